Background: an optimization exercise with open tools, aiming at small area. Do not read the settings as production practice.
Where RTL was checked, it was by simulation tests only, not by an equivalence proof against the original.
The runs stand in the order in which they began. Some may have run side by side, so a run need not build on the results above it, and the first need not be the original design.
Not every run is shown, and edits may drop behaviour that the tests do not exercise.
For runs 1 and 3, only the layout was checked, not whether the RTL still works.
The clock cells of runs 10 to 13 come from the design's own scripts or RTL, not from TritonCTS.
No driver is modelled on the clock port, so clock power and skew are understated where the tree is cut down; a real chip needs a root buffer or a tree.
Power and IR drop assume default switching activity.

$ cat design/flow/config.mk
export PLATFORM = sky130hd
export DESIGN_NAME = Pong
export DESIGN_NICKNAME = Pong
export VERILOG_FILES = /design/flow/design.v
export SDC_FILE = /design/flow/constraint.sdc
export NUM_CORES = 4
export LEC_CHECK = 0
export CAP_MARGIN = 20
export CORE_MARGIN = 2
export CORE_UTILIZATION = 40
export SLEW_MARGIN = 20
$ cat design/flow/constraint.sdc
create_clock -name core_clock -period 10.0 [get_ports {clk_in}]
set_input_delay 2.0000 -clock core_clock [delete_from_list [all_inputs] [get_ports {clk_in}]]
set_output_delay 2.0000 -clock core_clock [all_outputs]
set_load 0.01 [all_outputs]
$ cat design/flow/design.v
localparam X_GMV_LEFT1 = 0;
localparam X_GMV_LEFT2 = 320;
localparam X_GMV_RIGHT1 = 320;
localparam X_GMV_RIGHT2 = 640;
localparam Y_GMV_TOP = 0;
localparam Y_GMV_BOT = 480;
localparam Y_FLOOR = 475;
localparam Y_CEIL = 5;
localparam X_LWALL = 5;
localparam X_RWALL = 635;
localparam BALL_H = 10;
localparam BALL_W = 10;
localparam PAD_H = 100;
localparam ALT_PAD_H = 150;
localparam ALT2_PAD_H = 60;
localparam PAD_W = 12;
localparam Y_BALL_VEL = 2;
localparam X_BALL_VEL = 2;
localparam ALT_X_BALL_VEL = 3;
localparam Y_PAD_VEL = 2;
localparam ALT_Y_PAD_VEL = 4;
localparam X_PAD_VEL = 2;
localparam X_BALL_DEF = 315;
localparam Y_BALL_DEF = 235;
localparam X_PADA_DEF = 20;
localparam X_PADB_DEF = 610;
localparam Y_PAD_DEF = 200;
localparam BALL_DIR_DEF = 1;
localparam DEF_SCR = 0;
localparam LEFT = 0;
localparam UP = 0;
localparam DOWN = 1;
localparam RIGHT = 1;
localparam NORMAL = 0;
localparam LONG_PAD = 1;
localparam QUICK_PAD = 2;
localparam QUICK_BALL = 3;
localparam SMALL_PAD = 4;
localparam INVERTED_PAD = 5;
localparam FLICK_PAD = 6;
localparam POWER_UP_H = 17;
localparam POWER_UP_W = 17;
localparam PADBUZZ = 3;
localparam WALLBUZZ = 6;
localparam POWER_OFF_COUNT = 260;
localparam POWER_SPAWN_COUNT = 400;
localparam LEFT_START = 10'd50;
localparam RIGHT_START = 10'd590;
localparam TOP = 10'd20;
localparam BOT = 10'd25;
localparam W = 10'd5;
localparam SPACE = 10'd5;
`timescale 1ns / 1ps
module VGAController(
	input clk,
	input sys_rst_n,
	input altcolor,
	input altcolor2,
	input pixval,
	output reg hsync,
	output reg vsync,
	output reg [9:0] xpix,
	output reg [9:0] ypix,
	output reg [2:0] rgb,
	input altcolor3
);
wire ypix_enable;
always@(posedge clk) begin
	if (~sys_rst_n)
		ypix <= 10'd0;
	else if (ypix_enable) begin
		if(ypix < 524)			 
			ypix <= ypix + 1;
		else ypix <= 0;			 
	end
end
assign ypix_enable = (xpix == 799);
always@(posedge clk) begin
	if (~sys_rst_n)
		xpix <= 10'd0;
	else if(xpix < 799)				  
		xpix <= xpix + 1;
	else 
		xpix <= 0;				 
end
always @(posedge clk) begin
	if (~sys_rst_n)
		hsync <= 1'b1;
	else if(xpix >= 0 && xpix < 640)
		hsync <= 1;
	else 
		if (xpix >= 640 && xpix < 656)
			hsync <= 1;
		else 
			if (xpix >= 656 && xpix < 752)
				hsync <= 0;
			else 
				if (xpix < 800)
					hsync <= 1;
end
always @(posedge clk) begin
	if (~sys_rst_n)
		vsync <= 1'b1;
	else if(ypix <  480)
		vsync <= 1;
	else 
		if (ypix >= 480 && ypix < 490)
			vsync <= 1;
		else 
			if (ypix >= 490 && ypix < 492)
				vsync <= 0;
			else 
				if (ypix < 525)
					vsync <= 1;
end
always @(posedge clk) begin
	if (~sys_rst_n)
		rgb <= 3'd0;
	else if(xpix < 640  && ypix < 480) begin
		rgb[2] <= altcolor3? (0):(altcolor?  0 : pixval);	 
		rgb[1] <= altcolor3? (1):(pixval? ( altcolor2? 1 : 0 ) : 1);			 
		rgb[0] <= altcolor3? (0):(pixval? 0 : 1);
	end
	else
		rgb <= 3'd0;  
end
endmodule
module CounterModule #(parameter PLAYER = 0)(
	input [2:0] score,
	input [9:0] xpix,
	input [9:0] ypix, 
	output pixval,
	output altcolor
);
 localparam LEFT_START = 10'd50;
localparam RIGHT_START = 10'd590;
localparam TOP = 10'd20;
localparam BOT = 10'd25;
localparam W = 10'd5;
localparam SPACE = 10'd5;
wire l_0, l_1, l_2, l_3, l_4, l_5, l_6;
wire r_0, r_1, r_2, r_3, r_4, r_5, r_6;
assign altcolor = pixval;
assign l_0 = ((xpix >= LEFT_START) && (xpix < LEFT_START + W) && (ypix > TOP) && (ypix <= BOT))? 1 : 0;
assign l_1 = ((xpix >= LEFT_START + (W+SPACE)) && (xpix < LEFT_START + (W+SPACE) + W) && (ypix > TOP) && (ypix <= BOT))? 1 : 0;
assign l_2 = ((xpix >= LEFT_START + 2*(W+SPACE)) && (xpix < LEFT_START + 2*(W+SPACE) + W) && (ypix > TOP) && (ypix <= BOT))? 1 : 0;
assign l_3 = ((xpix >= LEFT_START + 3*(W+SPACE)) && (xpix < LEFT_START + 3*(W+SPACE) + W) && (ypix > TOP) && (ypix <= BOT))? 1 : 0;
assign l_4 = ((xpix >= LEFT_START + 4*(W+SPACE)) && (xpix < LEFT_START + 4*(W+SPACE) + W) && (ypix > TOP) && (ypix <= BOT))? 1 : 0;
assign l_5 = ((xpix >= LEFT_START + 5*(W+SPACE)) && (xpix < LEFT_START + 5*(W+SPACE) + W) && (ypix > TOP) && (ypix <= BOT))? 1 : 0;
assign l_6 = ((xpix >= LEFT_START + 6*(W+SPACE)) && (xpix < LEFT_START + 6*(W+SPACE) + W) && (ypix > TOP) && (ypix <= BOT))? 1 : 0;
assign r_0 = ((xpix < RIGHT_START && xpix >= RIGHT_START - W) && (ypix > TOP) && (ypix <=BOT))? 1: 0;
assign r_1 = ((xpix < RIGHT_START - (W + SPACE) && xpix >= RIGHT_START - (W + SPACE) - W) && (ypix > TOP) && (ypix <=BOT))? 1: 0;
assign r_2 = ((xpix < RIGHT_START - 2*(W + SPACE) && xpix >= RIGHT_START - 2*(W + SPACE) - W) && (ypix > TOP) && (ypix <=BOT))? 1: 0;
assign r_3 = ((xpix < RIGHT_START - 3*(W + SPACE) && xpix >= RIGHT_START - 3*(W + SPACE) - W) && (ypix > TOP) && (ypix <=BOT))? 1: 0;
assign r_4 = ((xpix < RIGHT_START - 4*(W + SPACE) && xpix >= RIGHT_START - 4*(W + SPACE) - W) && (ypix > TOP) && (ypix <=BOT))? 1: 0;
assign r_5 = ((xpix < RIGHT_START - 5*(W + SPACE) && xpix >= RIGHT_START - 5*(W + SPACE) - W) && (ypix > TOP) && (ypix <=BOT))? 1: 0;
assign r_6 = ((xpix < RIGHT_START - 6*(W + SPACE) && xpix >= RIGHT_START - 6*(W + SPACE) - W) && (ypix > TOP) && (ypix <=BOT))? 1: 0;
assign pixval = (PLAYER == 0)? (
					score == 0? (l_0 || l_1 || l_2 || l_3 || l_4 || l_5 || l_6) : (
					score == 1? (l_0 || l_1 || l_2 || l_3 || l_4 || l_5) : (
					score == 2? (l_0 || l_1 || l_2 || l_3 || l_4) : (
					score == 3? (l_0 || l_1 || l_2 || l_3) : (
					score == 4? (l_0 || l_1 || l_2) : (
					score == 5? (l_0 || l_1) : (
					score == 6? (l_0) : (
					0
					)
					)
					)
					)
					)
					)
					)
					)
				: (
					score == 0? (r_0 || r_1 || r_2 || r_3 || r_4 || r_5 || r_6) : (
					score == 1? (r_0 || r_1 || r_2 || r_3 || r_4 || r_5) : (
					score == 2? (r_0 || r_1 || r_2 || r_3 || r_4) : (
					score == 3? (r_0 || r_1 || r_2 || r_3) : (
					score == 4? (r_0 || r_1 || r_2) : (
					score == 5? (r_0 || r_1) : (
					score == 6? (r_0) : (
					0
					)
					)
					)
					)
					)
					)
					)
				);
endmodule
module DisplayController (
	input gmv_flash,
	input rst_n,
	input [9:0] x_ball,
	input [9:0] y_ball,
	input [9:0] x_padA,
	input [9:0] x_padB,
	input [9:0] y_padA,
	input [9:0] y_padB,
	input [2:0] scrA,
	input [2:0] scrB,
	input lossA,
	input lossB,
	input [9:0] xpix,
	input [9:0] ypix,
	input [7:0] padA_h,
	input [7:0] padB_h,
	output pixval,
	output altcol,
	output altcol2,
	input power_en,
	input [9:0] power_pos_x,
	input [8:0] power_pos_y,
	input powerA,
	input powerB,
	input affectedA,
	input affectedB,
	output altcol3,
	input affectpowerup,
	input flickpadA,
	input flickpadB,
	input flick
);
 localparam X_GMV_LEFT1 = 0;
localparam X_GMV_LEFT2 = 320;
localparam X_GMV_RIGHT1 = 320;
localparam X_GMV_RIGHT2 = 640;
localparam Y_GMV_TOP = 0;
localparam Y_GMV_BOT = 480;
localparam Y_FLOOR = 475;
localparam Y_CEIL = 5;
localparam X_LWALL = 5;
localparam X_RWALL = 635;
localparam BALL_H = 10;
localparam BALL_W = 10;
localparam PAD_H = 100;
localparam ALT_PAD_H = 150;
localparam ALT2_PAD_H = 60;
localparam PAD_W = 12;
localparam Y_BALL_VEL = 2;
localparam X_BALL_VEL = 2;
localparam ALT_X_BALL_VEL = 3;
localparam Y_PAD_VEL = 2;
localparam ALT_Y_PAD_VEL = 4;
localparam X_PAD_VEL = 2;
localparam X_BALL_DEF = 315;
localparam Y_BALL_DEF = 235;
localparam X_PADA_DEF = 20;
localparam X_PADB_DEF = 610;
localparam Y_PAD_DEF = 200;
localparam BALL_DIR_DEF = 1;
localparam DEF_SCR = 0;
localparam LEFT = 0;
localparam UP = 0;
localparam DOWN = 1;
localparam RIGHT = 1;
localparam NORMAL = 0;
localparam LONG_PAD = 1;
localparam QUICK_PAD = 2;
localparam QUICK_BALL = 3;
localparam SMALL_PAD = 4;
localparam INVERTED_PAD = 5;
localparam FLICK_PAD = 6;
localparam POWER_UP_H = 17;
localparam POWER_UP_W = 17;
localparam PADBUZZ = 3;
localparam WALLBUZZ = 6;
localparam POWER_OFF_COUNT = 260;
localparam POWER_SPAWN_COUNT = 400;
wire altcolA;
wire altcolB;
wire altcolC;
assign p_ball = (xpix >= x_ball) && (xpix < x_ball+BALL_W) && (ypix >= y_ball) && (ypix < y_ball+BALL_H);
assign p_padA = (((xpix > x_padA) && (xpix < x_padA+PAD_W) && (ypix > y_padA + 3) && (ypix < y_padA+padA_h - 3)) ||
((xpix> x_padA + 2) && (xpix < x_padA + PAD_W - 2) && (ypix>y_padA) && (ypix <= y_padA + 3)) ||
((xpix> x_padA + 2) && (xpix < x_padA + PAD_W - 2) && (ypix>=y_padA+padA_h - 3) && (ypix < y_padA + padA_h)));
assign p_padB = (((xpix > x_padB) && (xpix < x_padB+PAD_W) && (ypix > y_padB + 3) && (ypix < y_padB+padB_h - 3)) ||
((xpix> x_padB + 2) && (xpix < x_padB + PAD_W - 2) && (ypix>y_padB) && (ypix <= y_padB + 3)) ||
((xpix> x_padB + 2) && (xpix < x_padB + PAD_W - 2) && (ypix>=y_padB+padB_h - 3) && (ypix < y_padB + padB_h)));
wire left;
wire right;
assign left = ((xpix>=X_GMV_LEFT1) && (xpix < X_GMV_LEFT2) && (ypix >= Y_GMV_TOP) && (ypix < Y_GMV_BOT))? ( gmv_flash? (xpix[4]^ypix[4]) : (0) ) : (0);
assign right = ((xpix>=X_GMV_RIGHT1) && (xpix < X_GMV_RIGHT2) && (ypix >= Y_GMV_TOP) && (ypix < Y_GMV_BOT)? ( gmv_flash? (xpix[4]^ypix[4]) : (0) ) : (0));
assign p_gameover = (~rst_n)? (lossA? (left) : (lossB? (right) : (0))) : (0);
assign p_ball_s1 = (xpix == x_ball-10'd1) && (ypix >= y_ball+10'd1) && (ypix < y_ball+BALL_H+10'd1);
assign p_ball_s2 = (xpix >= x_ball-10'd1) && (xpix < x_ball+BALL_W-10'd1) && (ypix == y_ball+BALL_H);
assign p_padA_s = ((xpix == x_padA) && (ypix > y_padA + 10'd3) && (ypix < y_padA+padA_h - 10'd3)) 
					|| ((xpix == x_padA+10'd1||xpix==x_padA+10'd2) && ((ypix == y_padA+padA_h-10'd3) || (ypix == y_padA+padA_h-10'd2) || (ypix == y_padA+padA_h-10'd1)))					
					|| ((ypix == y_padA+padA_h) && (xpix> x_padA + 2) && (xpix < x_padA + PAD_W - 2));
assign p_padB_s = ((xpix == x_padB) && (ypix > y_padB + 10'd3) && (ypix < y_padB+padB_h - 10'd3)) 
					|| ((xpix == x_padB+10'd1||xpix==x_padB+10'd2) && ((ypix == y_padB+padB_h-10'd3) || (ypix == y_padB+padB_h-10'd2) || (ypix == y_padB+padB_h-10'd1))) 
					|| ((ypix == y_padB+padB_h) && (xpix> x_padB + 2) && (xpix < x_padB + PAD_W - 2));
CounterModule scrA_mod (.score(scrA),
						.xpix(xpix),
						.ypix(ypix),
						.pixval(p_scrA),
						.altcolor(altcolA)
					   );
defparam scrA_mod.PLAYER = 0;
CounterModule scrB_mod (.score(scrB),
					    .xpix(xpix),
					    .ypix(ypix),
					    .pixval(p_scrB),
					    .altcolor(altcolB)
					   );
defparam scrB_mod.PLAYER = 1;
assign p_powerup = (power_en && gmv_flash)? ((xpix >= power_pos_x) && (xpix < power_pos_x+POWER_UP_W) && (ypix >= power_pos_y) && (ypix < power_pos_y+POWER_UP_H)) : (0);
assign pixval = (p_ball||(flickpadA? (p_padA && flick) : (p_padA))||(flickpadB? (p_padB && flick) : p_padB)||p_gameover||p_scrA||p_scrB||
				 p_ball_s1||p_ball_s2||(flickpadA?(p_padA_s && flick):(p_padA_s))||(flickpadB?(p_padB_s && flick):(p_padB_s))||p_powerup
				);
assign altcol = ((altcolA||altcolB||p_gameover||
				 p_ball_s1||p_ball_s2||p_padA_s||p_padB_s) &&
				 ~(p_ball||p_padA||p_padB)
				);
assign altcol2 = (p_powerup && ~affectpowerup) || (powerA && p_padA) || (powerB && p_padB);
assign altcol3 = (p_padA && affectedA) || (p_padB && affectedB) || (p_powerup && affectpowerup);
endmodule
module CollisionController(
		input clk,
		input sys_rst_n,
		input game_en,
		input rst_n,
		input A_up,
		input A_down,
		input B_up,
		input B_down,
		input gmv,
		output reg [9:0] y_padA,
		output reg [9:0] x_padA,
		output reg [9:0] y_padB,
		output reg [9:0] x_padB,
		output reg [9:0] x_ball,
		output reg [9:0] y_ball,
		output reg [2:0] scrA,
		output reg [2:0] scrB,
		output reg wall_col,
		output reg pad_col,
		output lossA,
		output lossB,
		output reg [2:0] Astatus,
		output reg [2:0] Bstatus,
		output reg [7:0] padA_h,
		output reg [7:0] padB_h,
		input [8:0] rand_pos,
		input [1:0] rand_type,
		output reg power_en,
		output powerA,
		output powerB,
		output reg [8:0] power_pos_y,
		output reg [9:0] power_pos_x,
		output affectedA,
		output affectedB,
		output affectpowerup,
		output flickpadA,
		output flickpadB
);
reg x_ball_dir;	
reg y_ball_dir;
reg [2:0] x_l_ball_vel;
reg [2:0] x_r_ball_vel;
reg [2:0] y_padA_vel;
reg [2:0] y_padB_vel;
reg [14:0] powercount;
reg [11:0] poweroffcount;
reg power_spawn;
reg [2:0] power_type;
reg power_dir;
reg [4:0] buzzcount;
 localparam X_GMV_LEFT1 = 0;
localparam X_GMV_LEFT2 = 320;
localparam X_GMV_RIGHT1 = 320;
localparam X_GMV_RIGHT2 = 640;
localparam Y_GMV_TOP = 0;
localparam Y_GMV_BOT = 480;
localparam Y_FLOOR = 475;
localparam Y_CEIL = 5;
localparam X_LWALL = 5;
localparam X_RWALL = 635;
localparam BALL_H = 10;
localparam BALL_W = 10;
localparam PAD_H = 100;
localparam ALT_PAD_H = 150;
localparam ALT2_PAD_H = 60;
localparam PAD_W = 12;
localparam Y_BALL_VEL = 2;
localparam X_BALL_VEL = 2;
localparam ALT_X_BALL_VEL = 3;
localparam Y_PAD_VEL = 2;
localparam ALT_Y_PAD_VEL = 4;
localparam X_PAD_VEL = 2;
localparam X_BALL_DEF = 315;
localparam Y_BALL_DEF = 235;
localparam X_PADA_DEF = 20;
localparam X_PADB_DEF = 610;
localparam Y_PAD_DEF = 200;
localparam BALL_DIR_DEF = 1;
localparam DEF_SCR = 0;
localparam LEFT = 0;
localparam UP = 0;
localparam DOWN = 1;
localparam RIGHT = 1;
localparam NORMAL = 0;
localparam LONG_PAD = 1;
localparam QUICK_PAD = 2;
localparam QUICK_BALL = 3;
localparam SMALL_PAD = 4;
localparam INVERTED_PAD = 5;
localparam FLICK_PAD = 6;
localparam POWER_UP_H = 17;
localparam POWER_UP_W = 17;
localparam PADBUZZ = 3;
localparam WALLBUZZ = 6;
localparam POWER_OFF_COUNT = 260;
localparam POWER_SPAWN_COUNT = 400;
assign lossA = (scrA == 7 ?  1 : 0);
assign lossB = (scrB == 7 ?  1 : 0);
assign powerA = ~(Astatus == NORMAL);
assign powerB = ~(Bstatus == NORMAL);
assign affectedA = (Astatus == INVERTED_PAD || Astatus == SMALL_PAD || Astatus == QUICK_PAD);
assign affectedB = (Bstatus == INVERTED_PAD || Bstatus == SMALL_PAD || Bstatus == QUICK_PAD);
assign affectpowerup = (power_en && ((power_type == INVERTED_PAD) || (power_type == SMALL_PAD || power_type == QUICK_PAD || power_type == FLICK_PAD)));
assign flickpadA = (Astatus == FLICK_PAD);
assign flickpadB = (Bstatus == FLICK_PAD);
always @(posedge clk) begin
	if (~sys_rst_n) begin
		y_ball <= Y_BALL_DEF;
		x_ball <= X_BALL_DEF;
		x_ball_dir <= BALL_DIR_DEF;
		y_ball_dir <= BALL_DIR_DEF;
		x_l_ball_vel <= X_BALL_VEL;
		x_r_ball_vel <= Y_BALL_VEL;
		y_padA <= Y_PAD_DEF;
		x_padA <= X_PADA_DEF;
		y_padB <= Y_PAD_DEF;
		x_padB <= X_PADB_DEF;
		y_padA_vel <= Y_PAD_VEL;
		y_padB_vel <= Y_PAD_VEL;
		padA_h <= PAD_H;
		padB_h <= PAD_H;
		Astatus <= NORMAL;
		Bstatus <= NORMAL;
		power_type <= 3'd1;
		powercount <= 15'd0;
		poweroffcount <= 12'd0;
		power_spawn <= 1'b0;
		power_en <= 1'b0;
		power_pos_x <= 10'd320;
		power_pos_y <= 9'd0;
		power_dir <= 1'b0;
		buzzcount <= 5'd0;
		scrA <= 3'd0;
		scrB <= 3'd0;
		wall_col <= 1'b0;
		pad_col <= 1'b0;
	end
	else if(game_en) begin
		if(~rst_n) begin
			y_ball <= Y_BALL_DEF;
			x_ball <= X_BALL_DEF;
			x_ball_dir <= BALL_DIR_DEF;
			y_ball_dir <= BALL_DIR_DEF;
			x_l_ball_vel <= X_BALL_VEL;
			x_r_ball_vel <= Y_BALL_VEL;
			y_padA <= Y_PAD_DEF;
			x_padA <= X_PADA_DEF;
			y_padB <= Y_PAD_DEF;
			x_padB <= X_PADB_DEF;
			y_padA_vel <= Y_PAD_VEL;
			y_padB_vel <= Y_PAD_VEL;
			padA_h <= PAD_H;
			padB_h <= PAD_H;
			Astatus <= NORMAL;
			Bstatus <= NORMAL;
			power_type <= 2'd1;
			powercount <= 15'd0;
			poweroffcount <= 12'd0;
			power_spawn <= 1'b0;
			power_en <= 1'b0;
			power_pos_x <= 10'd320;
			if(gmv) begin
				scrA <= DEF_SCR;
				scrB <= DEF_SCR;
				wall_col <= 1'b0;
				pad_col <= 1'b0;
			end
		end
		else begin
			if(pad_col || wall_col) begin
				buzzcount <= buzzcount + 5'd1;
			end
			if(pad_col && buzzcount >= PADBUZZ) begin
				buzzcount <= 5'd0;
				pad_col <= 1'b0;
			end
			if(wall_col && buzzcount >= WALLBUZZ) begin
				buzzcount <= 5'd0;
				wall_col <= 1'b0;
			end
			if(x_ball_dir == LEFT) begin
				if ((x_ball < x_padA + PAD_W) && (x_ball > x_padA) && (y_ball>y_padA) && 
					((y_ball + BALL_H) < (y_padA + padA_h))) begin
					x_ball_dir <= 1'b1;
					pad_col <= 1'b1;
					buzzcount <= 5'd0;
				end
			end
			else begin
				if((x_ball > x_padB) && (x_ball < x_padB+PAD_W) && ((y_ball>y_padB ) && 
				   ((y_ball + BALL_H) < (y_padB + padB_h) ))) begin
					x_ball_dir <= 1'b0;
					pad_col <= 1'b1;
					buzzcount <= 5'd0;
				end	
			end
			if (x_ball_dir == LEFT) begin
				if((x_ball < X_LWALL)) begin
					x_ball <= X_BALL_DEF;
					y_ball <= Y_BALL_DEF;
					wall_col <= 1'b1;
					buzzcount <= 5'd0;
					scrA <= scrA + 4'b0001;
				end
				else
					x_ball <= (x_ball - x_l_ball_vel);
			end		
			else begin
				if(((x_ball + BALL_W) > X_RWALL)) begin
					x_ball <= X_BALL_DEF;
					y_ball <= Y_BALL_DEF;
					wall_col <= 1'b1;
					buzzcount <= 5'd0;
					scrB <= scrB + 4'b0001;
				end
				else
					x_ball <= (x_ball + x_r_ball_vel);
			end
			if(y_ball_dir == UP) begin
				if ((y_ball < Y_CEIL))
					y_ball_dir <= DOWN;
				else
					y_ball <= y_ball - Y_BALL_VEL;
			end
			else begin
				if (((y_ball+ BALL_H)) > Y_FLOOR)
					y_ball_dir <= UP;
				else
					y_ball <= y_ball + Y_BALL_VEL;
			end
			if(Astatus != NORMAL) begin
				if(poweroffcount < POWER_OFF_COUNT) begin
					poweroffcount <= poweroffcount + 12'd1;
				end
				else begin
					poweroffcount <= 12'd0;
					Astatus <= NORMAL;
				end
			end
			if(A_up) begin										 
				if(Astatus == INVERTED_PAD) begin
					if (y_padA + padA_h < Y_FLOOR)
						y_padA <= y_padA + y_padA_vel;
				end
				else begin
					if (y_padA > Y_CEIL)
						y_padA <= y_padA - y_padA_vel;	
				end
			end
			else if(A_down) begin									 
				if(Astatus == INVERTED_PAD) begin
					if (y_padA > Y_CEIL)
						y_padA <= y_padA - y_padA_vel;
				end
				else begin
					if (y_padA + padA_h < Y_FLOOR)
						y_padA <= y_padA + y_padA_vel;
				end
			end
			if(Astatus == LONG_PAD) begin
				padA_h = ALT_PAD_H;
			end
			else if(Astatus == QUICK_PAD) begin
				y_padA_vel = ALT_Y_PAD_VEL;
			end
			else if(Astatus == QUICK_BALL) begin
				x_r_ball_vel = ALT_X_BALL_VEL;
			end
			else if(Astatus == SMALL_PAD) begin
				padA_h = ALT2_PAD_H;
			end
			else if (Astatus == NORMAL) begin
				padA_h = PAD_H;
				y_padA_vel = Y_PAD_VEL;
				x_r_ball_vel = X_BALL_VEL;
			end
			if(Bstatus != NORMAL) begin
				if(poweroffcount < POWER_OFF_COUNT) begin
					poweroffcount <= poweroffcount + 12'd1;
				end
				else begin
					poweroffcount <= 12'd0;
					Bstatus <= NORMAL;
				end
			end
			if(B_up) begin										 
				if(Bstatus == INVERTED_PAD) begin
					if (y_padB + padB_h < Y_FLOOR)
						y_padB <= y_padB + y_padB_vel;
				end
				else begin
					if (y_padB > Y_CEIL)
						y_padB <= y_padB - y_padB_vel;	
				end
			end
			else if(B_down) begin									 
				if(Bstatus == INVERTED_PAD) begin
					if (y_padB > Y_CEIL)
						y_padB <= y_padB - y_padB_vel;
				end
				else begin
					if (y_padB + padB_h < Y_FLOOR)
						y_padB <= y_padB + y_padB_vel;
				end
			end
			if(Bstatus == LONG_PAD) begin
				padB_h = ALT_PAD_H;
			end
			else if(Bstatus == QUICK_PAD) begin
				y_padB_vel = ALT_Y_PAD_VEL;
			end
			else if(Bstatus == QUICK_BALL) begin
				x_l_ball_vel = ALT_X_BALL_VEL;
			end
			else if(Bstatus == SMALL_PAD) begin
				padB_h = ALT2_PAD_H;
			end
			else if (Bstatus == NORMAL) begin
				padB_h = PAD_H;
				y_padB_vel = Y_PAD_VEL;
				x_l_ball_vel = X_BALL_VEL;
			end
			if(powercount < POWER_SPAWN_COUNT) begin
				powercount <= powercount + 15'd1;
				power_spawn <= 1'b0;
			end
			else if (powercount >= POWER_SPAWN_COUNT) begin
				powercount <= 15'd0;
				power_spawn <= 1'b1;
				power_pos_x <= 320;
			end
			if(power_spawn) begin
				power_spawn <= 1'b0;
				power_en <= 1'b1;
				if(power_type == 6) begin
					power_type <= 2'd1;
				end
				else begin
					power_type <= power_type + 2'd1;
				end
				power_dir <= power_dir + 1'b1;
			end
			if(power_en) begin
				if ((power_pos_x < X_LWALL) || (power_pos_x + POWER_UP_W > X_RWALL) || (power_pos_y + POWER_UP_H > Y_FLOOR) ||					
					(power_pos_y < Y_CEIL)) begin
					power_en <= 1'b0;
					poweroffcount <= 12'd0;
					power_pos_x <= 320;
					power_pos_y <= 240;
				end
				else if ((power_pos_x < x_padA + PAD_W) && (power_pos_x > x_padA) && (power_pos_y>y_padA) && 
					((power_pos_y + POWER_UP_H) < (y_padA + padA_h))) begin
					if(power_type == INVERTED_PAD || power_type == SMALL_PAD || power_type == QUICK_PAD || power_type == FLICK_PAD)
						Bstatus <= power_type;
					else
						Astatus <= power_type;
					power_en <= 1'b0;
					power_pos_x <= 320;
					power_pos_y <= 240;
					poweroffcount <= 12'd0;
				end
				else if((power_pos_x + POWER_UP_W> x_padB) && (power_pos_x < x_padB+PAD_W) && ((power_pos_y>y_padB ) && 
				   ((power_pos_y + POWER_UP_H) < (y_padB + padB_h) ))) begin
					if(power_type == INVERTED_PAD || power_type == SMALL_PAD || power_type == QUICK_PAD || power_type == FLICK_PAD)
						Astatus <= power_type;
					else
						Bstatus <= power_type;
					power_en <= 1'b0;
					power_pos_x <= 320;
					power_pos_y <= 240;
					poweroffcount <= 12'd0;
				end
				else begin
					if(power_dir)
						power_pos_x <= power_pos_x + 1;
					else
						power_pos_x <= power_pos_x - 1;
				end
			end
		end
	end
end
endmodule
module EnableGenerator (
input clk,
input sys_rst_n,
input pause_pulse,
output reg game_en,
output reg gmv_flash,
output pad_buzz_en,
output wall_buzz_en,
output reg flick
);
reg pause;
reg pause_en;
localparam CLOCK_MODULO_DIV = 300;  
localparam DIVGMV = 8500;
localparam DIVFLICK = 17000;
reg [8:0] counter;
reg [13:0] countergmv;
reg [14:0] counterflick;
assign pad_buzz_en = counter[7];
assign wall_buzz_en = counter[4];
always@(posedge clk) begin
	if (~sys_rst_n) begin
		game_en <= 1'b0;
		pause <= 1'b0;
		pause_en <= 1'b0;
		counter <= 9'd0;
		countergmv <= 14'd0;
		counterflick <= 15'd0;
		gmv_flash <= 1'b0;
		flick <= 1'b0;
	end
	else begin
	game_en <= 1'b0;
	if(pause_en) begin
		if(~pause_pulse) begin
			pause <= ~pause;
			pause_en <= 1'b0;
		end
	end
	if(pause_pulse)
		pause_en <= 1'b1;
	if(~pause) begin
		if(counter < CLOCK_MODULO_DIV) begin 
			counter <= counter + 1'b1;
		end
		else begin
			counter <= 0;
			game_en <= 1'b1;
		end
		if(countergmv < DIVGMV) begin
			countergmv <= countergmv + 1'b1;
		end
		else begin
			countergmv <= 1'b0;
			gmv_flash <= ~gmv_flash;
		end
		if(counterflick < DIVFLICK) begin
			counterflick <= counterflick + 1'b1;
		end
		else begin
			counterflick <= 1'b0;
			flick <= ~flick;
		end
	end
	end
end
endmodule
module rst_gen(
   output rst_n,
   output gmv,
   input lock,
   input lossA,
   input lossB,
   input clk,
   input sys_rst_n
   );
localparam N=16;
reg [N-1:0] rst_cnt;
always @(posedge clk) begin
	if (~sys_rst_n)
		rst_cnt <= {N{1'b0}};
	else begin
	if (rst_cnt < {N{1'b1}}) begin
		if (lock)
			rst_cnt <= rst_cnt + 1'd1;
	end
	if((lossA||lossB) && rst_n)
		rst_cnt <= {N{1'b0}};
	end
end
assign gmv = (rst_cnt > {1'b0,{(N-1){1'b1}}});
assign rst_n = (rst_cnt == {N{1'b1}});
endmodule
module BuzzerModule(
input clk,
input buzzer_wall_col,
input buzzer_paddle_col,
input paddle_frequency,
input wall_frequency,
output buzzer
);
assign buzzer = buzzer_wall_col? (wall_frequency) : (buzzer_paddle_col? (paddle_frequency) : (1));
endmodule
`timescale 1ns / 100ps
module Pong (
   output j01,
   output j02,
   output j03,
   output j04,
   output j05,
   output j06,
	input j13,
	input j14,
	input j15,
	input j16,
	input j17,
	input j18,
	input clk_in,
	input rst_n
);
wire lock, clk, game_rst_n, hsync, vsync, pixval, altcol, altcol2, lossA, lossB, game_en, pad_buzz_en, wall_buzz_en, wall_col, pad_col;
wire A_up, A_down, B_up, B_down, gmv, gmv_flash, power_en, powerA, powerB, affectedA, affectedB, altcol3, affectpowerup, flickpadA, flickpadB;
wire pause_pulse, reset_n, total_reset, buzz_out, flick;
wire [2:0] rgb, scrA, scrB;
wire [9:0] xpix, ypix, x_padA, y_padA, x_padB, y_padB, x_ball, y_ball, power_pos_x;
wire [2:0] Astatus, Bstatus;
wire [1:0] rand_type;
wire [7:0] padA_h, padB_h;
wire [8:0] power_pos_y, rand_pos;
wire [2:0] powerup_type;
assign j01 = hsync;
assign j02 = rgb[2];
assign j03 = rgb[1];
assign j04 = rgb[0];
assign j05 = vsync;
assign j06 = buzz_out;
assign pause_pulse = ~j13;
assign A_up = ~j14;
assign A_down = ~j15;
assign B_up = ~j16;
assign B_down = ~j17;
assign reset_n = j18;
assign total_reset = reset_n && game_rst_n;
assign clk = clk_in;
assign lock = 1'b1;
assign rand_pos = 9'd0;
assign rand_type = 2'd0;
rst_gen rst_gen_inst(.clk(clk), 
					.sys_rst_n(rst_n),
					.rst_n(game_rst_n),
					.lock(lock),
					.lossA(lossA),
					.lossB(lossB),
					.gmv(gmv)
					);
VGAController vga_ctrl (.clk(clk),
						.sys_rst_n(rst_n),
						.altcolor(altcol),
						.altcolor2(altcol2),
						.altcolor3(altcol3),
						.pixval(pixval),
						.hsync(hsync),
						.vsync(vsync),
						.xpix(xpix),
						.ypix(ypix),
						.rgb(rgb)
						);
DisplayController  disp_ctrl(.gmv_flash(gmv_flash),
							 .rst_n(game_rst_n),
							 .x_ball(x_ball),
							 .y_ball(y_ball),
							 .x_padA(x_padA),
							 .x_padB(x_padB),
							 .y_padA(y_padA),
							 .y_padB(y_padB),
							 .scrA(scrA),
							 .scrB(scrB),
							 .lossA(lossA),
							 .lossB(lossB),
							 .xpix(xpix),
							 .ypix(ypix),
							 .pixval(pixval),
							 .altcol(altcol),
							 .altcol2(altcol2),
							 .padA_h(padA_h),
							 .padB_h(padB_h),
							 .power_en(power_en),
							 .power_pos_x(power_pos_x),
							 .power_pos_y(power_pos_y),
							 .powerA(powerA),
							 .powerB(powerB),
							 .affectedA(affectedA),
							 .affectedB(affectedB),
							 .altcol3(altcol3),
							 .affectpowerup(affectpowerup),
							 .flickpadA(flickpadA),
							 .flickpadB(flickpadB),
							 .flick(flick)
);
EnableGenerator enable_gen(.clk(clk),
						   .sys_rst_n(rst_n),
						   .pause_pulse(pause_pulse),
						   .game_en(game_en),
						   .gmv_flash(gmv_flash),
						   .pad_buzz_en(pad_buzz_en),
						   .wall_buzz_en(wall_buzz_en),
						   .flick(flick)
						  );
CollisionController col_ctrl(.clk(clk),
							 .sys_rst_n(rst_n),
							 .game_en(game_en),
							 .rst_n(total_reset),
							 .gmv(gmv),
							 .A_up(A_up),
							 .A_down(A_down),
							 .B_up(B_up),
							 .B_down(B_down),
							 .y_padA(y_padA),
							 .x_padA(x_padA),
							 .y_padB(y_padB),
							 .x_padB(x_padB),
							 .x_ball(x_ball),
							 .y_ball(y_ball),
							 .scrA(scrA),
							 .scrB(scrB),
							 .wall_col(wall_col),
							 .pad_col(pad_col),
							 .lossA(lossA),
							 .lossB(lossB),
							 .Astatus(Astatus),
							 .Bstatus(Bstatus),
							 .padA_h(padA_h),
							 .padB_h(padB_h),
							 .rand_pos(rand_pos),
							 .rand_type(rand_type),
							 .power_en(power_en),
							 .power_pos_x(power_pos_x),
							 .power_pos_y(power_pos_y),
							 .powerA(powerA),
							 .powerB(powerB),
							 .affectedA(affectedA),
							 .affectedB(affectedB),
							 .affectpowerup(affectpowerup),
							 .flickpadA(flickpadA),
							 .flickpadB(flickpadB)
							);
BuzzerModule buzzer_crtl(.clk(clk),
						 .buzzer_wall_col(wall_col),
						 .buzzer_paddle_col(pad_col),
						 .paddle_frequency(pad_buzz_en),
						 .wall_frequency(wall_buzz_en),
						 .buzzer(buzz_out)
						);
endmodule
$ cat design/flow/run.sh
#!/bin/bash
# synth_recipe.tcl (not shown) runs the flow's synth.tcl, then flattens the netlist and writes it again
# the make line also repeats each setting of config.mk as NAME=value (left out here)
make -C /OpenROAD-flow-scripts/flow DESIGN_CONFIG=/design/flow/config.mk WORK_HOME=/design/flow/orfs CLKGATE_MAP_FILE= SYNTH_SCRIPT=/design/flow/synth_recipe.tcl finish
==> metrics.md, run 1 <==
| Metric | Value |
|---|---|
| Synth top area cells | `dfxtp_1 (19%), ha_1 (18%), xnor2_1 (5.8%)` |
| Vias per std cell | `6.05` |
| Layout Skew | `roughly 0.021 ns` |
| Top FF cell, synth | `dfxtp_1` |
| Critical path cell sequence | `ha_1 -> o21a_1 -> a21oi_1 -> xor2_1 -> ha_1 -> a21o_1 -> a21oi_1 -> nor2b_1 -> a2111oi_0 -> o211ai_1 -> o31ai_1 -> nand4_1 -> nand3b_1 -> nand2_1 -> and3_1` |
| Resized cells post-CTS | `0` |
| Largest net degree at the start of global routing | `65` |
| Final ANT Viol Nets | `0` |
| Final non-filler cell total | `approximately 3700` |
| Total of max-cap violations | `0` |
| Pwr dens | `80.2 nW/µm²` |
| Vias | `between 20000 and 25000` |
| Chip Height | `between 200 and 250 µm` |
| N_diodes | `0` |
| Clock Path Buffers | `3` |
| Slew headroom | `slightly below 30%` |
| Post-DP HPWL | `~56 mm` |
| Buffers on Ports | `13` |
| Synthesized instance count | `a little under 3000` |
| Crit Path Class | `flip-flop to flip-flop` |
| Reg clk slew, reported paths | `0.07 ns` |
| Clock Latency Late Sink | `0.57 ns` |
| Share of the synthesized area in the top cell type | `between 10% and 20%` |
| DRT iter0 DRCs | `around 1900` |
| Placed insts | `3608` |
| Slowest cell on crit path | `o31ai_1` |
| Row count | `86` |
| HP Class | `flip-flop to flip-flop` |
| Critical path depth | `15` |
| Avg Cell Area, Syn | `7.61 µm²` |
| GRT Resource Usage Total | `approximately 26%` |
| I/O Pins | `14` |
| Clock sinks | `around 210` |
| Number of global-route vias before repair | `slightly above 20000` |
| Synth Cell Area | `between 20000 and 25000 µm²` |
| Critical Path AT | `~6 ns` |
| Placer congestion estimate | `approximately 0.94` |
| Per-cell routed wire length | `a little over 20 µm` |
| Register area share after synthesis | `18.7%` |
| Initial Utilization | `approximately 40%` |
| Met2 GRT Util | `about 40%` |
| WP buf/inv | `0` |
| Hold Startpoint | `col_ctrl.poweroffcount[9]` |
| Crit path launch type | `flip-flop` |
| RSZ-0062 raised after global routing | `no` |
| Distinct cell type count after synthesis | `96` |
| WHS Path Cells | `2` |
| Post-synth EDFFs | `0` |
| Most frequent cell after synthesis | `ha_1` |
| CTS buffer count | `26` |
| Worst slew pin tran | `~1.1 ns` |
| Final Hold Viols | `0` |
| H-tree depth | `1` |
| CP endpoint kind | `flip-flop` |
| Root Buffer | `clkbuf_16` |
| Initial antenna violation count | `0` |
| Layout area overhead | `7.73%` |
| Full die area | `a little under 60000 µm²` |
| Chip width | `approximately 240 µm` |
| GRT busiest layer | `met2` |
| Ratio of cells with drive above 1 in the final layout | `under 10%` |
| TritonRoute pass-1 iters | `5` |
| Setup bufs post-CTS | `0` |
| R2r worst-path depth | `15` |
| Crit-path max FO | `15` |
| Period utilization | `55.2%` |
| Max incr delay on CP | `about 0.85 ns` |
| FF-to-FF setup slack | `between 4 and 5 ns` |
| Fmax | `between 0.15 and 0.2 GHz` |
| Grt ovf | `0` |
| First-pass GRT wire length | `between 100 and 150 mm` |
| Hold endpoint | `col_ctrl.poweroffcount[9]` |
| Most frequent cells after synthesis | `ha_1 (327), nor2_1 (310), nand2_1 (237), dfxtp_1 (209), a21oi_1 (177)` |
| Number of hold buffers added after cts | `0` |
| P_leak | `~9.8 nW` |
| Status | `complete, no violations` |
| Met1 usage | `around a third` |
| CTS tree | `built` |
| Final nets | `around 3200` |
| Routed WL | `74.9 mm` |
| Min Tclk post-route | `about 5.5 ns` |
| Max Slew Vio Count | `0` |
| Core outline area | `around 55000 µm²` |
| Reg-to-reg critical path startpoint | `col_ctrl.y_padB[3]` |
| Synth area leader | `dfxtp_1` |
| Setup Viol. Count Final | `0` |
| RR Endpoint | `col_ctrl.buzzcount[4]` |
| CP top delay family | `compound AO/OA/AOI/OAI gates` |
| CP required | `between 10 and 15 ns` |
| Setup tns final | `0 ns` |
| Ys async rst share | `0%` |
| Maximum VDD drop | `120 µV` |
| Yosys reg bits | `around 210` |
| GR Layer Usage met3 | `roughly 3.4%` |
| DRC | `0` |
| Ys Warns | `15` |
## layout by cell type, fill, tap and decap left out, types with 10 or more instances in the layout
master / synthesis / layout
or2_2: 17 / 17
nand2_1: 237 / 237
ha_1: 327 / 327
o21ai_0: 139 / 139
inv_1: 136 / 135
a31oi_1: 34 / 34
o21a_1: 27 / 27
o211ai_1: 30 / 30
nand2b_1: 48 / 48
or4_1: 16 / 16
o21ai_1: 14 / 13
a21boi_0: 12 / 12
nand4_1: 77 / 77
nand3_1: 127 / 127
nor3b_1: 16 / 16
nor4_1: 33 / 31
and2_1: 27 / 27
nor2b_1: 31 / 31
dfxtp_1: 209 / 208
o31ai_1: 21 / 21
a21oi_1: 177 / 177
and3_1: 29 / 29
mux2i_1: 13 / 13
xnor2_1: 147 / 147
nor3_1: 85 / 85
clkdlybuf4s50_1: 0 / 12
a21o_1: 46 / 46
or3_1: 30 / 30
o22ai_1: 28 / 28
a211o_1: 15 / 15
a2111oi_0: 17 / 16
a211oi_1: 39 / 39
o21bai_1: 10 / 10
buf_4: 0 / 34
nor2_1: 310 / 310
xor2_1: 76 / 76
clkbuf_16: 0 / 27
## worst max-delay path by stage
| stage | startpoint | endpoint | slack (ns) |
|---|---|---|---|
| 6_report | col_ctrl.y_padB[3] | col_ctrl.buzzcount[4] | 4.48 |
| 5_1_grt | col_ctrl.y_padB[2] | vga_ctrl.rgb[1] | 4.02 |
| 4_1_cts | col_ctrl.y_padB[2] | col_ctrl.buzzcount[4] | 4.59 |
| 3_5_place_dp | col_ctrl.y_padA[3] | vga_ctrl.rgb[0] | 4.61 |
| 3_3_place_gp | col_ctrl.y_padB[3] | col_ctrl.buzzcount[3] | 4.81 |
| 2_1_floorplan | col_ctrl.y_padA[2] | vga_ctrl.rgb[0] | 5.52 |
## per-stage QoR
stage	setup slack [ns]	hold slack [ns]	util, %	total power, mW	cell area [µm²]
global route	4.02	0.479	43.6	2.00	24100
floorplan	5.52	0.426	-	0.923	22400
CTS	4.59	0.455	43.6	1.96	24100
detailed placement	4.61	0.441	42.0	0.955	23200
finish	4.48	0.456	43.6	1.93	24100
global placement	4.81	0.440	42.0	0.952	23200
## state kept, by name, summed over array words and instances (netlist names), 10 cells and up
signal / flops
col_ctrl.power_pos_x: 10
col_ctrl.powercount: 15
vga_ctrl.ypix: 10
col_ctrl.y_ball: 10
col_ctrl.x_ball: 10
vga_ctrl.xpix: 10
enable_gen.countergmv: 14
rst_gen_inst.rst_cnt: 16
enable_gen.counterflick: 15
col_ctrl.poweroffcount: 12
## worst min-delay path: cells and delay by family (launching register included)
family,cells,cell delay (ns)
AND/OR/NAND/NOR,1,0.06
flip-flops,1,0.32
AO/OA/AOI/OAI,1,0.03
## report_power, final
part	switching, mW	internal, mW
Combinational	0.0545	0.0288
Clock	0.401	0.595
Sequential	0.0115	0.842
Total	0.467	1.47
## layer usage
metal	up-vias	part of all wire (%)
li1	10652	-
met1	10578	44
met2	715	43
met3	173	6.6
met4	0	5.4
met5	-	0
## logic make-up after synthesis
family                     Yosys count  synth area share (%)
and+or+nand+nor                   1141                  25.5
AOI/OAI and AO/OA                  735                  21.9
adders and majority gates          337                  19.1
buffers and inverters              270                  4.67
xor gates and xnor gates           230                  9.42
DFF                                209                  18.7
muxes                               15                 0.683
other                                1                0.0168
## area by class of cell
| type | instances | area (µm²) |
|---|---|---|
| Fill cell | 5593 | 31100 |
| Multi-Input combinational cell | 2460 | 17200 |
| Sequential cell | 209 | 4190 |
| Tap cell | 748 | 936 |
| Clock buffer | 38 | 787 |
| Inverter | 144 | 541 |
| Timing Repair Buffer | 47 | 380 |
| Clock inverter | 9 | 105 |
==> run 2: changes to the inputs <==
==> design/flow/design.v (replaced) <==
module Pong (
   output j01,
   output j02,
   output j03,
   output j04,
   output j05,
   output j06,
   input j13,
   input j14,
   input j15,
   input j16,
   input j17,
   input j18,
   input clk_in,
   input rst_n
);
wire clk = clk_in;
wire A_up = ~j14;
wire A_down = ~j15;
wire B_up = ~j16;
wire B_down = ~j17;
reg [9:0] xpix, ypix;
reg [2:0] rgb;
always @(posedge clk) begin
	if (~rst_n) begin
		xpix <= 10'd0;
		ypix <= 10'd0;
	end else begin
		xpix <= (xpix == 10'd799) ? 10'd0 : xpix + 10'd1;
		if (xpix == 10'd799)
			ypix <= (ypix == 10'd524) ? 10'd0 : ypix + 10'd1;
	end
end
wire x0 = (xpix == 10'd0);
assign j01 = ~((xpix > 10'd656) && (xpix < 10'd753));
assign j05 = ~(x0 ? (ypix == 10'd491 || ypix == 10'd492) : (ypix == 10'd490 || ypix == 10'd491));
assign j02 = rgb[2];
assign j03 = rgb[1];
assign j04 = rgb[0];
reg game_en, pause, pause_en, gmv_flash, flick;
reg [8:0] counter;
reg [13:0] countergmv;
reg [14:0] counterflick;
always @(posedge clk) begin
	if (~rst_n) begin
		game_en <= 1'b0;
		pause <= 1'b0;
		pause_en <= 1'b0;
		counter <= 9'd0;
		countergmv <= 14'd0;
		counterflick <= 15'd0;
		gmv_flash <= 1'b0;
		flick <= 1'b0;
	end else begin
		game_en <= ~pause && (counter == 9'd300);
		if (pause_en && j13) begin
			pause <= ~pause;
			pause_en <= 1'b0;
		end
		if (~j13)
			pause_en <= 1'b1;
		if (~pause) begin
			counter <= (counter == 9'd300) ? 9'd0 : counter + 9'd1;
			if (countergmv == 14'd8500) begin
				countergmv <= 14'd0;
				gmv_flash <= ~gmv_flash;
			end else
				countergmv <= countergmv + 14'd1;
			if (counterflick == 15'd17000) begin
				counterflick <= 15'd0;
				flick <= ~flick;
			end else
				counterflick <= counterflick + 15'd1;
		end
	end
end
reg [15:0] rst_cnt;
wire game_rst_n = &rst_cnt;
wire gmv = rst_cnt[15];
reg [2:0] scrA, scrB;
wire lossA = &scrA;
wire lossB = &scrB;
always @(posedge clk) begin
	if (~rst_n)
		rst_cnt <= 16'd0;
	else if (game_rst_n) begin
		if (lossA || lossB)
			rst_cnt <= 16'd0;
	end else
		rst_cnt <= rst_cnt + 16'd1;
end
wire total_reset = j18 && game_rst_n;
reg [9:0] x_ball;
reg [7:0] yk;           
reg x_dir, y_dir;
reg xl_fast, xr_fast;   
reg [7:0] ma, mb;       
reg va_fast, vb_fast;   
reg [1:0] ha, hb;       
reg [2:0] Astatus, Bstatus;
reg [2:0] power_type;
reg [8:0] powercount;
reg [8:0] poweroffcount;
reg power_spawn, power_en, power_dir;
reg [9:0] power_pos_x;
reg py240;              
reg [2:0] buzzcount;
reg wall_col, pad_col;
wire [1:0] ha_n = (Astatus == 3'd1) ? 2'd1 : (Astatus == 3'd4) ? 2'd2 : (Astatus == 3'd0) ? 2'd0 : ha;
wire [1:0] hb_n = (Bstatus == 3'd1) ? 2'd1 : (Bstatus == 3'd4) ? 2'd2 : (Bstatus == 3'd0) ? 2'd0 : hb;
wire [7:0] ea = yk - ma;
wire [7:0] eb = yk - mb;
function ball_hit(input [7:0] e, input [1:0] h);
	ball_hit = (h == 2'd1) ? (e <= 8'd69) : (h == 2'd2) ? (e <= 8'd24) : (e <= 8'd44);
endfunction
function can_down(input [7:0] m, input [1:0] h);
	can_down = (h == 2'd1) ? (m <= 8'd162) : (h == 2'd2) ? (m <= 8'd207) : (m <= 8'd187);
endfunction
function catch_y(input [7:0] m, input [1:0] h);
	catch_y = (m < 8'd120) && ((h == 2'd1) ? (m >= 8'd54) : (h == 2'd2) ? (m >= 8'd99) : (m >= 8'd79));
endfunction
wire hitA = ~x_dir && (x_ball > 10'd20) && (x_ball < 10'd32) && ball_hit(ea, ha);
wire hitB = x_dir && (x_ball > 10'd610) && (x_ball < 10'd622) && ball_hit(eb, hb);
wire wallA = ~x_dir && (x_ball < 10'd5);
wire wallB = x_dir && (x_ball > 10'd625);
wire upA = A_up ? (Astatus != 3'd5) : A_down ? (Astatus == 3'd5) : 1'b0;
wire dnA = A_up ? (Astatus == 3'd5) : A_down ? (Astatus != 3'd5) : 1'b0;
wire upB = B_up ? (Bstatus != 3'd5) : B_down ? (Bstatus == 3'd5) : 1'b0;
wire dnB = B_up ? (Bstatus == 3'd5) : B_down ? (Bstatus != 3'd5) : 1'b0;
wire oob = ~py240 || (power_pos_x < 10'd5) || (power_pos_x > 10'd618);
wire catchA = (power_pos_x > 10'd20) && (power_pos_x < 10'd32) && catch_y(ma, ha_n);
wire catchB = (power_pos_x > 10'd593) && (power_pos_x < 10'd622) && catch_y(mb, hb_n);
wire bad_type = (power_type == 3'd2) || (power_type == 3'd4) || (power_type == 3'd5) || (power_type == 3'd6);
wire poc_done = (poweroffcount == 9'd260);
always @(posedge clk) begin
	if (~rst_n) begin
		yk <= 8'd117;
		x_ball <= 10'd315;
		x_dir <= 1'b1;
		y_dir <= 1'b1;
		xl_fast <= 1'b0;
		xr_fast <= 1'b0;
		ma <= 8'd100;
		mb <= 8'd100;
		va_fast <= 1'b0;
		vb_fast <= 1'b0;
		ha <= 2'd0;
		hb <= 2'd0;
		Astatus <= 3'd0;
		Bstatus <= 3'd0;
		power_type <= 3'd1;
		powercount <= 9'd0;
		poweroffcount <= 9'd0;
		power_spawn <= 1'b0;
		power_en <= 1'b0;
		power_pos_x <= 10'd320;
		py240 <= 1'b0;
		power_dir <= 1'b0;
		buzzcount <= 3'd0;
		scrA <= 3'd0;
		scrB <= 3'd0;
		wall_col <= 1'b0;
		pad_col <= 1'b0;
	end else if (game_en) begin
		if (~total_reset) begin
			yk <= 8'd117;
			x_ball <= 10'd315;
			x_dir <= 1'b1;
			y_dir <= 1'b1;
			xl_fast <= 1'b0;
			xr_fast <= 1'b0;
			ma <= 8'd100;
			mb <= 8'd100;
			va_fast <= 1'b0;
			vb_fast <= 1'b0;
			ha <= 2'd0;
			hb <= 2'd0;
			Astatus <= 3'd0;
			Bstatus <= 3'd0;
			power_type <= 3'd1;
			powercount <= 9'd0;
			poweroffcount <= 9'd0;
			power_spawn <= 1'b0;
			power_en <= 1'b0;
			power_pos_x <= 10'd320;
			if (gmv) begin
				scrA <= 3'd0;
				scrB <= 3'd0;
				wall_col <= 1'b0;
				pad_col <= 1'b0;
			end
		end else begin
			if (pad_col || wall_col)
				buzzcount <= buzzcount + 3'd1;
			if (pad_col && buzzcount >= 3'd3) begin
				buzzcount <= 3'd0;
				pad_col <= 1'b0;
			end
			if (wall_col && buzzcount >= 3'd6) begin
				buzzcount <= 3'd0;
				wall_col <= 1'b0;
			end
			if (hitA || hitB) begin
				x_dir <= ~x_dir;
				pad_col <= 1'b1;
				buzzcount <= 3'd0;
			end
			if (wallA || wallB) begin
				x_ball <= 10'd315;
				yk <= 8'd117;
				wall_col <= 1'b1;
				buzzcount <= 3'd0;
				if (wallA) scrA <= scrA + 3'd1;
				else scrB <= scrB + 3'd1;
			end else if (x_dir)
				x_ball <= x_ball + (xr_fast ? 10'd3 : 10'd2);
			else
				x_ball <= x_ball - (xl_fast ? 10'd3 : 10'd2);
			if (~y_dir) begin
				if (yk <= 8'd1) y_dir <= 1'b1;
				else yk <= yk - 8'd1;
			end else begin
				if (yk >= 8'd233) y_dir <= 1'b0;
				else yk <= yk + 8'd1;
			end
			if ((Astatus != 3'd0) || (Bstatus != 3'd0))
				poweroffcount <= poc_done ? 9'd0 : poweroffcount + 9'd1;
			if (poc_done && Astatus != 3'd0) Astatus <= 3'd0;
			if (poc_done && Bstatus != 3'd0) Bstatus <= 3'd0;
			if (upA && ma >= 8'd3)
				ma <= ma - (va_fast ? 8'd2 : 8'd1);
			else if (dnA && can_down(ma, ha))
				ma <= ma + (va_fast ? 8'd2 : 8'd1);
			ha <= ha_n;
			if (Astatus == 3'd2) va_fast <= 1'b1;
			else if (Astatus == 3'd0) va_fast <= 1'b0;
			if (Astatus == 3'd3) xr_fast <= 1'b1;
			else if (Astatus == 3'd0) xr_fast <= 1'b0;
			if (upB && mb >= 8'd3)
				mb <= mb - (vb_fast ? 8'd2 : 8'd1);
			else if (dnB && can_down(mb, hb))
				mb <= mb + (vb_fast ? 8'd2 : 8'd1);
			hb <= hb_n;
			if (Bstatus == 3'd2) vb_fast <= 1'b1;
			else if (Bstatus == 3'd0) vb_fast <= 1'b0;
			if (Bstatus == 3'd3) xl_fast <= 1'b1;
			else if (Bstatus == 3'd0) xl_fast <= 1'b0;
			if (powercount == 9'd400) begin
				powercount <= 9'd0;
				power_spawn <= 1'b1;
				power_pos_x <= 10'd320;
			end else begin
				powercount <= powercount + 9'd1;
				power_spawn <= 1'b0;
			end
			if (power_spawn) begin
				power_en <= 1'b1;
				power_type <= (power_type == 3'd6) ? 3'd1 : power_type + 3'd1;
				power_dir <= ~power_dir;
			end
			if (power_en) begin
				if (oob || catchA || catchB) begin
					power_en <= 1'b0;
					poweroffcount <= 9'd0;
					power_pos_x <= 10'd320;
					py240 <= 1'b1;
					if (~oob) begin
						if (catchA ^ bad_type)
							Astatus <= power_type;
						else
							Bstatus <= power_type;
					end
				end else if (power_dir)
					power_pos_x <= power_pos_x + 10'd1;
				else
					power_pos_x <= power_pos_x - 10'd1;
			end
		end
	end
end
wire [9:0] dxb = xpix - x_ball;
wire [9:0] dyb = ypix - {1'b0, yk, 1'b1};
wire [9:0] eyA = ypix - {1'b0, ma, 1'b0};
wire [9:0] eyB = ypix - {1'b0, mb, 1'b0};
wire [9:0] dxp = xpix - power_pos_x;
wire bx_in = dxb < 10'd10;
wire by_in = dyb < 10'd10;
wire p_ball = bx_in && by_in;
wire dxm1 = (dxb == 10'h3ff);
wire p_ball_s1 = dxm1 && (dyb >= 10'd1) && (dyb <= 10'd10);
wire p_ball_s2 = (dxm1 || dxb < 10'd9) && (dyb == 10'd10);
function [3:0] pad_bands(input [9:0] e, input [1:0] h);
	reg [9:0] hv;
	begin
		hv = (h == 2'd1) ? 10'd150 : (h == 2'd2) ? 10'd60 : 10'd100;
		pad_bands[0] = (e >= 10'd4) && (e <= hv - 10'd4);                
		pad_bands[1] = (e >= 10'd1 && e <= 10'd3);                         
		pad_bands[2] = (e >= hv - 10'd3) && (e < hv);                      
		pad_bands[3] = (e == hv);                                          
	end
endfunction
wire [3:0] bA = pad_bands(eyA, ha);
wire [3:0] bB = pad_bands(eyB, hb);
wire xA_full = (xpix > 10'd20) && (xpix < 10'd32);
wire xA_nar = (xpix > 10'd22) && (xpix < 10'd30);
wire xB_full = (xpix > 10'd610) && (xpix < 10'd622);
wire xB_nar = (xpix > 10'd612) && (xpix < 10'd620);
wire p_padA = (xA_full && bA[0]) || (xA_nar && (bA[1] || bA[2]));
wire p_padB = (xB_full && bB[0]) || (xB_nar && (bB[1] || bB[2]));
wire p_padA_s = ((xpix == 10'd20) && bA[0]) || ((xpix == 10'd21 || xpix == 10'd22) && bA[2]) || (bA[3] && xA_nar);
wire p_padB_s = ((xpix == 10'd610) && bB[0]) || ((xpix == 10'd611 || xpix == 10'd612) && bB[2]) || (bB[3] && xB_nar);
wire flickpadA = (Astatus == 3'd6);
wire flickpadB = (Bstatus == 3'd6);
wire powerA = (Astatus != 3'd0);
wire powerB = (Bstatus != 3'd0);
wire affectedA = (Astatus == 3'd5) || (Astatus == 3'd4) || (Astatus == 3'd2);
wire affectedB = (Bstatus == 3'd5) || (Bstatus == 3'd4) || (Bstatus == 3'd2);
wire affectpowerup = power_en && bad_type;
wire chk = gmv_flash && (xpix[4] ^ ypix[4]);
wire p_gameover = ~game_rst_n && (lossA ? (chk && xpix < 10'd320) : lossB ? (chk && xpix >= 10'd320 && xpix < 10'd640) : 1'b0);
wire y_scr = (ypix > 10'd20) && (ypix <= 10'd25);
function bars_l(input [9:0] x, input [2:0] s);
	integer i;
	begin
		bars_l = 1'b0;
		for (i = 0; i < 7; i = i + 1)
			if (i < 7 - s && x >= 50 + 10*i && x < 55 + 10*i) bars_l = 1'b1;
	end
endfunction
function bars_r(input [9:0] x, input [2:0] s);
	integer i;
	begin
		bars_r = 1'b0;
		for (i = 0; i < 7; i = i + 1)
			if (i < 7 - s && x >= 585 - 10*i && x < 590 - 10*i) bars_r = 1'b1;
	end
endfunction
wire p_scrA = y_scr && bars_l(xpix, scrA);
wire p_scrB = y_scr && bars_r(xpix, scrB);
wire p_powerup = power_en && gmv_flash && (dxp < 10'd17) && (py240 ? (ypix >= 10'd240 && ypix < 10'd257) : (ypix < 10'd17));
wire pixval = p_ball || (p_padA && (~flickpadA || flick)) || (p_padB && (~flickpadB || flick)) || p_gameover ||
              p_scrA || p_scrB || p_ball_s1 || p_ball_s2 || (p_padA_s && (~flickpadA || flick)) ||
              (p_padB_s && (~flickpadB || flick)) || p_powerup;
wire altcol = (p_scrA || p_scrB || p_gameover || p_ball_s1 || p_ball_s2 || p_padA_s || p_padB_s) &&
              ~(p_ball || p_padA || p_padB);
wire altcol2 = (p_powerup && ~affectpowerup) || (powerA && p_padA) || (powerB && p_padB);
wire altcol3 = (p_padA && affectedA) || (p_padB && affectedB) || (p_powerup && affectpowerup);
always @(posedge clk) begin
	if (~rst_n)
		rgb <= 3'd0;
	else if (xpix < 10'd640 && ypix < 10'd480) begin
		rgb[2] <= ~altcol3 && ~altcol && pixval;
		rgb[1] <= altcol3 || ~pixval || altcol2;
		rgb[0] <= ~altcol3 && ~pixval;
	end else
		rgb <= 3'd0;
end
assign j06 = wall_col ? counter[4] : (pad_col ? counter[7] : 1'b1);
endmodule
==> run 2 against run 1 <==
  * Sequential power shrank 15%
  * Sequential share of layout area grew 5.1 points
  * Via count shrank 36%
  * Highest routed layer is now met5
==> metrics.md, run 2 <==
| Metric | Value |
|---|---|
| Initial Utilization | `40.4% (-0.082 points)` |
| Share of the synthesized area in the top cell type | `24.2% (+5.5 points)` |
| P_leak | `6.27 nW (-36%)` |
| Cell Int Power | `1.09 mW (-26%)` |
| Largest registers | `rst_cnt (16), counterflick (15), countergmv (14)` |
| Most frequent cells after synthesis | `nor2_1 (213), dfxtp_1 (178), nand2_1 (163), a21oi_1 (143), ha_1 (140)` |
| Top reg by flops | `rst_cnt` |
| Vias per std cell | `5.90 (-2.5%)` |
| RSZ-0062 raised after global routing | `no` |
| Layout area overhead | `7.77% (about the same)` |
| DR WL met3 | `2.44 mm (-51%)` |
| TritonRoute pass-1 iters | `6 (+1)` |
| Clock Path Buffers | `2 (-1)` |
| Core outline area | `36400 µm² (-34%)` |
| HP Class | `flip-flop to flip-flop` |
| Reg clk slew, reported paths | `0.07 ns (about the same)` |
| Compound-Gate Fraction of Synth Area | `23.8% (+1.9 points)` |
| Min Tclk post-route | `4.91 ns (-0.610 ns)` |
| CTS buffer count | `17 (-35%)` |
| Synth area leader | `dfxtp_1` |
| Final ANT Viol Nets | `0 (unchanged)` |
| Clock sinks | `178 (-15%)` |
| Final nets | `2081 (-36%)` |
| Synthesized instance count | `1935 (-34%)` |
| Buffers on Ports | `13 (unchanged)` |
| Most frequent cell after synthesis | `nor2_1` |
| Simple-gate share of the synthesized area | `25.7% (+0.16 points)` |
| Sequential power share | `49.0% (+4.8 points)` |
| Final Hold Viols | `0 (unchanged)` |
| Full die area | `38400 µm² (-34%)` |
| Pwr dens | `93.4 nW/µm² (+16%)` |
| Switching Fraction | `26.8% (+2.6 points)` |
| Critical Path AT | `2.91 ns (-3.05 ns)` |
| I/O Pins | `14 (unchanged)` |
| Yosys reg bits | `178 (-15%)` |
| Commonest non-fill, non-tap cell in the layout | `nor2_1` |
| Resized cells post-CTS | `0 (unchanged)` |
| Fmax | `0.204 GHz (+12%)` |
| Status | `complete, no violations` |
| Chip Height | `196 µm (-19%)` |
| DRT iter0 DRCs | `1085 (-43%)` |
| Critical path cell sequence | `nor4_1 -> nand3_1 -> nor3_1 -> a21oi_1 -> o22ai_1 -> nand2_1 -> clkdlybuf4s50_1` |
| Largest net degree at the start of global routing | `71 (+9.2%)` |
| Crit Path Class | `flip-flop to output port` |
| Setup bufs post-CTS | `0 (unchanged)` |
| Post-DP HPWL | `31.2 mm (-44%)` |
| Grt ovf | `0 (unchanged)` |
| Register area share after synthesis | `24.2% (+5.5 points)` |
| H-tree depth | `4 (+3)` |
| Avg Cell Area, Syn | `7.61 µm² (about the same)` |
| Max incr delay on CP | `0.80 ns (-0.05 ns)` |
| Distinct cell type count after synthesis | `88 (-8.3%)` |
| Length of routed met2 wiring | `19.0 mm (-42%)` |
| Routed WL | `42.6 mm (-43%)` |
| Initial antenna violation count | `1 (+1)` |
| CTS tree | `built` |
| Combinational share of power | `5.6% (+1.3 points)` |
| Register area | `3560 µm² (-15%)` |
| Synth top area cells | `dfxtp_1 (24%), ha_1 (12%), nor2_1 (5.4%)` |
| Fin area | `15900 µm² (-34%)` |
| GRT Resource Usage Total | `22.1% (-3.4 points)` |
| FF-to-FF setup slack | `5.39 ns (+0.91 ns)` |
| Row count | `70 (-19%)` |
| Top FF cell, synth | `dfxtp_1` |
| Clock network power share | `45.4% (-6.1 points)` |
| Ys async rst share | `0% (unchanged)` |
| Slew headroom | `29.3% (-0.035 points)` |
| Vias | `14174 (-36%)` |
| Slowest cell on crit path | `nor4_1` |
| Root Buffer | `clkbuf_16` |
| Number of global-route vias before repair | `13064 (-37%)` |
| Clock Latency Late Sink | `0.46 ns (-0.11 ns)` |
| Maximum VDD drop | `108 µV (-9.9%)` |
| Ratio of cells with drive above 1 in the final layout | `4.34% (-0.096 points)` |
| Most frequent cells in the layout | `nor2_1 (213), dfxtp_1 (178), nand2_1 (163)` |
| CP endpoint kind | `output port` |
| Number of hold buffers added after cts | `0 (unchanged)` |
| Worst slew pin tran | `1.06 ns (+0.00419 ns)` |
| Setup Viol. Count Final | `0 (unchanged)` |
| Chip width | `196 µm (-19%)` |
| Adder-Cell Fraction of Synth Area | `13.4% (-5.7 points)` |
| Crit path launch type | `flip-flop` |
| Highest metal used | `met5` |
| Ys Warns | `1 (-14)` |
| Fill count | `3683 (-34%)` |
| Multiplexer share of the synthesized area | `1.11% (+0.43 points)` |
| Net Sw Power | `0.396 mW (-15%)` |
| DRC | `0 (unchanged)` |
| Setup tns final | `0 ns (unchanged)` |
| Max Slew Vio Count | `0 (unchanged)` |
| First-pass GRT wire length | `68.3 mm (-41%)` |
| Crit-path max FO | `18 (+3)` |
| Placer congestion estimate | `0.881 (-6.1%)` |
| Area occupied by multi-input gates | `10400 µm² (-39%)` |
| Synth Cell Area | `14700 µm² (-34%)` |
| Period utilization | `49.1% (-6.1 points)` |
| Layout Skew | `0.0241 ns (+0.00296 ns)` |
| Placed Area | `15300 µm² (-34%)` |
| Post-synth EDFFs | `0 (unchanged)` |
| CP required | `8.00 ns (-2.45 ns)` |
| Largest register FFs | `16 (unchanged)` |
| Largest family of logic cells by synthesized area | `simple AND/OR/NAND/NOR gates` |
| Total of max-cap violations | `0 (unchanged)` |
| Wl on met1 | `19.8 mm (-41%)` |
| N_diodes | `0 (unchanged)` |
| Per-cell routed wire length | `17.7 µm (-13%)` |
| Synth Area in XOR/XNOR | `6.54% (-2.9 points)` |
run 2: cell count changes in the layout (fill, tap and decap cells not counted), moves of 34 or more:
cell / previous run / this run
nand3_1: 127 / 84
o21ai_0: 139 / 87
ha_1: 327 / 140
xnor2_1: 147 / 58
nor3_1: 85 / 45
a21oi_1: 177 / 143
nand2_1: 237 / 163
nor2_1: 310 / 213
nand4_1: 77 / 26
run 2: worst paths after layout:
path                                    to  cells past startpoint        from
worst max-delay path                   j05                      7     xpix[4]
worst min register to register  rst_cnt[8]                      1  rst_cnt[8]
worst min-delay path            rst_cnt[8]                      1  rst_cnt[8]
worst max register to register      rgb[2]                     18     ypix[1]
run 2: cell type report:
class                   count  share of cell area (%)
clock inverters            14                   0.851
repair buffers             26                    1.40
flip-flops and latches    178                    22.5
inverters                 143                    3.38
well taps                 468                    3.69
multi-input cells        1556                    65.5
clock buffers              18                    2.77
run 2: per-layer routing:
layer	track usage (%)	up-vias
li1	-	7011
met1	29.8	6680
met2	35.4	403
met3	3.59	78
met4	9.03	2
met5	0	-
run 2: worst max-delay path, delay by kind of cell (launching register included):
family	cells	cell delay [ns]
simple gates	4	1.19
flops	1	0.57
compound gates	2	0.20
buf+inv	1	0.49
run 2: power by group through the flow:
stage / Combinational [mW] / Sequential, mW / Clock, mW
6_report: 0.0828 / 0.726 / 0.673
3_3_place_gp: 0.0810 / 0.742 / 0
3_5_place_dp: 0.0827 / 0.743 / 0
2_1_floorplan: 0.0620 / 0.739 / 0
5_1_grt: 0.0936 / 0.728 / 0.717
4_1_cts: 0.0832 / 0.726 / 0.694
run 2: cells by family (layout without fill, tap and decap cells):
family | count (synthesis) | count (layout)
simple gates | 756 | 756
xor+xnor | 110 | 110
flops | 178 | 178
buf+inv | 201 | 201
mux | 16 | 16
fa+ha+maj | 151 | 151
compound gates | 523 | 523
run 2: metrics by stage:
| stage | hold slack (ns) | worst slack, ns | util (%) | instances | power (mW) |
|---|---|---|---|---|---|
| after CTS | 0.472 | 5.10 | 43.6 | 2403 | 1.50 |
| after detailed placement | 0.460 | 4.83 | 42.0 | 2371 | 0.825 |
| after global placement | 0.452 | 4.90 | 42.0 | 2371 | 0.823 |
| final | 0.470 | 5.09 | 43.6 | 2403 | 1.48 |
| after floorplan | 0.431 | 5.60 | - | 1935 | 0.801 |
| after global routing | 0.491 | 4.95 | 43.6 | 2403 | 1.54 |
==> run 3: changes to the inputs <==
==> design/flow/design.v (replaced) <==
module Pong (
   output j01,
   output j02,
   output j03,
   output j04,
   output j05,
   output j06,
   input j13,
   input j14,
   input j15,
   input j16,
   input j17,
   input j18,
   input clk_in,
   input rst_n
);
wire clk = clk_in;
wire A_up = ~j14;
wire A_down = ~j15;
wire B_up = ~j16;
wire B_down = ~j17;
function lt(input [9:0] a, input [9:0] b);    
	integer i;
	reg c;
	begin
		c = 1'b0;
		for (i = 0; i < 10; i = i + 1)
			c = (~a[i] & b[i]) | (~(a[i] ^ b[i]) & c);
		lt = c;
	end
endfunction
function [9:0] add(input [9:0] a, input [9:0] b, input ci);
	integer i;
	reg c;
	begin
		c = ci;
		for (i = 0; i < 10; i = i + 1) begin
			add[i] = a[i] ^ b[i] ^ c;
			c = (a[i] & b[i]) | (a[i] & c) | (b[i] & c);
		end
	end
endfunction
function [9:0] sub(input [9:0] a, input [9:0] b);
	sub = add(a, ~b, 1'b1);
endfunction
function [9:0] inc(input [9:0] a, input ci);
	integer i;
	reg c;
	begin
		c = ci;
		for (i = 0; i < 10; i = i + 1) begin
			inc[i] = a[i] ^ c;
			c = a[i] & c;
		end
	end
endfunction
reg [9:0] xpix, ypix;
reg [2:0] rgb;
wire x_end = (xpix == 10'd799);
always @(posedge clk) begin
	if (~rst_n) begin
		xpix <= 10'd0;
		ypix <= 10'd0;
	end else begin
		xpix <= x_end ? 10'd0 : inc(xpix, 1'b1);
		if (x_end)
			ypix <= (ypix == 10'd524) ? 10'd0 : inc(ypix, 1'b1);
	end
end
wire x0 = (xpix == 10'd0);
assign j01 = ~(lt(10'd656, xpix) && lt(xpix, 10'd753));
assign j05 = ~(x0 ? (ypix == 10'd491 || ypix == 10'd492) : (ypix == 10'd490 || ypix == 10'd491));
assign j02 = rgb[2];
assign j03 = rgb[1];
assign j04 = rgb[0];
reg game_en, pause, pause_en, gmv_flash, flick;
reg [8:0] counter;
reg [13:0] countergmv;
reg [14:0] counterflick;
wire cnt_end = (counter == 9'd300);
wire gmv_end = (countergmv == 14'd8500);
wire flick_end = (counterflick == 15'd17000);
wire [9:0] counter_inc = inc({1'b0, counter}, 1'b1);
always @(posedge clk) begin
	if (~rst_n) begin
		game_en <= 1'b0;
		pause <= 1'b0;
		pause_en <= 1'b0;
		counter <= 9'd0;
		countergmv <= 14'd0;
		counterflick <= 15'd0;
		gmv_flash <= 1'b0;
		flick <= 1'b0;
	end else begin
		game_en <= ~pause && cnt_end;
		if (pause_en && j13) begin
			pause <= ~pause;
			pause_en <= 1'b0;
		end
		if (~j13)
			pause_en <= 1'b1;
		if (~pause) begin
			counter <= cnt_end ? 9'd0 : counter_inc[8:0];
			countergmv <= gmv_end ? 14'd0 : countergmv + 14'd1;
			counterflick <= flick_end ? 15'd0 : counterflick + 15'd1;
			if (gmv_end) gmv_flash <= ~gmv_flash;
			if (flick_end) flick <= ~flick;
		end
	end
end
reg [15:0] rst_cnt;
wire game_rst_n = &rst_cnt;
wire gmv = rst_cnt[15];
reg [2:0] scrA, scrB;
wire lossA = &scrA;
wire lossB = &scrB;
always @(posedge clk) begin
	if (~rst_n || (game_rst_n && (lossA || lossB)))
		rst_cnt <= 16'd0;
	else if (~game_rst_n)
		rst_cnt <= rst_cnt + 16'd1;
end
wire total_reset = j18 && game_rst_n;
reg [9:0] x_ball;
reg [7:0] yk;           
reg x_dir, y_dir;
reg xl_fast, xr_fast;   
reg [7:0] ma, mb;       
reg va_fast, vb_fast;   
reg [1:0] ha, hb;       
reg [2:0] Astatus, Bstatus;
reg [2:0] power_type;
reg [8:0] powercount;
reg [8:0] poweroffcount;
reg power_spawn, power_en, power_dir;
reg [9:0] power_pos_x;
reg py240;              
reg [2:0] buzzcount;
reg wall_col, pad_col;
wire [1:0] ha_n = (Astatus == 3'd1) ? 2'd1 : (Astatus == 3'd4) ? 2'd2 : (Astatus == 3'd0) ? 2'd0 : ha;
wire [1:0] hb_n = (Bstatus == 3'd1) ? 2'd1 : (Bstatus == 3'd4) ? 2'd2 : (Bstatus == 3'd0) ? 2'd0 : hb;
wire [9:0] ea = sub({2'b0, yk}, {2'b0, ma});
wire [9:0] eb = sub({2'b0, yk}, {2'b0, mb});
function ball_hit(input [9:0] e, input [1:0] h);
	ball_hit = ~e[8] && ((h == 2'd1) ? lt(e, 10'd70) : (h == 2'd2) ? lt(e, 10'd25) : lt(e, 10'd45));
endfunction
function can_down(input [7:0] m, input [1:0] h);
	can_down = (h == 2'd1) ? lt(m, 10'd163) : (h == 2'd2) ? lt(m, 10'd208) : lt(m, 10'd188);
endfunction
function catch_y(input [7:0] m, input [1:0] h);
	catch_y = lt(m, 10'd120) && ~((h == 2'd1) ? lt(m, 10'd54) : (h == 2'd2) ? lt(m, 10'd99) : lt(m, 10'd79));
endfunction
wire hitA = ~x_dir && lt(10'd20, x_ball) && lt(x_ball, 10'd32) && ball_hit(ea, ha);
wire hitB = x_dir && lt(10'd610, x_ball) && lt(x_ball, 10'd622) && ball_hit(eb, hb);
wire wallA = ~x_dir && lt(x_ball, 10'd5);
wire wallB = x_dir && lt(10'd625, x_ball);
wire upA = A_up ? (Astatus != 3'd5) : A_down ? (Astatus == 3'd5) : 1'b0;
wire dnA = A_up ? (Astatus == 3'd5) : A_down ? (Astatus != 3'd5) : 1'b0;
wire upB = B_up ? (Bstatus != 3'd5) : B_down ? (Bstatus == 3'd5) : 1'b0;
wire dnB = B_up ? (Bstatus == 3'd5) : B_down ? (Bstatus != 3'd5) : 1'b0;
wire oob = ~py240 || lt(power_pos_x, 10'd5) || lt(10'd618, power_pos_x);
wire catchA = lt(10'd20, power_pos_x) && lt(power_pos_x, 10'd32) && catch_y(ma, ha_n);
wire catchB = lt(10'd593, power_pos_x) && lt(power_pos_x, 10'd622) && catch_y(mb, hb_n);
wire bad_type = (power_type == 3'd2) || (power_type == 3'd4) || (power_type == 3'd5) || (power_type == 3'd6);
wire poc_done = (poweroffcount == 9'd260);
wire clr = ~rst_n || (game_en && ~total_reset);
wire tick = game_en && total_reset;
wire pad_end = pad_col && (buzzcount >= 3'd3);
wire wall_end = wall_col && (buzzcount >= 3'd6);
wire hit = hitA || hitB;
wire wall = wallA || wallB;
always @(posedge clk) begin
	if (~rst_n || (game_en && ~total_reset && gmv)) begin
		scrA <= 3'd0;
		scrB <= 3'd0;
		wall_col <= 1'b0;
		pad_col <= 1'b0;
	end else if (tick) begin
		pad_col <= hit || (pad_col && ~pad_end);
		wall_col <= wall || (wall_col && ~wall_end);
		if (wallA) scrA <= scrA + 3'd1;
		if (wallB) scrB <= scrB + 3'd1;
	end
end
wire p_gone = power_en && (oob || catchA || catchB);
always @(posedge clk) begin
	if (~rst_n) begin
		buzzcount <= 3'd0;
		py240 <= 1'b0;
		power_dir <= 1'b0;
	end else if (tick) begin
		if (pad_end || wall_end || hit || wall)
			buzzcount <= 3'd0;
		else if (pad_col || wall_col)
			buzzcount <= buzzcount + 3'd1;
		if (p_gone)
			py240 <= 1'b1;
		if (power_spawn)
			power_dir <= ~power_dir;
	end
end
wire bounce = y_dir ? ~lt({2'b0, yk}, 10'd233) : ~|yk[7:1];
wire x_load = clr || (tick && wall);
wire [9:0] x_step = ~tick ? 10'd0 :
                    x_dir ? {8'd1, xr_fast} :
                    (xl_fast ? 10'h3fd : 10'h3fe);
wire [9:0] x_sum = add(x_ball, x_step, 1'b0);
wire y_load = clr || (tick && wall && bounce);
wire [9:0] y_sum = add({2'b0, yk}, {{9{~y_dir}}, 1'b1}, 1'b0);
wire movA_up = tick && upA && ~lt({2'b0, ma}, 10'd3);
wire movA_dn = tick && ~movA_up && dnA && can_down(ma, ha);
wire movB_up = tick && upB && ~lt({2'b0, mb}, 10'd3);
wire movB_dn = tick && ~movB_up && dnB && can_down(mb, hb);
wire [9:0] ma_sum = add({2'b0, ma}, {{8{movA_up}}, movA_up | (movA_dn & va_fast), (movA_up | movA_dn) & ~va_fast}, 1'b0);
wire [9:0] mb_sum = add({2'b0, mb}, {{8{movB_up}}, movB_up | (movB_dn & vb_fast), (movB_up | movB_dn) & ~vb_fast}, 1'b0);
wire pc_end = (powercount == 9'd400);
wire px_load = clr || (tick && (power_en ? (oob || catchA || catchB) : pc_end));
wire px_move = tick && power_en;
wire [9:0] px_sum = add(power_pos_x, {{9{px_move & ~power_dir}}, px_move}, 1'b0);
wire [9:0] pc_sum = inc({1'b0, powercount}, tick);
wire status_on = (Astatus != 3'd0) || (Bstatus != 3'd0);
wire poc_clr = clr || (tick && (p_gone || (status_on && poc_done)));
wire [9:0] poc_sum = inc({1'b0, poweroffcount}, tick && status_on);
always @(posedge clk) begin
	x_ball <= x_load ? 10'd315 : x_sum;
	if (y_load) yk <= 8'd117;
	else if (tick && ~bounce) yk <= y_sum[7:0];
	ma <= clr ? 8'd100 : ma_sum[7:0];
	mb <= clr ? 8'd100 : mb_sum[7:0];
	power_pos_x <= px_load ? 10'd320 : px_sum;
	powercount <= (clr || (tick && pc_end)) ? 9'd0 : pc_sum[8:0];
	poweroffcount <= poc_clr ? 9'd0 : poc_sum[8:0];
end
always @(posedge clk) begin
	if (clr) begin
		x_dir <= 1'b1;
		y_dir <= 1'b1;
		xl_fast <= 1'b0;
		xr_fast <= 1'b0;
		va_fast <= 1'b0;
		vb_fast <= 1'b0;
		ha <= 2'd0;
		hb <= 2'd0;
		Astatus <= 3'd0;
		Bstatus <= 3'd0;
		power_type <= 3'd1;
		power_spawn <= 1'b0;
		power_en <= 1'b0;
	end else if (game_en) begin
		if (hit)
			x_dir <= ~x_dir;
		if (bounce)
			y_dir <= ~y_dir;
		if (poc_done) begin
			Astatus <= 3'd0;
			Bstatus <= 3'd0;
		end
		ha <= ha_n;
		if (Astatus == 3'd2) va_fast <= 1'b1;
		else if (Astatus == 3'd0) va_fast <= 1'b0;
		if (Astatus == 3'd3) xr_fast <= 1'b1;
		else if (Astatus == 3'd0) xr_fast <= 1'b0;
		hb <= hb_n;
		if (Bstatus == 3'd2) vb_fast <= 1'b1;
		else if (Bstatus == 3'd0) vb_fast <= 1'b0;
		if (Bstatus == 3'd3) xl_fast <= 1'b1;
		else if (Bstatus == 3'd0) xl_fast <= 1'b0;
		power_spawn <= pc_end;
		if (power_spawn) begin
			power_en <= 1'b1;
			power_type <= (power_type == 3'd6) ? 3'd1 : power_type + 3'd1;
		end
		if (p_gone) begin
			power_en <= 1'b0;
			if (~oob) begin
				if (catchA ^ bad_type)
					Astatus <= power_type;
				else
					Bstatus <= power_type;
			end
		end
	end
end
wire [9:0] dxb = sub(xpix, x_ball);
wire [9:0] dyb = sub(ypix, {1'b0, yk, 1'b1});
wire [9:0] eyA = {sub({1'b0, ypix[9:1]}, {2'b0, ma}), ypix[0]};
wire [9:0] eyB = {sub({1'b0, ypix[9:1]}, {2'b0, mb}), ypix[0]};
wire [9:0] dxp = sub(xpix, power_pos_x);
wire bx_in = lt(dxb, 10'd10);
wire by_in = lt(dyb, 10'd10);
wire p_ball = bx_in && by_in;
wire dxm1 = &dxb;
wire dy10 = (dyb == 10'd10);
wire p_ball_s1 = dxm1 && (by_in || dy10) && (dyb != 10'd0);
wire p_ball_s2 = (dxm1 || lt(dxb, 10'd9)) && dy10;
function [3:0] pad_bands(input [9:0] e, input [1:0] h);
	reg ge4, le_h4, lt_h, eq_h;
	begin
		ge4 = |e[9:2];
		le_h4 = (h == 2'd1) ? lt(e, 10'd147) : (h == 2'd2) ? lt(e, 10'd57) : lt(e, 10'd97);
		lt_h = (h == 2'd1) ? lt(e, 10'd150) : (h == 2'd2) ? lt(e, 10'd60) : lt(e, 10'd100);
		eq_h = (h == 2'd1) ? (e == 10'd150) : (h == 2'd2) ? (e == 10'd60) : (e == 10'd100);
		pad_bands[0] = ge4 && le_h4;
		pad_bands[1] = ~ge4 && (|e[1:0]);
		pad_bands[2] = ~le_h4 && lt_h;
		pad_bands[3] = eq_h;
	end
endfunction
wire [3:0] bA = pad_bands(eyA, ha);
wire [3:0] bB = pad_bands(eyB, hb);
wire xA_full = lt(10'd20, xpix) && lt(xpix, 10'd32);
wire xA_nar = lt(10'd22, xpix) && lt(xpix, 10'd30);
wire xB_full = lt(10'd610, xpix) && lt(xpix, 10'd622);
wire xB_nar = lt(10'd612, xpix) && lt(xpix, 10'd620);
wire p_padA = (xA_full && bA[0]) || (xA_nar && (bA[1] || bA[2]));
wire p_padB = (xB_full && bB[0]) || (xB_nar && (bB[1] || bB[2]));
wire p_padA_s = ((xpix == 10'd20) && bA[0]) || ((xpix == 10'd21 || xpix == 10'd22) && bA[2]) || (bA[3] && xA_nar);
wire p_padB_s = ((xpix == 10'd610) && bB[0]) || ((xpix == 10'd611 || xpix == 10'd612) && bB[2]) || (bB[3] && xB_nar);
wire flickpadA = (Astatus == 3'd6);
wire flickpadB = (Bstatus == 3'd6);
wire powerA = (Astatus != 3'd0);
wire powerB = (Bstatus != 3'd0);
wire affectedA = (Astatus == 3'd5) || (Astatus == 3'd4) || (Astatus == 3'd2);
wire affectedB = (Bstatus == 3'd5) || (Bstatus == 3'd4) || (Bstatus == 3'd2);
wire affectpowerup = power_en && bad_type;
wire chk = gmv_flash && (xpix[4] ^ ypix[4]);
wire x_left = lt(xpix, 10'd320);
wire p_gameover = ~game_rst_n && chk && (lossA ? x_left : (lossB && ~x_left));
wire y_scr = lt(10'd20, ypix) && lt(ypix, 10'd26);
function bars_l(input [9:0] x, input [2:0] s);
	integer i;
	begin
		bars_l = 1'b0;
		for (i = 0; i < 7; i = i + 1)
			if (lt({7'b0, s}, 7 - i) && ~lt(x, 50 + 10*i) && lt(x, 55 + 10*i)) bars_l = 1'b1;
	end
endfunction
function bars_r(input [9:0] x, input [2:0] s);
	integer i;
	begin
		bars_r = 1'b0;
		for (i = 0; i < 7; i = i + 1)
			if (lt({7'b0, s}, 7 - i) && ~lt(x, 585 - 10*i) && lt(x, 590 - 10*i)) bars_r = 1'b1;
	end
endfunction
wire p_scrA = y_scr && bars_l(xpix, scrA);
wire p_scrB = y_scr && bars_r(xpix, scrB);
wire p_powerup = power_en && gmv_flash && lt(dxp, 10'd17) &&
                 (py240 ? (~lt(ypix, 10'd240) && lt(ypix, 10'd257)) : lt(ypix, 10'd17));
wire pixval = p_ball || (p_padA && (~flickpadA || flick)) || (p_padB && (~flickpadB || flick)) || p_gameover ||
              p_scrA || p_scrB || p_ball_s1 || p_ball_s2 || (p_padA_s && (~flickpadA || flick)) ||
              (p_padB_s && (~flickpadB || flick)) || p_powerup;
wire altcol = (p_scrA || p_scrB || p_gameover || p_ball_s1 || p_ball_s2 || p_padA_s || p_padB_s) &&
              ~(p_ball || p_padA || p_padB);
wire altcol2 = (p_powerup && ~affectpowerup) || (powerA && p_padA) || (powerB && p_padB);
wire altcol3 = (p_padA && affectedA) || (p_padB && affectedB) || (p_powerup && affectpowerup);
wire visible = lt(xpix, 10'd640) && lt(ypix, 10'd480);
always @(posedge clk) begin
	if (~rst_n || ~visible)
		rgb <= 3'd0;
	else begin
		rgb[2] <= ~altcol3 && ~altcol && pixval;
		rgb[1] <= altcol3 || ~pixval || altcol2;
		rgb[0] <= ~altcol3 && ~pixval;
	end
end
assign j06 = wall_col ? counter[4] : (pad_col ? counter[7] : 1'b1);
endmodule
--- a/design/flow/config.mk
+++ b/design/flow/config.mk
@@ -7,5 +7,5 @@
 export LEC_CHECK = 0
 export CAP_MARGIN = 20
 export CORE_MARGIN = 2
-export CORE_UTILIZATION = 40
+export CORE_UTILIZATION = 60
 export SLEW_MARGIN = 20
==> run 3 against run 2 <==
  * Routed wire length fell by 30%
  * Synthesized cell count fell by 29%
  * Utilization increased by 22 points
  * Register-to-register slack got worse by 1.3 ns
  * Maximum frequency is 29% lower
  * Clock skew is 0.0044 ns lower
  * Hold slack improved by 0.0068 ns
  * Flip-flop and latch count did not move
  * Sequential share of layout area increased by 4.4 points
  * Final cell count decreased by 31%
  * Critical endpoint is now power_pos_x[9]
==> metrics.md, run 3 <==
| Metric | Value |
|---|---|
| Vias | `9896 (-30%)` |
| Pwr dens | `111 nW/µm² (+19%)` |
| Post-DP HPWL | `22.9 mm (-27%)` |
| Crit Path Class | `primary input to flip-flop` |
| Critical Path AT | `7.30 ns (+4.39 ns)` |
| Clock Path Buffers | `2 (unchanged)` |
| R2r worst-path depth | `19 (+1)` |
| TritonRoute pass-1 iters | `5 (-1)` |
| Reg clk slew, reported paths | `0.08 ns (about the same)` |
| Max incr delay on CP | `0.50 ns (-0.30 ns)` |
| Slowest cell on crit path | `clkdlybuf4s50_1` |
| Routed WL | `29.9 mm (-30%)` |
| Critical path cell sequence | `clkdlybuf4s50_1 -> inv_1 -> or4_1 -> inv_6 -> and2_2 -> and2b_1 -> inv_1 -> fa_1 -> inv_1 -> fa_1 -> fa_1 -> fa_1 -> fa_1 -> fa_1 -> fa_1 -> fa_1 -> xnor2_1 -> xnor2_1 -> and3_1` |
| Final Hold Viols | `0 (unchanged)` |
| Share of the synthesized area in the top cell type | `28.8% (+4.6 points)` |
| Fill count | `1700 (-54%)` |
| Worst slew pin tran | `0.952 ns (-0.105 ns)` |
| I/O Pins | `14 (unchanged)` |
| Layout area overhead | `7.31%` |
| Setup tns final | `0 ns (unchanged)` |
| Status | `complete, no violations` |
| Most frequent cells after synthesis | `dfxtp_1 (178), nor2_1 (134), inv_1 (105), nand2_1 (100), fa_1 (86)` |
| Met2 GRT Util | `45.2% (+9.8 points)` |
| Initial Utilization | `61.2% (+21 points)` |
| Chip width | `148 µm (-25%)` |
| Top FF cell, synth | `dfxtp_1` |
| CP required | `10.34 ns (+2.34 ns)` |
| Root Buffer | `clkbuf_16` |
| Fmax | `0.144 GHz (-29%)` |
| Most frequent cells in the layout | `dfxtp_1 (178), nor2_1 (134), inv_1 (105)` |
| Buffers on Ports | `13 (unchanged)` |
| GRT busiest layer | `met2` |
| Commonest non-fill, non-tap cell in the layout | `dfxtp_1` |
| Ratio of cells with drive above 1 in the final layout | `5.65% (+1.3 points)` |
| DRT iter0 DRCs | `546 (-50%)` |
| Per-cell routed wire length | `18.1 µm (+2.3%)` |
| Core outline area | `20200 µm² (-44%)` |
| Crit path launch type | `primary input` |
| Full die area | `21800 µm² (-43%)` |
| Setup bufs post-CTS | `0 (unchanged)` |
| Layout Skew | `0.0197 ns (-0.00443 ns)` |
| Ys Warns | `1 (unchanged)` |
| Synth Cell Area | `12400 µm² (-16%)` |
| GRT Resource Usage Total | `28.6% (+6.4 points)` |
| Total power | `1.47 mW (-0.57%)` |
| Period utilization | `69.6% (+21 points)` |
| Crit-path most repeated cell | `fa_1` |
| Vias per std cell | `5.99 (+1.6%)` |
| Largest net degree at the start of global routing | `29 (-59%)` |
| CTS buffer count | `17 (unchanged)` |
| Total of max-cap violations | `0 (unchanged)` |
| P_leak | `5.57 nW (-11%)` |
| CP endpoint kind | `flip-flop` |
| WHS Path Cells | `2 (+1)` |
| CTS tree | `built` |
| Max Slew Vio Count | `0 (unchanged)` |
| DRC | `0 (unchanged)` |
| Row count | `52 (-26%)` |
| HP Class | `flip-flop to flip-flop` |
| Yosys reg bits | `178 (unchanged)` |
| Placer congestion estimate | `0.936 (+6.3%)` |
| Synth area leader | `dfxtp_1` |
| Register area share after synthesis | `28.8% (+4.6 points)` |
| Grt ovf | `0 (unchanged)` |
| Slew headroom | `36.3% (+7.0 points)` |
| RSZ-0062 raised after global routing | `no` |
| Number of global-route vias before repair | `9542 (-27%)` |
| Avg Cell Area, Syn | `9.01 µm² (+18%)` |
| Ys async rst share | `0% (unchanged)` |
| Min Tclk post-route | `6.96 ns (+2.05 ns)` |
| Distinct cell type count after synthesis | `93 (+5.7%)` |
| First-pass GRT wire length | `49.3 mm (-28%)` |
| Synth top area cells | `dfxtp_1 (29%), fa_1 (14%), ha_1 (8.5%)` |
| Synthesized instance count | `1374 (-29%)` |
| Initial antenna violation count | `0 (-1)` |
| Met1 usage | `39.7% (+10 points)` |
| Post-synth EDFFs | `0 (unchanged)` |
| Chip Height | `148 µm (-25%)` |
| GR Layer Usage met3 | `4.10% (+0.51 points)` |
| Resized cells post-CTS | `0 (unchanged)` |
| Area occupied by multi-input gates | `8190 µm² (-21%)` |
| N_diodes | `0 (unchanged)` |
| Number of hold buffers added after cts | `0 (unchanged)` |
| Most frequent cell after synthesis | `dfxtp_1` |
| Largest registers | `rst_cnt (16), counterflick (15), countergmv (14)` |
| Largest register FFs | `16 (unchanged)` |
| Clock sinks | `178 (unchanged)` |
| Setup Viol. Count Final | `0 (unchanged)` |
| Clock Latency Late Sink | `0.44 ns (-0.02 ns)` |
| Final nets | `1546 (-26%)` |
| Final ANT Viol Nets | `0 (unchanged)` |
| Register area | `3560 µm² (unchanged)` |
| Crit-path max FO | `9 (-9)` |
| Top reg by flops | `rst_cnt` |
| H-tree depth | `4 (unchanged)` |
| Maximum VDD drop | `104 µV (-3.8%)` |
-- run 3: cell count changes in the layout (fill, tap and decap cells not counted), sizes merged, moves of 56 or more --
cell and delta:
ha -56, nand2 -63, o21ai -56, fa +75, nor2 -79, a21oi -88
-- run 3: final timing paths --
kind | startpoint | endpoint | slack (ns)
setup / recovery | j18 | power_pos_x[9] | 3.04
hold / removal | power_spawn | power_spawn | 0.48
setup reg to reg | xpix[0] | rgb[2] | 4.11
hold reg to reg | power_spawn | power_spawn | 0.48
-- run 3: cell families (layout without fill, tap and decap cells) --
logic type	Yosys count	count (layout)	synth area share (%)
and+or+nand+nor	555	555	24.4
AOI/OAI and AO/OA	226	226	12.5
DFF	178	178	28.8
adders and majority gates	170	170	22.4
buffers and inverters	152	159	5.06
xor gates and xnor gates	71	71	5.03
muxes	22	22	1.81
-- run 3: report_power, final --
group / internal, mW / leakage (nW) / total, mW / switching (mW)
Clock: 0.340 / 0.284 / 0.685 / 0.345
Sequential: 0.716 / 1.44 / 0.725 / 0.00909
Combinational: 0.0239 / 3.84 / 0.0631 / 0.0392
Total: 1.08 / 5.57 / 1.47 / 0.394
-- run 3: layout make-up --
class / count / share of cell area (%)
Clock inverter: 15 / 1.34
Sequential cell: 178 / 26.8
Timing Repair Buffer: 20 / 1.38
Clock buffer: 17 / 3.20
Multi-Input combinational cell: 1044 / 61.6
Tap cell: 270 / 2.54
Inverter: 107 / 3.06
-- run 3: stage by stage --
| stage | setup slack [ns] | hold WS (ns) | area (µm²) | util, % | instances |
|---|---|---|---|---|---|
| CTS | 3.07 | 0.478 | 13300 | 65.6 | 1651 |
| global route | 2.82 | 0.498 | 13300 | 65.6 | 1651 |
| global placement | 2.70 | 0.448 | 12700 | 62.6 | 1619 |
| floorplan | 3.59 | 0.440 | 12400 | - | 1374 |
| finish | 3.04 | 0.477 | 13300 | 65.6 | 1651 |
| detailed placement | 2.60 | 0.455 | 12700 | 62.6 | 1619 |
-- run 3: per-layer routing --
metal,up-vias,routed length (µm)
met3,53,1450
li1,4828,-
met1,4740,13800
met5,-,0
met2,275,13800
met4,0,895
-- run 3: worst max-delay path: cells and delay by family --
family / cells / cell delay [ns]
adders and majority gates: 8 / 2.91
and+or+nand+nor: 4 / 1.19
buffers and inverters: 5 / 0.94
xor gates and xnor gates: 2 / 0.27
==> run 4: changes to the inputs <==
--- a/design/flow/design.v
+++ b/design/flow/design.v
@@ -73,17 +73,16 @@
 assign j02 = rgb[2];
 assign j03 = rgb[1];
 assign j04 = rgb[0];
-reg game_en, pause, pause_en, gmv_flash, flick;
+reg pause, pause_en, gmv_flash, flick;
 reg [8:0] counter;
 reg [13:0] countergmv;
 reg [14:0] counterflick;
-wire cnt_end = (counter == 9'd300);
-wire gmv_end = (countergmv == 14'd8500);
-wire flick_end = (counterflick == 15'd17000);
-wire [9:0] counter_inc = inc({1'b0, counter}, 1'b1);
+wire game_en = &{counter[8], counter[5], counter[3], counter[2], counter[0]};
+wire gmv_end = &{countergmv[13], countergmv[8], countergmv[5], countergmv[4], countergmv[2]};
+wire flick_end = &{counterflick[14], counterflick[9], counterflick[6], counterflick[5], counterflick[3]};
+wire [9:0] counter_inc = inc({1'b0, counter}, ~pause);
 always @(posedge clk) begin
 	if (~rst_n) begin
-		game_en <= 1'b0;
 		pause <= 1'b0;
 		pause_en <= 1'b0;
 		counter <= 9'd0;
@@ -92,7 +91,7 @@
 		gmv_flash <= 1'b0;
 		flick <= 1'b0;
 	end else begin
-		game_en <= ~pause && cnt_end;
+		counter <= game_en ? {8'd0, ~pause} : counter_inc[8:0];
 		if (pause_en && j13) begin
 			pause <= ~pause;
 			pause_en <= 1'b0;
@@ -100,7 +99,6 @@
 		if (~j13)
 			pause_en <= 1'b1;
 		if (~pause) begin
-			counter <= cnt_end ? 9'd0 : counter_inc[8:0];
 			countergmv <= gmv_end ? 14'd0 : countergmv + 14'd1;
 			counterflick <= flick_end ? 15'd0 : counterflick + 15'd1;
 			if (gmv_end) gmv_flash <= ~gmv_flash;
@@ -132,7 +130,7 @@
 reg [2:0] power_type;
 reg [8:0] powercount;
 reg [8:0] poweroffcount;
-reg power_spawn, power_en, power_dir;
+reg power_en, power_dir;
 reg [9:0] power_pos_x;
 reg py240;              
 reg [2:0] buzzcount;
@@ -162,7 +160,7 @@
 wire catchA = lt(10'd20, power_pos_x) && lt(power_pos_x, 10'd32) && catch_y(ma, ha_n);
 wire catchB = lt(10'd593, power_pos_x) && lt(power_pos_x, 10'd622) && catch_y(mb, hb_n);
 wire bad_type = (power_type == 3'd2) || (power_type == 3'd4) || (power_type == 3'd5) || (power_type == 3'd6);
-wire poc_done = (poweroffcount == 9'd260);
+wire poc_done = poweroffcount[8] & poweroffcount[2];
 wire clr = ~rst_n || (game_en && ~total_reset);
 wire tick = game_en && total_reset;
 wire pad_end = pad_col && (buzzcount >= 3'd3);
@@ -213,7 +211,8 @@
 wire movB_dn = tick && ~movB_up && dnB && can_down(mb, hb);
 wire [9:0] ma_sum = add({2'b0, ma}, {{8{movA_up}}, movA_up | (movA_dn & va_fast), (movA_up | movA_dn) & ~va_fast}, 1'b0);
 wire [9:0] mb_sum = add({2'b0, mb}, {{8{movB_up}}, movB_up | (movB_dn & vb_fast), (movB_up | movB_dn) & ~vb_fast}, 1'b0);
-wire pc_end = (powercount == 9'd400);
+wire pc_end = &{powercount[8], powercount[7], powercount[4]} & ~powercount[0];
+wire power_spawn = &{powercount[8], powercount[7], powercount[4], powercount[0]};
 wire px_load = clr || (tick && (power_en ? (oob || catchA || catchB) : pc_end));
 wire px_move = tick && power_en;
 wire [9:0] px_sum = add(power_pos_x, {{9{px_move & ~power_dir}}, px_move}, 1'b0);
@@ -228,7 +227,7 @@
 	ma <= clr ? 8'd100 : ma_sum[7:0];
 	mb <= clr ? 8'd100 : mb_sum[7:0];
 	power_pos_x <= px_load ? 10'd320 : px_sum;
-	powercount <= (clr || (tick && pc_end)) ? 9'd0 : pc_sum[8:0];
+	powercount <= clr ? 9'd0 : (tick && power_spawn) ? 9'd1 : pc_sum[8:0];
 	poweroffcount <= poc_clr ? 9'd0 : poc_sum[8:0];
 end
 always @(posedge clk) begin
@@ -244,7 +243,6 @@
 		Astatus <= 3'd0;
 		Bstatus <= 3'd0;
 		power_type <= 3'd1;
-		power_spawn <= 1'b0;
 		power_en <= 1'b0;
 	end else if (game_en) begin
 		if (hit)
@@ -265,7 +263,6 @@
 		else if (Bstatus == 3'd0) vb_fast <= 1'b0;
 		if (Bstatus == 3'd3) xl_fast <= 1'b1;
 		else if (Bstatus == 3'd0) xl_fast <= 1'b0;
-		power_spawn <= pc_end;
 		if (power_spawn) begin
 			power_en <= 1'b1;
 			power_type <= (power_type == 3'd6) ? 3'd1 : power_type + 3'd1;
--- a/design/flow/config.mk
+++ b/design/flow/config.mk
@@ -7,5 +7,6 @@
 export LEC_CHECK = 0
 export CAP_MARGIN = 20
 export CORE_MARGIN = 2
-export CORE_UTILIZATION = 60
+export CORE_UTILIZATION = 70
+export CTS_BUF_LIST = sky130_fd_sc_hd__clkbuf_8
 export SLEW_MARGIN = 20
==> run 4 against run 3 <==
  * Flip-flop and latch count fell by 2
  * Maximum frequency rose by 3.3%
  * Clock power fell by 26%
  * Critical path depth did not move
  * Sequential power fell by 1%
  * Worst setup slack improved by 0.22 ns
  * Sequential share of layout area rose by 1.4 points
  * Synthesized cell count fell by 6.3%
  * Clock skew fell by 0.00052 ns
  * Clock-buffer cell count rose by 1
  * Die area fell by 18%
  * Register-to-register slack got worse by 0.10 ns
  * Highest routed layer unchanged
==> metrics.md, run 4 <==
| Metric | Value |
|---|---|
| DRT iter0 DRCs | `918 (+68%)` |
| Routed WL | `27.8 mm (-7.3%)` |
| CTS tree | `built` |
| Initial antenna violation count | `0 (unchanged)` |
| RSZ-0062 raised after global routing | `no` |
| Ratio of cells with drive above 1 in the final layout | `5.06% (-0.59 points)` |
| Total of max-cap violations | `0 (unchanged)` |
| DRC | `0 (unchanged)` |
| Synth Cell Area | `11700 µm² (-5.2%)` |
| Commonest non-fill, non-tap cell in the layout | `dfxtp_1` |
| Chip Height | `133 µm (-9.6%)` |
| Top FF cell, synth | `dfxtp_1` |
| Pwr dens | `102 nW/µm² (-7.6%)` |
| Buffers on Ports | `13 (unchanged)` |
| Synthesized instance count | `1287 (-6.3%)` |
| Register area share after synthesis | `30.0% (+1.2 points)` |
| Core outline area | `16500 µm² (-19%)` |
| Clock sinks | `176 (-1.1%)` |
| CP required | `10.41 ns (+0.07 ns)` |
| Crit path from | `j18` |
| Number of hold buffers added after cts | `0 (unchanged)` |
| P_leak | `5.21 nW (-6.3%)` |
| Crit Path Class | `primary input to flip-flop` |
| Share of the synthesized area in the top cell type | `30.0% (+1.2 points)` |
| WHS Path Cells | `2 (unchanged)` |
| Most frequent cell after synthesis | `dfxtp_1` |
| Avg Cell Area, Syn | `9.11 µm² (+1.2%)` |
| Root Buffer | `clkbuf_8` |
| Critical Path AT | `7.15 ns (-0.15 ns)` |
| Chip width | `133 µm (-9.6%)` |
| N_diodes | `0 (unchanged)` |
| Clock Path Buffers | `2 (unchanged)` |
| GRT Resource Usage Total | `32.4% (+3.8 points)` |
| First-pass GRT wire length | `45.6 mm (-7.6%)` |
| Status | `complete, no violations` |
| Top reg by flops | `rst_cnt` |
| Final nets | `1467 (-5.1%)` |
| Crit-path max FO | `12 (+3)` |
| Largest net degree at the start of global routing | `37 (+28%)` |
| Max Slew Vio Count | `0 (unchanged)` |
| Most frequent cells after synthesis | `dfxtp_1 (176), nor2_1 (108), inv_1 (98), nand2_1 (92), fa_1 (86)` |
| Vias per std cell | `6.24 (+4.1%)` |
| Per-cell routed wire length | `18.2 µm (+0.41%)` |
| I/O Pins | `14 (unchanged)` |
| Total power | `1.28 mW (-13%)` |
| Crit path launch type | `primary input` |
| Met1 usage | `43.0% (+3.3 points)` |
| Resized cells post-CTS | `0 (unchanged)` |
| Grt ovf | `0 (unchanged)` |
| Layout area overhead | `6.30%` |
| CP endpoint kind | `flip-flop` |
| Min Tclk post-route | `6.73 ns (-0.224 ns)` |
| Clock Latency Late Sink | `0.49 ns (+0.05 ns)` |
| Setup tns final | `0 ns (unchanged)` |
| Synth top area cells | `dfxtp_1 (30%), fa_1 (15%), ha_1 (8.7%)` |
| R2r worst-path depth | `21 (+2)` |
| Placer congestion estimate | `0.937 (+0.11%)` |
| Initial Utilization | `71.2% (+10 points)` |
| Ys async rst share | `0% (unchanged)` |
| Ys Warns | `1 (unchanged)` |
| Reg clk slew, reported paths | `0.11 ns (+0.03 ns)` |
| Synth area leader | `dfxtp_1` |
| GRT busiest layer | `met2` |
| Fmax | `0.148 GHz (+3.3%)` |
| CTS buffer count | `17 (unchanged)` |
| Setup bufs post-CTS | `0 (unchanged)` |
| Post-DP HPWL | `20.9 mm (-8.9%)` |
| Met2 GRT Util | `52.7% (+7.5 points)` |
| Post-synth EDFFs | `0 (unchanged)` |
| HP Class | `flip-flop to flip-flop` |
| FF-to-FF setup slack | `4.01 ns (-0.10 ns)` |
| Largest registers | `rst_cnt (16), counterflick (15), countergmv (14)` |
| Worst slew pin tran | `0.982 ns (+0.0302 ns)` |
| Maximum VDD drop | `112 µV (+7.6%)` |
| Final Hold Viols | `0 (unchanged)` |
| Crit path to | `power_pos_x[9]` |
| RR Endpoint | `power_pos_x[9]` |
| Reg-to-reg critical path startpoint | `rst_cnt[0]` |
| Vias | `9513 (-3.9%)` |
| H-tree depth | `4 (unchanged)` |
| Row count | `47 (-9.6%)` |
| TritonRoute pass-1 iters | `5 (unchanged)` |
| Most frequent cells in the layout | `dfxtp_1 (176), nor2_1 (108), inv_1 (98)` |
| Full die area | `17800 µm² (-18%)` |
| Slew headroom | `34.3% (-2.0 points)` |
| Largest register FFs | `16 (unchanged)` |
| Layout Skew | `0.0191 ns (-0.000522 ns)` |
| Final ANT Viol Nets | `0 (unchanged)` |
| Yosys reg bits | `176 (-1.1%)` |
| Distinct cell type count after synthesis | `79 (-15%)` |
| Period utilization | `67.3% (-2.2 points)` |
| Number of global-route vias before repair | `9148 (-4.1%)` |
| Setup Viol. Count Final | `0 (unchanged)` |
| GR Layer Usage met3 | `6.77% (+2.7 points)` |
[run 4: per-layer routing]
layer	share of wire [%]	wire length (µm)	up-vias
met5	0	0	-
met4	3.0	839	0
met3	7.3	2020	68
met2	47	13000	356
met1	43	11900	4578
li1	-	-	4511
[run 4: power by group]
group	leakage (nW)	total, mW	internal (mW)	switching, mW
clock network	0.203	0.505	0.197	0.308
registers	1.42	0.717	0.708	0.00914
logic	3.59	0.0556	0.0218	0.0338
total	5.21	1.28	0.927	0.351
[run 4: critical path, stage by stage]
cell and delay [ns]:
clkdlybuf4s50_1 0.44, nand3_1 0.09, buf_4 0.24, inv_1 0.33
nand2_1 0.26, nor2_1 0.25, inv_1 0.15, fa_1 0.17
inv_1 0.05, fa_1 0.37, fa_1 0.39, fa_1 0.39
fa_1 0.39, fa_1 0.39, fa_1 0.39, fa_1 0.39
xor2_1 0.17, xnor2_1 0.13, nor3_1 0.15
[run 4: how the worst min path moves through the flow]
| stage | startpoint | endpoint | slack [ns] |
|---|---|---|---|
| after floorplan | counterflick[14] | counterflick[14] | 0.44 |
| after global placement | counterflick[14] | counterflick[14] | 0.45 |
| after detailed placement | counterflick[14] | counterflick[14] | 0.46 |
| after CTS | counterflick[14] | counterflick[14] | 0.49 |
| after global routing | countergmv[13] | countergmv[13] | 0.52 |
| final | counterflick[14] | counterflick[14] | 0.50 |
[run 4: logic make-up (layout without fill, tap and decap cells)]
group                      count (synthesis)  in the layout  share of synthesized area (%)
muxes                                     14             14                           1.22
DFF                                      176            176                           30.0
and+or+nand+nor                          522            522                           23.8
AOI/OAI and AO/OA                        208            208                           12.3
xor gates and xnor gates                  65             65                           4.85
buffers and inverters                    134            151                           4.36
adders and majority gates                168            168                           23.4
[run 4: final cells by class]
cell class,instances,area (µm²)
Clock buffer,18,248
Tap cell,220,275
Clock inverter,14,166
Inverter,99,372
Fill cell,1231,4000
Sequential cell,176,3520
Multi-Input combinational cell,977,7700
Timing Repair Buffer,20,183
[run 4: per-stage QoR]
step / instance area, µm² / util (%) / setup slack [ns] / hold WS (ns) / instances
6_report: 12500 / 75.7 / 3.27 / 0.495 / 1524
3_5_place_dp: 12100 / 73.2 / 2.79 / 0.463 / 1492
5_1_grt: 12500 / 75.7 / 3.03 / 0.520 / 1524
4_1_cts: 12500 / 75.7 / 3.31 / 0.490 / 1524
3_3_place_gp: 12100 / 73.2 / 2.84 / 0.454 / 1492
2_1_floorplan: 11700 / - / 4.06 / 0.437 / 1287
==> run 5: changes to the inputs <==
==> design/flow/flow/run.sh (new file) <==
#!/bin/bash
# Own layout flow: the standard synthesis, then the logic between the
# registers is re-mapped with a stronger ABC script (the registers, their
# names and cell types are kept), then the standard layout from the
# floorplan on. Each tool writes its output to a log file of its own.
set -euo pipefail
WORK=$(pwd)
FLOWDIR=$WORK/flow
R=$WORK/orfs/results/${FLOW_PLATFORM}/Pong/base
LIB=$FLOW_HOME/platforms/${FLOW_PLATFORM}/lib/sky130_fd_sc_hd__tt_025C_1v80.lib

# 1. standard synthesis
bash standard.sh synth > $WORK/log_1_synth.txt 2>&1
cp $R/1_2_yosys.v $WORK/1_2_yosys_standard.v

# 2. re-map the combinational logic
python3 $FLOWDIR/genlogic.py $LIB $WORK/cells_logic.v > $WORK/log_2_genlogic.txt 2>&1
DONT_USE=$(grep -o 'cell *( *"\?sky130_fd_sc_hd__\(lpflow\|probe\)[a-z0-9_]*' $LIB | sed 's/.*(\s*"\?//' | sed 's/^/-dont_use /' | tr '\n' ' ')
cat > $WORK/reabc.ys <<EOT
read_liberty -lib $LIB
read_verilog $WORK/cells_logic.v
read_verilog $WORK/1_2_yosys_standard.v
hierarchy -top $FLOW_TOP
rename -hide w:_* c:_*
flatten
techmap
opt -fast
stat
abc -liberty $LIB $DONT_USE -script $FLOWDIR/area.abc
read_liberty -lib -overwrite $LIB
opt_clean -purge
splitnets
opt_clean -purge
hilomap -singleton -hicell sky130_fd_sc_hd__conb_1 HI -locell sky130_fd_sc_hd__conb_1 LO
insbuf -buf sky130_fd_sc_hd__buf_4 A X
check -assert -mapped
stat -liberty $LIB
write_verilog -noattr -noexpr -nohex -nodec $R/1_2_yosys.v
EOT
yosys -s $WORK/reabc.ys > $WORK/log_2_reabc.txt 2>&1

# 3. standard layout from the synthesized netlist on
CTS_ARGS="${CTS_ARGS_OVERRIDE:--sink_clustering_enable -repair_clock_nets -dont_use_dummy_load -buf_list sky130_fd_sc_hd__clkbuf_8}" bash standard.sh finish > $WORK/log_3_layout.txt 2>&1
==> design/flow/flow/area.abc (new file) <==
strash
&get -n
&deepsyn -T 60 -S 1
&dch -f
&nf -R 1000
&put
==> design/flow/flow/genlogic.py (new file) <==
# Writes Verilog models of the combinational cells of a liberty file (their
# 'function' attributes), so that yosys can re-map the logic between registers.
import re, sys
lib = open(sys.argv[1]).read()
out = []
def block(text, start):
    depth = 1
    i = start
    while depth:
        c = text[i]
        if c == '{':
            depth += 1
        elif c == '}':
            depth -= 1
        i += 1
    return text[start:i]
def conv(f):
    f = f.replace('!', '~')
    f = re.sub(r"(\w+)\s*'", r'~\1', f)
    f = f.replace('+', '|').replace('*', '&')
    f = re.sub(r'(\w|\))\s+(?=[\w(~])', r'\1 & ', f)
    return f
for m in re.finditer(r'\n\s*cell\s*\(\s*"?(\w+)"?\s*\)\s*\{', lib):
    name = m.group(1)
    body = block(lib, m.end())
    if re.search(r'\bff\s*\(|\blatch\s*\(|statetable', body):
        continue
    pins = []
    for pm in re.finditer(r'\bpin\s*\(\s*"?(\w+)"?\s*\)\s*\{', body):
        pb = block(body, pm.end())
        d = re.search(r'direction\s*:\s*"?(\w+)"?', pb)
        f = re.search(r'function\s*:\s*"([^"]*)"', pb)
        pins.append((pm.group(1), d.group(1) if d else None, f.group(1) if f else None))
    outs = [p for p in pins if p[1] == 'output']
    ins = [p for p in pins if p[1] == 'input']
    if not outs or any(f is None for _, _, f in outs):
        continue
    s = 'module %s(%s);\n' % (name, ', '.join([p[0] for p in ins] + [p[0] for p in outs]))
    for p in ins:
        s += '  input %s;\n' % p[0]
    for p in outs:
        s += '  output %s;\n  assign %s = %s;\n' % (p[0], p[0], conv(p[2]))
    out.append(s + 'endmodule\n')
open(sys.argv[2], 'w').write('\n'.join(out))
==> design/flow/standard.sh (new file) <==
#!/bin/bash
# synth_recipe.tcl (not shown) runs the flow's synth.tcl, then flattens the netlist and writes it again
# the make line also repeats each setting of config.mk as NAME=value (left out here)
make -C /OpenROAD-flow-scripts/flow DESIGN_CONFIG=/design/flow/config.mk WORK_HOME=/design/flow/orfs CLKGATE_MAP_FILE= SYNTH_SCRIPT=/design/flow/synth_recipe.tcl "${@:-finish}"
--- a/design/flow/config.mk
+++ b/design/flow/config.mk
@@ -8,5 +8,4 @@
 export CAP_MARGIN = 20
 export CORE_MARGIN = 2
 export CORE_UTILIZATION = 70
-export CTS_BUF_LIST = sky130_fd_sc_hd__clkbuf_8
 export SLEW_MARGIN = 20
removed: design/flow/run.sh
==> run 5 against run 4 <==
  * First-iteration DRC count grew 22%
  * Maximum frequency rose by 40%
  * Routed wire length shrank 0.40%
  * Critical path type is now flip-flop to output port
  * Combinational power grew 17%
  * Register-to-register slack improved by 1.6 ns
  * Clock skew grew 0.0053 ns
  * Die area down 13%
  * Hold slack worse by 0.039 ns
==> metrics.md, run 5 <==
| Metric | Value |
|---|---|
| Resized cells post-CTS | `0 (unchanged)` |
| Largest registers | `rst_cnt (16), counterflick (15), countergmv (14)` |
| Period utilization | `48.0% (-19 points)` |
| H-tree depth | `4 (unchanged)` |
| Fmax | `0.208 GHz (+40%)` |
| Ratio of cells with drive above 1 in the final layout | `1.56% (-3.5 points)` |
| GRT Resource Usage Total | `35.4% (+3.0 points)` |
| Max Slew Vio Count | `0 (unchanged)` |
| Final non-filler cell total | `1594 (+4.6%)` |
| I/O Pins | `14 (unchanged)` |
| Most frequent cells in the layout | `nor2_1 (179), dfxtp_1 (176), a21oi_1 (159)` |
| Clock Latency Late Sink | `0.47 ns (-0.02 ns)` |
| CTS tree | `built` |
| Chip width | `125 µm (-6.6%)` |
| Vias | `10352 (+8.8%)` |
| Final ANT Viol Nets | `0 (unchanged)` |
| Final nets | `1420 (-3.2%)` |
| Fin area | `10800 µm² (-13%)` |
| Synthesized instance count | `1375 (+6.8%)` |
| Number of hold buffers added after cts | `0 (unchanged)` |
| Placer congestion estimate | `1.00 (+6.8%)` |
| Row count | `44 (-6.4%)` |
| RSZ-0062 raised after global routing | `no` |
| Clock sinks | `176 (unchanged)` |
| Min Tclk post-route | `4.80 ns (-1.94 ns)` |
| Grt ovf | `0 (unchanged)` |
| Core outline area | `14400 µm² (-13%)` |
| Post-DP HPWL | `20.3 mm (-2.8%)` |
| Layout area overhead | `6.20% (about the same)` |
| P_leak | `3.80 nW (-27%)` |
| Setup Viol. Count Final | `0 (unchanged)` |
| Root Buffer | `clkbuf_8` |
| Largest net degree at the start of global routing | `30 (-19%)` |
| First-pass GRT wire length | `45.3 mm (-0.57%)` |
| Slew headroom | `37.4% (+3.1 points)` |
| Chip Height | `125 µm (-6.6%)` |
| Crit-path max FO | `14 (+2)` |
| Layout Skew | `0.0244 ns (+0.00528 ns)` |
| Placed insts | `1577 (+5.7%)` |
| Total of max-cap violations | `0 (unchanged)` |
| Top reg by flops | `rst_cnt` |
| Final Hold Viols | `0 (unchanged)` |
| Initial Utilization | `70.9% (-0.30 points)` |
| Crit Path Class | `flip-flop to output port` |
| Clock Path Buffers | `2 (unchanged)` |
| Placed Area | `10600 µm² (-12%)` |
| Avg Cell Area, Syn | `7.41 µm² (-19%)` |
| CP endpoint kind | `output port` |
| DRT iter0 DRCs | `1124 (+22%)` |
| Setup bufs post-CTS | `0 (unchanged)` |
| Worst slew pin tran | `0.929 ns (-0.0529 ns)` |
| Number of global-route vias before repair | `9401 (+2.8%)` |
| HP Class | `flip-flop to flip-flop` |
| Maximum VDD drop | `137 µV (+23%)` |
| TritonRoute pass-1 iters | `8 (+3)` |
| Full die area | `15500 µm² (-13%)` |
| Routed WL | `27.6 mm (-0.40%)` |
| Synth Cell Area | `10200 µm² (-13%)` |
| CTS buffer count | `17 (unchanged)` |
| Pwr dens | `108 nW/µm² (+5.1%)` |
| Per-cell routed wire length | `17.3 µm (-4.8%)` |
| CP required | `8.00 ns (-2.41 ns)` |
| Largest register FFs | `16 (unchanged)` |
| N_diodes | `0 (unchanged)` |
| DRC | `0 (unchanged)` |
| Critical Path AT | `2.80 ns (-4.35 ns)` |
| Setup tns final | `0 ns (unchanged)` |
| Crit path launch type | `flip-flop` |
| Initial antenna violation count | `0 (unchanged)` |
| Reg clk slew, reported paths | `0.09 ns (-0.02 ns)` |
| Status | `complete, no violations` |
| Vias per std cell | `6.49 (+4.0%)` |
| Commonest non-fill, non-tap cell in the layout | `nor2_1` |
| Ys Warns | `1 (unchanged)` |
| Buffers on Ports | `13 (unchanged)` |
## run 5: cell type report
class                   instances  area, µm²
multi-input cells            1162       6530
fillers                      1153       3540
flip-flops and latches        176       3520
clock buffers                  17        234
well taps                     184        230
repair buffers                 18        168
inverters                      37        139
## run 5: critical path, cell delays in order (launching register included)
cell and delay, ns:
dfxtp_1 0.47, or2_0 0.43, nor2_1 0.22, nand2_1 0.16, nor4_1 0.32, nand2_1 0.09, nand3_1 0.10, clkdlybuf4s50_1 0.55
## run 5: path summary, 6_finish.rpt
| kind | start | end | slack (ns) | depth (start not counted) |
|---|---|---|---|---|
| worst min register to register | powercount[2] | powercount[2] | 0.46 | 1 |
| worst max-delay path | xpix[1] | j05 | 5.20 | 7 |
| worst max register to register | ypix[2] | rgb[1] | 5.62 | 20 |
| worst min-delay path | powercount[2] | powercount[2] | 0.46 | 1 |
## run 5: metrics by stage
step | utilization (%) | worst slack [ns] | total power, mW | hold slack (ns)
after floorplan | - | 5.97 | 0.779 | 0.422
after global placement | 73.7 | 5.28 | 0.800 | 0.435
after detailed placement | 73.7 | 5.17 | 0.802 | 0.439
after CTS | 75.3 | 5.25 | 1.17 | 0.457
after global routing | 75.3 | 5.04 | 1.20 | 0.471
final | 75.3 | 5.20 | 1.17 | 0.456
## run 5: metal layers
layer	share of wire, %	wire [µm]	global-route usage, %	vias up
met3	8.7	2400	7.30	89
met5	0	0	0	-
li1	-	-	-	5053
met4	3.5	971	14.2	0
met2	45	12600	58.2	512
met1	42	11700	45.8	4698
## run 5: power by group
group,total (mW),internal (mW),switching (mW),leakage [nW]
combinational,0.0648,0.0245,0.0404,2.26
sequential,0.723,0.711,0.0124,1.42
clock,0.378,0.150,0.228,0.122
total,1.17,0.886,0.280,3.80
==> run 6: changes to the inputs <==
--- a/design/flow/design.v
+++ b/design/flow/design.v
@@ -137,8 +137,7 @@
 reg wall_col, pad_col;
 wire [1:0] ha_n = (Astatus == 3'd1) ? 2'd1 : (Astatus == 3'd4) ? 2'd2 : (Astatus == 3'd0) ? 2'd0 : ha;
 wire [1:0] hb_n = (Bstatus == 3'd1) ? 2'd1 : (Bstatus == 3'd4) ? 2'd2 : (Bstatus == 3'd0) ? 2'd0 : hb;
-wire [9:0] ea = sub({2'b0, yk}, {2'b0, ma});
-wire [9:0] eb = sub({2'b0, yk}, {2'b0, mb});
+wire [9:0] e_hit = sub({2'b0, yk}, {2'b0, x_dir ? mb : ma});
 function ball_hit(input [9:0] e, input [1:0] h);
 	ball_hit = ~e[8] && ((h == 2'd1) ? lt(e, 10'd70) : (h == 2'd2) ? lt(e, 10'd25) : lt(e, 10'd45));
 endfunction
@@ -148,8 +147,9 @@
 function catch_y(input [7:0] m, input [1:0] h);
 	catch_y = lt(m, 10'd120) && ~((h == 2'd1) ? lt(m, 10'd54) : (h == 2'd2) ? lt(m, 10'd99) : lt(m, 10'd79));
 endfunction
-wire hitA = ~x_dir && lt(10'd20, x_ball) && lt(x_ball, 10'd32) && ball_hit(ea, ha);
-wire hitB = x_dir && lt(10'd610, x_ball) && lt(x_ball, 10'd622) && ball_hit(eb, hb);
+wire hit_y = ball_hit(e_hit, x_dir ? hb : ha);
+wire hitA = ~x_dir && lt(10'd20, x_ball) && lt(x_ball, 10'd32) && hit_y;
+wire hitB = x_dir && lt(10'd610, x_ball) && lt(x_ball, 10'd622) && hit_y;
 wire wallA = ~x_dir && lt(x_ball, 10'd5);
 wire wallB = x_dir && lt(10'd625, x_ball);
 wire upA = A_up ? (Astatus != 3'd5) : A_down ? (Astatus == 3'd5) : 1'b0;
@@ -280,8 +280,8 @@
 end
 wire [9:0] dxb = sub(xpix, x_ball);
 wire [9:0] dyb = sub(ypix, {1'b0, yk, 1'b1});
-wire [9:0] eyA = {sub({1'b0, ypix[9:1]}, {2'b0, ma}), ypix[0]};
-wire [9:0] eyB = {sub({1'b0, ypix[9:1]}, {2'b0, mb}), ypix[0]};
+wire pad_sel = xpix[9];
+wire [9:0] eyP = {sub({1'b0, ypix[9:1]}, {2'b0, pad_sel ? mb : ma}), ypix[0]};
 wire [9:0] dxp = sub(xpix, power_pos_x);
 wire bx_in = lt(dxb, 10'd10);
 wire by_in = lt(dyb, 10'd10);
@@ -303,22 +303,18 @@
 		pad_bands[3] = eq_h;
 	end
 endfunction
-wire [3:0] bA = pad_bands(eyA, ha);
-wire [3:0] bB = pad_bands(eyB, hb);
-wire xA_full = lt(10'd20, xpix) && lt(xpix, 10'd32);
-wire xA_nar = lt(10'd22, xpix) && lt(xpix, 10'd30);
-wire xB_full = lt(10'd610, xpix) && lt(xpix, 10'd622);
-wire xB_nar = lt(10'd612, xpix) && lt(xpix, 10'd620);
-wire p_padA = (xA_full && bA[0]) || (xA_nar && (bA[1] || bA[2]));
-wire p_padB = (xB_full && bB[0]) || (xB_nar && (bB[1] || bB[2]));
-wire p_padA_s = ((xpix == 10'd20) && bA[0]) || ((xpix == 10'd21 || xpix == 10'd22) && bA[2]) || (bA[3] && xA_nar);
-wire p_padB_s = ((xpix == 10'd610) && bB[0]) || ((xpix == 10'd611 || xpix == 10'd612) && bB[2]) || (bB[3] && xB_nar);
-wire flickpadA = (Astatus == 3'd6);
-wire flickpadB = (Bstatus == 3'd6);
-wire powerA = (Astatus != 3'd0);
-wire powerB = (Bstatus != 3'd0);
-wire affectedA = (Astatus == 3'd5) || (Astatus == 3'd4) || (Astatus == 3'd2);
-wire affectedB = (Bstatus == 3'd5) || (Bstatus == 3'd4) || (Bstatus == 3'd2);
+wire [3:0] bA = pad_bands(eyP, pad_sel ? hb : ha);
+wire [3:0] bB = bA;
+wire x_full = (lt(10'd20, xpix) && lt(xpix, 10'd32)) || (lt(10'd610, xpix) && lt(xpix, 10'd622));
+wire x_nar = (lt(10'd22, xpix) && lt(xpix, 10'd30)) || (lt(10'd612, xpix) && lt(xpix, 10'd620));
+wire x_edge = (xpix == 10'd20) || (xpix == 10'd610);
+wire x_edge2 = (xpix == 10'd21) || (xpix == 10'd22) || (xpix == 10'd611) || (xpix == 10'd612);
+wire p_pad = (x_full && bA[0]) || (x_nar && (bA[1] || bA[2]));
+wire p_pad_s = (x_edge && bA[0]) || (x_edge2 && bA[2]) || (bA[3] && x_nar);
+wire [2:0] pstat = pad_sel ? Bstatus : Astatus;
+wire flickpad = (pstat == 3'd6);
+wire powerpad = (pstat != 3'd0);
+wire affectedpad = (pstat == 3'd5) || (pstat == 3'd4) || (pstat == 3'd2);
 wire affectpowerup = power_en && bad_type;
 wire chk = gmv_flash && (xpix[4] ^ ypix[4]);
 wire x_left = lt(xpix, 10'd320);
@@ -340,17 +336,15 @@
 			if (lt({7'b0, s}, 7 - i) && ~lt(x, 585 - 10*i) && lt(x, 590 - 10*i)) bars_r = 1'b1;
 	end
 endfunction
-wire p_scrA = y_scr && bars_l(xpix, scrA);
-wire p_scrB = y_scr && bars_r(xpix, scrB);
+wire p_scr = y_scr && (xpix[9] ? bars_r(xpix, scrB) : bars_l(xpix, scrA));
 wire p_powerup = power_en && gmv_flash && lt(dxp, 10'd17) &&
                  (py240 ? (~lt(ypix, 10'd240) && lt(ypix, 10'd257)) : lt(ypix, 10'd17));
-wire pixval = p_ball || (p_padA && (~flickpadA || flick)) || (p_padB && (~flickpadB || flick)) || p_gameover ||
-              p_scrA || p_scrB || p_ball_s1 || p_ball_s2 || (p_padA_s && (~flickpadA || flick)) ||
-              (p_padB_s && (~flickpadB || flick)) || p_powerup;
-wire altcol = (p_scrA || p_scrB || p_gameover || p_ball_s1 || p_ball_s2 || p_padA_s || p_padB_s) &&
-              ~(p_ball || p_padA || p_padB);
-wire altcol2 = (p_powerup && ~affectpowerup) || (powerA && p_padA) || (powerB && p_padB);
-wire altcol3 = (p_padA && affectedA) || (p_padB && affectedB) || (p_powerup && affectpowerup);
+wire pad_on = ~flickpad || flick;
+wire pixval = p_ball || (p_pad && pad_on) || p_gameover || p_scr || p_ball_s1 || p_ball_s2 ||
+              (p_pad_s && pad_on) || p_powerup;
+wire altcol = (p_scr || p_gameover || p_ball_s1 || p_ball_s2 || p_pad_s) && ~(p_ball || p_pad);
+wire altcol2 = (p_powerup && ~affectpowerup) || (powerpad && p_pad);
+wire altcol3 = (p_pad && affectedpad) || (p_powerup && affectpowerup);
 wire visible = lt(xpix, 10'd640) && lt(ypix, 10'd480);
 always @(posedge clk) begin
 	if (~rst_n || ~visible)
--- a/design/flow/flow/run.sh
+++ b/design/flow/flow/run.sh
@@ -8,6 +8,8 @@
 FLOWDIR=$WORK/flow
 R=$WORK/orfs/results/${FLOW_PLATFORM}/Pong/base
 LIB=$FLOW_HOME/platforms/${FLOW_PLATFORM}/lib/sky130_fd_sc_hd__tt_025C_1v80.lib
+# layout options (clock tree and port buffers)
+source $FLOWDIR/opts.sh
 
 # 1. standard synthesis
 bash standard.sh synth > $WORK/log_1_synth.txt 2>&1
@@ -40,4 +42,4 @@
 yosys -s $WORK/reabc.ys > $WORK/log_2_reabc.txt 2>&1
 
 # 3. standard layout from the synthesized netlist on
-CTS_ARGS="${CTS_ARGS_OVERRIDE:--sink_clustering_enable -repair_clock_nets -dont_use_dummy_load -buf_list sky130_fd_sc_hd__clkbuf_8}" bash standard.sh finish > $WORK/log_3_layout.txt 2>&1
+CTS_ARGS="$OPT_CTS_ARGS" BUFFER_PORTS_ARGS="$OPT_BUFFER_PORTS_ARGS" bash standard.sh finish > $WORK/log_3_layout.txt 2>&1
==> design/flow/flow/opts.sh (new file) <==
OPT_CTS_ARGS="-sink_clustering_enable -repair_clock_nets -dont_use_dummy_load -buf_list sky130_fd_sc_hd__clkbuf_8 -sink_clustering_size 30 -sink_clustering_max_diameter 80"
OPT_BUFFER_PORTS_ARGS="-buffer_cell sky130_fd_sc_hd__buf_1"
==> run 6 against run 5 <==
  * Still clean
  * Synthesized cell count decreased by 7.3%
  * Clock-buffer cell count unchanged
  * Maximum frequency decreased by 3.7%
  * Die area decreased by 4.1%
  * Final area decreased by 4.6%
  * Flip-flop and latch count unchanged
  * Worst setup slack got worse by 0.18 ns
  * Area after synthesis decreased by 4.2%
  * Via count decreased by 7.5%
  * Clock skew increased by 0.0082 ns
  * Clock power decreased by 2%
  * Global-route usage decreased by 1.1 points
  * Critical endpoint is now rgb[1]
==> metrics.md, run 6 <==
| Metric | Value |
|---|---|
| Placed Area | `10100 µm² (-4.7%)` |
| Min Tclk post-route | `4.98 ns (+0.183 ns)` |
| Commonest non-fill, non-tap cell in the layout | `dfxtp_1` |
| Crit Path Class | `flip-flop to flip-flop` |
| Chip Height | `122 µm (-2.1%)` |
| HP Class | `flip-flop to flip-flop` |
| Fill count | `1111 (-3.6%)` |
| RR Endpoint | `rgb[1]` |
| CTS buffer count | `17 (unchanged)` |
| Layout area overhead | `5.82%` |
| Period utilization | `49.8% (+1.8 points)` |
| Area occupied by multi-input gates | `6130 µm² (-6.2%)` |
| Final nets | `1322 (-6.9%)` |
| Final Hold Viols | `0 (unchanged)` |
| Grt ovf | `0 (unchanged)` |
| Avg Cell Area, Syn | `7.66 µm² (+3.4%)` |
| Crit-path max FO | `28 (+14)` |
| Resized cells post-CTS | `0 (unchanged)` |
| Number of global-route vias before repair | `8498 (-9.6%)` |
| CTS tree | `built` |
| Clock sinks | `176 (unchanged)` |
| Hold endpoint | `counterflick[13]` |
| Placer congestion estimate | `0.948 (-5.3%)` |
| Crit path launch type | `flip-flop` |
| RSZ-0062 raised after global routing | `no` |
| Critical Path AT | `5.33 ns (+2.53 ns)` |
| Hold Startpoint | `counterflick[13]` |
| Final ANT Viol Nets | `0 (unchanged)` |
| Most frequent cells in the layout | `dfxtp_1 (176), nor2_1 (162), a21oi_1 (126)` |
| Critical path cell sequence | `buf_4 -> mux2i_1 -> xnor2_1 -> o32a_1 -> maj3_1 -> maj3_1 -> maj3_1 -> maj3_1 -> xnor2_1 -> a21oi_1 -> o22a_1 -> nor3_1 -> o21bai_1 -> a32oi_1 -> a31o_1 -> o2111a_1 -> o21a_1` |
| Slowest cell on crit path | `maj3_1` |
| Ratio of cells with drive above 1 in the final layout | `1.91% (+0.35 points)` |
| Post-DP HPWL | `18.2 mm (-10%)` |
| Setup bufs post-CTS | `0 (unchanged)` |
| Core outline area | `13800 µm² (-4.1%)` |
| Vias per std cell | `6.42 (-1.2%)` |
| WHS Path Cells | `1 (unchanged)` |
| First-pass GRT wire length | `40.7 mm (-10%)` |
| Clock Latency Late Sink | `0.47 ns (about the same)` |
| Top reg by flops | `rst_cnt` |
| Placed insts | `1475 (-6.5%)` |
| Maximum VDD drop | `182 µV (+33%)` |
| Per-cell routed wire length | `16.8 µm (-3.3%)` |
| Clock Path Buffers | `2 (unchanged)` |
| Reg-to-reg critical path startpoint | `xpix[9]` |
| Fin worst setup slack | `5.02 ns (-0.183 ns)` |
| Initial Utilization | `70.9% (about the same)` |
| Reg clk slew, reported paths | `0.07 ns (-0.02 ns)` |
| R2r worst-path depth | `17 (-15%)` |
| Pwr dens | `111 nW/µm² (+2.9%)` |
| Row count | `43 (-2.3%)` |
| Chip width | `122 µm (-2.1%)` |
| Largest net degree at the start of global routing | `33 (+10%)` |
| Full die area | `14900 µm² (-4.1%)` |
| Worst slew pin tran | `0.946 ns (+0.0172 ns)` |
| Final non-filler cell total | `1492 (-6.4%)` |
| N_diodes | `0 (unchanged)` |
| Routed WL | `25.0 mm (-9.5%)` |
| Synth Cell Area | `9760 µm² (-4.2%)` |
| Max incr delay on CP | `0.41 ns (-0.14 ns)` |
| Total of max-cap violations | `0 (unchanged)` |
| GRT Resource Usage Total | `34.3% (-1.1 points)` |
| Largest register FFs | `16 (unchanged)` |
| Initial antenna violation count | `0 (unchanged)` |
| Vias | `9575 (-7.5%)` |
| Largest registers | `rst_cnt (16), counterflick (15), countergmv (14)` |
| Slew headroom | `36.3% (-1.2 points)` |
| Buffers on Ports | `13 (unchanged)` |
| Ys Warns | `1 (unchanged)` |
| Dpl ws | `5.13 ns (-0.0444 ns)` |
| H-tree depth | `4 (unchanged)` |
| Post-Route Utilization | `75.0% (-0.34 points)` |
| CP required | `10.35 ns (+2.35 ns)` |
| TritonRoute pass-1 iters | `6 (-2)` |
| Setup Viol. Count Final | `0 (unchanged)` |
| DRT iter0 DRCs | `941 (-16%)` |
| Status | `complete, no violations` |
| Number of hold buffers added after cts | `0 (unchanged)` |
| Fmax | `0.201 GHz (-3.7%)` |
| Max Slew Vio Count | `0 (unchanged)` |
| Root Buffer | `clkbuf_8` |
| Fin area | `10300 µm² (-4.6%)` |
| Crit-path most repeated cell | `maj3_1` |
| I/O Pins | `14 (unchanged)` |
| Register area | `3520 µm² (unchanged)` |
| P_leak | `3.63 nW (-4.5%)` |
| FF-to-FF setup slack | `5.02 ns (-0.60 ns)` |
| Layout Skew | `0.0326 ns (+0.00817 ns)` |
| CP endpoint kind | `flip-flop` |
| DRC | `0 (unchanged)` |
| Synthesized instance count | `1274 (-7.3%)` |
| Setup tns final | `0 ns (unchanged)` |
[run 6: critical path, delay by kind of cell (launching register included)]
kind	cells	cell delay, ns
flops	1	0.31
compound gates	8	1.58
xor+xnor	2	0.47
simple gates	1	0.25
fa+ha+maj	4	1.62
mux	1	0.32
buf+inv	1	0.31
[run 6: report_power, final]
group | switching (mW) | internal [mW] | leakage, nW
clock | 0.221 | 0.150 | 0.122
combinational | 0.0353 | 0.0180 | 2.09
sequential | 0.00986 | 0.711 | 1.42
[run 6: layer usage]
metal	share of wire, %	GRT usage (%)	vias to the layer above
met5	0	0	-
met4	3.0	12.6	0
met3	7.1	5.85	77
met2	44	54.3	375
met1	45	47.2	4397
li1	-	-	4726
[run 6: worst max-delay path by stage]
stage,from,end,slack [ns],depth (start not counted)
after floorplan,xpix[9],rgb[1],5.10,16
after global placement,xpix[9],rgb[1],5.23,17
after detailed placement,xpix[9],rgb[1],5.13,17
after CTS,xpix[9],rgb[1],5.08,17
after global routing,xpix[9],rgb[2],4.75,17
final,xpix[9],rgb[1],5.02,17
[run 6: area by class of cell]
class	instances	area share, %
clock buffer	17	2.27
inverter	30	1.09
multi-input combinational	1068	59.3
sequential	176	34.1
tap	180	2.18
timing repair buffer	21	1.05
[run 6: per-stage QoR]
step	total power [mW]	hold slack, ns
final	1.14	0.457
after global routing	1.18	0.488
after CTS	1.15	0.456
after detailed placement	0.789	0.443
after global placement	0.787	0.440
after floorplan	0.770	0.422
==> run 7: changes to the inputs <==
==> design/flow/flow/opts.sh (replaced) <==
OPT_CTS_ARGS="-sink_clustering_enable -repair_clock_nets -dont_use_dummy_load -buf_list sky130_fd_sc_hd__clkbuf_16 -sink_clustering_size 50 -sink_clustering_max_diameter 120"
OPT_BUFFER_PORTS_ARGS="-buffer_cell sky130_fd_sc_hd__buf_1"
==> run 7 against run 6 <==
  * Clock skew down 0.0099 ns
  * Sequential share of layout area fell by 0.62 points
  * First-iteration DRC count increased by 11%
  * Final cell count unchanged
  * Final area is 1.9% higher
  * Utilization grew 1.4 points
  * Routed wire length grew 0.64%
  * Worst setup slack got worse by 0.0048 ns
  * Global-route usage increased by 0.21 points
  * Critical path type unchanged
  * Critical endpoint is now rgb[2]
  * Largest power group unchanged
==> metrics.md, run 7 <==
| Metric | Value |
|---|---|
| Resized cells post-CTS | `0 (unchanged)` |
| Largest net degree at the start of global routing | `33 (unchanged)` |
| Crit-path most repeated cell | `maj3_1` |
| Layout Skew | `0.0226 ns (-0.00993 ns)` |
| Clock Path Buffers | `2 (unchanged)` |
| I/O Pins | `14 (unchanged)` |
| Crit-path max FO | `28 (unchanged)` |
| CTS buffer count | `17 (unchanged)` |
| Maximum VDD drop | `134 µV (-26%)` |
| Placer congestion estimate | `0.948 (unchanged)` |
| Largest register FFs | `16 (unchanged)` |
| Top reg by flops | `rst_cnt` |
| HP Class | `flip-flop to flip-flop` |
| Clock sinks | `176 (unchanged)` |
| Most frequent cells in the layout | `dfxtp_1 (176), nor2_1 (162), a21oi_1 (126)` |
| Commonest non-fill, non-tap cell in the layout | `dfxtp_1` |
| CTS tree | `built` |
| CP top delay family | `adder cells` |
| Initial antenna violation count | `0 (unchanged)` |
| P_leak | `3.72 nW (+2.4%)` |
| Pwr dens | `124 nW/µm² (+12%)` |
| Critical path cell sequence | `buf_4 -> mux2i_1 -> xnor2_1 -> o32a_1 -> maj3_1 -> maj3_1 -> maj3_1 -> maj3_1 -> xnor2_1 -> a21oi_1 -> o22a_1 -> nor3_1 -> o21bai_1 -> a32oi_1 -> a31o_1 -> o2111a_1 -> nor3_1` |
| DRC | `0 (unchanged)` |
| Ys Warns | `1 (unchanged)` |
| Row count | `43 (unchanged)` |
| Final Hold Viols | `0 (unchanged)` |
| Status | `complete, no violations` |
| Number of global-route vias before repair | `8633 (+1.6%)` |
| Core outline area | `13800 µm² (unchanged)` |
| Avg Cell Area, Syn | `7.66 µm² (unchanged)` |
| Max Slew Vio Count | `0 (unchanged)` |
| Number of hold buffers added after cts | `0 (unchanged)` |
| First-pass GRT wire length | `41.1 mm (+1.1%)` |
| Post-DP HPWL | `18.2 mm (unchanged)` |
| Synthesized instance count | `1274 (unchanged)` |
| Setup tns final | `0 ns (unchanged)` |
| Max incr delay on CP | `0.41 ns (about the same)` |
| Final non-filler cell total | `1492 (unchanged)` |
| Setup Viol. Count Final | `0 (unchanged)` |
| Crit path launch type | `flip-flop` |
| Vias | `9616 (+0.43%)` |
| Synth Cell Area | `9760 µm² (unchanged)` |
| Total power | `1.31 mW (+14%)` |
| Dpl ws | `5.13 ns (unchanged)` |
| Critical Path AT | `5.32 ns (about the same)` |
| Clock Latency Late Sink | `0.43 ns (-0.04 ns)` |
| Initial Utilization | `70.9% (unchanged)` |
| CP required | `10.33 ns (-0.02 ns)` |
| Root Buffer | `clkbuf_16` |
| Setup bufs post-CTS | `0 (unchanged)` |
| Placed insts | `1475 (unchanged)` |
| Full die area | `14900 µm² (unchanged)` |
| Crit Path Class | `flip-flop to flip-flop` |
| Per-cell routed wire length | `16.9 µm (+0.64%)` |
| Period utilization | `49.9% (about the same)` |
| GRT Resource Usage Total | `34.5% (+0.21 points)` |
| H-tree depth | `4 (unchanged)` |
| Largest registers | `rst_cnt (16), counterflick (15), countergmv (14)` |
| CP endpoint kind | `flip-flop` |
| Area occupied by multi-input gates | `6130 µm² (unchanged)` |
| Buffers on Ports | `13 (unchanged)` |
| Total of max-cap violations | `0 (unchanged)` |
| Final ANT Viol Nets | `0 (unchanged)` |
| TritonRoute pass-1 iters | `6 (unchanged)` |
| Slew headroom | `30.9% (-5.3 points)` |
| Final nets | `1322 (unchanged)` |
| Grt ovf | `0 (unchanged)` |
| Min Tclk post-route | `4.99 ns (+0.00482 ns)` |
| Ratio of cells with drive above 1 in the final layout | `1.91% (unchanged)` |
| Fin worst setup slack | `5.01 ns (-0.00482 ns)` |
| Chip width | `122 µm (unchanged)` |
| DRT iter0 DRCs | `1045 (+11%)` |
| Layout area overhead | `7.78%` |
| Fmax | `0.201 GHz (about the same)` |
| Routed WL | `25.2 mm (+0.64%)` |
| WP buf/inv | `1 (unchanged)` |
| Reg clk slew, reported paths | `0.07 ns (about the same)` |
| Vias per std cell | `6.45 (+0.43%)` |
| Worst slew pin tran | `1.02 ns (+0.0789 ns)` |
| Fill count | `1066 (-4.1%)` |
| Chip Height | `122 µm (unchanged)` |
| Register area | `3520 µm² (unchanged)` |
| RSZ-0062 raised after global routing | `no` |
| N_diodes | `0 (unchanged)` |
| Slowest cell on crit path | `maj3_1` |
run 7: report_power, final:
group	total, mW	internal (mW)	leakage [nW]	switching (mW)
registers	0.722	0.712	1.42	0.0102
logic	0.0537	0.0180	2.09	0.0357
clock network	0.533	0.295	0.209	0.238
run 7: path summary, 6_finish.rpt:
| kind | from | end | slack (ns) | cells past startpoint |
|---|---|---|---|---|
| max | xpix[9] | rgb[2] | 5.01 | 17 |
| min | poweroffcount[7] | poweroffcount[7] | 0.45 | 1 |
| max reg2reg | xpix[9] | rgb[2] | 5.01 | 17 |
| min reg2reg | poweroffcount[7] | poweroffcount[7] | 0.45 | 1 |
run 7: layout make-up:
class,count,share of cell area [%]
Multi-Input combinational cell,1068,58.2
Sequential cell,176,33.5
Clock buffer,17,4.04
Tap cell,180,2.14
Inverter,30,1.07
Timing Repair Buffer,21,1.03
run 7: per-layer routing:
metal / GRT usage, % / vias up / wire length, µm
met4: 12.6 / 0 / 775
met1: 47.2 / 4418 / 11300
met2: 55.1 / 402 / 11200
met5: 0 / - / 0
li1: - / 4728 / -
met3: 5.76 / 68 / 1920
run 7: worst register-to-register path: stages, from the launching register on:
cell      delay, ns
dfxtp_1        0.30
buf_4          0.31
mux2i_1        0.33
xnor2_1        0.16
o32a_1         0.36
maj3_1         0.41
maj3_1         0.41
maj3_1         0.40
maj3_1         0.40
xnor2_1        0.31
a21oi_1        0.07
o22a_1         0.24
nor3_1         0.25
o21bai_1       0.14
a32oi_1        0.10
a31o_1         0.22
o2111a_1       0.27
nor3_1         0.21
run 7: metrics by stage:
stage	area (µm²)	hold slack, ns	utilization, %
floorplan	9760	0.422	-
global placement	10100	0.440	73.3
detailed placement	10100	0.443	73.3
CTS	10500	0.454	76.4
global route	10500	0.483	76.4
finish	10500	0.455	76.4
==> run 8: changes to the inputs <==
--- a/design/flow/flow/run.sh
+++ b/design/flow/flow/run.sh
@@ -15,10 +15,13 @@
 bash standard.sh synth > $WORK/log_1_synth.txt 2>&1
 cp $R/1_2_yosys.v $WORK/1_2_yosys_standard.v
 
-# 2. re-map the combinational logic
+# 2. re-map the combinational logic (a few seeds of ABC's deepsyn, the
+#    smallest result is kept)
 python3 $FLOWDIR/genlogic.py $LIB $WORK/cells_logic.v > $WORK/log_2_genlogic.txt 2>&1
 DONT_USE=$(grep -o 'cell *( *"\?sky130_fd_sc_hd__\(lpflow\|probe\)[a-z0-9_]*' $LIB | sed 's/.*(\s*"\?//' | sed 's/^/-dont_use /' | tr '\n' ' ')
-cat > $WORK/reabc.ys <<EOT
+for S in 1 2 3; do
+  sed "s/@SEED@/$S/" $FLOWDIR/area.abc > $WORK/area_$S.abc
+  cat > $WORK/reabc_$S.ys <<EOT
 read_liberty -lib $LIB
 read_verilog $WORK/cells_logic.v
 read_verilog $WORK/1_2_yosys_standard.v
@@ -27,8 +30,7 @@
 flatten
 techmap
 opt -fast
-stat
-abc -liberty $LIB $DONT_USE -script $FLOWDIR/area.abc
+abc -liberty $LIB $DONT_USE -script $WORK/area_$S.abc
 read_liberty -lib -overwrite $LIB
 opt_clean -purge
 splitnets
@@ -36,10 +38,19 @@
 hilomap -singleton -hicell sky130_fd_sc_hd__conb_1 HI -locell sky130_fd_sc_hd__conb_1 LO
 insbuf -buf sky130_fd_sc_hd__buf_4 A X
 check -assert -mapped
-stat -liberty $LIB
-write_verilog -noattr -noexpr -nohex -nodec $R/1_2_yosys.v
+tee -o $WORK/area_$S.txt stat -liberty $LIB
+write_verilog -noattr -noexpr -nohex -nodec $WORK/reabc_$S.v
 EOT
-yosys -s $WORK/reabc.ys > $WORK/log_2_reabc.txt 2>&1
+  yosys -s $WORK/reabc_$S.ys > $WORK/log_2_reabc_$S.txt 2>&1 &
+done
+wait
+BEST=$(for S in 1 2 3; do
+  if [[ -s $WORK/area_$S.txt && -s $WORK/reabc_$S.v ]]; then
+    echo "$(grep 'Chip area' $WORK/area_$S.txt | awk '{print $NF}') $S"
+  fi
+done | sort -g | head -1 | awk '{print $2}')
+echo "kept seed $BEST" > $WORK/log_2_choice.txt
+cp $WORK/reabc_$BEST.v $R/1_2_yosys.v
 
 # 3. standard layout from the synthesized netlist on
 CTS_ARGS="$OPT_CTS_ARGS" BUFFER_PORTS_ARGS="$OPT_BUFFER_PORTS_ARGS" bash standard.sh finish > $WORK/log_3_layout.txt 2>&1
==> design/flow/flow/area.abc (replaced) <==
strash
&get -n
&deepsyn -T 60 -S @SEED@
&put
dch -f
amap -m
topo
==> design/flow/flow/opts.sh (replaced) <==
OPT_CTS_ARGS="-sink_clustering_enable -repair_clock_nets -dont_use_dummy_load -buf_list sky130_fd_sc_hd__clkbuf_8"
OPT_BUFFER_PORTS_ARGS="-buffer_cell sky130_fd_sc_hd__buf_1"
==> run 8 against run 7 <==
  * Area after synthesis fell by 1.4%
  * Non-clock buffer count fell by 4
  * Synthesized cell count rose by 9.5%
  * Sequential power fell by 1%
  * First-iteration DRC count rose by 35%
  * Clock skew rose by 0.0084 ns
  * Worst setup slack got worse by 0.25 ns
  * Flip-flop and latch count did not move
  * Routed wire length rose by 5.2%
  * Hold slack improved by 0.0096 ns
  * Die area fell by 1.4%
  * Largest power group unchanged
==> metrics.md, run 8 <==
| Metric | Value |
|---|---|
| Slowest cell on crit path | `dfxtp_1` |
| First-pass GRT wire length | `43.2 mm (+5.1%)` |
| Setup Viol. Count Final | `0 (unchanged)` |
| GR Layer Usage met3 | `9.07% (+3.3 points)` |
| Final nets | `1439 (+8.9%)` |
| Setup tns final | `0 ns (unchanged)` |
| CTS tree | `built` |
| Final ANT Viol Nets | `0 (unchanged)` |
| Worst slew pin tran | `0.785 ns (-0.240 ns)` |
| Final Hold Viols | `0 (unchanged)` |
| Status | `complete, no violations` |
| Crit-path max FO | `21 (-25%)` |
| Setup bufs post-CTS | `0 (unchanged)` |
| RSZ-0062 raised after global routing | `no` |
| Max incr delay on CP | `0.79 ns (+0.38 ns)` |
| Met1 usage | `48.1% (+0.97 points)` |
| Initial Utilization | `72.1% (+1.2 points)` |
| GRT Resource Usage Total | `36.6% (+2.1 points)` |
| Crit path from | `xpix[9]` |
| RR Endpoint | `rgb[2]` |
| Top reg by flops | `rst_cnt` |
| Full die area | `14700 µm² (-1.4%)` |
| Clock Path Buffers | `2 (unchanged)` |
| Chip Height | `121 µm (-0.70%)` |
| Per-cell routed wire length | `16.5 µm (-2.2%)` |
| Ratio of cells with drive above 1 in the final layout | `1.47% (-0.44 points)` |
| Largest net degree at the start of global routing | `22 (-33%)` |
| P_leak | `3.29 nW (-11%)` |
| Placer congestion estimate | `1.04 (+9.8%)` |
| Avg Cell Area, Syn | `6.90 µm² (-10%)` |
| Fmax | `0.191 GHz (-4.7%)` |
| Critical Path AT | `5.54 ns (+0.22 ns)` |
| Synth Cell Area | `9620 µm² (-1.4%)` |
| CTS buffer count | `17 (unchanged)` |
| WP buf/inv | `2 (+1)` |
| Met2 GRT Util | `57.4% (+2.3 points)` |
| Root Buffer | `clkbuf_8` |
| Critical path depth | `21 (+4)` |
| I/O Pins | `14 (unchanged)` |
| Crit-path most repeated cell | `nand2_1` |
| Most frequent cells in the layout | `nor2_1 (328), dfxtp_1 (176), clkinv_1 (176)` |
| Clock sinks | `176 (unchanged)` |
| Initial antenna violation count | `0 (unchanged)` |
| Slew headroom | `47.7% (+17 points)` |
| Resized cells post-CTS | `0 (unchanged)` |
| Commonest non-fill, non-tap cell in the layout | `nor2_1` |
| Buffers on Ports | `13 (unchanged)` |
| Maximum VDD drop | `124 µV (-7.8%)` |
| Ys Warns | `1 (unchanged)` |
| Post-DP HPWL | `20.1 mm (+11%)` |
| Number of hold buffers added after cts | `0 (unchanged)` |
| Vias per std cell | `6.48 (+0.47%)` |
| Layout area overhead | `5.54%` |
| Max Slew Vio Count | `0 (unchanged)` |
| Layout Skew | `0.0310 ns (+0.00838 ns)` |
| Largest registers | `rst_cnt (16), counterflick (15), countergmv (14)` |
| CP required | `10.31 ns (-0.02 ns)` |
| Vias | `10393 (+8.1%)` |
| Grt ovf | `0 (unchanged)` |
| Total of max-cap violations | `0 (unchanged)` |
| Post-Route Utilization | `76.1% (-0.32 points)` |
| Reg clk slew, reported paths | `0.09 ns (+0.02 ns)` |
| Number of global-route vias before repair | `9277 (+7.5%)` |
| Crit path launch type | `flip-flop` |
| Chip width | `121 µm (-0.70%)` |
| Row count | `42 (-2.3%)` |
| Largest register FFs | `16 (unchanged)` |
| HP Class | `flip-flop to flip-flop` |
| DRT iter0 DRCs | `1408 (+35%)` |
| FF-to-FF setup slack | `4.77 ns (-0.25 ns)` |
| DRC | `0 (unchanged)` |
| Synthesized instance count | `1395 (+9.5%)` |
| Placed Area | `9920 µm² (-1.7%)` |
| Min Hold Slack | `0.465 ns (+0.00959 ns)` |
| Crit Path Class | `flip-flop to flip-flop` |
| Clock Latency Late Sink | `0.47 ns (+0.04 ns)` |
| Crit path to | `rgb[2]` |
| Core outline area | `13300 µm² (-3.1%)` |
| Critical path cell sequence | `clkinv_1 -> o22ai_1 -> nand2_1 -> a21oi_1 -> nand2_1 -> o21ai_0 -> nand2_1 -> o21a_1 -> a21oi_1 -> nand2_1 -> o21ai_0 -> o21ai_0 -> nor3_1 -> clkinv_1 -> o41ai_1 -> nor2_1 -> a211oi_1 -> nor2_1 -> o32a_1 -> nor4_1 -> a2111oi_0` |
| Fin area | `10200 µm² (-3.5%)` |
| CP top delay family | `compound AO/OA/AOI/OAI gates` |
| Routed WL | `26.5 mm (+5.2%)` |
| Period utilization | `52.3% (+2.5 points)` |
| N_diodes | `0 (unchanged)` |
| R2r worst-path depth | `21 (+4)` |
| H-tree depth | `4 (unchanged)` |
| CP endpoint kind | `flip-flop` |
| Reg-to-reg critical path startpoint | `xpix[9]` |
| Min Tclk post-route | `5.23 ns (+0.246 ns)` |
| TritonRoute pass-1 iters | `8 (+2)` |
| Pwr dens | `112 nW/µm² (-9.8%)` |
| GRT busiest layer | `met2` |
[run 8: changes by cell type in the layout (fill, tap and decap cells not counted), sizes merged, moves of 15 or more]
cell,delta
and2,-15
o22ai,+53
xor2,-32
mux2i,-18
nand2b,-22
nor2,+166
nand2,-22
a211oi,+34
xnor2,-62
a21oi,-61
o221ai,+20
nor3,+19
o21ai,-19
clkinv,+146
[run 8: cell type report]
cell class / count / area, µm²
well taps: 176 / 220
inverters: 176 / 661
flip-flops and latches: 176 / 3520
clock buffers: 17 / 234
repair buffers: 17 / 78.8
multi-input cells: 1043 / 5440
fillers: 1030 / 3190
[run 8: through the flow]
step / power (mW) / std cells / setup WS [ns]
finish: 1.14 / 1605 / 4.77
global route: 1.17 / 1605 / 4.10
CTS: 1.14 / 1605 / 4.90
detailed placement: 0.781 / 1588 / 4.92
global placement: 0.779 / 1588 / 5.10
floorplan: 0.764 / 1395 / 5.78
[run 8: how the worst min path moves through the flow]
stage / start / end / slack, ns / depth (start not counted)
after floorplan: buzzcount[0] / buzzcount[0] / 0.43 / 2
after global placement: pause_en / pause / 0.45 / 2
final: pause_en / pause / 0.46 / 1
after CTS: pause_en / pause / 0.46 / 1
after global routing: pause_en / pause / 0.48 / 1
after detailed placement: pause_en / pause / 0.45 / 1
[run 8: power breakdown]
| part | internal (mW) | leakage, nW | switching [mW] |
|---|---|---|---|
| combinational | 0.0154 | 1.75 | 0.0360 |
| sequential | 0.708 | 1.42 | 0.00635 |
| clock | 0.150 | 0.122 | 0.223 |
[run 8: worst register-to-register path: cells and delay by family (launching register included)]
family / cells / cell delay (ns)
simple gates: 8 / 1.18
buf+inv: 2 / 0.85
compound gates: 11 / 2.27
flops: 1 / 0.79
[run 8: metal layers]
metal	share of wire, %	vias to the layer above	wire length [µm]
li1	-	5093	-
met1	41	4596	11000
met2	43	582	11500
met3	11	122	2950
met4	4.1	0	1090
met5	0	-	0
==> run 9: changes to the inputs <==
--- a/design/flow/design.v
+++ b/design/flow/design.v
@@ -107,16 +107,22 @@
 	end
 end
 reg [15:0] rst_cnt;
-wire game_rst_n = &rst_cnt;
-wire gmv = rst_cnt[15];
+reg gmv_half;
+wire game_rst_n = ~|rst_cnt;
+wire gmv = gmv_half;
 reg [2:0] scrA, scrB;
 wire lossA = &scrA;
 wire lossB = &scrB;
+wire rst_fb = rst_cnt[15] ^ rst_cnt[14] ^ rst_cnt[12] ^ rst_cnt[3] ^ (rst_cnt[15] & ~|rst_cnt[14:0]);
 always @(posedge clk) begin
-	if (~rst_n || (game_rst_n && (lossA || lossB)))
-		rst_cnt <= 16'd0;
-	else if (~game_rst_n)
-		rst_cnt <= rst_cnt + 16'd1;
+	if (~rst_n || (game_rst_n && (lossA || lossB))) begin
+		rst_cnt <= 16'd1;
+		gmv_half <= 1'b0;
+	end else begin
+		rst_cnt <= {rst_cnt[14:0], rst_fb};
+		if (rst_cnt == 16'h7f99)
+			gmv_half <= 1'b1;
+	end
 end
 wire total_reset = j18 && game_rst_n;
 reg [9:0] x_ball;
==> run 9 against run 8 <==
  * Worst setup slack better by 0.31 ns
  * Critical endpoint is now yk[7]
  * Synthesized cell count is 2.2% lower
  * Critical path depth fell by 8
  * Combinational power fell by 3%
  * Routed wire length increased by 0.55%
  * Clock power about the same
  * Via count down 2.1%
  * Area after synthesis shrank 1.6%
  * Clock skew rose by 0.0035 ns
  * Still clean on timing, DRC and antenna
  * Hold slack worse by 0.019 ns
  * Sequential share of layout area increased by 0.72 points
==> metrics.md, run 9 <==
| Metric | Value |
|---|---|
| Status | `complete, no violations` |
| Vias per std cell | `6.46 (-0.27%)` |
| Number of global-route vias before repair | `9222 (-0.59%)` |
| Final nets | `1409 (-2.1%)` |
| Period utilization | `49.2% (-3.1 points)` |
| DRT iter0 DRCs | `1092 (-22%)` |
| Row count | `42 (unchanged)` |
| Hold Startpoint | `rst_cnt[7]` |
| Initial antenna violation count | `0 (unchanged)` |
| Slew headroom | `39.4% (-8.3 points)` |
| TritonRoute pass-1 iters | `8 (unchanged)` |
| Area occupied by multi-input gates | `5270 µm² (-3.1%)` |
| Crit Path Class | `primary input to flip-flop` |
| Pwr dens | `114 nW/µm² (+1.8%)` |
| H-tree depth | `4 (unchanged)` |
| Maximum VDD drop | `175 µV (+42%)` |
| Initial Utilization | `71.5% (-0.62 points)` |
| Setup Viol. Count Final | `0 (unchanged)` |
| Full die area | `14500 µm² (-1.6%)` |
| Commonest non-fill, non-tap cell in the layout | `nor2_1` |
| Clock Path Buffers | `2 (unchanged)` |
| Synthesized instance count | `1364 (-2.2%)` |
| Worst slew pin tran | `0.906 ns (+0.121 ns)` |
| Top reg by flops | `rst_cnt` |
| Grt ovf | `0 (unchanged)` |
| RSZ-0062 raised after global routing | `no` |
| Crit path launch type | `primary input` |
| Min Hold Slack | `0.446 ns (-0.0185 ns)` |
| P_leak | `3.36 nW (+2.1%)` |
| Clock sinks | `177 (+0.57%)` |
| Vias | `10171 (-2.1%)` |
| Ratio of cells with drive above 1 in the final layout | `1.57% (+0.10 points)` |
| R2r worst-path depth | `24 (+14%)` |
| CTS tree | `built` |
| Routed WL | `26.6 mm (+0.55%)` |
| N_diodes | `0 (unchanged)` |
| HP Class | `flip-flop to flip-flop` |
| Reg-to-reg critical path startpoint | `xpix[9]` |
| Avg Cell Area, Syn | `6.94 µm² (+0.60%)` |
| Crit-path max FO | `14 (-33%)` |
| Min Tclk post-route | `4.92 ns (-0.313 ns)` |
| Per-cell routed wire length | `16.9 µm (+2.5%)` |
| Setup bufs post-CTS | `0 (unchanged)` |
| Core outline area | `13200 µm² (-0.79%)` |
| Final Hold Viols | `0 (unchanged)` |
| Critical Path AT | `5.32 ns (-0.22 ns)` |
| CP required | `10.40 ns (+0.09 ns)` |
| Layout area overhead | `5.71%` |
| Register area | `3540 µm² (+0.57%)` |
| I/O Pins | `14 (unchanged)` |
| Placer congestion estimate | `0.969 (-6.9%)` |
| Final ANT Viol Nets | `0 (unchanged)` |
| Most frequent cells in the layout | `nor2_1 (314), dfxtp_1 (177), clkinv_1 (173)` |
| Reg clk slew, reported paths | `0.10 ns (about the same)` |
| DRC | `0 (unchanged)` |
| Fmax | `0.203 GHz (+6.4%)` |
| Resized cells post-CTS | `0 (unchanged)` |
| Layout Skew | `0.0346 ns (+0.00354 ns)` |
| Chip width | `120 µm (-0.79%)` |
| Buffers on Ports | `13 (unchanged)` |
| WHS Path Cells | `2 (+1)` |
| Number of hold buffers added after cts | `0 (unchanged)` |
| Largest register FFs | `16 (unchanged)` |
| Ys Warns | `1 (unchanged)` |
| Hold endpoint | `rst_cnt[8]` |
| CTS buffer count | `17 (unchanged)` |
| First-pass GRT wire length | `43.8 mm (+1.5%)` |
| GRT Resource Usage Total | `37.4% (+0.81 points)` |
| Total of max-cap violations | `0 (unchanged)` |
| Largest net degree at the start of global routing | `40 (+82%)` |
| FF-to-FF setup slack | `5.09 ns (+0.32 ns)` |
| Post-DP HPWL | `19.9 mm (-0.88%)` |
| RR Endpoint | `rgb[2]` |
| Root Buffer | `clkbuf_8` |
| Synth Cell Area | `9460 µm² (-1.6%)` |
| CP endpoint kind | `flip-flop` |
| Max Slew Vio Count | `0 (unchanged)` |
| Chip Height | `120 µm (-0.79%)` |
| Fill count | `1154 (+12%)` |
| Setup tns final | `0 ns (unchanged)` |
| Largest registers | `rst_cnt (16), counterflick (15), countergmv (14)` |
| Clock Latency Late Sink | `0.48 ns (about the same)` |
run 9: how the worst max path moves through the flow:
stage | from | endpoint | cells after the start
final | rst_n | yk[7] | 13
after detailed placement | rst_n | yk[7] | 13
after CTS | xpix[9] | rgb[2] | 24
after global placement | rst_n | yk[7] | 13
after global routing | xpix[9] | rgb[2] | 24
after floorplan | rst_n | yk[7] | 11
run 9: final cells by class:
cell class              count  area share (%)
well taps                 176            2.20
repair buffers             18           0.863
multi-input cells        1014            52.7
clock buffers              17            2.34
inverters                 173            6.49
flip-flops and latches    177            35.4
run 9: per-layer routing:
metal  GRT usage (%)  vias to the layer above  wire length (µm)
met5               0                        -                 0
li1                -                     4950                 -
met4            16.4                        0              1140
met2            59.7                      484             11800
met3            7.69                      107              2390
met1            49.2                     4630             11300
run 9: per-stage QoR:
stage | instances | instance area (µm²) | setup slack (ns) | total power [mW] | util, %
3_5_place_dp | 1558 | 9770 | 4.71 | 0.782 | 73.8
2_1_floorplan | 1364 | 9460 | 5.33 | 0.766 | -
3_3_place_gp | 1558 | 9770 | 4.89 | 0.781 | 73.8
6_report | 1575 | 10000 | 5.08 | 1.14 | 75.5
5_1_grt | 1575 | 10000 | 4.53 | 1.18 | 75.5
4_1_cts | 1575 | 10000 | 5.17 | 1.14 | 75.5
run 9: report_power, final:
part	switching, mW	internal [mW]	leakage [nW]
sequential	0.00657	0.711	1.43
clock	0.225	0.150	0.122
combinational	0.0351	0.0146	1.81
total	0.267	0.876	3.36
run 9: worst max-delay path, cell delays in order:
cell and delay [ns]:
buf_1 0.39, clkinv_1 0.18, nor2_1 0.52, nor2_1 0.38, buf_4 0.30, nor2_1 0.33, clkinv_1 0.27, o21ai_0 0.24
clkinv_1 0.22, a21oi_1 0.14, o21ai_0 0.12, clkinv_1 0.07, a32o_1 0.14
==> run 10: changes to the inputs <==
--- a/design/flow/flow/run.sh
+++ b/design/flow/flow/run.sh
@@ -15,11 +15,11 @@
 bash standard.sh synth > $WORK/log_1_synth.txt 2>&1
 cp $R/1_2_yosys.v $WORK/1_2_yosys_standard.v
 
-# 2. re-map the combinational logic (a few seeds of ABC's deepsyn, the
+# 2. re-map the combinational logic (four seeds of ABC's deepsyn, the
 #    smallest result is kept)
 python3 $FLOWDIR/genlogic.py $LIB $WORK/cells_logic.v > $WORK/log_2_genlogic.txt 2>&1
 DONT_USE=$(grep -o 'cell *( *"\?sky130_fd_sc_hd__\(lpflow\|probe\)[a-z0-9_]*' $LIB | sed 's/.*(\s*"\?//' | sed 's/^/-dont_use /' | tr '\n' ' ')
-for S in 1 2 3; do
+for S in 1 2 3 4; do
   sed "s/@SEED@/$S/" $FLOWDIR/area.abc > $WORK/area_$S.abc
   cat > $WORK/reabc_$S.ys <<EOT
 read_liberty -lib $LIB
@@ -44,7 +44,7 @@
   yosys -s $WORK/reabc_$S.ys > $WORK/log_2_reabc_$S.txt 2>&1 &
 done
 wait
-BEST=$(for S in 1 2 3; do
+BEST=$(for S in 1 2 3 4; do
   if [[ -s $WORK/area_$S.txt && -s $WORK/reabc_$S.v ]]; then
     echo "$(grep 'Chip area' $WORK/area_$S.txt | awk '{print $NF}') $S"
   fi
@@ -53,4 +53,6 @@
 cp $WORK/reabc_$BEST.v $R/1_2_yosys.v
 
 # 3. standard layout from the synthesized netlist on
-CTS_ARGS="$OPT_CTS_ARGS" BUFFER_PORTS_ARGS="$OPT_BUFFER_PORTS_ARGS" bash standard.sh finish > $WORK/log_3_layout.txt 2>&1
+#    (after clock_tree_synthesis, flow/clock_tree.tcl replaces its tree with a
+#    two-level one of fewer buffers)
+POST_CTS_TCL=$FLOWDIR/clock_tree.tcl CTS_ARGS="$OPT_CTS_ARGS" BUFFER_PORTS_ARGS="$OPT_BUFFER_PORTS_ARGS" bash standard.sh finish > $WORK/log_3_layout.txt 2>&1
==> design/flow/flow/clock_tree.tcl (new file) <==
# Replaces the clock tree that clock_tree_synthesis built with a two-level
# tree: one root buffer driving K leaf buffers, each placed at the centre of a
# cluster of at most ceil(n/K)+1 flip-flops. Used as ORFS's POST_CTS_TCL hook.
proc remove_clock_tree {} {
  set block [ord::get_db_block]
  set clknet [$block findNet clk_in]
  set bufs {}
  foreach inst [$block getInsts] {
    set m [[$inst getMaster] getName]
    if {[string match "sky130_fd_sc_hd__clkbuf_*" $m]} {
      set a [$inst findITerm A]
      set an [$a getNet]
      if {$an != "NULL" && [$an getSigType] == "CLOCK"} { lappend bufs $inst }
    }
  }
  foreach inst [$block getInsts] {
    set it [$inst findITerm CLK]
    if {$it != "NULL" && [$it getNet] != "NULL"} {
      set net [$it getNet]
      if {[$net getName] != "clk_in"} { $it disconnect; $it connect $clknet }
    }
  }
  set nets {}
  foreach b $bufs {
    set xn [[$b findITerm X] getNet]
    if {$xn != "NULL"} { lappend nets $xn }
    odb::dbInst_destroy $b
  }
  foreach n [lsort -unique $nets] {
    if {[llength [$n getITerms]] == 0 && [llength [$n getBTerms]] == 0} { odb::dbNet_destroy $n }
  }
  puts "removed [llength $bufs] clock buffers"
}
# manual two-level clock tree: K leaf clkbuf cells at the centroids of K
# clusters of flip-flops, driven by one root buffer at the clock port side.
proc build_clock_tree {K leafcell rootcell} {
  set db [ord::get_db]
  set block [ord::get_db_block]
  set clknet [$block findNet clk_in]
  set flops {}
  foreach it [$clknet getITerms] {
    lappend flops [$it getInst]
  }
  set n [llength $flops]
  # coordinates
  set xs {}; set ys {}
  foreach f $flops {
    set b [$f getBBox]
    lappend xs [expr {([$b xMin] + [$b xMax]) / 2.0}]
    lappend ys [expr {([$b yMin] + [$b yMax]) / 2.0}]
  }
  # k-means, initial centers spread by sorting on x then y
  set idx [lsort -integer -indices [lmap x $xs {expr {int($x)}}]]
  set cx {}; set cy {}
  for {set k 0} {$k < $K} {incr k} {
    set i [lindex $idx [expr {int(($k + 0.5) * $n / $K)}]]
    lappend cx [lindex $xs $i]; lappend cy [lindex $ys $i]
  }
  set assign [lrepeat $n 0]
  for {set iter 0} {$iter < 20} {incr iter} {
    # balanced assignment: closest (flop, center) pairs first, at most cap per center
    set cap [expr {($n + $K - 1) / $K + 1}]
    set pairs {}
    for {set i 0} {$i < $n} {incr i} {
      for {set k 0} {$k < $K} {incr k} {
        lappend pairs [list [expr {abs([lindex $xs $i] - [lindex $cx $k]) + abs([lindex $ys $i] - [lindex $cy $k])}] $i $k]
      }
    }
    set pairs [lsort -real -index 0 $pairs]
    set cnt [lrepeat $K 0]
    set done [lrepeat $n 0]
    foreach p $pairs {
      lassign $p d i k
      if {[lindex $done $i] || [lindex $cnt $k] >= $cap} continue
      lset assign $i $k; lset done $i 1; lset cnt $k [expr {[lindex $cnt $k] + 1}]
    }
    for {set k 0} {$k < $K} {incr k} {
      set sx 0; set sy 0; set c 0
      for {set i 0} {$i < $n} {incr i} {
        if {[lindex $assign $i] == $k} {set sx [expr {$sx + [lindex $xs $i]}]; set sy [expr {$sy + [lindex $ys $i]}]; incr c}
      }
      if {$c > 0} {lset cx $k [expr {$sx / $c}]; lset cy $k [expr {$sy / $c}]}
    }
  }
  set lm [$db findMaster $leafcell]
  set rm [$db findMaster $rootcell]
  # root buffer at the centroid of the leaf buffers
  set root [odb::dbInst_create $block $rm "clkroot"]
  set rootnet [odb::dbNet_create $block "clknet_root"]
  $rootnet setSigType CLOCK
  set rx 0; set ry 0
  foreach x $cx y $cy {set rx [expr {$rx + $x}]; set ry [expr {$ry + $y}]}
  $root setLocation [expr {int($rx / $K)}] [expr {int($ry / $K)}]
  $root setPlacementStatus PLACED
  for {set k 0} {$k < $K} {incr k} {
    set leaf [odb::dbInst_create $block $lm "clkleaf_$k"]
    set net [odb::dbNet_create $block "clknet_leaf_$k"]
    $net setSigType CLOCK
    $leaf setLocation [expr {int([lindex $cx $k])}] [expr {int([lindex $cy $k])}]
    $leaf setPlacementStatus PLACED
    [$leaf findITerm A] connect $rootnet
    [$leaf findITerm X] connect $net
    for {set i 0} {$i < $n} {incr i} {
      if {[lindex $assign $i] == $k} {
        set it [[lindex $flops $i] findITerm CLK]
        $it disconnect
        $it connect $net
      }
    }
  }
  [$root findITerm A] connect $clknet
  [$root findITerm X] connect $rootnet
  # report cluster sizes
  set sizes {}
  for {set k 0} {$k < $K} {incr k} {lappend sizes [llength [lsearch -all $assign $k]]}
  puts "CLUSTERS $sizes"
}

remove_clock_tree
build_clock_tree 12 sky130_fd_sc_hd__clkbuf_8 sky130_fd_sc_hd__clkbuf_8
detailed_placement
check_placement -verbose
estimate_parasitics -placement
==> run 10 against run 9 <==
  * Still clean on timing, DRC and antenna
  * First-iteration DRC count up 38%
  * Hold slack worse by 0.013 ns
  * Via count up 0.32%
  * Area after synthesis up 0.57%
  * Critical endpoint is now rgb[2]
==> metrics.md, run 10 <==
| Metric | Value |
|---|---|
| Layout Skew | `0.0132 ns (-0.0214 ns)` |
| Largest register FFs | `16 (unchanged)` |
| P_leak | `3.34 nW (-0.71%)` |
| HP Class | `flip-flop to flip-flop` |
| WP buf/inv | `2 (-4)` |
| Crit path launch type | `flip-flop` |
| Crit-path max FO | `23 (+9)` |
| CP top delay family | `compound AO/OA/AOI/OAI gates` |
| Routed WL | `26.1 mm (-2.1%)` |
| Number of global-route vias before repair | `9061 (-1.7%)` |
| First-pass GRT wire length | `43.2 mm (-1.4%)` |
| Fin area | `10000 µm² (about the same)` |
| Placed Area | `9820 µm² (+0.47%)` |
| Vias | `10204 (+0.32%)` |
| Row count | `42 (unchanged)` |
| Chip Height | `121 µm (+0.27%)` |
| Pwr dens | `111 nW/µm² (-3.0%)` |
| RSZ-0062 raised after global routing | `no` |
| Total power | `1.11 mW (-3.1%)` |
| Buffers on Ports | `13 (unchanged)` |
| Full die area | `14500 µm² (+0.55%)` |
| GRT Resource Usage Total | `36.0% (-1.4 points)` |
| Placer congestion estimate | `1.07 (+11%)` |
| Initial Utilization | `71.9% (+0.41 points)` |
| Critical Path AT | `5.81 ns (+0.49 ns)` |
| Max Slew Vio Count | `0 (unchanged)` |
| Fin worst setup slack | `4.61 ns (-0.476 ns)` |
| Final ANT Viol Nets | `0 (unchanged)` |
| CP required | `10.42 ns (+0.02 ns)` |
| I/O Pins | `14 (unchanged)` |
| Final non-filler cell total | `1579 (+0.25%)` |
| Placed insts | `1566 (+0.51%)` |
| Core outline area | `13200 µm² (unchanged)` |
| Largest net degree at the start of global routing | `37 (-7.5%)` |
| Top reg by flops | `rst_cnt` |
| Post-DP HPWL | `19.7 mm (-1.4%)` |
| Final nets | `1413 (+0.28%)` |
| Layout area overhead | `5.04%` |
| Per-cell routed wire length | `16.5 µm (-2.4%)` |
| Worst slew pin tran | `0.901 ns (-0.00448 ns)` |
| Clock sinks | `177 (unchanged)` |
| Clock Latency Late Sink | `0.46 ns (-0.02 ns)` |
| Largest registers | `rst_cnt (16), counterflick (15), countergmv (14)` |
| Most frequent cells in the layout | `nor2_1 (322), clkinv_1 (194), dfxtp_1 (177)` |
| GRT busiest layer | `met2` |
| Vias per std cell | `6.46 (about the same)` |
| Synth Cell Area | `9520 µm² (+0.57%)` |
| Crit Path Class | `flip-flop to flip-flop` |
| Fmax | `0.185 GHz (-8.8%)` |
| N_diodes | `0 (unchanged)` |
| Slowest cell on crit path | `dfxtp_1` |
| Maximum VDD drop | `118 µV (-33%)` |
| Chip width | `121 µm (+0.27%)` |
| DRT iter0 DRCs | `1511 (+38%)` |
| DRC | `0 (unchanged)` |
| Avg Cell Area, Syn | `6.93 µm² (about the same)` |
| Ratio of cells with drive above 1 in the final layout | `1.21% (-0.36 points)` |
| Commonest non-fill, non-tap cell in the layout | `nor2_1` |
| Period utilization | `53.9% (+4.8 points)` |
| GR Layer Usage met3 | `5.71% (-2.0 points)` |
| TritonRoute pass-1 iters | `6 (-2)` |
| Setup Viol. Count Final | `0 (unchanged)` |
| Dpl ws | `4.81 ns (+0.105 ns)` |
| Final Hold Viols | `0 (unchanged)` |
| Min Tclk post-route | `5.39 ns (+0.476 ns)` |
| Fill count | `1063 (-7.9%)` |
| Ys Warns | `1 (unchanged)` |
| Synthesized instance count | `1373 (+0.66%)` |
| Setup tns final | `0 ns (unchanged)` |
| Grt ovf | `0 (unchanged)` |
| Status | `complete, no violations` |
| Met2 GRT Util | `56.7% (-3.0 points)` |
| Reg clk slew, reported paths | `0.10 ns (about the same)` |
| CP endpoint kind | `flip-flop` |
| Met1 usage | `50.1% (+0.89 points)` |
| Initial antenna violation count | `0 (unchanged)` |
| Total of max-cap violations | `0 (unchanged)` |
| Slew headroom | `39.8% (+0.37 points)` |
| Max incr delay on CP | `0.86 ns (+0.34 ns)` |
[run 10: per-stage QoR]
step	util [%]	hold WS, ns
5_1_grt	75.5	0.455
2_1_floorplan	-	0.397
3_3_place_gp	74.1	0.401
6_report	75.5	0.433
3_5_place_dp	74.1	0.417
[run 10: path summary, 6_finish.rpt]
kind / from / end / slack (ns) / cells past startpoint
worst min register to register: rst_cnt[5] / rst_cnt[6] / 0.43 / 2
worst max-delay path: xpix[9] / rgb[2] / 4.61 / 27
worst min-delay path: rst_cnt[5] / rst_cnt[6] / 0.43 / 2
worst max register to register: xpix[9] / rgb[2] / 4.61 / 27
[run 10: routing by layer]
layer	up-vias	routed length, µm
met5	-	0
met4	0	906
met3	72	2650
met2	555	11200
met1	4612	11300
li1	4965	-
[run 10: power by group]
part	total, mW	internal, mW	leakage [nW]	switching [mW]
logic	0.0556	0.0157	1.81	0.0399
registers	0.717	0.711	1.43	0.00630
clock network	0.335	0.116	0.0935	0.218
total	1.11	0.843	3.34	0.265
[run 10: cell type report]
| cell class | count | area, µm² | area share, % |
|---|---|---|---|
| multi-input combinational | 1002 | 5250 | 52.5 |
| sequential | 177 | 3540 | 35.4 |
| inverter | 194 | 728 | 7.29 |
| tap | 176 | 220 | 2.20 |
| buffer | 13 | 179 | 1.79 |
| timing repair buffer | 17 | 78.8 | 0.789 |
[run 10: tightest hold or removal path, cell delays in order, from the launching register on]
cell and delay [ns]:
dfxtp_1 0.31, clkinv_1 0.05, nor2_1 0.04
==> run 11: changes to the inputs <==
--- a/design/flow/design.v
+++ b/design/flow/design.v
@@ -134,6 +134,8 @@
 reg [1:0] ha, hb;       
 reg [2:0] Astatus, Bstatus;
 reg [2:0] power_type;
+localparam [2:0] S_N = 3'b010, T1 = 3'b000, T2 = 3'b001, T3 = 3'b011,
+                 T4 = 3'b111, T5 = 3'b110, T6 = 3'b100;
 reg [8:0] powercount;
 reg [8:0] poweroffcount;
 reg power_en, power_dir;
@@ -141,8 +143,8 @@
 reg py240;              
 reg [2:0] buzzcount;
 reg wall_col, pad_col;
-wire [1:0] ha_n = (Astatus == 3'd1) ? 2'd1 : (Astatus == 3'd4) ? 2'd2 : (Astatus == 3'd0) ? 2'd0 : ha;
-wire [1:0] hb_n = (Bstatus == 3'd1) ? 2'd1 : (Bstatus == 3'd4) ? 2'd2 : (Bstatus == 3'd0) ? 2'd0 : hb;
+wire [1:0] ha_n = (Astatus == T1) ? 2'd1 : (Astatus == T4) ? 2'd2 : (Astatus == S_N) ? 2'd0 : ha;
+wire [1:0] hb_n = (Bstatus == T1) ? 2'd1 : (Bstatus == T4) ? 2'd2 : (Bstatus == S_N) ? 2'd0 : hb;
 wire [9:0] e_hit = sub({2'b0, yk}, {2'b0, x_dir ? mb : ma});
 function ball_hit(input [9:0] e, input [1:0] h);
 	ball_hit = ~e[8] && ((h == 2'd1) ? lt(e, 10'd70) : (h == 2'd2) ? lt(e, 10'd25) : lt(e, 10'd45));
@@ -158,14 +160,14 @@
 wire hitB = x_dir && lt(10'd610, x_ball) && lt(x_ball, 10'd622) && hit_y;
 wire wallA = ~x_dir && lt(x_ball, 10'd5);
 wire wallB = x_dir && lt(10'd625, x_ball);
-wire upA = A_up ? (Astatus != 3'd5) : A_down ? (Astatus == 3'd5) : 1'b0;
-wire dnA = A_up ? (Astatus == 3'd5) : A_down ? (Astatus != 3'd5) : 1'b0;
-wire upB = B_up ? (Bstatus != 3'd5) : B_down ? (Bstatus == 3'd5) : 1'b0;
-wire dnB = B_up ? (Bstatus == 3'd5) : B_down ? (Bstatus != 3'd5) : 1'b0;
+wire upA = A_up ? (Astatus != T5) : A_down ? (Astatus == T5) : 1'b0;
+wire dnA = A_up ? (Astatus == T5) : A_down ? (Astatus != T5) : 1'b0;
+wire upB = B_up ? (Bstatus != T5) : B_down ? (Bstatus == T5) : 1'b0;
+wire dnB = B_up ? (Bstatus == T5) : B_down ? (Bstatus != T5) : 1'b0;
 wire oob = ~py240 || lt(power_pos_x, 10'd5) || lt(10'd618, power_pos_x);
 wire catchA = lt(10'd20, power_pos_x) && lt(power_pos_x, 10'd32) && catch_y(ma, ha_n);
 wire catchB = lt(10'd593, power_pos_x) && lt(power_pos_x, 10'd622) && catch_y(mb, hb_n);
-wire bad_type = (power_type == 3'd2) || (power_type == 3'd4) || (power_type == 3'd5) || (power_type == 3'd6);
+wire bad_type = ~(~power_type[2] && (power_type[1] == power_type[0]));
 wire poc_done = poweroffcount[8] & poweroffcount[2];
 wire clr = ~rst_n || (game_en && ~total_reset);
 wire tick = game_en && total_reset;
@@ -223,7 +225,7 @@
 wire px_move = tick && power_en;
 wire [9:0] px_sum = add(power_pos_x, {{9{px_move & ~power_dir}}, px_move}, 1'b0);
 wire [9:0] pc_sum = inc({1'b0, powercount}, tick);
-wire status_on = (Astatus != 3'd0) || (Bstatus != 3'd0);
+wire status_on = (Astatus != S_N) || (Bstatus != S_N);
 wire poc_clr = clr || (tick && (p_gone || (status_on && poc_done)));
 wire [9:0] poc_sum = inc({1'b0, poweroffcount}, tick && status_on);
 always @(posedge clk) begin
@@ -246,9 +248,9 @@
 		vb_fast <= 1'b0;
 		ha <= 2'd0;
 		hb <= 2'd0;
-		Astatus <= 3'd0;
-		Bstatus <= 3'd0;
-		power_type <= 3'd1;
+		Astatus <= S_N;
+		Bstatus <= S_N;
+		power_type <= T1;
 		power_en <= 1'b0;
 	end else if (game_en) begin
 		if (hit)
@@ -256,22 +258,22 @@
 		if (bounce)
 			y_dir <= ~y_dir;
 		if (poc_done) begin
-			Astatus <= 3'd0;
-			Bstatus <= 3'd0;
+			Astatus <= S_N;
+			Bstatus <= S_N;
 		end
 		ha <= ha_n;
-		if (Astatus == 3'd2) va_fast <= 1'b1;
-		else if (Astatus == 3'd0) va_fast <= 1'b0;
-		if (Astatus == 3'd3) xr_fast <= 1'b1;
-		else if (Astatus == 3'd0) xr_fast <= 1'b0;
+		if (Astatus == T2) va_fast <= 1'b1;
+		else if (Astatus == S_N) va_fast <= 1'b0;
+		if (Astatus == T3) xr_fast <= 1'b1;
+		else if (Astatus == S_N) xr_fast <= 1'b0;
 		hb <= hb_n;
-		if (Bstatus == 3'd2) vb_fast <= 1'b1;
-		else if (Bstatus == 3'd0) vb_fast <= 1'b0;
-		if (Bstatus == 3'd3) xl_fast <= 1'b1;
-		else if (Bstatus == 3'd0) xl_fast <= 1'b0;
+		if (Bstatus == T2) vb_fast <= 1'b1;
+		else if (Bstatus == S_N) vb_fast <= 1'b0;
+		if (Bstatus == T3) xl_fast <= 1'b1;
+		else if (Bstatus == S_N) xl_fast <= 1'b0;
 		if (power_spawn) begin
 			power_en <= 1'b1;
-			power_type <= (power_type == 3'd6) ? 3'd1 : power_type + 3'd1;
+			power_type <= {power_type[1:0], ~power_type[2]};
 		end
 		if (p_gone) begin
 			power_en <= 1'b0;
@@ -318,9 +320,9 @@
 wire p_pad = (x_full && bA[0]) || (x_nar && (bA[1] || bA[2]));
 wire p_pad_s = (x_edge && bA[0]) || (x_edge2 && bA[2]) || (bA[3] && x_nar);
 wire [2:0] pstat = pad_sel ? Bstatus : Astatus;
-wire flickpad = (pstat == 3'd6);
-wire powerpad = (pstat != 3'd0);
-wire affectedpad = (pstat == 3'd5) || (pstat == 3'd4) || (pstat == 3'd2);
+wire flickpad = (pstat == T6);
+wire powerpad = (pstat != S_N);
+wire affectedpad = (pstat == T5) || (pstat == T4) || (pstat == T2);
 wire affectpowerup = power_en && bad_type;
 wire chk = gmv_flash && (xpix[4] ^ ypix[4]);
 wire x_left = lt(xpix, 10'd320);
==> design/flow/flow/run.sh (replaced) <==
#!/bin/bash
# Own layout flow: the standard synthesis, then the logic between the
# registers is re-mapped with a stronger ABC script (the registers, their
# names and cell types are kept), then the standard layout from the
# floorplan on. Each tool writes its output to a log file of its own.
set -euo pipefail
WORK=$(pwd)
FLOWDIR=$WORK/flow
R=$WORK/orfs/results/${FLOW_PLATFORM}/Pong/base
LIB=$FLOW_HOME/platforms/${FLOW_PLATFORM}/lib/sky130_fd_sc_hd__tt_025C_1v80.lib
# layout options (clock tree and port buffers)
source $FLOWDIR/opts.sh

# 1. standard synthesis
bash standard.sh synth > $WORK/log_1_synth.txt 2>&1
cp $R/1_2_yosys.v $WORK/1_2_yosys_standard.v

# 2. re-map the combinational logic: two rounds of four seeds of ABC's
#    deepsyn, the second round starting from the smallest result of the first
python3 $FLOWDIR/genlogic.py $LIB $WORK/cells_logic.v > $WORK/log_2_genlogic.txt 2>&1
DONT_USE=$(grep -o 'cell *( *"\?sky130_fd_sc_hd__\(lpflow\|probe\)[a-z0-9_]*' $LIB | sed 's/.*(\s*"\?//' | sed 's/^/-dont_use /' | tr '\n' ' ')
remap() {  # remap ROUND INPUT: writes reabc_ROUND_SEED.v and .area
  local RD=$1 IN=$2 S
  for S in 1 2 3 4; do
    sed "s/@SEED@/$((RD * 10 + S))/" $FLOWDIR/area.abc > $WORK/reabc_${RD}_$S.abc
    cat > $WORK/reabc_${RD}_$S.ys <<EOT
read_liberty -lib $LIB
read_verilog $WORK/cells_logic.v
read_verilog $IN
hierarchy -top $FLOW_TOP
rename -hide w:_* c:_*
flatten
techmap
opt -fast
abc -liberty $LIB $DONT_USE -script $WORK/reabc_${RD}_$S.abc
read_liberty -lib -overwrite $LIB
opt_clean -purge
splitnets
opt_clean -purge
hilomap -singleton -hicell sky130_fd_sc_hd__conb_1 HI -locell sky130_fd_sc_hd__conb_1 LO
insbuf -buf sky130_fd_sc_hd__buf_4 A X
check -assert -mapped
tee -o $WORK/reabc_${RD}_$S.area stat -liberty $LIB
write_verilog -noattr -noexpr -nohex -nodec $WORK/reabc_${RD}_$S.v
EOT
    yosys -s $WORK/reabc_${RD}_$S.ys > $WORK/log_2_reabc_${RD}_$S.txt 2>&1 &
  done
  wait
}
best() {  # the netlist with the smallest area among reabc_*.v
  local F
  for F in $WORK/reabc_*_*.v; do
    if [[ -s $F && -s ${F%.v}.area ]]; then
      echo "$(grep 'Chip area' ${F%.v}.area | awk '{print $NF}') $F"
    fi
  done | sort -g | head -1 | awk '{print $2}'
}
remap 1 $WORK/1_2_yosys_standard.v
B1=$(best)
remap 2 $B1
BEST=$(best)
echo "round 1: $B1; kept: $BEST" > $WORK/log_2_choice.txt
cp $BEST $R/1_2_yosys.v

# 3. standard layout from the synthesized netlist on
#    (after clock_tree_synthesis, flow/clock_tree.tcl replaces its tree with a
#    two-level one of fewer buffers)
POST_CTS_TCL=$FLOWDIR/clock_tree.tcl CTS_ARGS="$OPT_CTS_ARGS" BUFFER_PORTS_ARGS="$OPT_BUFFER_PORTS_ARGS" bash standard.sh finish > $WORK/log_3_layout.txt 2>&1
==> run 11 against run 10 <==
  * Still clean on timing, DRC and antenna
  * Utilization shrank 0.60 points
  * Sequential power hardly changed
  * Hold slack got worse by 0.012 ns
  * Sequential share of layout area increased by 0.43 points
  * Area after synthesis fell by 1.4%
  * Flip-flop and latch count unchanged
  * Routed wire length up 0.46%
  * Clock skew is 0.0081 ns higher
  * First-iteration DRC count down 25%
  * Total power down 0.11%
  * Critical path type unchanged
  * Largest cell class unchanged
  * Largest power group unchanged
  * Highest routed layer unchanged
==> metrics.md, run 11 <==
| Metric | Value |
|---|---|
| Placer congestion estimate | `1.01 (-5.7%)` |
| Final nets | `1394 (-1.3%)` |
| Fill count | `1033 (-2.8%)` |
| Initial antenna violation count | `0 (unchanged)` |
| Max incr delay on CP | `0.57 ns (-0.29 ns)` |
| Fmax | `0.207 GHz (+12%)` |
| Crit-path max FO | `22 (-4.3%)` |
| Grt ovf | `0 (unchanged)` |
| Full die area | `14400 µm² (-1.3%)` |
| Ys Warns | `1 (unchanged)` |
| Chip width | `120 µm (-0.66%)` |
| Post-Route Utilization | `74.9% (-0.60 points)` |
| Buffers on Ports | `13 (unchanged)` |
| Commonest non-fill, non-tap cell in the layout | `nor2_1` |
| DR WL met3 | `2.29 mm (-14%)` |
| RSZ-0062 raised after global routing | `no` |
| Synthesized instance count | `1352 (-1.5%)` |
| Final non-filler cell total | `1560 (-1.2%)` |
| Crit path launch type | `flip-flop` |
| Initial Utilization | `71.2% (-0.70 points)` |
| Vias per std cell | `6.43 (-0.48%)` |
| Slew headroom | `18.2% (-22 points)` |
| Crit Path Class | `flip-flop to flip-flop` |
| TritonRoute pass-1 iters | `6 (unchanged)` |
| Ratio of cells with drive above 1 in the final layout | `1.37% (+0.16 points)` |
| Core outline area | `13200 µm² (-0.40%)` |
| Slowest cell on crit path | `clkinv_1` |
| Row count | `42 (unchanged)` |
| N_diodes | `0 (unchanged)` |
| Wl on met1 | `10.9 mm (-3.5%)` |
| Pwr dens | `112 nW/µm² (+1.1%)` |
| Per-cell routed wire length | `16.8 µm (+1.7%)` |
| Chip Height | `120 µm (-0.66%)` |
| Length of routed met2 wiring | `12.1 mm (+7.5%)` |
| Placed insts | `1547 (-1.2%)` |
| Final ANT Viol Nets | `0 (unchanged)` |
| Setup Viol. Count Final | `0 (unchanged)` |
| Post-DP HPWL | `19.7 mm (+0.10%)` |
| DRC | `0 (unchanged)` |
| Net Sw Power | `0.264 mW (-0.19%)` |
| Layout Skew | `0.0212 ns (+0.00808 ns)` |
| Highest metal used | `met4` |
| Largest net degree at the start of global routing | `31 (-16%)` |
| Final Hold Viols | `0 (unchanged)` |
| Status | `complete, no violations` |
| Period utilization | `48.4% (-5.6 points)` |
| WP buf/inv | `3 (+1)` |
| Setup tns final | `0 ns (unchanged)` |
| Clock sinks | `177 (unchanged)` |
| First-pass GRT wire length | `43.1 mm (-0.25%)` |
| CP endpoint kind | `flip-flop` |
| Placed Area | `9700 µm² (-1.2%)` |
| GRT Resource Usage Total | `36.4% (+0.41 points)` |
| Min Tclk post-route | `4.84 ns (-0.557 ns)` |
| CP required | `10.42 ns (about the same)` |
| Clock Latency Late Sink | `0.47 ns (about the same)` |
| DRT iter0 DRCs | `1127 (-25%)` |
| Vias | `10033 (-1.7%)` |
| Maximum VDD drop | `155 µV (+32%)` |
| Fin area | `9880 µm² (-1.2%)` |
| P_leak | `3.22 nW (-3.5%)` |
| CP top delay family | `compound AO/OA/AOI/OAI gates` |
| Cell Int Power | `0.842 mW (about the same)` |
| Most frequent cells in the layout | `nor2_1 (304), dfxtp_1 (177), clkinv_1 (173)` |
| I/O Pins | `14 (unchanged)` |
| HP Class | `flip-flop to flip-flop` |
| Routed WL | `26.2 mm (+0.46%)` |
| Layout area overhead | `5.23%` |
| Top reg by flops | `rst_cnt` |
| Total of max-cap violations | `0 (unchanged)` |
| Largest register FFs | `16 (unchanged)` |
| Worst slew pin tran | `1.20 ns (+0.295 ns)` |
| Combinational share of power | `4.7% (-0.3 points)` |
| Largest registers | `rst_cnt (16), counterflick (15), countergmv (14)` |
| Critical Path AT | `5.26 ns (-0.55 ns)` |
| Switching Fraction | `23.9% (about the same)` |
| Synth Cell Area | `9390 µm² (-1.4%)` |
| Number of global-route vias before repair | `9188 (+1.4%)` |
| Min Hold Slack | `0.421 ns (-0.0121 ns)` |
| Avg Cell Area, Syn | `6.94 µm² (+0.16%)` |
| Clock network power share | `30.4% (+0.2 points)` |
| Sequential power share | `64.9% (about the same)` |
| Reg clk slew, reported paths | `0.11 ns (about the same)` |
| Max Slew Vio Count | `0 (unchanged)` |
run 11: cell types whose count changed in the layout (fill, tap and decap cells not counted), moves of 4 or more:
cell / change
clkinv_1: -21
nor2_1: -18
a21oi_1: +14
nand2_1: +8
nor3_1: -7
o221ai_1: -7
a31oi_1: +6
a211oi_1: -5
o21ai_0: +5
o22ai_1: +5
a22oi_1: +4
run 11: worst paths after layout:
| check | startpoint | endpoint | slack (ns) | cells past startpoint |
|---|---|---|---|---|
| worst max-delay path | xpix[9] | rgb[2] | 5.16 | 29 |
| worst max register to register | xpix[9] | rgb[2] | 5.16 | 29 |
| worst min-delay path | rst_cnt[5] | rst_cnt[6] | 0.42 | 2 |
| worst min register to register | rst_cnt[5] | rst_cnt[6] | 0.42 | 2 |
run 11: layout make-up:
class / instances / area, µm² / share of cell area (%)
Buffer: 13 / 179 / 1.81
Inverter: 173 / 649 / 6.57
Multi-Input combinational cell: 1002 / 5190 / 52.6
Sequential cell: 177 / 3540 / 35.9
Tap cell: 176 / 220 / 2.23
Timing Repair Buffer: 19 / 91.3 / 0.925
run 11: per-layer routing:
layer  track usage [%]  vias to the layer above
met4              14.3                        0
met2              58.9                      478
met1              49.0                     4549
li1                  -                     4918
met3              5.66                       88
met5                 0                        -
run 11: power by group through the flow:
stage	clock network, mW	registers (mW)	logic, mW
detailed placement	0	0.734	0.0502
global route	0.357	0.719	0.0574
global placement	0	0.733	0.0494
finish	0.337	0.718	0.0518
floorplan	0	0.732	0.0342
run 11: worst reg2reg max path, delay by kind of cell, from the launching register on:
| kind | cells | cell delay (ns) |
|---|---|---|
| buf+inv | 3 | 0.78 |
| compound gates | 18 | 2.96 |
| flops | 1 | 0.35 |
| simple gates | 8 | 0.70 |
run 11: stage by stage:
stage	setup slack, ns	power (mW)
global route	4.45	1.13
finish	5.16	1.11
detailed placement	4.80	0.784
floorplan	5.53	0.766
global placement	5.00	0.783
==> run 12: changes to the inputs <==
--- a/design/flow/flow/run.sh
+++ b/design/flow/flow/run.sh
@@ -15,8 +15,8 @@
 bash standard.sh synth > $WORK/log_1_synth.txt 2>&1
 cp $R/1_2_yosys.v $WORK/1_2_yosys_standard.v
 
-# 2. re-map the combinational logic: two rounds of four seeds of ABC's
-#    deepsyn, the second round starting from the smallest result of the first
+# 2. re-map the combinational logic: three rounds of four seeds of ABC's
+#    deepsyn, each round starting from the smallest result so far
 python3 $FLOWDIR/genlogic.py $LIB $WORK/cells_logic.v > $WORK/log_2_genlogic.txt 2>&1
 DONT_USE=$(grep -o 'cell *( *"\?sky130_fd_sc_hd__\(lpflow\|probe\)[a-z0-9_]*' $LIB | sed 's/.*(\s*"\?//' | sed 's/^/-dont_use /' | tr '\n' ' ')
 remap() {  # remap ROUND INPUT: writes reabc_ROUND_SEED.v and .area
@@ -58,8 +58,10 @@
 remap 1 $WORK/1_2_yosys_standard.v
 B1=$(best)
 remap 2 $B1
+B2=$(best)
+remap 3 $B2
 BEST=$(best)
-echo "round 1: $B1; kept: $BEST" > $WORK/log_2_choice.txt
+echo "round 1: $B1; round 2: $B2; kept: $BEST" > $WORK/log_2_choice.txt
 cp $BEST $R/1_2_yosys.v
 
 # 3. standard layout from the synthesized netlist on
--- a/design/flow/config.mk
+++ b/design/flow/config.mk
@@ -7,5 +7,6 @@
 export LEC_CHECK = 0
 export CAP_MARGIN = 20
 export CORE_MARGIN = 2
-export CORE_UTILIZATION = 70
+export CORE_UTILIZATION = 80
+export GPL_TIMING_DRIVEN = 0
 export SLEW_MARGIN = 20
==> run 12 against run 11 <==
  * Largest cell class unchanged
  * First-iteration DRC count up 43%
  * Area after synthesis unchanged
  * Register-to-register slack worse by 1.3 ns
  * Maximum frequency down 21%
  * Critical path type unchanged
==> metrics.md, run 12 <==
| Metric | Value |
|---|---|
| Highest metal used | `met4` |
| Layout area overhead | `4.52%` |
| Grt ovf | `0 (unchanged)` |
| N_diodes | `0 (unchanged)` |
| Routed WL | `27.0 mm (+3.2%)` |
| Top reg by flops | `rst_cnt` |
| Register area | `3540 µm² (unchanged)` |
| Worst slew pin tran | `1.10 ns (-0.0976 ns)` |
| Synth Cell Area | `9390 µm² (unchanged)` |
| DRC | `0 (unchanged)` |
| Layout Skew | `0.0222 ns (+0.000991 ns)` |
| Fill count | `707 (-32%)` |
| TritonRoute pass-1 iters | `6 (unchanged)` |
| Post-DP HPWL | `19.2 mm (-2.6%)` |
| Wl on met1 | `10.1 mm (-6.8%)` |
| Initial antenna violation count | `0 (unchanged)` |
| Per-cell routed wire length | `17.8 µm (+5.8%)` |
| DR WL met3 | `3.42 mm (+50%)` |
| Maximum VDD drop | `142 µV (-8.7%)` |
| Crit-path max FO | `22 (unchanged)` |
| Placer congestion estimate | `1.04 (+2.7%)` |
| Setup tns final | `0 ns (unchanged)` |
| Ratio of cells with drive above 1 in the final layout | `1.09% (-0.29 points)` |
| First-pass GRT wire length | `44.6 mm (+3.6%)` |
| Chip Height | `112 µm (-6.2%)` |
| Largest net degree at the start of global routing | `31 (unchanged)` |
| Full die area | `12600 µm² (-12%)` |
| Commonest non-fill, non-tap cell in the layout | `nor2_1` |
| Number of global-route vias before repair | `9720 (+5.8%)` |
| GRT Resource Usage Total | `42.2% (+5.8 points)` |
| Ys Warns | `1 (unchanged)` |
| Most frequent cells in the layout | `nor2_1 (303), dfxtp_1 (177), clkinv_1 (173)` |
| Fmax | `0.163 GHz (-21%)` |
| Max incr delay on CP | `0.91 ns (+0.34 ns)` |
| CP endpoint kind | `flip-flop` |
| Vias | `10485 (+4.5%)` |
| Avg Cell Area, Syn | `6.94 µm² (unchanged)` |
| CP required | `10.39 ns (-0.03 ns)` |
| Fin worst setup slack | `3.87 ns (-1.29 ns)` |
| Final Hold Viols | `0 (unchanged)` |
| Setup Viol. Count Final | `0 (unchanged)` |
| Status | `complete, no violations` |
| Critical Path AT | `6.52 ns (+1.26 ns)` |
| Buffers on Ports | `13 (unchanged)` |
| Initial Utilization | `82.2% (+11 points)` |
| Total of max-cap violations | `0 (unchanged)` |
| Length of routed met2 wiring | `12.2 mm (+1.0%)` |
| RSZ-0062 raised after global routing | `no` |
| I/O Pins | `14 (unchanged)` |
| Dpl ws | `3.96 ns (-0.841 ns)` |
| Max Slew Vio Count | `0 (unchanged)` |
| Area occupied by multi-input gates | `5200 µm² (about the same)` |
| Vias per std cell | `6.89 (+7.1%)` |
| HP Class | `flip-flop to flip-flop` |
| Crit Path Class | `flip-flop to flip-flop` |
| Slew headroom | `26.0% (+7.8 points)` |
| Period utilization | `61.3% (+13 points)` |
| Pwr dens | `113 nW/µm² (+0.99%)` |
| Synthesized instance count | `1352 (unchanged)` |
| Largest registers | `rst_cnt (16), counterflick (15), countergmv (14)` |
| Min Tclk post-route | `6.13 ns (+1.29 ns)` |
| Core outline area | `11400 µm² (-13%)` |
| Largest register FFs | `16 (unchanged)` |
| Row count | `39 (-7.1%)` |
| P_leak | `3.20 nW (-0.68%)` |
| DRT iter0 DRCs | `1615 (+43%)` |
| Crit path launch type | `flip-flop` |
| Clock sinks | `177 (unchanged)` |
| Final ANT Viol Nets | `0 (unchanged)` |
| Clock Latency Late Sink | `0.47 ns (about the same)` |
| Final nets | `1389 (-0.36%)` |
| Chip width | `112 µm (-6.2%)` |
| Slowest cell on crit path | `dfxtp_1` |
| Reg clk slew, reported paths | `0.10 ns (about the same)` |
==> run 12: changes by cell type in the layout (fill, tap and decap cells not counted) <==
cell	change
buf_4	-5
buf_2	-1
buf_8	+1
nor2_2	+1
nor2_1	-1
==> run 12: cell type report <==
cell class | count | area share, %
buffer | 13 | 1.82
inverter | 173 | 6.62
tap | 143 | 1.82
multi-input combinational | 1002 | 53.0
timing repair buffer | 14 | 0.650
sequential | 177 | 36.1
==> run 12: worst paths after layout <==
kind / startpoint / to / slack [ns] / cells past startpoint
max: xpix[9] / rgb[2] / 3.87 / 29
max reg2reg: xpix[9] / rgb[2] / 3.87 / 29
min: rst_cnt[0] / rst_cnt[1] / 0.44 / 2
min reg2reg: rst_cnt[0] / rst_cnt[1] / 0.44 / 2
==> run 12: stage by stage <==
step / cell area (µm²) / utilization [%] / hold slack (ns) / power, mW / cells
floorplan: 9390 / - / 0.397 / 0.766 / 1352
global placement: 9610 / 84.2 / 0.400 / 0.781 / 1508
detailed placement: 9630 / 84.4 / 0.416 / 0.783 / 1509
global route: 9810 / 85.9 / 0.455 / 1.13 / 1522
finish: 9810 / 85.9 / 0.440 / 1.11 / 1522
==> run 12: routing by layer <==
layer | global-route usage, % | vias up
met5 | 0 | -
met4 | 19.3 | 0
met3 | 8.42 | 167
met2 | 70.8 | 782
met1 | 52.7 | 4631
li1 | - | 4905
==> run 12: where the power goes <==
part | total, mW | switching (mW) | internal [mW]
Sequential | 0.717 | 0.00565 | 0.711
Clock | 0.340 | 0.224 | 0.116
Combinational | 0.0525 | 0.0381 | 0.0144
Total | 1.11 | 0.268 | 0.842
==> run 12: critical path, delay by kind of cell (launching register included) <==
kind / cells / cell delay [ns]
flops: 1 / 0.91
compound gates: 18 / 3.31
buf+inv: 3 / 1.10
simple gates: 8 / 0.72
==> run 13: changes to the inputs <==
--- a/design/flow/flow/run.sh
+++ b/design/flow/flow/run.sh
@@ -15,8 +15,8 @@
 bash standard.sh synth > $WORK/log_1_synth.txt 2>&1
 cp $R/1_2_yosys.v $WORK/1_2_yosys_standard.v
 
-# 2. re-map the combinational logic: three rounds of four seeds of ABC's
-#    deepsyn, each round starting from the smallest result so far
+# 2. re-map the combinational logic with ABC's deepsyn: four seeds from the
+#    standard netlist, then twice eight seeds from the smallest result so far
 python3 $FLOWDIR/genlogic.py $LIB $WORK/cells_logic.v > $WORK/log_2_genlogic.txt 2>&1
 DONT_USE=$(grep -o 'cell *( *"\?sky130_fd_sc_hd__\(lpflow\|probe\)[a-z0-9_]*' $LIB | sed 's/.*(\s*"\?//' | sed 's/^/-dont_use /' | tr '\n' ' ')
 remap() {  # remap ROUND INPUT: writes reabc_ROUND_SEED.v and .area
@@ -58,10 +58,12 @@
 remap 1 $WORK/1_2_yosys_standard.v
 B1=$(best)
 remap 2 $B1
+remap 3 $B1
 B2=$(best)
-remap 3 $B2
+remap 4 $B2
+remap 5 $B2
 BEST=$(best)
-echo "round 1: $B1; round 2: $B2; kept: $BEST" > $WORK/log_2_choice.txt
+echo "rounds 1: $B1; 2-3: $B2; kept: $BEST" > $WORK/log_2_choice.txt
 cp $BEST $R/1_2_yosys.v
 
 # 3. standard layout from the synthesized netlist on
==> run 13 against run 12 <==
  * Highest routed layer unchanged
  * Clock skew fell by 0.0010 ns
  * Critical endpoint unchanged
  * Largest power group unchanged
  * Total power fell by 0.51%
  * Routed wire length fell by 2.4%
  * Still clean
==> metrics.md, run 13 <==
| Metric | Value |
|---|---|
| Synth Cell Area | `9370 µm² (-0.23%)` |
| Cell Int Power | `0.844 mW (+0.20%)` |
| Net Sw Power | `0.260 mW (-2.8%)` |
| Layout area overhead | `4.65%` |
| HP Class | `flip-flop to flip-flop` |
| Row count | `39 (unchanged)` |
| P_leak | `3.27 nW (+2.2%)` |
| Fin worst setup slack | `3.59 ns (-0.281 ns)` |
| Commonest non-fill, non-tap cell in the layout | `nor2_1` |
| Final nets | `1393 (+0.29%)` |
| Initial Utilization | `82.0% (-0.19 points)` |
| Status | `complete, no violations` |
| GRT Resource Usage Total | `41.7% (-0.53 points)` |
| Period utilization | `64.1% (+2.8 points)` |
| Crit path from | `xpix[9]` |
| Final Hold Viols | `0 (unchanged)` |
| First-pass GRT wire length | `44.1 mm (-1.1%)` |
| Synthesized instance count | `1355 (+0.22%)` |
| Ratio of cells with drive above 1 in the final layout | `1.16% (+0.069 points)` |
| Crit-path max FO | `22 (unchanged)` |
| DRT iter0 DRCs | `1393 (-14%)` |
| Setup Viol. Count Final | `0 (unchanged)` |
| Largest register FFs | `16 (unchanged)` |
| Vias per std cell | `6.72 (-2.4%)` |
| Core outline area | `11400 µm² (unchanged)` |
| Largest registers | `rst_cnt (16), counterflick (15), countergmv (14)` |
| Chip Height | `112 µm (-0.11%)` |
| Combinational share of power | `5.0% (+0.3 points)` |
| Dpl ws | `3.92 ns (-0.0443 ns)` |
| RSZ-0062 raised after global routing | `no` |
| Crit path launch type | `flip-flop` |
| Layout Skew | `0.0212 ns (-0.00100 ns)` |
| Number of global-route vias before repair | `9461 (-2.7%)` |
| Clock network power share | `29.9% (-0.8 points)` |
| Maximum VDD drop | `181 µV (+28%)` |
| Post-DP HPWL | `19.2 mm (+0.22%)` |
| Hold Startpoint | `rst_cnt[1]` |
| Worst slew pin tran | `0.804 ns (-0.295 ns)` |
| Slew headroom | `46.4% (+20 points)` |
| Min Tclk post-route | `6.41 ns (+0.281 ns)` |
| Crit Path Class | `flip-flop to flip-flop` |
| CP endpoint kind | `flip-flop` |
| N_diodes | `0 (unchanged)` |
| TritonRoute pass-1 iters | `6 (unchanged)` |
| Placer congestion estimate | `1.22 (+17%)` |
| Ys Warns | `1 (unchanged)` |
| Clock Latency Late Sink | `0.45 ns (-0.02 ns)` |
| DRC | `0 (unchanged)` |
| Reg clk slew, reported paths | `0.10 ns (about the same)` |
| Most frequent cells in the layout | `nor2_1 (326), dfxtp_1 (177), clkinv_1 (172)` |
| CP required | `10.29 ns (-0.10 ns)` |
| Total of max-cap violations | `0 (unchanged)` |
| Switching Fraction | `23.6% (-0.55 points)` |
| Fmax | `0.156 GHz (-4.4%)` |
| Final non-filler cell total | `1526 (+0.26%)` |
| Largest net degree at the start of global routing | `36 (+16%)` |
| Clock sinks | `177 (unchanged)` |
| Critical Path AT | `6.69 ns (+0.17 ns)` |
| Final ANT Viol Nets | `0 (unchanged)` |
| Reg-to-reg critical path startpoint | `xpix[9]` |
| Pwr dens | `113 nW/µm² (-0.41%)` |
| Top reg by flops | `rst_cnt` |
| Placed insts | `1512 (+0.20%)` |
| Vias | `10255 (-2.2%)` |
| Buffers on Ports | `13 (unchanged)` |
| Full die area | `12600 µm² (-0.22%)` |
| Per-cell routed wire length | `17.3 µm (-2.6%)` |
| Max Slew Vio Count | `0 (unchanged)` |
| Setup tns final | `0 ns (unchanged)` |
| Initial antenna violation count | `0 (unchanged)` |
| Grt ovf | `0 (unchanged)` |
| Chip width | `112 µm (-0.11%)` |
| Routed WL | `26.4 mm (-2.4%)` |
| Avg Cell Area, Syn | `6.91 µm² (-0.45%)` |
| I/O Pins | `14 (unchanged)` |
| Sequential power share | `65.0% (+0.4 points)` |
## run 13: critical path: stages (launching register included)
cell       delay (ns)
dfxtp_1          0.82
clkinv_1         0.82
o22ai_1          0.61
nor2_1           0.07
a21oi_1          0.23
nand2_1          0.10
o21ai_0          0.14
a21oi_1          0.13
nand2_1          0.10
o21a_1           0.14
nand2_1          0.06
o21ai_0          0.13
a21oi_1          0.13
nand2_1          0.09
o21ai_0          0.11
a211oi_1         0.19
a31oi_1          0.07
or4_1            0.44
nor2_1           0.15
o311ai_0         0.20
o22ai_1          0.33
clkinv_1         0.13
o21ai_0          0.13
a21o_1           0.20
nor2_1           0.06
a2111oi_0        0.61
## run 13: final timing paths
check / slack [ns] / end / depth (start not counted)
worst min register to register: 0.42 / rst_cnt[2] / 2
worst max-delay path: 3.59 / rgb[2] / 25
worst max register to register: 3.59 / rgb[2] / 25
worst min-delay path: 0.42 / rst_cnt[2] / 2
## run 13: layout make-up
cell class	instances	area, µm²
flip-flops and latches	177	3540
repair buffers	15	75.1
multi-input cells	1006	5180
inverters	172	646
plain buffers	13	179
well taps	143	179
fillers	700	1620
## run 13: metal layers
layer / GRT usage (%) / vias up / wire length, µm
met5: 0 / - / 0
met4: 19.6 / 0 / 1410
met3: 6.37 / 142 / 2610
met2: 67.6 / 615 / 11700
met1: 55.1 / 4600 / 10700
li1: - / 4898 / -
## run 13: power groups by stage
| stage | clock [mW] | sequential (mW) | combinational [mW] |
|---|---|---|---|
| global placement | 0 | 0.734 | 0.0492 |
| floorplan | 0 | 0.733 | 0.0356 |
| global route | 0.353 | 0.719 | 0.0606 |
| finish | 0.331 | 0.718 | 0.0555 |
| detailed placement | 0 | 0.734 | 0.0521 |
## run 13: stage by stage
step | utilization, % | power [mW] | hold WS (ns) | instance area (µm²)
5_1_grt | 85.8 | 1.13 | 0.441 | 9800
6_report | 85.8 | 1.10 | 0.423 | 9800
3_3_place_gp | 84.0 | 0.783 | 0.405 | 9590
2_1_floorplan | - | 0.768 | 0.397 | 9370
3_5_place_dp | 84.1 | 0.786 | 0.410 | 9610

separate check: timing with driven ports:
The results above use ideal ports. As a check the final layouts listed here were re-extracted and re-timed, cells and wires unchanged. Step 1: set_driving_cell puts a clkbuf_16 on clk_in and a buf_2 on each other input, an assumption about the parent block. Step 2 adds t to the input delays and takes it off the output delays; t is the mean of the earliest and latest rising clock arrival at the registers after step 1. Input paths then give back, and output paths get back, about the clock's delay inside the block. Three values: ideal, step 1, step 2; two values: the first two.
run	t (ns)	setup slack, ns	clock arrival spread, ns	slew at the worst register clock pin (ns)	pins driven straight from the clock port
run 1	0.613	4.484 / 4.484 / 4.484	0.021 / 0.021	0.07 / 0.07	1
run 2	0.500	5.094 / 5.038 / 4.794	0.024 / 0.024	0.08 / 0.08	1
run 3	0.484	3.042 / 3.055 / 2.571	0.019 / 0.020	0.08 / 0.08	1
run 4	0.519	3.265 / 3.286 / 2.767	0.022 / 0.022	0.11 / 0.11	1
run 5	0.495	5.202 / 5.162 / 5.080	0.030 / 0.030	0.10 / 0.10	1
run 6	0.497	5.019 / 5.019 / 5.019	0.033 / 0.033	0.10 / 0.10	1
run 7	0.463	5.014 / 5.014 / 5.014	0.022 / 0.022	0.07 / 0.07	1
run 8	0.491	4.768 / 4.768 / 4.768	0.032 / 0.033	0.09 / 0.09	1
run 9	0.499	5.081 / 5.092 / 4.599	0.036 / 0.036	0.10 / 0.10	1
run 10	0.495	4.606 / 4.606 / 4.606	0.014 / 0.015	0.10 / 0.10	1
run 11	0.500	5.163 / 5.163 / 4.755	0.022 / 0.022	0.11 / 0.11	1
run 12	0.498	3.873 / 3.873 / 3.689	0.023 / 0.023	0.11 / 0.11	1
run 13	0.479	3.592 / 3.592 / 3.592	0.021 / 0.022	0.10 / 0.10	1
After both steps setup and hold are still met in every run listed. The setup slack of run 4, which loses most, moves by +0.021 ns with the drivers and by -0.498 ns with both steps.
